This is an optimization exercise on Yosys and OpenROAD, whose aim is a short achievable clock period and few clock cycles, not a production implementation. Where RTL was checked, it was by simulation tests only, not by an equivalence proof against the original. Runs are listed by start time; runs that overlapped did not see each other's results, and the first one shown may already differ from the original design. The series may have gaps, and a smaller design here may also do less where the tests do not look. For runs 2 to 6, only the layout was checked, not whether the RTL still works. No activity file was given, so power comes from the tool's default toggle rates.

===== design/flow/run.sh =====
#!/bin/bash
# synth_recipe.tcl (not shown) runs the flow's synth.tcl, then flattens the netlist and writes it again
# the make line also repeats each setting of config.mk as NAME=value (left out here)
make -C /OpenROAD-flow-scripts/flow DESIGN_CONFIG=/design/flow/config.mk WORK_HOME=/design/flow/orfs CLKGATE_MAP_FILE= SYNTH_SCRIPT=/design/flow/synth_recipe.tcl finish

===== design/flow/constraint.sdc =====
create_clock -name core_clock -period 12.0 [get_ports {clk}]
set_input_delay 2.4000 -clock core_clock [delete_from_list [all_inputs] [get_ports {clk}]]
set_output_delay 2.4000 -clock core_clock [all_outputs]
set_load 0.01 [all_outputs]

===== design/flow/design.v =====
module pc_adder(a,b,c);
  input [31:0]a,b;
  output [31:0]c;
  assign c=a+b;
endmodule
module ALU(A,B,Result,ALUControl,OverFlow,Carry,Zero,Negative);
    input [31:0]A,B;
    input [2:0]ALUControl;
    output Carry,OverFlow,Zero,Negative;
    output [31:0]Result;
    wire Cout;
    wire [31:0]Sum;
    assign {Cout,Sum} = (ALUControl[0] == 1'b0) ? A + B :
                                          (A + ((~B)+1)) ;
    assign Result = (ALUControl == 3'b000) ? Sum :
                    (ALUControl == 3'b001) ? Sum :
                    (ALUControl == 3'b010) ? A & B :
                    (ALUControl == 3'b011) ? A | B :
                    (ALUControl == 3'b101) ? {{31{1'b0}},(Sum[31])} : {32{1'b0}};
    assign OverFlow = ((Sum[31] ^ A[31]) & 
                      (~(ALUControl[0] ^ B[31] ^ A[31])) &
                      (~ALUControl[1]));
    assign Carry = ((~ALUControl[1]) & Cout);
    assign Zero = &(~Result);
    assign Negative = Result[31];
endmodule
module alu_decoder (ALUOp,op,ALUControl,Funct3,Funct7);
  input [6:0] op,Funct7;
  input [1:0]ALUOp;
  input [2:0]Funct3;
  output [2:0] ALUControl;
  wire [1:0] concat;
  assign concat = {op[5],Funct7[5]};
  assign ALUControl = 
     (ALUOp == 2'b00) ? 3'b000:
     (ALUOp == 2'b01) ? 3'b001:
    ((ALUOp == 2'b10) & (Funct3 == 3'b010)) ? 3'b101 :
    ((ALUOp == 2'b10) & (Funct3 == 3'b110)) ? 3'b011 :
    ((ALUOp == 2'b10) & (Funct3 == 3'b111)) ? 3'b010 :
    ((ALUOp == 2'b10) & (Funct3 == 3'b000) & (concat == 2'b11)) ? 3'b001 :
    ((ALUOp == 2'b10) & (Funct3 == 3'b000) & (concat != 2'b11)) ? 3'b000 :3'b000;
    endmodule
module and_gate (a,b,c);
  input a,b;
  output c;
  assign c = a & b;
endmodule
module Main_Decoder(op,RegWrite,ImmSrc,ALUSrc,MemWrite,ResultSrc,Branch,ALUOp,PCSrc,Zero);
  input Zero;
  input [6:0]op;
    output RegWrite,ALUSrc,MemWrite,ResultSrc,Branch,PCSrc;
    output [1:0]ImmSrc,ALUOp;
  assign RegWrite = ((op == 7'b0000011) | (op  == 7'b0110011)) |(op == 7'b0010011) ? 1'b1 : 1'b0 ;
 assign MemWrite = (op == 7'b0100011) ? 1'b1 : 1'b0 ;
  assign ALUSrc = ((op == 7'b0000011) | (op  == 7'b0100011) | (op  == 7'b0010011)) ? 1'b1 : 1'b0 ;
 assign Branch = (op == 7'b1100011) ? 1'b1 : 1'b0 ;
 assign ResultSrc = (op == 7'b0000011) ? 1'b1 : 1'b0 ;
  assign ImmSrc = (op == 7'b0100011) ? 2'b01 : (op == 7'b1100011) ? 2'b10 : (op == 7'b0000011) | (op == 7'b0010011) ? 2'b00 :2'b00 ;
  assign ALUOp = (op == 7'b0110011) | (op == 7'b0010011) ? 2'b10 : (op == 7'b1100011) ? 2'b01 : 2'b00;
  assign  PCSrc = Zero & Branch;
  endmodule
module control_unit(op,RegWrite,ImmSrc,ALUSrc,MemWrite,ResultSrc,Branch,PCSrc,Zero,ALUControl,Funct3,Funct7);
  input [6:0]op,Funct7;
                    input Zero;
  input [2:0]Funct3;
    output RegWrite,ALUSrc,MemWrite,ResultSrc,Branch,PCSrc;
    output [1:0]ImmSrc;
    output [2:0]ALUControl;
 wire [1:0]ALUOp;
 Main_Decoder main_dec(.op(op)
             ,.RegWrite(RegWrite)
             ,.ImmSrc(ImmSrc)
             ,.ALUSrc(ALUSrc)
             ,.MemWrite(MemWrite)
             ,.ResultSrc(ResultSrc)
             ,.Branch(Branch)
             ,.ALUOp(ALUOp)
             ,.PCSrc(PCSrc)
             ,.Zero(Zero));
alu_decoder alu_dec (.ALUOp(ALUOp)
             ,.op(op)
             ,.ALUControl(ALUControl)
             ,.Funct3(Funct3)
             ,.Funct7(Funct7));                    
endmodule
module MUX (a,b,c,s);
  input [31:0]a,b;
  input s;
  output [31:0]c;
  assign c = (~s) ? a : b;
endmodule
module Program_Counter(clk,reset,pc_next,pc_out);
  input clk,reset;
  input [31:0] pc_next;
  output reg [31:0] pc_out;
  always @(posedge clk) begin
    if(reset) begin
      pc_out<=32'b0;
    end
    else begin
    pc_out<=pc_next;
    end
  end
endmodule
module register_file(clk,reset,A1,A2,A3,WD3,WE3,RD1,RD2);
  input [4:0] A1,A2,A3;
  input clk,reset,WE3;
  input [31:0] WD3;
  output [31:0] RD1,RD2;
  reg [31:0] Reg [31:0];
  always@(posedge clk) begin
    if(WE3 && (A3 != 5'd0)) begin
        Reg[A3] <= WD3;
      end
  end
  assign RD1 = (reset || (A1 == 5'd0)) ? 32'b0 : Reg[A1];
  assign RD2 = (reset || (A2 == 5'd0)) ? 32'b0 : Reg[A2];
endmodule
module sign_extend(in,out,ImmSrc);
  input [31:0] in;
  input [1:0] ImmSrc;
  output [31:0] out;
  assign out = (ImmSrc == 2'b00 ) ? {{20{in[31]}},in[31:20]} :( ImmSrc == 2'b01) ? {{20{in[31]}},in[31:25],in[11:7]}: 
    (ImmSrc == 2'b10) ? {{20{in[31]}},in[7],in[30:25],in[11:8],1'b0} :
    ({20{in[31:0]}});
endmodule
module top(clk,reset,imem_addr,imem_rdata,dmem_addr,dmem_wdata,dmem_we,dmem_rdata);
  input clk,reset;
  output [31:0] imem_addr;
  input [31:0] imem_rdata;
  output [31:0] dmem_addr;
  output [31:0] dmem_wdata;
  output dmem_we;
  input [31:0] dmem_rdata;
  wire [31:0] pc_instmem,instmem_cu,reg_mux,extend_top,srcA,srcB,ALU_datamem,datamem_out,mux_reg,bmux_pc,adder_mux,pc_input,shiftleft_wire,b_adder_wire,branch_pc;
  wire regwritewire,alusrc_wire,zero_wire,memwrite_wire,resultsrc_wire,pcsrc_wire,branch_wire,b_mux_control;
  wire [1:0] immsrc_wire;
  wire [2:0] alu_Control;
  Program_Counter pc(.clk(clk)
                     ,.reset(reset)
                     ,.pc_next(bmux_pc)
                     ,.pc_out(pc_instmem));
  assign imem_addr = pc_instmem;
  assign instmem_cu = (reset == 1'b1 ) ? 32'b0 : imem_rdata;
  register_file regfile(.clk(clk)
                ,.reset(reset)
                ,.A1(instmem_cu[19:15])
                ,.A2(instmem_cu[24:20])
                ,.A3(instmem_cu[11:7])
                ,.WD3(mux_reg)
                ,.WE3(regwritewire)
                ,.RD1(srcA)
                ,.RD2(reg_mux)); 
  control_unit cu(.op(instmem_cu[6:0])
                  ,.RegWrite(regwritewire)
                  ,.ImmSrc(immsrc_wire)
                  ,.ALUSrc(alusrc_wire)
                  ,.MemWrite(memwrite_wire)
                  ,.ResultSrc(resultsrc_wire)
                  ,.Branch(branch_wire)
                  ,.PCSrc(pcsrc_wire)
                  ,.Zero(zero_wire)
                  ,.ALUControl(alu_Control)
                  ,.Funct3(instmem_cu[14:12])
                  ,.Funct7(instmem_cu[31:25])); 
  sign_extend sign_ext (.in(instmem_cu)
                        ,.out(extend_top)
                        ,.ImmSrc(immsrc_wire));
  MUX mux_alu (.a(reg_mux)
               ,.b(extend_top)
               ,.c(srcB)
               ,.s(alusrc_wire));
  ALU alu(.A(srcA)
          ,.B(srcB)
          ,.Result(ALU_datamem)
          ,.ALUControl(alu_Control)
          ,.OverFlow()
          ,.Carry()
          ,.Zero(zero_wire)
          ,.Negative());
  assign dmem_addr = ALU_datamem;
  assign dmem_wdata = reg_mux;
  assign dmem_we = memwrite_wire;
  assign datamem_out = (reset) ? 32'b0 : dmem_rdata;
  MUX mux_datamem (.a(ALU_datamem)
               ,.b(datamem_out)
               ,.c(mux_reg)
               ,.s(resultsrc_wire));
  pc_adder addermux(.a(pc_instmem)
           ,.b(32'd4)
           ,.c(branch_pc));
  pc_adder branch_adder(.a(pc_instmem)
                        ,.b(extend_top)
                        ,.c(b_adder_wire));
  MUX branch_mux (.a(branch_pc)
                  ,.b(b_adder_wire)
                  ,.c(bmux_pc)
                  ,.s(b_mux_control));
  and_gate andgate (.a(branch_wire)
                    ,.b(zero_wire)
                    ,.c(b_mux_control));
endmodule

===== design/flow/config.mk =====
export PLATFORM = sky130hd
export DESIGN_NAME = top
export DESIGN_NICKNAME = top
export VERILOG_FILES = /design/flow/design.v
export SDC_FILE = /design/flow/constraint.sdc
export NUM_CORES = 4
export LEC_CHECK = 0
export CAP_MARGIN = 20
export CORE_MARGIN = 2
export CORE_UTILIZATION = 40
export SLEW_MARGIN = 20

==> results.yml, run 1 <==
detailed_routing:
  drt_iter0_drc: 6770
  via_per_inst: 6.628
  wirelength_mm: 233.6
  first_pass_iters: 9
  drt-wirelength-per-cell_um: 31.79
  drc: 0
  drt.antenna.violating_nets: 0
  vias: 48719
synth:
  synth_area_leader_cell: "edfxtp_1"
  ys_seq_area_share_pct: 54.15
  synthesis.area_um2: 57970
  synth_edf_count: 1024
  synth_seq_cells: 1056
  avgSynthCellArea_um2: 10.98
  post_synth_num_cell_types: 91
  synthCells: 5282
  synth_top_cell_area_share_pct: 53.04
  synth_warnings: 2
  synth_top_cells_by_area: "edfxtp_1, mux2i_1, a211oi_1, nand2_1, ha_1"
  synthArstFlopShare_pct: 0
  ys.flop_type: "edfxtp_1"
sta:
  fmax_mhz: 86.39
  grt_setup_unrepaired: "false"
  tightestPinTransition_ns: 1.140
  finalCritPeriodShare_pct: 96.47
  setup-tns-final_ns: 0
  clock_skew_ns: 0.09172
  hold_viol_final: 0
  finalSetupViolations: 0
  slew_headroom_pct: 23.50
  finalMaxSlewViolations: 0
  min_period_ns: 11.58
clock_tree:
  hold_buffers: 0
  cts_resized: 0
  cts_max_path_buffers: 3
  insertion_delay_ns: 0.79
  cts_root_buf: "clkbuf_16"
  clkSinkCount: 1056
  cts_max_level: 3
  cts_setup_buffers: 0
  cts_made_buffers: 111
  cts_tree: "built"
  clkTransAtPathRegs_ns: 0.07
pwr:
  p_clk_share_pct: 36.0
  vdd_drop_max_v: 0.0001344
  combPwrFrac_pct: 19.4
  p_sw_share_pct: 29.40
  p_leak_nw: 22.74
  p_int_mw: 6.950
  power_density_nw_per_um2: 148.2
  switchingPower_mw: 2.894
  seq_power_share_pct: 44.7
worst_setup_path:
  crit_type: "input port to output pin"
  cp-end-kind: "output pin"
  cp.required_ns: 9.60
  cp_max_fo: 11
  setup.worst_path.start_class: "input port"
  worst_ep_arrival_time_ns: 9.18
die:
  core-area_um2: 143700
  initial_utilization_pct: 40.35
  die_w_um: 384.7
  ios: 163
  die_area_um2: 148000
  placementRows: 139
  die_h_um: 384.7
finish:
  nets: 5553
  num_antenna_cells: 0
  drive_gt1_share_pct: 9.675
  final_cell_area_um2: 66430
  syn_to_final_growth_pct: 14.60
  fillers: 13025
outcome:
  status: "complete, no violations"
place:
  placed_cell_area_um2: 62740
  hpwl_mm: 138.3
  routabilityCongestion: 0.9373
  port_buffers: 162
hold_path:
  min_path_type: "flop to flop"
global_route:
  grt-ovfl-total: 0
  grt_usage_pct: 30.54
  grt_pass1_vias: 45659
  grt_max_degree: 118
  grt_pass1_wl_mm: 327.6
  grt_antenna_before_repair: 8
flow_run:
  cap_violations: 0
## path summary, 6_finish.rpt
kind                      startpoint             to  slack (ns)  depth (start not counted)
setup / recovery      imem_rdata[23]   dmem_addr[0]        0.42                         21
hold / removal          pc.pc_out[0]   pc.pc_out[0]        0.56                          2
setup reg to reg  regfile.Reg[9][11]  pc.pc_out[30]        4.70                         20
hold reg to reg         pc.pc_out[0]   pc.pc_out[0]        0.56                          2
## synthesized netlist by cell type, types with 9 or more instances
| library cell | count |
|---|---|
| edfxtp_1 | 1024 |
| nand2_1 | 564 |
| mux2i_1 | 387 |
| clkbuf_1 | 367 |
| nor2_1 | 354 |
| a211oi_1 | 331 |
| nor2b_1 | 254 |
| a31oi_1 | 231 |
| o21ai_0 | 207 |
| o22ai_1 | 170 |
| a21oi_1 | 159 |
| ha_1 | 130 |
| inv_1 | 124 |
| nor3_1 | 106 |
| a311oi_1 | 78 |
| a221oi_1 | 70 |
| a221o_1 | 68 |
| mux2_2 | 67 |
| a2111oi_0 | 65 |
| buf_1 | 58 |
| nand3_1 | 45 |
| xnor2_1 | 42 |
| a22oi_1 | 36 |
| dfxtp_1 | 32 |
| o21a_1 | 29 |
| xor2_1 | 27 |
| a21o_1 | 20 |
| and3_1 | 18 |
| nand2b_1 | 16 |
| o211ai_1 | 16 |
| nand4_1 | 14 |
| o21bai_1 | 14 |
| buf_2 | 13 |
| nor4_1 | 12 |
| a211o_1 | 10 |
| or4_1 | 9 |
## worst max-delay path, stage by stage
cell	delay, ns
clkdlybuf4s50_1	0.63
o21ai_4	0.53
buf_4	0.33
o21ai_0	0.12
o21ai_0	0.14
nor2_1	0.06
o21ai_0	0.85
inv_1	0.32
a21oi_1	0.42
ha_1	0.34
a21oi_1	0.14
o21ai_0	0.20
a2111oi_0	0.44
nand3_1	0.25
a311oi_1	0.33
o21bai_1	0.12
o21ai_0	0.22
xor2_1	0.12
or4_1	0.50
nand2_1	0.13
clkdlybuf4s50_1	0.55
## logic make-up (layout without fill, tap and decap cells)
logic type                 after synthesis  in the layout  synth area share, %
buffers and inverters                  566            700                3.721
adders and majority gates              133            133                2.909
muxes                                  454            454                7.984
DFF                                   1056           1056                54.15
and+or+nand+nor                       1438           1438                11.40
xor gates and xnor gates                69             69                1.042
AOI/OAI and AO/OA                     1565           1565                18.79
other                                    1             32             0.006469
## area by class of cell
type	instances	area [um^2]	share of cell area, %
sequential	1056	31390	47.25
tap	1903	2381	3.584
timing repair buffer	370	3515	5.290
clock buffer	138	2910	4.381
multi-input combinational	3691	24990	37.62
clock inverter	68	782.0	1.177
inverter	124	465.4	0.7006
## layer usage
layer  vias up  track usage, %  routed length, um  share of wire, %
met5         -               0                 97             0.042
met3       590           8.148              29460                13
met4        14           13.33              11180               4.8
met1     24165           41.54              91730                39
met2      3447           45.76             101200                43
li1      20503               -                  -                 -
## power by group through the flow
stage | Combinational (mW) | Clock [mW] | Sequential, mW
after floorplan | 0.991 | 0 | 4.47
after global placement | 1.83 | 0 | 4.47
after detailed placement | 1.85 | 0 | 4.47
after CTS | 1.85 | 3.56 | 4.40
after global routing | 2.00 | 3.70 | 4.40
final | 1.91 | 3.54 | 4.40
## registers in the layout, indices dropped and copies added (netlist names)
signal,cells
regfile.Reg,1024
pc.pc_out,32
## layout by cell type, fill, tap and decap left out, drive strengths merged, types with 20 or more instances in the layout
cell type | synthesis | layout
nor2b | 255 | 255
mux2 | 67 | 67
a311oi | 79 | 79
xnor2 | 42 | 42
a21o | 20 | 20
a211oi | 331 | 331
o21ai | 213 | 213
a21oi | 159 | 159
clkbuf | 368 | 139
o21a | 29 | 29
a2111oi | 68 | 68
clkinv | 0 | 50
nand2 | 564 | 564
nor2 | 356 | 356
clkdlybuf4s50 | 0 | 151
nor3 | 106 | 106
edfxtp | 1024 | 1024
buf | 74 | 218
mux2i | 387 | 387
xor2 | 27 | 27
a22oi | 36 | 36
o22ai | 170 | 170
ha | 130 | 130
dfxtp | 32 | 32
a31oi | 231 | 231
a221oi | 70 | 70
conb | 1 | 32
a221o | 68 | 68
nand3 | 45 | 45
inv | 124 | 126
## per-stage QoR
stage | instances | setup WS [ns] | hold slack, ns | util, % | total power [mW]
floorplan | 5313 | 2.458 | 0.5105 | - | 5.461
global placement | 7144 | 0.6903 | 0.5158 | 43.68 | 6.308
detailed placement | 7144 | 0.7202 | 0.5444 | 43.68 | 6.321
CTS | 7350 | 0.6973 | 0.5547 | 46.25 | 9.807
global route | 7350 | 0.2388 | 0.5737 | 46.25 | 10.10
finish | 7350 | 0.4239 | 0.5609 | 46.25 | 9.844
Testbench counts, summed over its fixed seeds: cycles 146,144.
==> run 2: changes to the inputs <==
--- a/design/flow/design.v
+++ b/design/flow/design.v
@@ -132,71 +132,124 @@
   output [31:0] dmem_wdata;
   output dmem_we;
   input [31:0] dmem_rdata;
-  wire [31:0] pc_instmem,instmem_cu,reg_mux,extend_top,srcA,srcB,ALU_datamem,datamem_out,mux_reg,bmux_pc,adder_mux,pc_input,shiftleft_wire,b_adder_wire,branch_pc;
-  wire regwritewire,alusrc_wire,zero_wire,memwrite_wire,resultsrc_wire,pcsrc_wire,branch_wire,b_mux_control;
-  wire [1:0] immsrc_wire;
-  wire [2:0] alu_Control;
-  Program_Counter pc(.clk(clk)
-                     ,.reset(reset)
-                     ,.pc_next(bmux_pc)
-                     ,.pc_out(pc_instmem));
-  assign imem_addr = pc_instmem;
-  assign instmem_cu = (reset == 1'b1 ) ? 32'b0 : imem_rdata;
-  register_file regfile(.clk(clk)
-                ,.reset(reset)
-                ,.A1(instmem_cu[19:15])
-                ,.A2(instmem_cu[24:20])
-                ,.A3(instmem_cu[11:7])
-                ,.WD3(mux_reg)
-                ,.WE3(regwritewire)
-                ,.RD1(srcA)
-                ,.RD2(reg_mux)); 
-  control_unit cu(.op(instmem_cu[6:0])
-                  ,.RegWrite(regwritewire)
-                  ,.ImmSrc(immsrc_wire)
-                  ,.ALUSrc(alusrc_wire)
-                  ,.MemWrite(memwrite_wire)
-                  ,.ResultSrc(resultsrc_wire)
-                  ,.Branch(branch_wire)
-                  ,.PCSrc(pcsrc_wire)
-                  ,.Zero(zero_wire)
-                  ,.ALUControl(alu_Control)
-                  ,.Funct3(instmem_cu[14:12])
-                  ,.Funct7(instmem_cu[31:25])); 
-  sign_extend sign_ext (.in(instmem_cu)
-                        ,.out(extend_top)
-                        ,.ImmSrc(immsrc_wire));
-  MUX mux_alu (.a(reg_mux)
-               ,.b(extend_top)
-               ,.c(srcB)
-               ,.s(alusrc_wire));
-  ALU alu(.A(srcA)
-          ,.B(srcB)
-          ,.Result(ALU_datamem)
-          ,.ALUControl(alu_Control)
-          ,.OverFlow()
-          ,.Carry()
-          ,.Zero(zero_wire)
-          ,.Negative());
-  assign dmem_addr = ALU_datamem;
-  assign dmem_wdata = reg_mux;
-  assign dmem_we = memwrite_wire;
-  assign datamem_out = (reset) ? 32'b0 : dmem_rdata;
-  MUX mux_datamem (.a(ALU_datamem)
-               ,.b(datamem_out)
-               ,.c(mux_reg)
-               ,.s(resultsrc_wire));
-  pc_adder addermux(.a(pc_instmem)
-           ,.b(32'd4)
-           ,.c(branch_pc));
-  pc_adder branch_adder(.a(pc_instmem)
-                        ,.b(extend_top)
-                        ,.c(b_adder_wire));
-  MUX branch_mux (.a(branch_pc)
-                  ,.b(b_adder_wire)
-                  ,.c(bmux_pc)
-                  ,.s(b_mux_control));
-  and_gate andgate (.a(branch_wire)
-                    ,.b(zero_wire)
-                    ,.c(b_mux_control));
-endmodule
+  localparam NBTB = 4;
+  reg [31:0] pc_f;
+  reg        x_valid, x_pred;
+  reg [31:0] x_ir, x_pc;
+  reg        m_rw, m_load, m_we;
+  reg [4:0]  m_rd;
+  reg [31:0] m_res, m_wdata;
+  reg        w_rw, w_load;
+  reg [4:0]  w_rd;
+  reg [31:0] w_res, w_ld;
+  reg [31:0] rf [1:31];
+  reg [NBTB-1:0] btb_v;
+  reg [31:0] btb_pc  [0:NBTB-1];
+  reg [31:0] btb_tgt [0:NBTB-1];
+  reg [$clog2(NBTB)-1:0] btb_ptr;
+  assign imem_addr  = pc_f;
+  assign dmem_addr  = m_res;
+  assign dmem_wdata = m_wdata;
+  assign dmem_we    = m_we;
+  wire [6:0] op  = x_ir[6:0];
+  wire [2:0] f3  = x_ir[14:12];
+  wire [4:0] rs1 = x_ir[19:15];
+  wire [4:0] rs2 = x_ir[24:20];
+  wire [4:0] rd  = x_ir[11:7];
+  wire is_r  = (op == 7'b0110011);
+  wire is_i  = (op == 7'b0010011);
+  wire is_lw = (op == 7'b0000011);
+  wire is_sw = (op == 7'b0100011);
+  wire is_br = (op == 7'b1100011);
+  wire regw  = is_r | is_i | is_lw;
+  wire [31:0] imm_i = {{20{x_ir[31]}}, x_ir[31:20]};
+  wire [31:0] imm_s = {{20{x_ir[31]}}, x_ir[31:25], x_ir[11:7]};
+  wire [31:0] imm_b = {{20{x_ir[31]}}, x_ir[7], x_ir[30:25], x_ir[11:8], 1'b0};
+  wire [31:0] w_val = w_load ? w_ld : w_res;
+  function [31:0] rdreg(input [4:0] a);
+    rdreg = (a == 5'd0) ? 32'd0 : rf[a];
+  endfunction
+  wire fm1 = m_rw & ~m_load & (m_rd == rs1);
+  wire fm2 = m_rw & ~m_load & (m_rd == rs2);
+  wire fw1 = w_rw & (w_rd == rs1);
+  wire fw2 = w_rw & (w_rd == rs2);
+  wire [31:0] a = fm1 ? m_res : fw1 ? w_val : rdreg(rs1);
+  wire [31:0] b = fm2 ? m_res : fw2 ? w_val : rdreg(rs2);
+  wire use2 = is_r | is_sw | is_br;
+  wire stall = x_valid & m_rw & m_load &
+               ((m_rd == rs1) | (use2 & (m_rd == rs2)));
+  wire        alu_sub = is_br | (is_r & (f3 == 3'b000) & x_ir[30]) |
+                        ((is_r | is_i) & (f3 == 3'b010));
+  wire [31:0] opb = is_r ? b : is_sw ? imm_s : imm_i;
+  wire [31:0] sum = a + (alu_sub ? ~opb : opb) + {31'd0, alu_sub};
+  reg  [31:0] res;
+  always @* begin
+    res = sum;
+    if (is_r | is_i) begin
+      case (f3)
+        3'b010: res = {31'd0, sum[31]};
+        3'b110: res = a | opb;
+        3'b111: res = a & opb;
+        default: res = sum;
+      endcase
+    end
+  end
+  wire taken    = is_br & (a == b);
+  wire go       = x_valid & ~stall;
+  wire redirect = go & (taken != x_pred);
+  wire [31:0] tgt_t = x_pc + imm_b;
+  wire [31:0] tgt_n = x_pc + 32'd4;
+  wire [31:0] redir_pc = taken ? tgt_t : tgt_n;
+  reg hit;
+  reg [31:0] hit_tgt;
+  integer k;
+  always @* begin
+    hit = 1'b0; hit_tgt = pc_f + 32'd4;
+    for (k = 0; k < NBTB; k = k + 1)
+      if (btb_v[k] && btb_pc[k] == pc_f) begin hit = 1'b1; hit_tgt = btb_tgt[k]; end
+  end
+  reg xhit;
+  reg [$clog2(NBTB)-1:0] xidx;
+  always @* begin
+    xhit = 1'b0; xidx = 0;
+    for (k = 0; k < NBTB; k = k + 1)
+      if (btb_v[k] && btb_pc[k] == x_pc) begin xhit = 1'b1; xidx = k; end
+  end
+  always @(posedge clk) begin
+    if (reset) begin
+      pc_f <= 32'd0;
+      x_valid <= 1'b0; x_pred <= 1'b0;
+      m_rw <= 1'b0; m_load <= 1'b0; m_we <= 1'b0;
+      w_rw <= 1'b0; w_load <= 1'b0;
+      btb_v <= 0; btb_ptr <= 0;
+    end else begin
+      if (redirect) begin
+        pc_f <= redir_pc;
+        x_valid <= 1'b0; x_pred <= 1'b0;
+      end else if (!stall) begin
+        pc_f <= hit ? hit_tgt : pc_f + 32'd4;
+        x_valid <= 1'b1; x_pred <= hit;
+        x_ir <= imem_rdata; x_pc <= pc_f;
+      end
+      m_rw   <= go & regw & (rd != 5'd0);
+      m_load <= go & is_lw;
+      m_we   <= go & is_sw;
+      m_rd   <= rd;
+      m_res  <= res;
+      m_wdata <= b;
+      w_rw   <= m_rw; w_load <= m_load; w_rd <= m_rd;
+      w_res  <= m_res; w_ld <= dmem_rdata;
+      if (go & is_br & taken & ~xhit) begin
+        btb_v[btb_ptr] <= 1'b1;
+        btb_ptr <= btb_ptr + 1'b1;
+      end else if (go & is_br & ~taken & xhit) begin
+        btb_v[xidx] <= 1'b0;
+      end
+    end
+    if (go & is_br & taken & ~xhit) begin
+      btb_pc[btb_ptr] <= x_pc;
+      btb_tgt[btb_ptr] <= tgt_t;
+    end
+    if (w_rw) rf[w_rd] <= w_val;
+  end
+endmodule
==> results.yml, run 2 <==
outcome:
  status: "complete, no violations"
finish:
  final_cell_area_um2: 84680
  drive_gt1_share_pct: 18.72
  regMostFlops: "rf"
  stdcell_count: 7767
  top_regs: "rf x992, btb_pc x128, btb_tgt x124"
  finish.utilization_pct: 45.67
  nets: 5288
  layout_commonest_cell: "edfxtp_1"
  fillers: 16272
  syn_to_final_growth_pct: 13.49
  final_cell_mix: "edfxtp_1, mux4_2, xnor2_1"
  largest_reg_flops: 992
global_route:
  grt_pass1_vias: 48156
  grt_max_degree: 101
  busiest_layer: "met2"
  grt_util_met3_pct: 7.653
  grt_use_met2_pct: 42.82
  met1_usage_pct: 39.80
  grt_antenna_before_repair: 10
  grt_pass1_wl_mm: 386.4
  grt_usage_pct: 28.99
  grt-ovfl-total: 0
sta:
  slew_headroom_pct: 16.64
  tightestPinTransition_ns: 1.250
  finalMaxSlewViolations: 0
  finalSetupViolations: 0
  min_period_ns: 7.739
  hold_viol_final: 0
  setup-tns-final_ns: 0
  setup_slack_ns: 4.261
  hold_slack_ns: 0.4789
  fmax_mhz: 129.2
  finalCritPeriodShare_pct: 64.49
  grt_setup_unrepaired: "false"
  clock_skew_ns: 0.06954
worst_setup_path:
  cp_max_fo: 41
  worst_ep_arrival_time_ns: 8.24
  worstSetupPathDepth: 14
  r2r_end: "x_pc[29]"
  cp-end-kind: "flop"
  r2r_slack_ns: 4.26
  r2r.worst_path.cells: 14
  max_stage_delay_ns: 0.77
  crit_type: "flop to flop"
  cp.required_ns: 12.50
  path_buf_inv: 4
  slowest_stage: "and2_4"
  cp_top_family: "simple AND/OR/NAND/NOR gates"
  setup.worst_path.start_class: "flop"
  crit_chain: "buf_4, buf_4, mux4_2, a22oi_1, nand4_1, a221o_1, xor2_1, nand4_1, nor4_1, and3_1, buf_4, mux2i_2, and2_4, buf_12"
  crit_top_cell: "buf_4"
clock_tree:
  cts_max_level: 4
  cts_root_buf: "clkbuf_16"
  insertion_delay_ns: 0.84
  hold_buffers: 0
  clkSinkCount: 1501
  clkTransAtPathRegs_ns: 0.06
  cts_max_path_buffers: 3
  cts_tree: "built"
  cts_made_buffers: 162
  cts_resized: 0
  cts_setup_buffers: 0
pwr:
  p_int_mw: 9.484
  seq_power_share_pct: 47.6
  p_clk_share_pct: 38.4
  combPwrFrac_pct: 14.1
  power_mw: 13.05
  vdd_drop_max_v: 0.0001169
  p_sw_share_pct: 27.30
  switchingPower_mw: 3.562
  p_leak_nw: 27.71
  power_density_nw_per_um2: 154.1
synth:
  synthesis.area_um2: 74610
  synth_top_cell_area_share_pct: 58.20
  synth_edf_count: 1446
  synthTopCellsByCount: "edfxtp_1, mux4_2, xnor2_1"
  synth_adder_area_share_pct: 1.583
  ys.flop_type: "edfxtp_1"
  synthCells: 4998
  post_synth_num_cell_types: 87
  synth_area_leader_cell: "edfxtp_1"
  ys_seq_area_share_pct: 59.67
  avgSynthCellArea_um2: 14.93
  synthMuxAreaShare_pct: 16.38
  synthArstFlopShare_pct: 0
  synth_seq_cells: 1501
  synth-simple-area-share_pct: 6.726
  synth_warnings: 1
  synth_xor_area_share_pct: 5.177
  synth_top_cells_by_area: "edfxtp_1, mux4_2, xnor2_1, mux2i_1, xor2_1"
  yosysMostFrequentCell: "edfxtp_1"
  synth_top_family_by_area: "multiplexers"
  synth-compound-area-share_pct: 7.818
hold_path:
  min_delay_path_depth: 1
  min_path_type: "flop to flop"
  min_to: "pc_f[4]"
  min_from: "pc_f[4]"
die:
  ios: 163
  die_area_um2: 190000
  core-area_um2: 185400
  initial_utilization_pct: 40.24
  placementRows: 158
  die_h_um: 435.9
  die_w_um: 435.9
place:
  placedCellCount: 7468
  pre_cts_ws_ns: 4.282
  port_buffers: 162
  hpwl_mm: 181.4
  placed_cell_area_um2: 79410
  routabilityCongestion: 0.9763
detailed_routing:
  via_per_inst: 6.536
  wirelength_mm: 282.4
  drt.antenna.violating_nets: 0
  vias: 50763
  first_pass_iters: 9
  drc: 0
  drt-wirelength-per-cell_um: 36.36
  drt_iter0_drc: 8388
flow_run:
  cap_violations: 0
-- run 2: how the worst max path moves through the flow --
stage	to	slack, ns
global route	x_pc[29]	3.90
CTS	x_pc[29]	4.27
global placement	flop	4.22
detailed placement	x_pc[23]	4.28
floorplan	pc_f[27]	4.81
finish	x_pc[29]	4.26
-- run 2: metal layers --
layer,vias up,routed length [um]
li1,20341,-
met1,26099,108500
met2,3663,123000
met3,656,35140
met4,4,15760
met5,-,29
-- run 2: cell type report --
class	count	area [um^2]	area share, %
multi-input combinational	3066	28430	33.58
clock inverter	94	930.9	1.099
antenna	5	12.51	0.01478
tap	2480	3103	3.664
timing repair buffer	341	3025	3.573
inverter	80	305.3	0.3605
clock buffer	200	4318	5.099
sequential	1501	44550	52.61
-- run 2: logic make-up (layout without fill, tap and decap cells) --
logic type,Yosys count,after routing
DFF,1501,1501
and+or+nand+nor,999,999
AOI/OAI and AO/OA,836,836
muxes,691,691
xor gates and xnor gates,441,441
buffers and inverters,431,715
adders and majority gates,99,99
other,0,5
-- run 2: power by group through the flow --
stage	Clock [mW]	Sequential (mW)	Combinational, mW
3_5_place_dp	0	6.31	1.78
6_report	5.00	6.21	1.84
5_1_grt	5.24	6.20	1.91
4_1_cts	5.05	6.20	1.79
2_1_floorplan	0	6.18	1.09
3_3_place_gp	0	6.31	1.77
==> run 3: changes to the inputs <==
--- a/design/flow/design.v
+++ b/design/flow/design.v
@@ -133,15 +133,19 @@
   output dmem_we;
   input [31:0] dmem_rdata;
   localparam NBTB = 4;
+  localparam USE_BTB = 1;
   reg [31:0] pc_f;
   reg        x_valid, x_pred;
-  reg [31:0] x_ir, x_pc;
+  reg [31:0] x_ir, x_pc, x_ra, x_rb;
   reg        m_rw, m_load, m_we;
   reg [4:0]  m_rd;
   reg [31:0] m_res, m_wdata;
   reg        w_rw, w_load;
   reg [4:0]  w_rd;
   reg [31:0] w_res, w_ld;
+  reg        z_rw;
+  reg [4:0]  z_rd;
+  reg [31:0] z_val;
   reg [31:0] rf [1:31];
   reg [NBTB-1:0] btb_v;
   reg [31:0] btb_pc  [0:NBTB-1];
@@ -151,6 +155,26 @@
   assign dmem_addr  = m_res;
   assign dmem_wdata = m_wdata;
   assign dmem_we    = m_we;
+  wire [31:0] fi = imem_rdata;
+  function [31:0] rdreg(input [4:0] a);
+    rdreg = (a == 5'd0) ? 32'd0 : rf[a];
+  endfunction
+  wire [31:0] f_ra = rdreg(fi[19:15]);
+  wire [31:0] f_rb = rdreg(fi[24:20]);
+  wire f_br   = (fi[6:0] == 7'b1100011);
+  wire f_spred = f_br & ((fi[19:15] == fi[24:20]) | fi[31]);
+  wire [31:0] f_immb = {{20{fi[31]}}, fi[7], fi[30:25], fi[11:8], 1'b0};
+  wire [31:0] f_stgt = pc_f + f_immb;
+  reg hit;
+  reg [31:0] hit_tgt;
+  integer k;
+  always @* begin
+    hit = 1'b0; hit_tgt = 32'd0;
+    for (k = 0; k < NBTB; k = k + 1)
+      if (USE_BTB && btb_v[k] && btb_pc[k] == pc_f) begin hit = 1'b1; hit_tgt = btb_tgt[k]; end
+  end
+  wire f_pred = hit | f_spred;
+  wire [31:0] f_next = hit ? hit_tgt : f_spred ? f_stgt : pc_f + 32'd4;
   wire [6:0] op  = x_ir[6:0];
   wire [2:0] f3  = x_ir[14:12];
   wire [4:0] rs1 = x_ir[19:15];
@@ -166,15 +190,14 @@
   wire [31:0] imm_s = {{20{x_ir[31]}}, x_ir[31:25], x_ir[11:7]};
   wire [31:0] imm_b = {{20{x_ir[31]}}, x_ir[7], x_ir[30:25], x_ir[11:8], 1'b0};
   wire [31:0] w_val = w_load ? w_ld : w_res;
-  function [31:0] rdreg(input [4:0] a);
-    rdreg = (a == 5'd0) ? 32'd0 : rf[a];
-  endfunction
   wire fm1 = m_rw & ~m_load & (m_rd == rs1);
   wire fm2 = m_rw & ~m_load & (m_rd == rs2);
   wire fw1 = w_rw & (w_rd == rs1);
   wire fw2 = w_rw & (w_rd == rs2);
-  wire [31:0] a = fm1 ? m_res : fw1 ? w_val : rdreg(rs1);
-  wire [31:0] b = fm2 ? m_res : fw2 ? w_val : rdreg(rs2);
+  wire fz1 = z_rw & (z_rd == rs1);
+  wire fz2 = z_rw & (z_rd == rs2);
+  wire [31:0] a = fm1 ? m_res : fw1 ? w_val : fz1 ? z_val : x_ra;
+  wire [31:0] b = fm2 ? m_res : fw2 ? w_val : fz2 ? z_val : x_rb;
   wire use2 = is_r | is_sw | is_br;
   wire stall = x_valid & m_rw & m_load &
                ((m_rd == rs1) | (use2 & (m_rd == rs2)));
@@ -200,14 +223,6 @@
   wire [31:0] tgt_t = x_pc + imm_b;
   wire [31:0] tgt_n = x_pc + 32'd4;
   wire [31:0] redir_pc = taken ? tgt_t : tgt_n;
-  reg hit;
-  reg [31:0] hit_tgt;
-  integer k;
-  always @* begin
-    hit = 1'b0; hit_tgt = pc_f + 32'd4;
-    for (k = 0; k < NBTB; k = k + 1)
-      if (btb_v[k] && btb_pc[k] == pc_f) begin hit = 1'b1; hit_tgt = btb_tgt[k]; end
-  end
   reg xhit;
   reg [$clog2(NBTB)-1:0] xidx;
   always @* begin
@@ -221,32 +236,37 @@
       x_valid <= 1'b0; x_pred <= 1'b0;
       m_rw <= 1'b0; m_load <= 1'b0; m_we <= 1'b0;
       w_rw <= 1'b0; w_load <= 1'b0;
+      z_rw <= 1'b0;
       btb_v <= 0; btb_ptr <= 0;
     end else begin
       if (redirect) begin
         pc_f <= redir_pc;
         x_valid <= 1'b0; x_pred <= 1'b0;
       end else if (!stall) begin
-        pc_f <= hit ? hit_tgt : pc_f + 32'd4;
-        x_valid <= 1'b1; x_pred <= hit;
-        x_ir <= imem_rdata; x_pc <= pc_f;
+        pc_f <= f_next;
+        x_valid <= 1'b1; x_pred <= f_pred;
       end
       m_rw   <= go & regw & (rd != 5'd0);
       m_load <= go & is_lw;
       m_we   <= go & is_sw;
-      m_rd   <= rd;
-      m_res  <= res;
-      m_wdata <= b;
-      w_rw   <= m_rw; w_load <= m_load; w_rd <= m_rd;
-      w_res  <= m_res; w_ld <= dmem_rdata;
-      if (go & is_br & taken & ~xhit) begin
+      w_rw   <= m_rw; w_load <= m_load;
+      z_rw   <= w_rw;
+      if (go & is_br & taken & ~xhit & ~x_pred) begin
         btb_v[btb_ptr] <= 1'b1;
         btb_ptr <= btb_ptr + 1'b1;
       end else if (go & is_br & ~taken & xhit) begin
         btb_v[xidx] <= 1'b0;
       end
     end
-    if (go & is_br & taken & ~xhit) begin
+    if (stall) begin
+      x_ra <= a; x_rb <= b;
+    end else begin
+      x_ir <= fi; x_pc <= pc_f; x_ra <= f_ra; x_rb <= f_rb;
+    end
+    m_rd <= rd; m_res <= res; m_wdata <= b;
+    w_rd <= m_rd; w_res <= m_res; w_ld <= dmem_rdata;
+    z_rd <= w_rd; z_val <= w_val;
+    if (go & is_br & taken & ~xhit & ~x_pred) begin
       btb_pc[btb_ptr] <= x_pc;
       btb_tgt[btb_ptr] <= tgt_t;
     end
==> design/flow/flow/run.sh (new file) <==
#!/bin/bash
set -uo pipefail
bash standard.sh SETUP_SLACK_MARGIN=8.6 finish > flow_standard.log 2>&1
==> design/flow/standard.sh (new file) <==
#!/bin/bash
# synth_recipe.tcl (not shown) runs the flow's synth.tcl, then flattens the netlist and writes it again
# the make line also repeats each setting of config.mk as NAME=value (left out here)
make -C /OpenROAD-flow-scripts/flow DESIGN_CONFIG=/design/flow/config.mk WORK_HOME=/design/flow/orfs CLKGATE_MAP_FILE= SYNTH_SCRIPT=/design/flow/synth_recipe.tcl "${@:-finish}"
--- a/design/flow/config.mk
+++ b/design/flow/config.mk
@@ -5,6 +5,7 @@
 export SDC_FILE = /design/flow/constraint.sdc
 export NUM_CORES = 4
 export LEC_CHECK = 0
+export ABC_CLOCK_PERIOD_IN_PS = 3000
 export CAP_MARGIN = 20
 export CORE_MARGIN = 2
 export CORE_UTILIZATION = 40
removed: design/flow/run.sh
==> results.yml, run 3 <==
pwr:
  p_clk_share_pct: 36.0
  seq_power_share_pct: 46.2
  combPwrFrac_pct: 17.7
  power_mw: 14.73
  p_sw_share_pct: 28.47
  p_leak_nw: 35.38
  power_density_nw_per_um2: 145.8
  p_int_mw: 10.54
  switchingPower_mw: 4.193
  vdd_drop_max_v: 0.0001301
synth:
  synth_top_cells_by_area: "edfxtp_1, mux4_2, dfxtp_1, xnor2_1, mux2i_1"
  post_synth_num_cell_types: 89
  synthCells: 5236
  synthTopCellsByCount: "edfxtp_1, mux4_2, dfxtp_1"
  avgSynthCellArea_um2: 14.84
  yosysMostFrequentCell: "edfxtp_1"
  synth_top_cell_area_share_pct: 50.56
  synth_area_leader_cell: "edfxtp_1"
  synthesis.area_um2: 77690
  synthArstFlopShare_pct: 0
  synth_seq_cells: 1593
  ys.flop_type: "edfxtp_1"
  synth_edf_count: 1308
  ys_seq_area_share_pct: 57.90
  synth_warnings: 1
clock_tree:
  cts_root_buf: "clkbuf_16"
  cts_max_path_buffers: 3
  clkSinkCount: 1593
  insertion_delay_ns: 0.86
  cts_tree: "built"
  cts_made_buffers: 168
  clkTransAtPathRegs_ns: 0.06
  cts_max_level: 4
global_route:
  grt_pass1_wl_mm: 429.6
  grt_usage_pct: 31.15
  grt_max_degree: 63
  grt-ovfl-total: 0
  grt_antenna_before_repair: 12
  grt_pass1_vias: 54292
sta:
  slew_headroom_pct: 21.97
  hold_viol_final: 0
  finalSetupViolations: 0
  fmax_mhz: 201.8
  grt_setup_unrepaired: "true"
  finalCritPeriodShare_pct: 41.30
  setup-tns-final_ns: 0
  setup_slack_ns: 7.043
  finalMaxSlewViolations: 0
  hold_slack_ns: 0.3958
  min_period_ns: 4.957
  tightestPinTransition_ns: 1.170
  clock_skew_ns: 0.06598
place:
  placedCellCount: 7720
  routabilityCongestion: 0.9078
  pre_cts_ws_ns: 5.560
  hpwl_mm: 167.6
  port_buffers: 162
  placed_cell_area_um2: 83270
finish:
  syn_to_final_growth_pct: 30.00
  drive_gt1_share_pct: 38.52
  top_regs: "rf x992, btb_pc x128, btb_tgt x124"
  final_cell_area_um2: 101000
  finish.utilization_pct: 52.39
  stdcell_count: 8663
  final_cell_mix: "edfxtp_1, mux4_2, buf_4"
  layout_commonest_cell: "edfxtp_1"
  largest_reg_flops: 992
  regMostFlops: "rf"
  nets: 6155
die:
  core-area_um2: 192800
  die_h_um: 444.7
  die_area_um2: 197800
  die_w_um: 444.7
  ios: 163
  initial_utilization_pct: 40.30
  placementRows: 161
worst_setup_path:
  cp-end-kind: "flop"
  max_stage_delay_ns: 0.41
  setup.worst_path.start_class: "flop"
  crit_type: "flop to flop"
  crit_top_cell: "a21oi_2"
  cp.required_ns: 12.67
  slowest_stage: "a221o_1"
  cp_max_fo: 5
  worst_ep_arrival_time_ns: 5.63
detailed_routing:
  drc: 0
  first_pass_iters: 7
  wirelength_mm: 318.7
  drt_iter0_drc: 7935
  drt-wirelength-per-cell_um: 36.78
  vias: 56434
  drt.antenna.violating_nets: 0
  via_per_inst: 6.514
outcome:
  status: "complete, no violations"
flow_run:
  cap_violations: 0
hold_path:
  min_path_type: "flop to flop"
-- run 3: cell type report --
class | instances | area, um^2
repair buffers | 906 | 11940
multi-input cells | 3166 | 34420
fillers | 15323 | 91790
repair inverters | 10 | 50.05
inverters | 143 | 593.1
clock buffers | 223 | 4624
clock inverters | 91 | 988.4
diodes | 5 | 12.51
flip-flops and latches | 1593 | 45210
well taps | 2526 | 3161
-- run 3: worst paths after layout --
kind,start,endpoint,slack [ns],cells after the start
worst max-delay path,x_ir[22],m_res[26],7.04,26
worst min-delay path,m_res[29],w_res[29],0.40,0
worst max register to register,x_ir[22],m_res[26],7.04,26
worst min register to register,m_res[29],w_res[29],0.40,0
-- run 3: power groups by stage --
stage / sequential (mW) / clock [mW] / combinational [mW]
after global placement: 6.91 / 0 / 1.76
after CTS: 6.79 / 5.34 / 2.37
after global routing: 6.80 / 5.55 / 2.67
after detailed placement: 6.91 / 0 / 1.79
final: 6.81 / 5.31 / 2.61
after floorplan: 6.78 / 0 / 1.05
-- run 3: what timing repair did --
item	in CTS	in global routing
endpoints found under the setup margin	582	578
gates resized for setup	1375	233
cloned	114	29
buffers inserted	374	103
pin swaps	128	133
hold buffers	0	0
-- run 3: critical path, delay by kind of cell (launching register included) --
family / cells / cell delay, ns
fa+ha+maj: 1 / 0.28
flops: 1 / 0.40
compound gates: 13 / 2.28
buf+inv: 5 / 0.76
xor+xnor: 3 / 0.50
simple gates: 4 / 0.58
-- run 3: cell families (layout without fill, tap and decap cells) --
| group | count (synthesis) | after routing | synth area share, % |
|---|---|---|---|
| AO/OA/AOI/OAI | 766 | 766 | 6.259 |
| buffers and inverters | 500 | 1373 | 2.485 |
| XOR/XNOR | 483 | 483 | 5.465 |
| flip-flops | 1593 | 1593 | 57.90 |
| AND/OR/NAND/NOR | 966 | 986 | 6.217 |
| adder cells (fa/ha/maj) | 107 | 107 | 1.733 |
| multiplexers | 821 | 824 | 19.94 |
| other | 0 | 5 | 0 |
-- run 3: layer usage --
metal | vias up | share of wire, % | wire [um] | track usage (%)
li1 | 22353 | - | - | -
met1 | 28706 | 34 | 107400 | 36.91
met2 | 4115 | 46 | 146800 | 49.72
met3 | 1252 | 11 | 34730 | 7.493
met4 | 8 | 9.3 | 29660 | 22.56
met5 | - | 0.022 | 69 | 0
==> run 4: changes to the inputs <==
==> design/flow/run.sh (new file) <==
#!/bin/bash
# synth_recipe.tcl (not shown) runs the flow's synth.tcl, then flattens the netlist and writes it again
# the make line also repeats each setting of config.mk as NAME=value (left out here)
make -C /OpenROAD-flow-scripts/flow DESIGN_CONFIG=/design/flow/config.mk WORK_HOME=/design/flow/orfs CLKGATE_MAP_FILE= SYNTH_SCRIPT=/design/flow/synth_recipe.tcl finish
--- a/design/flow/config.mk
+++ b/design/flow/config.mk
@@ -9,4 +9,5 @@
 export CAP_MARGIN = 20
 export CORE_MARGIN = 2
 export CORE_UTILIZATION = 40
+export SETUP_SLACK_MARGIN = 5
 export SLEW_MARGIN = 20
removed: design/flow/flow/run.sh
removed: design/flow/standard.sh
==> results.yml, run 4 <==
outcome:
  status: "complete, no violations"
sta:
  tightestPinTransition_ns: 1.230
  finalSetupViolations: 0
  setup-tns-final_ns: 0
  setup_slack_ns: 5.231
  min_period_ns: 6.769
  fmax_mhz: 147.7
  clock_skew_ns: 0.09202
  hold_slack_ns: 0.4122
  grt_setup_unrepaired: "false"
  slew_headroom_pct: 17.99
  hold_viol_final: 0
  finalCritPeriodShare_pct: 56.41
  finalMaxSlewViolations: 0
synth:
  synthCells: 5236
  synth_warnings: 1
  synth_seq_cells: 1593
  ys_seq_area_share_pct: 57.90
  synthesis.area_um2: 77690
  avgSynthCellArea_um2: 14.84
  synthArstFlopShare_pct: 0
  ys.flop_type: "edfxtp_1"
  synth_top_cell_area_share_pct: 50.56
  synth_top_cells_by_area: "edfxtp_1, mux4_2, dfxtp_1, xnor2_1, mux2i_1"
  synthTopCellsByCount: "edfxtp_1, mux4_2, dfxtp_1"
  yosysMostFrequentCell: "edfxtp_1"
  post_synth_num_cell_types: 89
  synth_edf_count: 1308
  synth_area_leader_cell: "edfxtp_1"
worst_setup_path:
  max_stage_delay_ns: 0.89
  path_buf_inv: 2
  setup.worst_path.start_class: "flop"
  crit_chain: "xnor2_1, nand4_2, nor2_4, mux2_2, o221ai_1, xnor2_1, nand3_1, nor4_4, nand3_1, buf_4, nor4_4, and2_4, buf_4"
  slowest_stage: "o221ai_1"
  cp-end-kind: "flop"
  cp_max_fo: 33
  cp_top_family: "simple AND/OR/NAND/NOR gates"
  worst_ep_arrival_time_ns: 7.16
  crit_type: "flop to flop"
  cp.required_ns: 12.39
die:
  initial_utilization_pct: 40.30
  die_h_um: 444.7
  placementRows: 161
  core-area_um2: 192800
  die_area_um2: 197800
  ios: 163
  die_w_um: 444.7
finish:
  drive_gt1_share_pct: 20.42
  regMostFlops: "rf"
  final_cell_mix: "edfxtp_1, mux4_2, dfxtp_1"
  layout_commonest_cell: "edfxtp_1"
  top_regs: "rf x992, btb_pc x128, btb_tgt x124"
  largest_reg_flops: 992
  syn_to_final_growth_pct: 13.57
  nets: 5527
global_route:
  met1_usage_pct: 32.40
  grt_usage_pct: 25.48
  grt_max_degree: 105
  grt_antenna_before_repair: 11
  grt-ovfl-total: 0
  grt_use_met2_pct: 42.60
  grt_pass1_wl_mm: 361.5
  grt_util_met3_pct: 3.931
  busiest_layer: "met2"
  grt_pass1_vias: 48716
detailed_routing:
  drt_iter0_drc: 5634
  via_per_inst: 6.157
  vias: 49438
  drt-wirelength-per-cell_um: 31.88
  drc: 0
  first_pass_iters: 6
  wirelength_mm: 255.9
  drt.antenna.violating_nets: 0
place:
  hpwl_mm: 161.6
  routabilityCongestion: 0.9511
  pre_cts_ws_ns: 5.007
  port_buffers: 162
pwr:
  vdd_drop_max_v: 0.0001344
  switchingPower_mw: 3.658
  p_clk_share_pct: 38.1
  p_sw_share_pct: 26.56
  seq_power_share_pct: 49.1
  combPwrFrac_pct: 12.8
  p_leak_nw: 29.83
  power_density_nw_per_um2: 156.1
  p_int_mw: 10.11
clock_tree:
  cts_made_buffers: 169
  cts_max_path_buffers: 3
  insertion_delay_ns: 0.84
  clkTransAtPathRegs_ns: 0.06
  cts_root_buf: "clkbuf_16"
  hold_buffers: 0
  clkSinkCount: 1593
  cts_max_level: 4
  cts_tree: "built"
hold_path:
  min_path_type: "flop to flop"
flow_run:
  cap_violations: 0
run 4: cell types whose count changed in the layout (fill, tap and decap cells not counted), sizes merged, moves of 5 or more:
cell	delta
clkbuf	-16
clkinvlp	-22
buf	-657
clkinv	-5
clkdlybuf4s50	+109
bufbuf	-19
and2	-15
inv	+5
run 4: per-layer routing:
layer | up-vias | part of all wire, %
li1 | 20966 | -
met1 | 25631 | 38
met2 | 2283 | 49
met3 | 558 | 7.0
met4 | 0 | 5.4
met5 | - | 0
run 4: kinds of logic (layout without fill, tap and decap cells):
group | Yosys count | in the layout | synth area share [%]
AND/OR/NAND/NOR | 966 | 967 | 6.217
adder cells (fa/ha/maj) | 107 | 107 | 1.733
other | 0 | 3 | 0
buffers and inverters | 500 | 763 | 2.485
multiplexers | 821 | 821 | 19.94
flip-flops | 1593 | 1593 | 57.90
AO/OA/AOI/OAI | 766 | 766 | 6.259
XOR/XNOR | 483 | 483 | 5.465
run 4: power by group through the flow:
stage | combinational (mW) | clock [mW] | sequential [mW]
after floorplan | 0.974 | 0 | 6.77
after global placement | 1.71 | 0 | 6.87
after detailed placement | 1.74 | 0 | 6.87
after CTS | 1.74 | 5.31 | 6.76
after global routing | 1.86 | 5.53 | 6.77
final | 1.76 | 5.25 | 6.76
run 4: metrics by stage:
step	power (mW)	std cells	utilization [%]	area [um^2]
floorplan	7.743	5236	-	77690
global placement	8.581	7709	42.78	82460
detailed placement	8.608	7711	42.82	82540
CTS	13.81	8022	45.72	88130
global route	14.17	8029	45.77	88230
finish	13.77	8029	45.77	88230
run 4: final cells by class:
type	instances	area, um^2
antenna	3	7.507
clock buffer	233	4725
inverter	143	541.8
tap	2526	3161
clock inverter	78	860.8
timing repair buffer	309	2854
multi-input combinational	3144	31100
sequential	1593	44990
fill	16731	104500
run 4: path summary, 6_finish.rpt:
kind | start | endpoint | slack (ns) | cells past startpoint
setup / recovery | x_ir[22] | btb_tgt[1][19] | 5.23 | 13
hold / removal | m_rd[0] | w_rd[0] | 0.41 | 0
setup reg to reg | x_ir[22] | btb_tgt[1][19] | 5.23 | 13
hold reg to reg | m_rd[0] | w_rd[0] | 0.41 | 0
run 4: timing repair:
action / CTS / global route
cloned: 0 / 1
setup buffers: 0 / 0
resized for setup: 1 / 4
setup endpoints to repair: 45 / 109
pin swaps: 0 / 1
hold endpoints to repair: 0 / 0
==> run 5: changes to the inputs <==
--- a/design/flow/design.v
+++ b/design/flow/design.v
@@ -133,13 +133,40 @@
   output dmem_we;
   input [31:0] dmem_rdata;
   localparam NBTB = 4;
-  localparam USE_BTB = 1;
+  function [31:0] ks_add;
+    input [31:0] x, y;
+    input cin;
+    reg [31:0] p, g, pp, gg, ng, np;
+    integer i, l, d;
+    begin
+      p = x ^ y;
+      g = x & y;
+      gg = g;
+      gg[0] = g[0] | (p[0] & cin);
+      pp = p;
+      for (l = 0; l < 5; l = l + 1) begin
+        d = 1 << l;
+        ng = gg; np = pp;
+        for (i = 0; i < 32; i = i + 1)
+          if (i >= d) begin
+            ng[i] = gg[i] | (pp[i] & gg[i-d]);
+            np[i] = pp[i] & pp[i-d];
+          end
+        gg = ng; pp = np;
+      end
+      ks_add = p ^ {gg[30:0], cin};
+    end
+  endfunction
   reg [31:0] pc_f;
   reg        x_valid, x_pred;
-  reg [31:0] x_ir, x_pc, x_ra, x_rb;
-  reg        m_rw, m_load, m_we;
+  reg [31:0] x_ir, x_ra, x_rb, x_imm, x_btgt, x_pc, x_pc4;
+  reg        x_isr, x_isi, x_islw, x_issw, x_isbr, x_rseq, x_rdnz;
+  reg [4:0]  x_sel;                        
+  reg        x_am, x_aw, x_az, x_bm, x_bw, x_bz;
+  reg        m_rw, m_load, m_we, m_late, m_pa, m_pb;
+  reg [4:0]  m_sel;
   reg [4:0]  m_rd;
-  reg [31:0] m_res, m_wdata;
+  reg [31:0] m_res, m_wdata, m_a, m_b;
   reg        w_rw, w_load;
   reg [4:0]  w_rd;
   reg [31:0] w_res, w_ld;
@@ -155,74 +182,86 @@
   assign dmem_addr  = m_res;
   assign dmem_wdata = m_wdata;
   assign dmem_we    = m_we;
+  wire [4:0] rs1 = x_ir[19:15];
+  wire [4:0] rs2 = x_ir[24:20];
+  wire [4:0] rd  = x_ir[11:7];
+  wire m_pend = m_load | m_late;          
+  wire pm1 = x_am & m_pend;
+  wire pm2 = x_bm & m_pend;
+  wire fm1 = x_am & ~m_pend;
+  wire fm2 = x_bm & ~m_pend;
+  wire fwl1 = ~x_am & x_aw & w_load;
+  wire fwl2 = ~x_bm & x_bw & w_load;
+  wire fwr1 = ~x_am & x_aw & ~w_load;
+  wire fwr2 = ~x_bm & x_bw & ~w_load;
+  wire fz1 = ~x_am & ~x_aw & x_az;
+  wire fz2 = ~x_bm & ~x_bw & x_bz;
+  wire fr1 = ~x_am & ~x_aw & ~x_az;
+  wire fr2 = ~x_bm & ~x_bw & ~x_bz;
+  wire [31:0] a = ({32{fm1}} & m_res) | ({32{fwl1}} & w_ld) | ({32{fwr1}} & w_res) |
+                  ({32{fz1}} & z_val) | ({32{fr1}} & x_ra);
+  wire [31:0] b = ({32{fm2}} & m_res) | ({32{fwl2}} & w_ld) | ({32{fwr2}} & w_res) |
+                  ({32{fz2}} & z_val) | ({32{fr2}} & x_rb);
+  wire [31:0] opb = x_isr ? b : x_imm;
+  wire late  = x_valid & (x_isr | x_isi) & (pm1 | (x_isr & pm2));
+  wire stall = x_valid & (((x_islw | x_issw) & pm1) |
+                          (x_isbr & (pm1 | pm2) & ~x_rseq));
+  wire go    = x_valid & ~stall;
+  wire [31:0] sum_add = ks_add(a, opb, 1'b0);
+  wire [31:0] sum_sub = ks_add(a, ~opb, 1'b1);
+  wire [31:0] res = ({32{x_sel[0]}} & sum_add) | ({32{x_sel[1]}} & sum_sub) |
+                    {31'd0, x_sel[2] & sum_sub[31]} |
+                    ({32{x_sel[3]}} & (a | opb)) | ({32{x_sel[4]}} & (a & opb));
+  wire taken    = x_isbr & (a == b);
+  wire redirect = go & (taken ^ x_pred);
+  wire [31:0] redir_pc = taken ? x_btgt : x_pc4;
+  wire [31:0] w_val = w_load ? w_ld : w_res;
+  wire [31:0] la = m_pa ? w_val : m_a;
+  wire [31:0] lb = m_pb ? w_val : m_b;
+  wire [31:0] lsum_add = ks_add(la, lb, 1'b0);
+  wire [31:0] lsum_sub = ks_add(la, ~lb, 1'b1);
+  wire [31:0] lres = ({32{m_sel[0]}} & lsum_add) | ({32{m_sel[1]}} & lsum_sub) |
+                     {31'd0, m_sel[2] & lsum_sub[31]} |
+                     ({32{m_sel[3]}} & (la | lb)) | ({32{m_sel[4]}} & (la & lb));
   wire [31:0] fi = imem_rdata;
-  function [31:0] rdreg(input [4:0] a);
-    rdreg = (a == 5'd0) ? 32'd0 : rf[a];
-  endfunction
-  wire [31:0] f_ra = rdreg(fi[19:15]);
-  wire [31:0] f_rb = rdreg(fi[24:20]);
-  wire f_br   = (fi[6:0] == 7'b1100011);
-  wire f_spred = f_br & ((fi[19:15] == fi[24:20]) | fi[31]);
+  wire [6:0]  fop = fi[6:0];
+  wire [2:0]  ff3 = fi[14:12];
+  wire [4:0]  frs1 = fi[19:15];
+  wire [4:0]  frs2 = fi[24:20];
+  wire f_isr  = (fop == 7'b0110011);
+  wire f_isi  = (fop == 7'b0010011);
+  wire f_islw = (fop == 7'b0000011);
+  wire f_issw = (fop == 7'b0100011);
+  wire f_isbr = (fop == 7'b1100011);
+  wire f_alu  = f_isr | f_isi;
+  wire [4:0] f_sel;
+  assign f_sel[2] = f_alu & (ff3 == 3'b010);
+  assign f_sel[3] = f_alu & (ff3 == 3'b110);
+  assign f_sel[4] = f_alu & (ff3 == 3'b111);
+  assign f_sel[1] = f_isr & (ff3 == 3'b000) & fi[30];
+  assign f_sel[0] = ~(f_sel[1] | f_sel[2] | f_sel[3] | f_sel[4]);
+  wire [31:0] f_imm = f_issw ? {{20{fi[31]}}, fi[31:25], fi[11:7]}
+                             : {{20{fi[31]}}, fi[31:20]};
   wire [31:0] f_immb = {{20{fi[31]}}, fi[7], fi[30:25], fi[11:8], 1'b0};
-  wire [31:0] f_stgt = pc_f + f_immb;
+  function [31:0] rdreg(input [4:0] ad);
+    rdreg = (ad == 5'd0) ? 32'd0 : rf[ad];
+  endfunction
+  wire [31:0] f_ra = rdreg(frs1);
+  wire [31:0] f_rb = rdreg(frs2);
+  wire nm_rw = go & (x_isr | x_isi | x_islw) & x_rdnz;
+  wire [31:0] f_stgt = ks_add(pc_f, f_immb, 1'b0);
+  wire [31:0] f_pc4  = pc_f + 32'd4;
+  wire f_spred = f_isbr & ((frs1 == frs2) | fi[31]);
   reg hit;
   reg [31:0] hit_tgt;
   integer k;
   always @* begin
     hit = 1'b0; hit_tgt = 32'd0;
     for (k = 0; k < NBTB; k = k + 1)
-      if (USE_BTB && btb_v[k] && btb_pc[k] == pc_f) begin hit = 1'b1; hit_tgt = btb_tgt[k]; end
+      if (btb_v[k] && btb_pc[k] == pc_f) begin hit = 1'b1; hit_tgt = btb_tgt[k]; end
   end
   wire f_pred = hit | f_spred;
-  wire [31:0] f_next = hit ? hit_tgt : f_spred ? f_stgt : pc_f + 32'd4;
-  wire [6:0] op  = x_ir[6:0];
-  wire [2:0] f3  = x_ir[14:12];
-  wire [4:0] rs1 = x_ir[19:15];
-  wire [4:0] rs2 = x_ir[24:20];
-  wire [4:0] rd  = x_ir[11:7];
-  wire is_r  = (op == 7'b0110011);
-  wire is_i  = (op == 7'b0010011);
-  wire is_lw = (op == 7'b0000011);
-  wire is_sw = (op == 7'b0100011);
-  wire is_br = (op == 7'b1100011);
-  wire regw  = is_r | is_i | is_lw;
-  wire [31:0] imm_i = {{20{x_ir[31]}}, x_ir[31:20]};
-  wire [31:0] imm_s = {{20{x_ir[31]}}, x_ir[31:25], x_ir[11:7]};
-  wire [31:0] imm_b = {{20{x_ir[31]}}, x_ir[7], x_ir[30:25], x_ir[11:8], 1'b0};
-  wire [31:0] w_val = w_load ? w_ld : w_res;
-  wire fm1 = m_rw & ~m_load & (m_rd == rs1);
-  wire fm2 = m_rw & ~m_load & (m_rd == rs2);
-  wire fw1 = w_rw & (w_rd == rs1);
-  wire fw2 = w_rw & (w_rd == rs2);
-  wire fz1 = z_rw & (z_rd == rs1);
-  wire fz2 = z_rw & (z_rd == rs2);
-  wire [31:0] a = fm1 ? m_res : fw1 ? w_val : fz1 ? z_val : x_ra;
-  wire [31:0] b = fm2 ? m_res : fw2 ? w_val : fz2 ? z_val : x_rb;
-  wire use2 = is_r | is_sw | is_br;
-  wire stall = x_valid & m_rw & m_load &
-               ((m_rd == rs1) | (use2 & (m_rd == rs2)));
-  wire        alu_sub = is_br | (is_r & (f3 == 3'b000) & x_ir[30]) |
-                        ((is_r | is_i) & (f3 == 3'b010));
-  wire [31:0] opb = is_r ? b : is_sw ? imm_s : imm_i;
-  wire [31:0] sum = a + (alu_sub ? ~opb : opb) + {31'd0, alu_sub};
-  reg  [31:0] res;
-  always @* begin
-    res = sum;
-    if (is_r | is_i) begin
-      case (f3)
-        3'b010: res = {31'd0, sum[31]};
-        3'b110: res = a | opb;
-        3'b111: res = a & opb;
-        default: res = sum;
-      endcase
-    end
-  end
-  wire taken    = is_br & (a == b);
-  wire go       = x_valid & ~stall;
-  wire redirect = go & (taken != x_pred);
-  wire [31:0] tgt_t = x_pc + imm_b;
-  wire [31:0] tgt_n = x_pc + 32'd4;
-  wire [31:0] redir_pc = taken ? tgt_t : tgt_n;
+  wire [31:0] f_next = hit ? hit_tgt : f_spred ? f_stgt : f_pc4;
   reg xhit;
   reg [$clog2(NBTB)-1:0] xidx;
   always @* begin
@@ -230,11 +269,12 @@
     for (k = 0; k < NBTB; k = k + 1)
       if (btb_v[k] && btb_pc[k] == x_pc) begin xhit = 1'b1; xidx = k; end
   end
+  wire btb_ins = go & x_isbr & taken & ~xhit & ~x_pred;
   always @(posedge clk) begin
     if (reset) begin
       pc_f <= 32'd0;
       x_valid <= 1'b0; x_pred <= 1'b0;
-      m_rw <= 1'b0; m_load <= 1'b0; m_we <= 1'b0;
+      m_rw <= 1'b0; m_load <= 1'b0; m_we <= 1'b0; m_late <= 1'b0;
       w_rw <= 1'b0; w_load <= 1'b0;
       z_rw <= 1'b0;
       btb_v <= 0; btb_ptr <= 0;
@@ -246,29 +286,48 @@
         pc_f <= f_next;
         x_valid <= 1'b1; x_pred <= f_pred;
       end
-      m_rw   <= go & regw & (rd != 5'd0);
-      m_load <= go & is_lw;
-      m_we   <= go & is_sw;
+      m_rw   <= nm_rw;
+      m_load <= go & x_islw;
+      m_we   <= go & x_issw;
+      m_late <= late;
       w_rw   <= m_rw; w_load <= m_load;
       z_rw   <= w_rw;
-      if (go & is_br & taken & ~xhit & ~x_pred) begin
+      if (btb_ins) begin
         btb_v[btb_ptr] <= 1'b1;
         btb_ptr <= btb_ptr + 1'b1;
-      end else if (go & is_br & ~taken & xhit) begin
+      end else if (go & x_isbr & ~taken & xhit) begin
         btb_v[xidx] <= 1'b0;
       end
     end
     if (stall) begin
       x_ra <= a; x_rb <= b;
+      x_am <= 1'b0;
+      x_aw <= m_rw & (m_rd == rs1);
+      x_az <= w_rw & (w_rd == rs1);
+      x_bm <= 1'b0;
+      x_bw <= m_rw & (m_rd == rs2);
+      x_bz <= w_rw & (w_rd == rs2);
     end else begin
-      x_ir <= fi; x_pc <= pc_f; x_ra <= f_ra; x_rb <= f_rb;
+      x_ir <= fi; x_pc <= pc_f; x_pc4 <= f_pc4; x_btgt <= f_stgt;
+      x_ra <= f_ra; x_rb <= f_rb; x_imm <= f_imm;
+      x_isr <= f_isr; x_isi <= f_isi; x_islw <= f_islw; x_issw <= f_issw; x_isbr <= f_isbr;
+      x_rseq <= (frs1 == frs2); x_rdnz <= (fi[11:7] != 5'd0);
+      x_sel <= f_sel;
+      x_am <= nm_rw & (rd == frs1);
+      x_aw <= m_rw & (m_rd == frs1);
+      x_az <= w_rw & (w_rd == frs1);
+      x_bm <= nm_rw & (rd == frs2);
+      x_bw <= m_rw & (m_rd == frs2);
+      x_bz <= w_rw & (w_rd == frs2);
     end
-    m_rd <= rd; m_res <= res; m_wdata <= b;
-    w_rd <= m_rd; w_res <= m_res; w_ld <= dmem_rdata;
+    m_rd <= rd; m_res <= res;
+    m_wdata <= pm2 ? (m_load ? dmem_rdata : lres) : b;
+    m_a <= a; m_b <= opb; m_pa <= pm1; m_pb <= x_isr & pm2; m_sel <= x_sel;
+    w_rd <= m_rd; w_res <= m_late ? lres : m_res; w_ld <= dmem_rdata;
     z_rd <= w_rd; z_val <= w_val;
-    if (go & is_br & taken & ~xhit & ~x_pred) begin
+    if (btb_ins) begin
       btb_pc[btb_ptr] <= x_pc;
-      btb_tgt[btb_ptr] <= tgt_t;
+      btb_tgt[btb_ptr] <= x_btgt;
     end
     if (w_rw) rf[w_rd] <= w_val;
   end
==> design/flow/flow/run.sh (new file) <==
#!/bin/bash
set -uo pipefail
bash standard.sh SETUP_SLACK_MARGIN=8.6 finish > flow_standard.log 2>&1
==> design/flow/standard.sh (new file) <==
#!/bin/bash
# synth_recipe.tcl (not shown) runs the flow's synth.tcl, then flattens the netlist and writes it again
# the make line also repeats each setting of config.mk as NAME=value (left out here)
make -C /OpenROAD-flow-scripts/flow DESIGN_CONFIG=/design/flow/config.mk WORK_HOME=/design/flow/orfs CLKGATE_MAP_FILE= SYNTH_SCRIPT=/design/flow/synth_recipe.tcl "${@:-finish}"
--- a/design/flow/config.mk
+++ b/design/flow/config.mk
@@ -9,5 +9,4 @@
 export CAP_MARGIN = 20
 export CORE_MARGIN = 2
 export CORE_UTILIZATION = 40
-export SETUP_SLACK_MARGIN = 5
 export SLEW_MARGIN = 20
removed: design/flow/run.sh
==> results.yml, run 5 <==
pwr:
  vdd_drop_max_v: 0.0001649
  p_clk_share_pct: 34.6
  p_int_mw: 11.59
  p_leak_nw: 41.59
  power_mw: 16.34
  switchingPower_mw: 4.755
  p_sw_share_pct: 29.09
  power_density_nw_per_um2: 143.4
  combPwrFrac_pct: 21.7
  seq_power_share_pct: 43.7
worst_setup_path:
  crit_top_cell: "buf_6"
  worst_ep_arrival_time_ns: 5.19
  cp-end-kind: "flop"
  crit_type: "flop to flop"
  crit_start: "w_load"
  crit_end: "btb_tgt[0][6]"
  cp.required_ns: 12.56
  max_stage_delay_ns: 0.40
  r2r_end: "btb_tgt[0][6]"
  r2r.worst_path.cells: 22
  setup.worst_path.start_class: "flop"
  worstReg2RegStart: "w_load"
  slowest_stage: "dfxtp_4"
  r2r_slack_ns: 7.37
  cp_max_fo: 7
  crit_chain: "buf_12, buf_8, mux2i_4, buf_12, buf_12, inv_16, a222oi_1, buf_4, buf_6, buf_6, buf_6, xor2_2, nor4_2, nand4_1, nor4_4, buf_6, nand2_8, nor3_4, buf_6, and3_4, and2_4, buf_12"
global_route:
  grt_pass1_wl_mm: 472.2
  met1_usage_pct: 39.14
  grt-ovfl-total: 0
  busiest_layer: "met2"
  grt_pass1_vias: 63273
  grt_max_degree: 65
  grt_antenna_before_repair: 11
  grt_util_met3_pct: 7.861
  grt_usage_pct: 29.65
  grt_use_met2_pct: 45.96
finish:
  stdcell_count: 10377
  drive_gt1_share_pct: 37.00
  fillers: 17481
  nets: 7668
  top_regs: "rf x992, btb_pc x128, btb_tgt x124"
  final_cell_area_um2: 114000
  regMostFlops: "rf"
  syn_to_final_growth_pct: 30.97
  largest_reg_flops: 992
  final_cell_mix: "edfxtp_1, buf_4, mux4_2"
  regArea_um2: 48730
  multi_input_area_um2: 41600
  layout_commonest_cell: "edfxtp_1"
place:
  port_buffers: 162
  routabilityCongestion: 0.9223
  hpwl_mm: 187.2
  placed_cell_area_um2: 93050
  placedCellCount: 9213
die:
  ios: 163
  initial_utilization_pct: 40.15
  core-area_um2: 216700
  placementRows: 171
  die_w_um: 470.4
  die_area_um2: 221300
  die_h_um: 470.4
synth:
  synthArstFlopShare_pct: 0
  synth_seq_cells: 1733
  synthTopCellsByCount: "edfxtp_1, a21oi_1, mux4_2"
  synth_top_cell_area_share_pct: 47.48
  synth_area_leader_cell: "edfxtp_1"
  yosysMostFrequentCell: "edfxtp_1"
  synth_warnings: 1
  ys_seq_area_share_pct: 55.70
  synthesis.area_um2: 87020
  synthCells: 6498
  synth_top_cells_by_area: "edfxtp_1, mux4_2, dfxtp_1, mux2i_1, ha_1"
  post_synth_num_cell_types: 99
  avgSynthCellArea_um2: 13.39
  synth_edf_count: 1376
  ys.flop_type: "edfxtp_1"
detailed_routing:
  wirelength_mm: 343.2
  drt-wirelength-per-cell_um: 33.07
  first_pass_iters: 8
  drt_iter0_drc: 10113
  drt.antenna.violating_nets: 0
  drc: 0
  via_per_inst: 6.414
  vias: 66559
sta:
  grt_setup_unrepaired: "true"
  tightestPinTransition_ns: 1.258
  finalMaxSlewViolations: 0
  setup-tns-final_ns: 0
  hold_viol_final: 0
  clock_skew_ns: 0.09564
  fmax_mhz: 215.9
  finalCritPeriodShare_pct: 38.60
  finalSetupViolations: 0
  slew_headroom_pct: 16.16
  min_period_ns: 4.632
clock_tree:
  hold_buffers: 0
  cts_max_level: 4
  cts_tree: "built"
  cts_max_path_buffers: 3
  cts_root_buf: "clkbuf_16"
  insertion_delay_ns: 0.88
  clkSinkCount: 1733
  clkTransAtPathRegs_ns: 0.06
  cts_made_buffers: 185
outcome:
  status: "complete, no violations"
hold_path:
  min_path_type: "flop to flop"
flow_run:
  cap_violations: 0
-- run 5: changes by cell type in the layout (fill, tap and decap cells not counted), sizes merged, moves of 71 or more --
cell / delta
buf: +865
a21oi: +227
mux4: -140
inv: +138
ha: +131
clkdlybuf4s50: -111
o21ai: +103
mux2i: +100
nor2: +98
dfxtp: +72
a21o: +71
-- run 5: metrics by stage --
step	hold slack, ns	utilization [%]	worst slack, ns
2_1_floorplan	0.3462	-	7.046
5_1_grt	0.4254	52.58	7.202
4_1_cts	0.4037	50.70	7.334
3_3_place_gp	0.4040	42.92	5.412
6_report	0.4082	52.58	7.368
3_5_place_dp	0.3895	42.93	5.184
-- run 5: final cells by class --
type                       instances  area share, %
clock inverter                    89         0.7926
timing repair buffer            1102          11.20
clock buffer                     251          4.395
antenna                            1       0.002196
tap                             2854          3.133
timing repair inverter            12        0.07575
sequential                      1733          42.75
multi-input combinational       4057          36.50
inverter                         278          1.142
-- run 5: critical path, delay by kind of cell, from the launching register on --
family | cells | cell delay [ns]
flip-flops | 1 | 0.40
AND/OR/NAND/NOR | 7 | 1.68
buffers and inverters | 12 | 1.56
AO/OA/AOI/OAI | 1 | 0.34
XOR/XNOR | 1 | 0.07
multiplexers | 1 | 0.25
-- run 5: routing by layer --
layer	vias to the layer above	share of wire [%]
met5	-	0.0035
met4	2	5.0
met3	892	12
met2	4591	45
met1	34000	38
li1	27074	-
-- run 5: repair_timing --
item,4_1_cts,5_1_grt
resized for setup,1569,468
gates cloned,93,23
pin swaps,273,324
endpoints found under the setup margin,710,570
setup buffers,509,197
-- run 5: cells by family (layout without fill, tap and decap cells) --
kind of cell,count (synthesis),in the layout,synth area share (%)
multiplexers,851,851,16.26
XOR/XNOR,403,403,4.056
adder cells (fa/ha/maj),233,233,3.385
AND/OR/NAND/NOR,1078,1109,6.020
AO/OA/AOI/OAI,1461,1461,11.22
other,0,1,0
buffers and inverters,739,1732,3.359
flip-flops,1733,1733,55.70
-- run 5: worst min-delay path by stage --
stage                     startpoint  endpoint  slack, ns  cells after the start
after floorplan             x_sel[0]  m_sel[0]       0.35                      0
final                        m_rd[1]   w_rd[1]       0.41                      0
after CTS                    m_rd[1]   w_rd[1]       0.40                      0
after global routing         m_rd[3]   w_rd[3]       0.43                      0
after detailed placement     m_rd[1]   w_rd[1]       0.39                      0
after global placement       m_rd[3]   w_rd[3]       0.40                      0
-- run 5: power groups by stage --
stage	registers, mW	clock network (mW)	logic, mW
after global routing	7.14	5.92	3.68
after global placement	7.26	0	2.22
after detailed placement	7.27	0	2.25
after CTS	7.12	5.68	3.13
after floorplan	7.18	0	1.44
final	7.14	5.66	3.55
==> run 6: changes to the inputs <==
--- a/design/flow/design.v
+++ b/design/flow/design.v
@@ -163,10 +163,9 @@
   reg        x_isr, x_isi, x_islw, x_issw, x_isbr, x_rseq, x_rdnz;
   reg [4:0]  x_sel;                        
   reg        x_am, x_aw, x_az, x_bm, x_bw, x_bz;
-  reg        m_rw, m_load, m_we, m_late, m_pa, m_pb;
-  reg [4:0]  m_sel;
+  reg        m_rw, m_load, m_we;
   reg [4:0]  m_rd;
-  reg [31:0] m_res, m_wdata, m_a, m_b;
+  reg [31:0] m_res, m_wdata;
   reg        w_rw, w_load;
   reg [4:0]  w_rd;
   reg [31:0] w_res, w_ld;
@@ -185,11 +184,10 @@
   wire [4:0] rs1 = x_ir[19:15];
   wire [4:0] rs2 = x_ir[24:20];
   wire [4:0] rd  = x_ir[11:7];
-  wire m_pend = m_load | m_late;          
-  wire pm1 = x_am & m_pend;
-  wire pm2 = x_bm & m_pend;
-  wire fm1 = x_am & ~m_pend;
-  wire fm2 = x_bm & ~m_pend;
+  wire pm1 = x_am & m_load;               
+  wire pm2 = x_bm & m_load;
+  wire fm1 = x_am & ~m_load;
+  wire fm2 = x_bm & ~m_load;
   wire fwl1 = ~x_am & x_aw & w_load;
   wire fwl2 = ~x_bm & x_bw & w_load;
   wire fwr1 = ~x_am & x_aw & ~w_load;
@@ -198,15 +196,13 @@
   wire fz2 = ~x_bm & ~x_bw & x_bz;
   wire fr1 = ~x_am & ~x_aw & ~x_az;
   wire fr2 = ~x_bm & ~x_bw & ~x_bz;
-  wire [31:0] a = ({32{fm1}} & m_res) | ({32{fwl1}} & w_ld) | ({32{fwr1}} & w_res) |
+  wire [31:0] a = ({32{pm1}} & dmem_rdata) | ({32{fm1}} & m_res) | ({32{fwl1}} & w_ld) | ({32{fwr1}} & w_res) |
                   ({32{fz1}} & z_val) | ({32{fr1}} & x_ra);
-  wire [31:0] b = ({32{fm2}} & m_res) | ({32{fwl2}} & w_ld) | ({32{fwr2}} & w_res) |
+  wire [31:0] b = ({32{pm2}} & dmem_rdata) | ({32{fm2}} & m_res) | ({32{fwl2}} & w_ld) | ({32{fwr2}} & w_res) |
                   ({32{fz2}} & z_val) | ({32{fr2}} & x_rb);
   wire [31:0] opb = x_isr ? b : x_imm;
-  wire late  = x_valid & (x_isr | x_isi) & (pm1 | (x_isr & pm2));
-  wire stall = x_valid & (((x_islw | x_issw) & pm1) |
-                          (x_isbr & (pm1 | pm2) & ~x_rseq));
-  wire go    = x_valid & ~stall;
+  wire stall = 1'b0;
+  wire go    = x_valid;
   wire [31:0] sum_add = ks_add(a, opb, 1'b0);
   wire [31:0] sum_sub = ks_add(a, ~opb, 1'b1);
   wire [31:0] res = ({32{x_sel[0]}} & sum_add) | ({32{x_sel[1]}} & sum_sub) |
@@ -216,13 +212,6 @@
   wire redirect = go & (taken ^ x_pred);
   wire [31:0] redir_pc = taken ? x_btgt : x_pc4;
   wire [31:0] w_val = w_load ? w_ld : w_res;
-  wire [31:0] la = m_pa ? w_val : m_a;
-  wire [31:0] lb = m_pb ? w_val : m_b;
-  wire [31:0] lsum_add = ks_add(la, lb, 1'b0);
-  wire [31:0] lsum_sub = ks_add(la, ~lb, 1'b1);
-  wire [31:0] lres = ({32{m_sel[0]}} & lsum_add) | ({32{m_sel[1]}} & lsum_sub) |
-                     {31'd0, m_sel[2] & lsum_sub[31]} |
-                     ({32{m_sel[3]}} & (la | lb)) | ({32{m_sel[4]}} & (la & lb));
   wire [31:0] fi = imem_rdata;
   wire [6:0]  fop = fi[6:0];
   wire [2:0]  ff3 = fi[14:12];
@@ -274,7 +263,7 @@
     if (reset) begin
       pc_f <= 32'd0;
       x_valid <= 1'b0; x_pred <= 1'b0;
-      m_rw <= 1'b0; m_load <= 1'b0; m_we <= 1'b0; m_late <= 1'b0;
+      m_rw <= 1'b0; m_load <= 1'b0; m_we <= 1'b0;
       w_rw <= 1'b0; w_load <= 1'b0;
       z_rw <= 1'b0;
       btb_v <= 0; btb_ptr <= 0;
@@ -289,7 +278,6 @@
       m_rw   <= nm_rw;
       m_load <= go & x_islw;
       m_we   <= go & x_issw;
-      m_late <= late;
       w_rw   <= m_rw; w_load <= m_load;
       z_rw   <= w_rw;
       if (btb_ins) begin
@@ -321,9 +309,8 @@
       x_bz <= w_rw & (w_rd == frs2);
     end
     m_rd <= rd; m_res <= res;
-    m_wdata <= pm2 ? (m_load ? dmem_rdata : lres) : b;
-    m_a <= a; m_b <= opb; m_pa <= pm1; m_pb <= x_isr & pm2; m_sel <= x_sel;
-    w_rd <= m_rd; w_res <= m_late ? lres : m_res; w_ld <= dmem_rdata;
+    m_wdata <= b;
+    w_rd <= m_rd; w_res <= m_res; w_ld <= dmem_rdata;
     z_rd <= w_rd; z_val <= w_val;
     if (btb_ins) begin
       btb_pc[btb_ptr] <= x_pc;
==> results.yml, run 6 <==
finish:
  nets: 6120
  largest_reg_flops: 992
  final_cell_mix: "edfxtp_1, mux4_2, buf_4"
  layout_commonest_cell: "edfxtp_1"
  final_cell_area_um2: 101000
  stdcell_count: 8610
  syn_to_final_growth_pct: 29.63
  finish.utilization_pct: 52.03
  top_regs: "rf x992, btb_pc x128, btb_tgt x124"
  regMostFlops: "rf"
  drive_gt1_share_pct: 37.87
global_route:
  grt_antenna_before_repair: 19
  grt-ovfl-total: 0
  grt_max_degree: 50
  grt_usage_pct: 28.46
  grt_pass1_vias: 52726
  grt_pass1_wl_mm: 401.3
pwr:
  power_mw: 14.71
  vdd_drop_max_v: 0.0001421
  p_leak_nw: 35.19
  power_density_nw_per_um2: 145.6
place:
  routabilityCongestion: 0.9136
  hpwl_mm: 159.1
  port_buffers: 162
  pre_cts_ws_ns: 4.926
  placed_cell_area_um2: 84180
  placedCellCount: 7784
synth:
  synth_top_cells_by_area: "edfxtp_1, mux4_2, dfxtp_1, mux2i_1, xor2_1"
  synth_top_cell_area_share_pct: 47.93
  synthesis.area_um2: 77940
  synth_edf_count: 1244
  post_synth_num_cell_types: 85
  synthArstFlopShare_pct: 0
  synth_warnings: 1
  synth_seq_cells: 1650
  synthTopCellsByCount: "edfxtp_1, mux4_2, dfxtp_1"
  avgSynthCellArea_um2: 14.61
  synth_area_leader_cell: "edfxtp_1"
  synthCells: 5336
  ys_seq_area_share_pct: 58.36
  ys.flop_type: "edfxtp_1"
  yosysMostFrequentCell: "edfxtp_1"
detailed_routing:
  drt.antenna.violating_nets: 0
  vias: 54441
  drt-wirelength-per-cell_um: 33.82
  via_per_inst: 6.323
  wirelength_mm: 291.2
  first_pass_iters: 7
  drt_iter0_drc: 7154
  drc: 0
worst_setup_path:
  setup.worst_path.start_class: "input port"
  cp_max_fo: 5
  worstReg2RegStart: "w_load"
  crit_type: "input port to flop"
  max_stage_delay_ns: 0.51
  worst_ep_arrival_time_ns: 5.89
  slowest_stage: "or4b_4"
  cp.required_ns: 12.79
  r2r.worst_path.cells: 13
  r2r_end: "m_res[28]"
  crit_chain: "clkdlybuf4s50_1, mux2_2, mux2i_4, a21oi_2, inv_1, ha_1, a21oi_1, o311ai_2, a221oi_2, o31ai_4, buf_6, a211oi_4, nor3_2, or4b_4, nand3_1"
  cp-end-kind: "flop"
  r2r_slack_ns: 7.13
hold_path:
  min_from: "m_res[18]"
  min_delay_path_depth: 0
  min_path_type: "flop to flop"
  min_to: "w_res[18]"
sta:
  setup-tns-final_ns: 0
  slew_headroom_pct: 16.19
  finalCritPeriodShare_pct: 42.49
  fmax_mhz: 196.1
  clock_skew_ns: 0.08804
  hold_slack_ns: 0.3799
  finalMaxSlewViolations: 0
  grt_setup_unrepaired: "true"
  setup_slack_ns: 6.901
  hold_viol_final: 0
  finalSetupViolations: 0
  min_period_ns: 5.099
  tightestPinTransition_ns: 1.247
die:
  initial_utilization_pct: 40.14
  placementRows: 162
  ios: 163
  die_area_um2: 198400
  die_h_um: 445.4
  die_w_um: 445.4
  core-area_um2: 194200
clock_tree:
  clkSinkCount: 1650
  cts_max_path_buffers: 3
  cts_root_buf: "clkbuf_16"
  clkTransAtPathRegs_ns: 0.06
  hold_buffers: 0
  cts_tree: "built"
  cts_made_buffers: 176
  insertion_delay_ns: 0.86
  cts_max_level: 4
flow_run:
  cap_violations: 0
outcome:
  status: "complete, no violations"
## run 6: layout make-up
type / count / area [um^2]
diodes: 2 / 5.005
clock buffers: 237 / 4841
clock inverters: 88 / 1091
fillers: 15485 / 93150
inverters: 180 / 679.4
multi-input cells: 3139 / 35360
flip-flops and latches: 1650 / 45730
well taps: 2542 / 3181
repair buffers: 772 / 10150
## run 6: logic make-up (layout without fill, tap and decap cells)
| group | Yosys count | in the layout | synth area share (%) |
|---|---|---|---|
| AO/OA/AOI/OAI | 835 | 835 | 7.682 |
| XOR/XNOR | 379 | 379 | 4.259 |
| adder cells (fa/ha/maj) | 135 | 135 | 2.196 |
| buffers and inverters | 555 | 1277 | 2.814 |
| flip-flops | 1650 | 1650 | 58.36 |
| multiplexers | 910 | 913 | 19.05 |
| other | 0 | 2 | 0 |
| AND/OR/NAND/NOR | 872 | 877 | 5.644 |
## run 6: report_power, final
| group | switching (mW) | internal [mW] | leakage [nW] |
|---|---|---|---|
| combinational | 1.41 | 0.986 | 17.8 |
| sequential | 0.146 | 6.60 | 14.6 |
| clock | 2.40 | 3.17 | 2.86 |
## run 6: routing by layer
| metal | part of all wire (%) | global-route usage, % | vias to the layer above |
|---|---|---|---|
| met1 | 38 | 38.42 | 28061 |
| met4 | 5.0 | 12.46 | 10 |
| met5 | 0.025 | 0 | - |
| met2 | 46 | 44.56 | 3372 |
| met3 | 10 | 5.805 | 654 |
| li1 | - | - | 22344 |
## run 6: how the worst max path moves through the flow
stage,startpoint,endpoint,slack [ns],depth (start not counted)
finish,dmem_rdata[13],m_res[0],6.90,15
global route,dmem_rdata[16],m_res[0],6.79,18
CTS,dmem_rdata[23],m_res[28],6.88,12
detailed placement,dmem_rdata[19],pc_f[23],4.93,11
global placement,dmem_rdata[19],pc_f[22],5.07,11
floorplan,dmem_rdata[19],btb_pc[1][0],6.12,8
## run 6: worst max-delay path, delay by kind of cell
family	cells	cell delay, ns
simple gates	3	0.69
fa+ha+maj	1	0.28
buf+inv	3	0.73
compound gates	6	1.45
mux	2	0.33
## run 6: timing repair
item,CTS,global route
gates cloned,79,26
pin swaps,176,164
hold endpoints to repair,0,0
setup buffers,292,99
gates resized for setup,1359,276
setup endpoints to repair,512,506
==> run 7: changes to the inputs <==
--- a/design/flow/design.v
+++ b/design/flow/design.v
@@ -133,6 +133,7 @@
   output dmem_we;
   input [31:0] dmem_rdata;
   localparam NBTB = 4;
+  localparam BTBW = 2;                     
   function [31:0] ks_add;
     input [31:0] x, y;
     input cin;
@@ -163,9 +164,10 @@
   reg        x_isr, x_isi, x_islw, x_issw, x_isbr, x_rseq, x_rdnz;
   reg [4:0]  x_sel;                        
   reg        x_am, x_aw, x_az, x_bm, x_bw, x_bz;
-  reg        m_rw, m_load, m_we;
+  reg        m_rw, m_load, m_we, m_late, m_pa, m_pb;
+  reg [4:0]  m_sel;
   reg [4:0]  m_rd;
-  reg [31:0] m_res, m_wdata;
+  reg [31:0] m_res, m_wdata, m_a, m_b;
   reg        w_rw, w_load;
   reg [4:0]  w_rd;
   reg [31:0] w_res, w_ld;
@@ -176,7 +178,7 @@
   reg [NBTB-1:0] btb_v;
   reg [31:0] btb_pc  [0:NBTB-1];
   reg [31:0] btb_tgt [0:NBTB-1];
-  reg [$clog2(NBTB)-1:0] btb_ptr;
+  reg [BTBW-1:0] btb_ptr;
   assign imem_addr  = pc_f;
   assign dmem_addr  = m_res;
   assign dmem_wdata = m_wdata;
@@ -184,10 +186,11 @@
   wire [4:0] rs1 = x_ir[19:15];
   wire [4:0] rs2 = x_ir[24:20];
   wire [4:0] rd  = x_ir[11:7];
-  wire pm1 = x_am & m_load;               
-  wire pm2 = x_bm & m_load;
-  wire fm1 = x_am & ~m_load;
-  wire fm2 = x_bm & ~m_load;
+  wire m_pend = m_load | m_late;          
+  wire pm1 = x_am & m_pend;
+  wire pm2 = x_bm & m_pend;
+  wire fm1 = x_am & ~m_pend;
+  wire fm2 = x_bm & ~m_pend;
   wire fwl1 = ~x_am & x_aw & w_load;
   wire fwl2 = ~x_bm & x_bw & w_load;
   wire fwr1 = ~x_am & x_aw & ~w_load;
@@ -196,13 +199,15 @@
   wire fz2 = ~x_bm & ~x_bw & x_bz;
   wire fr1 = ~x_am & ~x_aw & ~x_az;
   wire fr2 = ~x_bm & ~x_bw & ~x_bz;
-  wire [31:0] a = ({32{pm1}} & dmem_rdata) | ({32{fm1}} & m_res) | ({32{fwl1}} & w_ld) | ({32{fwr1}} & w_res) |
+  wire [31:0] a = ({32{fm1}} & m_res) | ({32{fwl1}} & w_ld) | ({32{fwr1}} & w_res) |
                   ({32{fz1}} & z_val) | ({32{fr1}} & x_ra);
-  wire [31:0] b = ({32{pm2}} & dmem_rdata) | ({32{fm2}} & m_res) | ({32{fwl2}} & w_ld) | ({32{fwr2}} & w_res) |
+  wire [31:0] b = ({32{fm2}} & m_res) | ({32{fwl2}} & w_ld) | ({32{fwr2}} & w_res) |
                   ({32{fz2}} & z_val) | ({32{fr2}} & x_rb);
   wire [31:0] opb = x_isr ? b : x_imm;
-  wire stall = 1'b0;
-  wire go    = x_valid;
+  wire late  = x_valid & (x_isr | x_isi) & (pm1 | (x_isr & pm2));
+  wire stall = x_valid & (((x_islw | x_issw) & pm1) |
+                          (x_isbr & (pm1 | pm2) & ~x_rseq));
+  wire go    = x_valid & ~stall;
   wire [31:0] sum_add = ks_add(a, opb, 1'b0);
   wire [31:0] sum_sub = ks_add(a, ~opb, 1'b1);
   wire [31:0] res = ({32{x_sel[0]}} & sum_add) | ({32{x_sel[1]}} & sum_sub) |
@@ -212,6 +217,13 @@
   wire redirect = go & (taken ^ x_pred);
   wire [31:0] redir_pc = taken ? x_btgt : x_pc4;
   wire [31:0] w_val = w_load ? w_ld : w_res;
+  wire [31:0] la = m_pa ? w_val : m_a;
+  wire [31:0] lb = m_pb ? w_val : m_b;
+  wire [31:0] lsum_add = ks_add(la, lb, 1'b0);
+  wire [31:0] lsum_sub = ks_add(la, ~lb, 1'b1);
+  wire [31:0] lres = ({32{m_sel[0]}} & lsum_add) | ({32{m_sel[1]}} & lsum_sub) |
+                     {31'd0, m_sel[2] & lsum_sub[31]} |
+                     ({32{m_sel[3]}} & (la | lb)) | ({32{m_sel[4]}} & (la & lb));
   wire [31:0] fi = imem_rdata;
   wire [6:0]  fop = fi[6:0];
   wire [2:0]  ff3 = fi[14:12];
@@ -252,7 +264,7 @@
   wire f_pred = hit | f_spred;
   wire [31:0] f_next = hit ? hit_tgt : f_spred ? f_stgt : f_pc4;
   reg xhit;
-  reg [$clog2(NBTB)-1:0] xidx;
+  reg [BTBW-1:0] xidx;
   always @* begin
     xhit = 1'b0; xidx = 0;
     for (k = 0; k < NBTB; k = k + 1)
@@ -263,7 +275,7 @@
     if (reset) begin
       pc_f <= 32'd0;
       x_valid <= 1'b0; x_pred <= 1'b0;
-      m_rw <= 1'b0; m_load <= 1'b0; m_we <= 1'b0;
+      m_rw <= 1'b0; m_load <= 1'b0; m_we <= 1'b0; m_late <= 1'b0;
       w_rw <= 1'b0; w_load <= 1'b0;
       z_rw <= 1'b0;
       btb_v <= 0; btb_ptr <= 0;
@@ -278,6 +290,7 @@
       m_rw   <= nm_rw;
       m_load <= go & x_islw;
       m_we   <= go & x_issw;
+      m_late <= late;
       w_rw   <= m_rw; w_load <= m_load;
       z_rw   <= w_rw;
       if (btb_ins) begin
@@ -309,8 +322,9 @@
       x_bz <= w_rw & (w_rd == frs2);
     end
     m_rd <= rd; m_res <= res;
-    m_wdata <= b;
-    w_rd <= m_rd; w_res <= m_res; w_ld <= dmem_rdata;
+    m_wdata <= pm2 ? (m_load ? dmem_rdata : lres) : b;
+    m_a <= a; m_b <= opb; m_pa <= pm1; m_pb <= x_isr & pm2; m_sel <= x_sel;
+    w_rd <= m_rd; w_res <= m_late ? lres : m_res; w_ld <= dmem_rdata;
     z_rd <= w_rd; z_val <= w_val;
     if (btb_ins) begin
       btb_pc[btb_ptr] <= x_pc;
==> results.yml, run 7 <==
place:
  placed_cell_area_um2: 93050
  port_buffers: 162
  hpwl_mm: 187.2
  placedCellCount: 9213
  routabilityCongestion: 0.9223
synth:
  synth-compound-area-share_pct: 11.22
  synth_seq_cells: 1733
  synth_edf_count: 1376
  yosysMostFrequentCell: "edfxtp_1"
  synth_top_cells_by_area: "edfxtp_1, mux4_2, dfxtp_1, mux2i_1, ha_1"
  avgSynthCellArea_um2: 13.39
  synthCells: 6498
  synthesis.area_um2: 87020
  synth_warnings: 1
  synth_adder_area_share_pct: 3.385
  synth_top_cell_area_share_pct: 47.48
  synth_xor_area_share_pct: 4.056
  synthArstFlopShare_pct: 0
  ys.flop_type: "edfxtp_1"
  synth_area_leader_cell: "edfxtp_1"
  synthMuxAreaShare_pct: 16.26
  post_synth_num_cell_types: 99
  synth-simple-area-share_pct: 6.020
  ys_seq_area_share_pct: 55.70
  synthTopCellsByCount: "edfxtp_1, a21oi_1, mux4_2"
  synth_top_family_by_area: "multiplexers"
finish:
  drive_gt1_share_pct: 37.00
  finish.utilization_pct: 52.58
  nets: 7668
  top_regs: "rf x992, btb_pc x128, btb_tgt x124"
  syn_to_final_growth_pct: 30.97
  layout_commonest_cell: "edfxtp_1"
  final_cell_area_um2: 114000
  fillers: 17481
  final_cell_mix: "edfxtp_1, buf_4, mux4_2"
  regArea_um2: 48730
  multi_input_area_um2: 41600
  regMostFlops: "rf"
  stdcell_count: 10377
  largest_reg_flops: 992
sta:
  tightestPinTransition_ns: 1.258
  setup-tns-final_ns: 0
  min_period_ns: 4.632
  clock_skew_ns: 0.09564
  finalCritPeriodShare_pct: 38.60
  hold_slack_ns: 0.4082
  fmax_mhz: 215.9
  finalSetupViolations: 0
  slew_headroom_pct: 16.16
  finalMaxSlewViolations: 0
  hold_viol_final: 0
  grt_setup_unrepaired: "true"
detailed_routing:
  wirelength_mm: 343.2
  vias: 66559
  drt_iter0_drc: 10113
  drc: 0
  drt-wirelength-per-cell_um: 33.07
  drt.antenna.violating_nets: 0
  first_pass_iters: 8
  via_per_inst: 6.414
flow_run:
  cap_violations: 0
clock_tree:
  clkSinkCount: 1733
  cts_made_buffers: 185
  cts_max_level: 4
  cts_root_buf: "clkbuf_16"
  cts_max_path_buffers: 3
  cts_tree: "built"
  clkTransAtPathRegs_ns: 0.06
  insertion_delay_ns: 0.88
  hold_buffers: 0
pwr:
  p_leak_nw: 41.59
  vdd_drop_max_v: 0.0001649
  power_density_nw_per_um2: 143.4
global_route:
  grt_pass1_wl_mm: 472.2
  grt-ovfl-total: 0
  grt_antenna_before_repair: 11
  grt_pass1_vias: 63273
  grt_usage_pct: 29.65
  grt_max_degree: 65
worst_setup_path:
  cp_max_fo: 7
  worstReg2RegStart: "w_load"
  cp.required_ns: 12.56
  cp-end-kind: "flop"
  crit_type: "flop to flop"
  worst_ep_arrival_time_ns: 5.19
  setup.worst_path.start_class: "flop"
  r2r_end: "btb_tgt[0][6]"
  r2r.worst_path.cells: 22
  r2r_slack_ns: 7.37
outcome:
  status: "complete, no violations"
die:
  core-area_um2: 216700
  initial_utilization_pct: 40.15
  placementRows: 171
  die_w_um: 470.4
  ios: 163
  die_area_um2: 221300
  die_h_um: 470.4
hold_path:
  min_from: "m_rd[1]"
  min_delay_path_depth: 0
  min_to: "w_rd[1]"
  min_path_type: "flop to flop"
==> run 7: cell count changes in the layout (fill, tap and decap cells not counted), sizes merged, moves of 63 or more <==
cell    change
buf       +338
a21oi     +284
edfxtp    +132
nor2      +130
o21ai     +110
inv       +103
ha         +97
a221oi     -91
nand2      +91
xnor2      +87
a21o       +82
xor2       -63
==> run 7: where the power goes <==
group	internal, mW	total [mW]	switching (mW)
Sequential	6.96	7.14	0.173
Combinational	1.49	3.55	2.07
Clock	3.14	5.66	2.52
==> run 7: routing by layer <==
| layer | global-route usage, % | vias to the layer above | wire length (um) |
|---|---|---|---|
| li1 | - | 27074 | - |
| met1 | 39.14 | 34000 | 128700 |
| met2 | 45.96 | 4591 | 155400 |
| met3 | 7.861 | 892 | 41700 |
| met4 | 12.98 | 2 | 17300 |
| met5 | 0 | - | 12 |
==> run 7: cell type report <==
class	count	area share, %
antenna	1	0.002196
clock buffer	251	4.395
clock inverter	89	0.7926
inverter	278	1.142
multi-input combinational	4057	36.50
sequential	1733	42.75
tap	2854	3.133
timing repair buffer	1102	11.20
timing repair inverter	12	0.07575
==> run 7: through the flow <==
step / power, mW / setup slack (ns)
finish: 16.34 / 7.368
global route: 16.74 / 7.202
CTS: 15.94 / 7.334
detailed placement: 9.517 / 5.184
global placement: 9.483 / 5.412
floorplan: 8.614 / 7.046
==> run 7: cell families (layout without fill, tap and decap cells) <==
family	count (synthesis)	after routing
AO/OA/AOI/OAI	1461	1461
XOR/XNOR	403	403
adder cells (fa/ha/maj)	233	233
buffers and inverters	739	1732
flip-flops	1733	1733
multiplexers	851	851
other	0	1
AND/OR/NAND/NOR	1078	1109
==> run 7: worst max-delay path, stage by stage, from the launching register on <==
cell and delay (ns):
dfxtp_4 0.40, buf_12 0.18, buf_8 0.15, mux2i_4 0.25, buf_12 0.14, buf_12 0.13, inv_16 0.03, a222oi_1 0.34
buf_4 0.19, buf_6 0.08, buf_6 0.08, buf_6 0.08, xor2_2 0.07, nor4_2 0.36, nand4_1 0.21, nor4_4 0.30
buf_6 0.19, nand2_8 0.07, nor3_4 0.27, buf_6 0.14, and3_4 0.24, and2_4 0.23, buf_12 0.17
==> run 7: how the worst max path moves through the flow <==
stage / cells after the start / endpoint / from / slack [ns]
finish: 22 / btb_tgt[0][6] / w_load / 7.37
global route: 24 / m_res[31] / w_load / 7.20
CTS: 17 / m_wdata[31] / w_load / 7.33
detailed placement: 12 / btb_tgt[0][26] / w_load / 5.18
global placement: 12 / btb_tgt[0][26] / w_load / 5.41
floorplan: 14 / pc_f[31] / imem_rdata[8] / 7.05
==> run 7: what timing repair did <==
action / in CTS / in global routing
resized for setup: 1569 / 468
setup endpoints to repair: 710 / 570
gates cloned: 93 / 23
setup buffers: 509 / 197
pin swaps: 273 / 324
Testbench counts for the RTL of run 7, summed over its fixed seeds: cycles 155,137.
==> run 8: changes to the inputs <==
--- a/design/flow/design.v
+++ b/design/flow/design.v
@@ -168,9 +168,9 @@
   reg [4:0]  m_sel;
   reg [4:0]  m_rd;
   reg [31:0] m_res, m_wdata, m_a, m_b;
-  reg        w_rw, w_load;
+  reg        w_rw;
   reg [4:0]  w_rd;
-  reg [31:0] w_res, w_ld;
+  reg [31:0] w_val;
   reg        z_rw;
   reg [4:0]  z_rd;
   reg [31:0] z_val;
@@ -179,6 +179,9 @@
   reg [31:0] btb_pc  [0:NBTB-1];
   reg [31:0] btb_tgt [0:NBTB-1];
   reg [BTBW-1:0] btb_ptr;
+  reg        bi_ins, bi_rm;                
+  reg [BTBW-1:0] bi_idx;
+  reg [31:0] bi_pc, bi_tgt;
   assign imem_addr  = pc_f;
   assign dmem_addr  = m_res;
   assign dmem_wdata = m_wdata;
@@ -191,17 +194,15 @@
   wire pm2 = x_bm & m_pend;
   wire fm1 = x_am & ~m_pend;
   wire fm2 = x_bm & ~m_pend;
-  wire fwl1 = ~x_am & x_aw & w_load;
-  wire fwl2 = ~x_bm & x_bw & w_load;
-  wire fwr1 = ~x_am & x_aw & ~w_load;
-  wire fwr2 = ~x_bm & x_bw & ~w_load;
+  wire fw1 = ~x_am & x_aw;
+  wire fw2 = ~x_bm & x_bw;
   wire fz1 = ~x_am & ~x_aw & x_az;
   wire fz2 = ~x_bm & ~x_bw & x_bz;
   wire fr1 = ~x_am & ~x_aw & ~x_az;
   wire fr2 = ~x_bm & ~x_bw & ~x_bz;
-  wire [31:0] a = ({32{fm1}} & m_res) | ({32{fwl1}} & w_ld) | ({32{fwr1}} & w_res) |
+  wire [31:0] a = ({32{fm1}} & m_res) | ({32{fw1}} & w_val) |
                   ({32{fz1}} & z_val) | ({32{fr1}} & x_ra);
-  wire [31:0] b = ({32{fm2}} & m_res) | ({32{fwl2}} & w_ld) | ({32{fwr2}} & w_res) |
+  wire [31:0] b = ({32{fm2}} & m_res) | ({32{fw2}} & w_val) |
                   ({32{fz2}} & z_val) | ({32{fr2}} & x_rb);
   wire [31:0] opb = x_isr ? b : x_imm;
   wire late  = x_valid & (x_isr | x_isi) & (pm1 | (x_isr & pm2));
@@ -216,7 +217,6 @@
   wire taken    = x_isbr & (a == b);
   wire redirect = go & (taken ^ x_pred);
   wire [31:0] redir_pc = taken ? x_btgt : x_pc4;
-  wire [31:0] w_val = w_load ? w_ld : w_res;
   wire [31:0] la = m_pa ? w_val : m_a;
   wire [31:0] lb = m_pb ? w_val : m_b;
   wire [31:0] lsum_add = ks_add(la, lb, 1'b0);
@@ -276,9 +276,10 @@
       pc_f <= 32'd0;
       x_valid <= 1'b0; x_pred <= 1'b0;
       m_rw <= 1'b0; m_load <= 1'b0; m_we <= 1'b0; m_late <= 1'b0;
-      w_rw <= 1'b0; w_load <= 1'b0;
+      w_rw <= 1'b0;
       z_rw <= 1'b0;
       btb_v <= 0; btb_ptr <= 0;
+      bi_ins <= 1'b0; bi_rm <= 1'b0;
     end else begin
       if (redirect) begin
         pc_f <= redir_pc;
@@ -291,13 +292,15 @@
       m_load <= go & x_islw;
       m_we   <= go & x_issw;
       m_late <= late;
-      w_rw   <= m_rw; w_load <= m_load;
+      w_rw   <= m_rw;
       z_rw   <= w_rw;
-      if (btb_ins) begin
+      bi_ins <= btb_ins;
+      bi_rm  <= go & x_isbr & ~taken & xhit;
+      if (bi_ins) begin
         btb_v[btb_ptr] <= 1'b1;
         btb_ptr <= btb_ptr + 1'b1;
-      end else if (go & x_isbr & ~taken & xhit) begin
-        btb_v[xidx] <= 1'b0;
+      end else if (bi_rm) begin
+        btb_v[bi_idx] <= 1'b0;
       end
     end
     if (stall) begin
@@ -324,11 +327,13 @@
     m_rd <= rd; m_res <= res;
     m_wdata <= pm2 ? (m_load ? dmem_rdata : lres) : b;
     m_a <= a; m_b <= opb; m_pa <= pm1; m_pb <= x_isr & pm2; m_sel <= x_sel;
-    w_rd <= m_rd; w_res <= m_late ? lres : m_res; w_ld <= dmem_rdata;
+    w_rd <= m_rd;
+    w_val <= m_late ? lres : m_load ? dmem_rdata : m_res;
     z_rd <= w_rd; z_val <= w_val;
-    if (btb_ins) begin
-      btb_pc[btb_ptr] <= x_pc;
-      btb_tgt[btb_ptr] <= x_btgt;
+    bi_idx <= xidx; bi_pc <= x_pc; bi_tgt <= x_btgt;
+    if (bi_ins) begin
+      btb_pc[btb_ptr] <= bi_pc;
+      btb_tgt[btb_ptr] <= bi_tgt;
     end
     if (w_rw) rf[w_rd] <= w_val;
   end
==> results.yml, run 8 <==
place:
  routabilityCongestion: 0.9563
  hpwl_mm: 200.1
  placedCellCount: 9444
  port_buffers: 162
synth:
  post_synth_num_cell_types: 105
  yosysMostFrequentCell: "edfxtp_1"
  synth_edf_count: 1376
  synthCells: 6621
  ys_seq_area_share_pct: 55.40
  synth_warnings: 1
  synth_area_leader_cell: "edfxtp_1"
  synth_seq_cells: 1767
  synthTopCellsByCount: "edfxtp_1, mux4_2, a21oi_1"
  ys.flop_type: "edfxtp_1"
  synthArstFlopShare_pct: 0
  synth_top_cells_by_area: "edfxtp_1, mux4_2, dfxtp_1, mux2i_1, ha_1"
  synth_top_cell_area_share_pct: 46.57
  avgSynthCellArea_um2: 13.40
  synthesis.area_um2: 88720
worst_setup_path:
  cp_max_fo: 8
  worst_ep_arrival_time_ns: 5.07
  cp.required_ns: 12.75
  crit_type: "flop to flop"
  setup.worst_path.start_class: "flop"
  cp-end-kind: "flop"
clock_tree:
  clkSinkCount: 1767
  hold_buffers: 0
  cts_max_path_buffers: 3
  cts_tree: "built"
  cts_made_buffers: 188
  cts_max_level: 4
  clkTransAtPathRegs_ns: 0.07
  cts_root_buf: "clkbuf_16"
  insertion_delay_ns: 0.87
global_route:
  grt_pass1_vias: 65433
  grt_usage_pct: 31.61
  grt-ovfl-total: 0
  grt_antenna_before_repair: 23
  grt_max_degree: 58
  grt_pass1_wl_mm: 504.5
die:
  core-area_um2: 220200
  die_area_um2: 225600
  ios: 163
  die_w_um: 475.0
  initial_utilization_pct: 40.30
  placementRows: 172
  die_h_um: 475.0
finish:
  top_regs: "rf x992, btb_pc x128, btb_tgt x124"
  finish.utilization_pct: 53.02
  drive_gt1_share_pct: 37.80
  regMostFlops: "rf"
  syn_to_final_growth_pct: 31.58
  stdcell_count: 10541
  final_cell_mix: "edfxtp_1, buf_4, mux4_2"
  nets: 7710
  layout_commonest_cell: "edfxtp_1"
  largest_reg_flops: 992
pwr:
  seq_power_share_pct: 44.8
  p_sw_share_pct: 29.12
  p_clk_share_pct: 36.1
  combPwrFrac_pct: 19.1
  power_density_nw_per_um2: 143.6
  switchingPower_mw: 4.881
  vdd_drop_max_v: 0.0001710
  p_leak_nw: 41.34
  p_int_mw: 11.88
detailed_routing:
  first_pass_iters: 6
  via_per_inst: 6.531
  drt.antenna.violating_nets: 0
  drt-wirelength-per-cell_um: 35.20
  wirelength_mm: 371.1
  drt_iter0_drc: 9809
  vias: 68845
  drc: 0
sta:
  hold_viol_final: 0
  finalMaxSlewViolations: 0
  tightestPinTransition_ns: 1.110
  clock_skew_ns: 0.07014
  fmax_mhz: 231.6
  finalCritPeriodShare_pct: 35.98
  setup-tns-final_ns: 0
  slew_headroom_pct: 25.83
  min_period_ns: 4.317
  grt_setup_unrepaired: "true"
  finalSetupViolations: 0
hold_path:
  min_path_type: "flop to flop"
flow_run:
  cap_violations: 0
outcome:
  status: "complete, no violations"
==> run 8: per-stage QoR <==
| step | hold slack, ns | worst slack, ns | instance area [um^2] | power (mW) |
|---|---|---|---|---|
| after floorplan | 0.3429 | 7.370 | 91020 | 8.734 |
| after global placement | 0.3475 | 5.380 | 94840 | 9.693 |
| after detailed placement | 0.3536 | 5.242 | 94840 | 9.717 |
| after CTS | 0.3699 | 7.942 | 113100 | 16.40 |
| after global routing | 0.3769 | 7.731 | 116700 | 17.13 |
| final | 0.3711 | 7.683 | 116700 | 16.76 |
==> run 8: power groups by stage <==
stage	clock network, mW	registers [mW]	logic, mW
global route	6.32	7.52	3.29
global placement	0	7.63	2.06
floorplan	0	7.47	1.26
finish	6.05	7.51	3.20
detailed placement	0	7.64	2.08
CTS	6.08	7.48	2.84
==> run 8: cell type report <==
cell class	count	area, um^2
repair buffers	1062	12980
clock buffers	252	5175
fillers	17780	103400
repair inverters	4	50.05
inverters	243	997.2
multi-input cells	4145	43180
flip-flops and latches	1767	49470
well taps	2958	3701
diodes	11	27.53
clock inverters	99	1164
==> run 8: logic make-up after synthesis <==
group,share of synthesized area (%)
mux,16.53
flops,55.40
fa+ha+maj,3.320
simple gates,6.252
xor+xnor,3.732
buf+inv,3.382
compound gates,11.38
==> run 8: worst paths after layout <==
kind,end,slack [ns],depth (start not counted),startpoint
min,bi_tgt[17],0.37,0,x_btgt[17]
max,m_res[30],7.68,19,x_bz
max reg2reg,m_res[30],7.68,19,x_bz
min reg2reg,bi_tgt[17],0.37,0,x_btgt[17]
==> run 8: per-layer routing <==
| metal | wire length, um | vias to the layer above | GRT usage, % |
|---|---|---|---|
| met3 | 45580 | 1266 | 8.018 |
| met5 | 83 | - | 0 |
| met1 | 135800 | 34977 | 41.13 |
| li1 | - | 27512 | - |
| met4 | 26110 | 12 | 17.92 |
| met2 | 163500 | 5078 | 48.04 |
==> run 8: critical path, stage by stage (launching register included) <==
cell	delay, ns
dfxtp_4	0.43
buf_12	0.20
mux2i_1	0.26
o21ai_1	0.12
a22oi_2	0.27
a21oi_2	0.14
buf_4	0.19
ha_4	0.16
inv_2	0.05
fa_2	0.20
nor2b_4	0.17
o21ai_2	0.09
a21oi_2	0.27
o2111ai_4	0.20
a21oi_2	0.23
o211ai_1	0.19
a21oi_2	0.38
o211ai_1	0.19
a31o_1	0.26
a22o_1	0.19
==> run 8: timing repair <==
action	4_1_cts	5_1_grt
pin swaps	275	264
cloned	97	15
endpoints found under the setup margin	370	295
setup buffers	440	183
resized for setup	1791	407
Testbench counts for the RTL of run 8, summed over its fixed seeds: cycles 155,137.
==> run 9: changes to the inputs <==
--- a/design/flow/design.v
+++ b/design/flow/design.v
@@ -160,10 +160,14 @@
   endfunction
   reg [31:0] pc_f;
   reg        x_valid, x_pred;
-  reg [31:0] x_ir, x_ra, x_rb, x_imm, x_btgt, x_pc, x_pc4;
+  reg [31:0] x_ir, x_imm, x_pc, x_pc4;
+  reg [31:0] x_ralo, x_rahi, x_rblo, x_rbhi;   
+  reg [31:0] x_sa, x_sb;                       
   reg        x_isr, x_isi, x_islw, x_issw, x_isbr, x_rseq, x_rdnz;
   reg [4:0]  x_sel;                        
-  reg        x_am, x_aw, x_az, x_bm, x_bw, x_bz;
+  reg        x_ap, x_am, x_aw, x_az, x_alo, x_ahi, x_as;
+  reg        x_bp, x_bm, x_bw, x_bz, x_blo, x_bhi, x_bs;
+  reg        x_om, x_ow, x_oz, x_olo, x_ohi, x_os, x_oi;
   reg        m_rw, m_load, m_we, m_late, m_pa, m_pb;
   reg [4:0]  m_sel;
   reg [4:0]  m_rd;
@@ -171,8 +175,6 @@
   reg        w_rw;
   reg [4:0]  w_rd;
   reg [31:0] w_val;
-  reg        z_rw;
-  reg [4:0]  z_rd;
   reg [31:0] z_val;
   reg [31:0] rf [1:31];
   reg [NBTB-1:0] btb_v;
@@ -189,22 +191,15 @@
   wire [4:0] rs1 = x_ir[19:15];
   wire [4:0] rs2 = x_ir[24:20];
   wire [4:0] rd  = x_ir[11:7];
-  wire m_pend = m_load | m_late;          
-  wire pm1 = x_am & m_pend;
-  wire pm2 = x_bm & m_pend;
-  wire fm1 = x_am & ~m_pend;
-  wire fm2 = x_bm & ~m_pend;
-  wire fw1 = ~x_am & x_aw;
-  wire fw2 = ~x_bm & x_bw;
-  wire fz1 = ~x_am & ~x_aw & x_az;
-  wire fz2 = ~x_bm & ~x_bw & x_bz;
-  wire fr1 = ~x_am & ~x_aw & ~x_az;
-  wire fr2 = ~x_bm & ~x_bw & ~x_bz;
-  wire [31:0] a = ({32{fm1}} & m_res) | ({32{fw1}} & w_val) |
-                  ({32{fz1}} & z_val) | ({32{fr1}} & x_ra);
-  wire [31:0] b = ({32{fm2}} & m_res) | ({32{fw2}} & w_val) |
-                  ({32{fz2}} & z_val) | ({32{fr2}} & x_rb);
-  wire [31:0] opb = x_isr ? b : x_imm;
+  wire pm1 = x_ap;
+  wire pm2 = x_bp;
+  wire [31:0] a   = ({32{x_am}} & m_res) | ({32{x_aw}} & w_val) | ({32{x_az}} & z_val) |
+                    ({32{x_alo}} & x_ralo) | ({32{x_ahi}} & x_rahi) | ({32{x_as}} & x_sa);
+  wire [31:0] b   = ({32{x_bm}} & m_res) | ({32{x_bw}} & w_val) | ({32{x_bz}} & z_val) |
+                    ({32{x_blo}} & x_rblo) | ({32{x_bhi}} & x_rbhi) | ({32{x_bs}} & x_sb);
+  wire [31:0] opb = ({32{x_om}} & m_res) | ({32{x_ow}} & w_val) | ({32{x_oz}} & z_val) |
+                    ({32{x_olo}} & x_rblo) | ({32{x_ohi}} & x_rbhi) | ({32{x_os}} & x_sb) |
+                    ({32{x_oi}} & x_imm);
   wire late  = x_valid & (x_isr | x_isi) & (pm1 | (x_isr & pm2));
   wire stall = x_valid & (((x_islw | x_issw) & pm1) |
                           (x_isbr & (pm1 | pm2) & ~x_rseq));
@@ -216,6 +211,7 @@
                     ({32{x_sel[3]}} & (a | opb)) | ({32{x_sel[4]}} & (a & opb));
   wire taken    = x_isbr & (a == b);
   wire redirect = go & (taken ^ x_pred);
+  wire [31:0] x_btgt = ks_add(x_pc, {{20{x_ir[31]}}, x_ir[7], x_ir[30:25], x_ir[11:8], 1'b0}, 1'b0);
   wire [31:0] redir_pc = taken ? x_btgt : x_pc4;
   wire [31:0] la = m_pa ? w_val : m_a;
   wire [31:0] lb = m_pb ? w_val : m_b;
@@ -243,16 +239,25 @@
   assign f_sel[0] = ~(f_sel[1] | f_sel[2] | f_sel[3] | f_sel[4]);
   wire [31:0] f_imm = f_issw ? {{20{fi[31]}}, fi[31:25], fi[11:7]}
                              : {{20{fi[31]}}, fi[31:20]};
-  wire [31:0] f_immb = {{20{fi[31]}}, fi[7], fi[30:25], fi[11:8], 1'b0};
-  function [31:0] rdreg(input [4:0] ad);
-    rdreg = (ad == 5'd0) ? 32'd0 : rf[ad];
+  function [31:0] rdlo(input [3:0] ad);
+    rdlo = (ad == 4'd0) ? 32'd0 : rf[{1'b0, ad}];
   endfunction
-  wire [31:0] f_ra = rdreg(frs1);
-  wire [31:0] f_rb = rdreg(frs2);
-  wire nm_rw = go & (x_isr | x_isi | x_islw) & x_rdnz;
-  wire [31:0] f_stgt = ks_add(pc_f, f_immb, 1'b0);
+  function [31:0] rdhi(input [3:0] ad);
+    rdhi = rf[{1'b1, ad}];
+  endfunction
+  wire nm_rw   = go & (x_isr | x_isi | x_islw) & x_rdnz;
+  wire nm_pend = x_islw | late;
+  wire nm1 = nm_rw & (rd == frs1);
+  wire nm2 = nm_rw & (rd == frs2);
+  wire nw1 = m_rw & (m_rd == frs1);
+  wire nw2 = m_rw & (m_rd == frs2);
+  wire nz1 = w_rw & (w_rd == frs1);
+  wire nz2 = w_rw & (w_rd == frs2);
+  wire nr1 = ~nm1 & ~nw1 & ~nz1;
+  wire nr2 = ~nm2 & ~nw2 & ~nz2;
+  wire hw1 = m_rw & (m_rd == rs1);
+  wire hw2 = m_rw & (m_rd == rs2);
   wire [31:0] f_pc4  = pc_f + 32'd4;
-  wire f_spred = f_isbr & ((frs1 == frs2) | fi[31]);
   reg hit;
   reg [31:0] hit_tgt;
   integer k;
@@ -261,8 +266,8 @@
     for (k = 0; k < NBTB; k = k + 1)
       if (btb_v[k] && btb_pc[k] == pc_f) begin hit = 1'b1; hit_tgt = btb_tgt[k]; end
   end
-  wire f_pred = hit | f_spred;
-  wire [31:0] f_next = hit ? hit_tgt : f_spred ? f_stgt : f_pc4;
+  wire f_pred = hit;
+  wire [31:0] f_next = hit ? hit_tgt : f_pc4;
   reg xhit;
   reg [BTBW-1:0] xidx;
   always @* begin
@@ -277,7 +282,6 @@
       x_valid <= 1'b0; x_pred <= 1'b0;
       m_rw <= 1'b0; m_load <= 1'b0; m_we <= 1'b0; m_late <= 1'b0;
       w_rw <= 1'b0;
-      z_rw <= 1'b0;
       btb_v <= 0; btb_ptr <= 0;
       bi_ins <= 1'b0; bi_rm <= 1'b0;
     end else begin
@@ -293,7 +297,6 @@
       m_we   <= go & x_issw;
       m_late <= late;
       w_rw   <= m_rw;
-      z_rw   <= w_rw;
       bi_ins <= btb_ins;
       bi_rm  <= go & x_isbr & ~taken & xhit;
       if (bi_ins) begin
@@ -304,32 +307,38 @@
       end
     end
     if (stall) begin
-      x_ra <= a; x_rb <= b;
-      x_am <= 1'b0;
-      x_aw <= m_rw & (m_rd == rs1);
-      x_az <= w_rw & (w_rd == rs1);
-      x_bm <= 1'b0;
-      x_bw <= m_rw & (m_rd == rs2);
-      x_bz <= w_rw & (w_rd == rs2);
+      x_sa <= a; x_sb <= b;
+      x_ap <= 1'b0; x_am <= 1'b0; x_aw <= hw1; x_az <= 1'b0;
+      x_alo <= 1'b0; x_ahi <= 1'b0; x_as <= ~hw1;
+      x_bp <= 1'b0; x_bm <= 1'b0; x_bw <= hw2; x_bz <= 1'b0;
+      x_blo <= 1'b0; x_bhi <= 1'b0; x_bs <= ~hw2;
+      x_om <= 1'b0; x_ow <= x_isr & hw2; x_oz <= 1'b0;
+      x_olo <= 1'b0; x_ohi <= 1'b0; x_os <= x_isr & ~hw2; x_oi <= ~x_isr;
     end else begin
-      x_ir <= fi; x_pc <= pc_f; x_pc4 <= f_pc4; x_btgt <= f_stgt;
-      x_ra <= f_ra; x_rb <= f_rb; x_imm <= f_imm;
+      x_ir <= fi; x_pc <= pc_f; x_pc4 <= f_pc4;
+      x_ralo <= rdlo(frs1[3:0]); x_rahi <= rdhi(frs1[3:0]);
+      x_rblo <= rdlo(frs2[3:0]); x_rbhi <= rdhi(frs2[3:0]);
+      x_imm <= f_imm;
       x_isr <= f_isr; x_isi <= f_isi; x_islw <= f_islw; x_issw <= f_issw; x_isbr <= f_isbr;
       x_rseq <= (frs1 == frs2); x_rdnz <= (fi[11:7] != 5'd0);
       x_sel <= f_sel;
-      x_am <= nm_rw & (rd == frs1);
-      x_aw <= m_rw & (m_rd == frs1);
-      x_az <= w_rw & (w_rd == frs1);
-      x_bm <= nm_rw & (rd == frs2);
-      x_bw <= m_rw & (m_rd == frs2);
-      x_bz <= w_rw & (w_rd == frs2);
+      x_ap <= nm1 & nm_pend; x_am <= nm1 & ~nm_pend;
+      x_aw <= ~nm1 & nw1;    x_az <= ~nm1 & ~nw1 & nz1;
+      x_alo <= nr1 & ~frs1[4]; x_ahi <= nr1 & frs1[4]; x_as <= 1'b0;
+      x_bp <= nm2 & nm_pend; x_bm <= nm2 & ~nm_pend;
+      x_bw <= ~nm2 & nw2;    x_bz <= ~nm2 & ~nw2 & nz2;
+      x_blo <= nr2 & ~frs2[4]; x_bhi <= nr2 & frs2[4]; x_bs <= 1'b0;
+      x_om <= f_isr & nm2 & ~nm_pend; x_ow <= f_isr & ~nm2 & nw2;
+      x_oz <= f_isr & ~nm2 & ~nw2 & nz2;
+      x_olo <= f_isr & nr2 & ~frs2[4]; x_ohi <= f_isr & nr2 & frs2[4];
+      x_os <= 1'b0; x_oi <= ~f_isr;
     end
     m_rd <= rd; m_res <= res;
     m_wdata <= pm2 ? (m_load ? dmem_rdata : lres) : b;
     m_a <= a; m_b <= opb; m_pa <= pm1; m_pb <= x_isr & pm2; m_sel <= x_sel;
     w_rd <= m_rd;
     w_val <= m_late ? lres : m_load ? dmem_rdata : m_res;
-    z_rd <= w_rd; z_val <= w_val;
+    z_val <= w_val;
     bi_idx <= xidx; bi_pc <= x_pc; bi_tgt <= x_btgt;
     if (bi_ins) begin
       btb_pc[btb_ptr] <= bi_pc;
==> results.yml, run 9 <==
outcome:
  status: "complete, no violations"
worst_setup_path:
  worst_ep_arrival_time_ns: 4.70
  cp-end-kind: "flop"
  cp_max_fo: 11
  worstReg2RegStart: "w_val[0]"
  cp.required_ns: 12.65
  r2r.worst_path.cells: 19
  r2r_slack_ns: 7.95
  r2r_end: "m_wdata[26]"
  setup.worst_path.start_class: "flop"
  crit_start: "w_val[0]"
  crit_type: "flop to flop"
pwr:
  power_mw: 17.12
  p_leak_nw: 40.11
  power_density_nw_per_um2: 150.4
  vdd_drop_max_v: 0.0001482
detailed_routing:
  wirelength_mm: 349.8
  via_per_inst: 6.402
  drt_iter0_drc: 9172
  first_pass_iters: 9
  drt.antenna.violating_nets: 0
  drt-wirelength-per-cell_um: 33.89
  vias: 66072
  drc: 0
sta:
  setup_slack_ns: 7.954
  min_period_ns: 4.046
  clock_skew_ns: 0.1009
  fmax_mhz: 247.2
  slew_headroom_pct: 21.87
  finalSetupViolations: 0
  hold_viol_final: 0
  setup-tns-final_ns: 0
  finalMaxSlewViolations: 0
  finalCritPeriodShare_pct: 33.72
  tightestPinTransition_ns: 1.172
  grt_setup_unrepaired: "true"
synth:
  synthCells: 6566
  synth_seq_cells: 1879
  synth_top_cells_by_area: "edfxtp_1, mux4_2, dfxtp_1, ha_1, mux2i_1"
  post_synth_num_cell_types: 88
  synthTopCellsByCount: "edfxtp_1, mux4_2, dfxtp_1"
  synth_edf_count: 1537
  avgSynthCellArea_um2: 13.87
  ys.flop_type: "edfxtp_1"
  synthesis.area_um2: 91100
  yosysMostFrequentCell: "edfxtp_1"
  synthArstFlopShare_pct: 0
  synth_warnings: 1
  synth_area_leader_cell: "edfxtp_1"
  ys_seq_area_share_pct: 58.18
  synth_top_cell_area_share_pct: 50.66
place:
  pre_cts_ws_ns: 6.143
  routabilityCongestion: 0.9382
  placed_cell_area_um2: 96890
  hpwl_mm: 202.4
  port_buffers: 162
hold_path:
  min_path_type: "flop to flop"
  min_delay_path_depth: 0
  min_from: "x_ap"
  min_to: "m_pa"
finish:
  layout_commonest_cell: "edfxtp_1"
  final_cell_area_um2: 113800
  drive_gt1_share_pct: 30.30
  regMostFlops: "rf"
  syn_to_final_growth_pct: 24.94
  nets: 7431
  top_regs: "rf x992, btb_pc x128, btb_tgt x124"
  largest_reg_flops: 992
  final_cell_mix: "edfxtp_1, mux4_2, buf_4"
  finish.utilization_pct: 50.18
die:
  core-area_um2: 226800
  ios: 163
  die_w_um: 481.2
  placementRows: 175
  die_h_um: 481.2
  initial_utilization_pct: 40.16
  die_area_um2: 231600
clock_tree:
  clkSinkCount: 1879
  cts_tree: "built"
  cts_root_buf: "clkbuf_16"
  cts_made_buffers: 198
  cts_max_path_buffers: 3
  cts_max_level: 4
  clkTransAtPathRegs_ns: 0.06
  insertion_delay_ns: 0.90
global_route:
  grt-ovfl-total: 0
  grt_antenna_before_repair: 19
  grt_pass1_vias: 63279
  grt_max_degree: 67
  grt_usage_pct: 29.04
  grt_pass1_wl_mm: 479.6
flow_run:
  cap_violations: 0
run 9: cell types whose count changed in the layout (fill, tap and decap cells not counted), sizes merged, moves of 103 or more:
cell | before | now
o21ai | 318 | 166
a22oi | 15 | 283
a21oi | 415 | 312
edfxtp | 1376 | 1537
mux2i | 384 | 280
buf | 975 | 711
run 9: where the power goes:
group	switching, mW	internal [mW]	leakage (nW)
Clock	2.74	3.59	3.22
Combinational	1.65	1.17	19.7
Sequential	0.440	7.52	17.2
run 9: worst max-delay path, cell delays in order (launching register included):
cell and delay, ns:
dfxtp_4 0.53, mux2i_4 0.14, buf_6 0.13, buf_6 0.11, ha_4 0.17, inv_2 0.05, fa_2 0.22, nor2b_4 0.17
o311a_4 0.19, o211ai_1 0.10, buf_4 0.17, a2111oi_4 0.48, nor2_4 0.10, o21ba_4 0.24, or3_4 0.34, nand3_4 0.10
xnor2_2 0.07, a221oi_2 0.23, buf_4 0.18, a21oi_2 0.08
run 9: worst max path at each step:
stage	slack (ns)	depth (start not counted)	endpoint
6_report	7.95	19	m_wdata[26]
5_1_grt	7.87	18	m_wdata[26]
4_1_cts	7.95	17	m_wdata[26]
3_5_place_dp	6.14	7	x_ralo[30]
3_3_place_gp	6.16	7	x_ralo[29]
2_1_floorplan	7.97	5	x_rbhi[10]
run 9: routing by layer:
layer | wire [um] | up-vias | share of wire, % | GRT usage, %
met3 | 44000 | 658 | 13 | 7.745
met5 | 9 | - | 0.0026 | 0
li1 | - | 27022 | - | -
met1 | 136900 | 34026 | 39 | 40.24
met2 | 154900 | 4364 | 44 | 43.99
met4 | 13970 | 2 | 4.0 | 10.17
run 9: kinds of logic after synthesis:
kind of cell / after synthesis / share of synthesized area [%]
DFF: 1879 / 58.18
AOI/OAI and AO/OA: 1412 / 10.82
and+or+nand+nor: 1188 / 6.456
muxes: 772 / 14.57
buffers and inverters: 676 / 2.829
xor gates and xnor gates: 405 / 3.894
adders and majority gates: 234 / 3.255
run 9: cell type report:
cell class,count,area [um^2]
antenna,8,20.02
inverter,233,892.1
timing repair buffer,805,9569
fill,18958,113000
sequential,1879,53340
tap,3009,3765
clock inverter,102,1249
clock buffer,270,5464
multi-input combinational,4014,39530
run 9: what timing repair did:
action / 4_1_cts / 5_1_grt
gates resized for setup: 1326 / 272
hold buffers: 0 / 0
pin swaps: 184 / 176
setup buffers: 308 / 125
gates cloned: 45 / 15
setup endpoints to repair: 532 / 423
run 9: metrics by stage:
step                      cells  hold WS [ns]
after global routing      10313        0.3786
after floorplan            6566        0.3458
after CTS                 10172        0.3718
final                     10320        0.3697
after global placement     9446        0.3550
after detailed placement   9447        0.3633
Testbench counts for the RTL of run 9, summed over its fixed seeds: cycles 159,247.
==> run 10: changes to the inputs <==
--- a/design/flow/design.v
+++ b/design/flow/design.v
@@ -134,30 +134,6 @@
   input [31:0] dmem_rdata;
   localparam NBTB = 4;
   localparam BTBW = 2;                     
-  function [31:0] ks_add;
-    input [31:0] x, y;
-    input cin;
-    reg [31:0] p, g, pp, gg, ng, np;
-    integer i, l, d;
-    begin
-      p = x ^ y;
-      g = x & y;
-      gg = g;
-      gg[0] = g[0] | (p[0] & cin);
-      pp = p;
-      for (l = 0; l < 5; l = l + 1) begin
-        d = 1 << l;
-        ng = gg; np = pp;
-        for (i = 0; i < 32; i = i + 1)
-          if (i >= d) begin
-            ng[i] = gg[i] | (pp[i] & gg[i-d]);
-            np[i] = pp[i] & pp[i-d];
-          end
-        gg = ng; pp = np;
-      end
-      ks_add = p ^ {gg[30:0], cin};
-    end
-  endfunction
   reg [31:0] pc_f;
   reg        x_valid, x_pred;
   reg [31:0] x_ir, x_imm, x_pc, x_pc4;
@@ -204,22 +180,16 @@
   wire stall = x_valid & (((x_islw | x_issw) & pm1) |
                           (x_isbr & (pm1 | pm2) & ~x_rseq));
   wire go    = x_valid & ~stall;
-  wire [31:0] sum_add = ks_add(a, opb, 1'b0);
-  wire [31:0] sum_sub = ks_add(a, ~opb, 1'b1);
-  wire [31:0] res = ({32{x_sel[0]}} & sum_add) | ({32{x_sel[1]}} & sum_sub) |
-                    {31'd0, x_sel[2] & sum_sub[31]} |
-                    ({32{x_sel[3]}} & (a | opb)) | ({32{x_sel[4]}} & (a & opb));
+  wire [31:0] res;
+  rv_alu alu_x (.a(a), .b(opb), .sel(x_sel), .res(res));
   wire taken    = x_isbr & (a == b);
   wire redirect = go & (taken ^ x_pred);
-  wire [31:0] x_btgt = ks_add(x_pc, {{20{x_ir[31]}}, x_ir[7], x_ir[30:25], x_ir[11:8], 1'b0}, 1'b0);
+  wire [31:0] x_btgt = x_pc + {{20{x_ir[31]}}, x_ir[7], x_ir[30:25], x_ir[11:8], 1'b0};
   wire [31:0] redir_pc = taken ? x_btgt : x_pc4;
   wire [31:0] la = m_pa ? w_val : m_a;
   wire [31:0] lb = m_pb ? w_val : m_b;
-  wire [31:0] lsum_add = ks_add(la, lb, 1'b0);
-  wire [31:0] lsum_sub = ks_add(la, ~lb, 1'b1);
-  wire [31:0] lres = ({32{m_sel[0]}} & lsum_add) | ({32{m_sel[1]}} & lsum_sub) |
-                     {31'd0, m_sel[2] & lsum_sub[31]} |
-                     ({32{m_sel[3]}} & (la | lb)) | ({32{m_sel[4]}} & (la & lb));
+  wire [31:0] lres;
+  rv_alu alu_m (.a(la), .b(lb), .sel(m_sel), .res(lres));
   wire [31:0] fi = imem_rdata;
   wire [6:0]  fop = fi[6:0];
   wire [2:0]  ff3 = fi[14:12];
@@ -347,3 +317,37 @@
     if (w_rw) rf[w_rd] <= w_val;
   end
 endmodule
+module rv_alu(a, b, sel, res);
+  input  [31:0] a, b;
+  input  [4:0]  sel;
+  output [31:0] res;
+  function [31:0] ks_add;
+    input [31:0] x, y;
+    input cin;
+    reg [31:0] p, g, pp, gg, ng, np;
+    integer i, l, d;
+    begin
+      p = x ^ y;
+      g = x & y;
+      gg = g;
+      gg[0] = g[0] | (p[0] & cin);
+      pp = p;
+      for (l = 0; l < 5; l = l + 1) begin
+        d = 1 << l;
+        ng = gg; np = pp;
+        for (i = 0; i < 32; i = i + 1)
+          if (i >= d) begin
+            ng[i] = gg[i] | (pp[i] & gg[i-d]);
+            np[i] = pp[i] & pp[i-d];
+          end
+        gg = ng; pp = np;
+      end
+      ks_add = p ^ {gg[30:0], cin};
+    end
+  endfunction
+  wire [31:0] sum_add = ks_add(a, b, 1'b0);
+  wire [31:0] sum_sub = ks_add(a, ~b, 1'b1);
+  assign res = ({32{sel[0]}} & sum_add) | ({32{sel[1]}} & sum_sub) |
+               {31'd0, sel[2] & sum_sub[31]} |
+               ({32{sel[3]}} & (a | b)) | ({32{sel[4]}} & (a & b));
+endmodule
--- a/design/flow/config.mk
+++ b/design/flow/config.mk
@@ -10,3 +10,4 @@
 export CORE_MARGIN = 2
 export CORE_UTILIZATION = 40
 export SLEW_MARGIN = 20
+export SYNTH_HIERARCHICAL = 1
==> results.yml, run 10 <==
outcome:
  status: "complete, no violations"
detailed_routing:
  drt_iter0_drc: 9995
  first_pass_iters: 9
  vias: 67967
  drc: 0
  drt.antenna.violating_nets: 0
  drt-wirelength-per-cell_um: 35.40
  wirelength_mm: 371.0
  via_per_inst: 6.484
die:
  die_area_um2: 235300
  die_w_um: 485.0
  core-area_um2: 230100
  ios: 163
  die_h_um: 485.0
  initial_utilization_pct: 40.22
  placementRows: 176
worst_setup_path:
  cp-end-kind: "output pin"
  crit_type: "flop to output pin"
  r2r_slack_ns: 8.13
  cp_max_fo: 2
  worst_ep_arrival_time_ns: 1.49
  setup.worst_path.start_class: "flop"
  cp.required_ns: 9.60
synth:
  synthArstFlopShare_pct: 0
  yosysMostFrequentCell: "edfxtp_1"
  synth_top_cells_by_area: "edfxtp_1, mux4_2, dfxtp_1, ha_1, xnor2_1"
  synth_warnings: 8
  synthTopCellsByCount: "edfxtp_1, mux4_2, dfxtp_1"
  synth_top_family_by_area: "multiplexers"
  avgSynthCellArea_um2: 13.84
  synth_top_cell_area_share_pct: 49.87
  post_synth_num_cell_types: 100
  synth_seq_cells: 1879
  synthMuxAreaShare_pct: 14.43
  synthesis.area_um2: 92560
  synth_area_leader_cell: "edfxtp_1"
  synthCells: 6688
  ys.flop_type: "edfxtp_1"
  synth-simple-area-share_pct: 6.882
  synth-compound-area-share_pct: 11.22
  ys_seq_area_share_pct: 57.26
  synth_edf_count: 1537
  synth_adder_area_share_pct: 3.204
  synth_xor_area_share_pct: 3.955
sta:
  hold_viol_final: 0
  clock_skew_ns: 0.1367
  finalCritPeriodShare_pct: 32.41
  grt_setup_unrepaired: "true"
  fmax_mhz: 257.1
  min_period_ns: 3.889
  setup-tns-final_ns: 0
  finalMaxSlewViolations: 0
  tightestPinTransition_ns: 1.186
  finalSetupViolations: 0
  slew_headroom_pct: 20.97
clock_tree:
  insertion_delay_ns: 0.91
  cts_root_buf: "clkbuf_16"
  cts_tree: "built"
  cts_max_level: 4
  cts_max_path_buffers: 3
  clkSinkCount: 1879
  clkTransAtPathRegs_ns: 0.07
  cts_made_buffers: 196
  hold_buffers: 0
global_route:
  grt-ovfl-total: 0
  grt_antenna_before_repair: 22
  grt_usage_pct: 30.24
  grt_pass1_vias: 65381
  grt_max_degree: 67
  grt_pass1_wl_mm: 506.4
pwr:
  power_mw: 17.84
  vdd_drop_max_v: 0.0001502
  power_density_nw_per_um2: 153.3
  p_leak_nw: 40.45
finish:
  syn_to_final_growth_pct: 25.71
  final_cell_mix: "edfxtp_1, mux4_2, buf_4"
  top_regs: "rf x992, btb_pc x128, btb_tgt x124"
  regMostFlops: "rf"
  drive_gt1_share_pct: 33.00
  layout_commonest_cell: "edfxtp_1"
  nets: 7574
  largest_reg_flops: 992
flow_run:
  cap_violations: 0
place:
  routabilityCongestion: 0.9521
  port_buffers: 162
  hpwl_mm: 212.6
hold_path:
  min_path_type: "flop to flop"
## run 10: changes by cell type in the layout (fill, tap and decap cells not counted), sizes merged, moves of 22 or more
| cell | delta |
|---|---|
| xnor2 | +41 |
| mux2 | +50 |
| nand2 | +46 |
| xor2 | -28 |
| o211ai | +22 |
| and3 | +25 |
| mux2i | -80 |
| clkbuf | -36 |
| buf | +45 |
## run 10: cell families after synthesis
kind of cell / after synthesis
buffers and inverters: 693
flip-flops: 1879
multiplexers: 756
AND/OR/NAND/NOR: 1263
adder cells (fa/ha/maj): 234
XOR/XNOR: 418
AO/OA/AOI/OAI: 1445
## run 10: routing by layer
metal,vias to the layer above,global-route usage (%),share of wire [%]
met5,-,0,0.0043
met4,2,11.37,4.5
met3,732,8.294,13
met2,4467,46.52,45
met1,35062,40.81,38
li1,27704,-,-
## run 10: timing repair
item,in CTS,in global routing
pin swaps,201,162
hold endpoints to repair,0,0
gates cloned,48,16
resized for setup,1466,271
setup buffers,367,119
setup endpoints to repair,604,273
## run 10: per-module statistics from Yosys, one instance, submodules excluded
module	times used	cell area, um^2	flip-flops and latches	cells inside
top	1	82840	1879	5232
rv_alu	2	4857	0	728
## run 10: final timing paths
path | start | endpoint | cells past startpoint
hold / removal | bi_tgt[14] | btb_tgt[2][14] | 0
hold reg to reg | bi_tgt[14] | btb_tgt[2][14] | 0
setup / recovery | pc_f[9] | imem_addr[9] | 2
setup reg to reg | m_pa | m_wdata[27] | 17
## run 10: worst max-delay path, cell delays in order (launching register included)
cell and delay (ns):
dfxtp_4 0.35, buf_12 0.13, buf_6 0.11
## run 10: area by class of cell
type                            instances  area, um^2
Sequential cell                      1879       53390
Clock inverter                        137        1772
Clock buffer                          235        5111
Fill cell                           19004      113800
Timing Repair Buffer                  847        9941
Multi-Input combinational cell       4127       41450
Inverter                              223       878.3
Tap cell                             3026        3786
Antenna cell                            8       20.02
## run 10: per-stage QoR
stage | hold WS (ns) | setup slack, ns | area, um^2 | utilization [%] | instances
floorplan | 0.3462 | 7.896 | 94180 | - | 6688
global placement | 0.4449 | 5.991 | 98090 | 42.63 | 9552
detailed placement | 0.4519 | 5.980 | 98090 | 42.63 | 9552
CTS | 0.4309 | 8.077 | 113700 | 49.43 | 10339
global route | 0.4362 | 8.040 | 116300 | 50.56 | 10481
finish | 0.4339 | 8.111 | 116300 | 50.56 | 10482
## run 10: report_power, final
part	switching, mW	internal, mW	total (mW)
clock	2.78	3.71	6.49
combinational	1.95	1.36	3.31
sequential	0.483	7.56	8.05
total	5.21	12.6	17.8
Testbench counts for the RTL of run 10, summed over its fixed seeds: cycles 159,247.
==> run 11: changes to the inputs <==
--- a/design/flow/design.v
+++ b/design/flow/design.v
@@ -236,8 +236,13 @@
     for (k = 0; k < NBTB; k = k + 1)
       if (btb_v[k] && btb_pc[k] == pc_f) begin hit = 1'b1; hit_tgt = btb_tgt[k]; end
   end
-  wire f_pred = hit;
-  wire [31:0] f_next = hit ? hit_tgt : f_pc4;
+  wire [31:0] f_early = redirect ? redir_pc : stall ? pc_f : hit ? hit_tgt : f_pc4;
+  wire        f_block = redirect | stall | hit;
+  wire [31:0] f_next;
+  wire        f_spred;
+  rv_fnext fnext (.pc(pc_f), .ir(fi), .early(f_early), .block(f_block),
+                  .next(f_next), .spred(f_spred));
+  wire f_pred = hit | f_spred;
   reg xhit;
   reg [BTBW-1:0] xidx;
   always @* begin
@@ -255,11 +260,10 @@
       btb_v <= 0; btb_ptr <= 0;
       bi_ins <= 1'b0; bi_rm <= 1'b0;
     end else begin
+      pc_f <= f_next;
       if (redirect) begin
-        pc_f <= redir_pc;
         x_valid <= 1'b0; x_pred <= 1'b0;
       end else if (!stall) begin
-        pc_f <= f_next;
         x_valid <= 1'b1; x_pred <= f_pred;
       end
       m_rw   <= nm_rw;
@@ -351,3 +355,18 @@
                {31'd0, sel[2] & sum_sub[31]} |
                ({32{sel[3]}} & (a | b)) | ({32{sel[4]}} & (a & b));
 endmodule
+module rv_fnext(pc, ir, early, block, next, spred);
+  input  [31:0] pc, ir, early;
+  input         block;
+  output [31:0] next;
+  output        spred;
+  wire [12:0] immb = {ir[31], ir[7], ir[30:25], ir[11:8], 1'b0};
+  wire        near = (&immb[12:7]) | ~(|immb[12:7]);
+  assign spred = (ir[6:0] == 7'b1100011) & ((ir[19:15] == ir[24:20]) | ir[31]) & near;
+  wire [7:0]  lo   = {1'b0, pc[6:0]} + {1'b0, immb[6:0]};
+  wire [24:0] hi   = pc[31:7];
+  wire [24:0] hip1 = hi + 25'd1;
+  wire [24:0] him1 = hi - 25'd1;
+  wire [24:0] hsel = ir[31] ? (lo[7] ? hi : him1) : (lo[7] ? hip1 : hi);
+  assign next = (spred & ~block) ? {hsel, lo[6:0]} : early;
+endmodule
==> results.yml, run 11 <==
hold_path:
  min_delay_path_depth: 0
  min_from: "x_ap"
  min_to: "m_pa"
  min_path_type: "flop to flop"
synth:
  synth_top_cells_by_area: "edfxtp_1, mux4_2, dfxtp_1, ha_1, xnor2_1"
  synthArstFlopShare_pct: 0
  synthTopCellsByCount: "edfxtp_1, mux4_2, dfxtp_1"
  ys_seq_area_share_pct: 55.79
  synth_warnings: 8
  ys.flop_type: "edfxtp_1"
  synth_area_leader_cell: "edfxtp_1"
  synth_seq_cells: 1879
  synth_top_cell_area_share_pct: 48.59
  post_synth_num_cell_types: 108
  synthesis.area_um2: 95000
  yosysMostFrequentCell: "edfxtp_1"
  synth_edf_count: 1537
  synthCells: 7075
  avgSynthCellArea_um2: 13.43
detailed_routing:
  wirelength_mm: 389.9
  drt.antenna.violating_nets: 0
  first_pass_iters: 10
  drc: 0
  drt_iter0_drc: 11078
  drt-wirelength-per-cell_um: 35.01
  via_per_inst: 6.585
  vias: 73334
finish:
  top_regs: "rf x992, btb_pc x128, btb_tgt x124"
  syn_to_final_growth_pct: 28.04
  final_cell_mix: "edfxtp_1, buf_4, mux4_2"
  largest_reg_flops: 992
  drive_gt1_share_pct: 33.94
  stdcell_count: 11137
  regMostFlops: "rf"
  layout_commonest_cell: "edfxtp_1"
  nets: 8107
global_route:
  grt_max_degree: 77
  grt_antenna_before_repair: 33
  grt-ovfl-total: 0
  grt_pass1_vias: 69925
  grt_usage_pct: 30.69
  grt_pass1_wl_mm: 530.8
die:
  ios: 163
  die_w_um: 491.3
  initial_utilization_pct: 40.32
  die_h_um: 491.3
  core-area_um2: 235600
  placementRows: 178
  die_area_um2: 241400
pwr:
  power_density_nw_per_um2: 147.5
  switchingPower_mw: 5.195
  p_leak_nw: 42.90
  combPwrFrac_pct: 18.2
  seq_power_share_pct: 44.7
  p_sw_share_pct: 28.97
  vdd_drop_max_v: 0.0001460
  p_clk_share_pct: 37.1
  p_int_mw: 12.74
sta:
  fmax_mhz: 245.8
  hold_slack_ns: 0.4000
  grt_setup_unrepaired: "true"
  tightestPinTransition_ns: 1.344
  setup-tns-final_ns: 0
  min_period_ns: 4.069
  finalSetupViolations: 0
  slew_headroom_pct: 10.32
  finalMaxSlewViolations: 0
  clock_skew_ns: 0.1250
  finalCritPeriodShare_pct: 33.91
  setup_slack_ns: 7.931
  hold_viol_final: 0
worst_setup_path:
  r2r_slack_ns: 7.93
  r2r.worst_path.cells: 18
  cp_max_fo: 12
  cp-end-kind: "flop"
  crit_type: "flop to flop"
  worst_ep_arrival_time_ns: 4.85
  worstReg2RegStart: "x_am"
  r2r_end: "pc_f[21]"
  slowest_stage: "xor2_1"
  max_stage_delay_ns: 0.55
  setup.worst_path.start_class: "flop"
  cp.required_ns: 12.78
  crit_chain: "buf_12, buf_16, a22oi_1, nand3_2, xor2_1, nor4_2, nand4_1, buf_6, nor3_4, buf_12, buf_4, buf_4, nor2_4, a22oi_1, o211ai_1, nand2_1, o21ai_1, nor2b_1"
clock_tree:
  insertion_delay_ns: 0.91
  cts_max_level: 4
  cts_root_buf: "clkbuf_16"
  cts_tree: "built"
  clkTransAtPathRegs_ns: 0.07
  cts_made_buffers: 202
  clkSinkCount: 1879
  cts_max_path_buffers: 3
  hold_buffers: 0
flow_run:
  cap_violations: 0
outcome:
  status: "complete, no violations"
place:
  hpwl_mm: 216.3
  pre_cts_ws_ns: 5.931
  routabilityCongestion: 0.9581
  port_buffers: 162
  placedCellCount: 10051
==> run 11: timing repair <==
item	4_1_cts	5_1_grt
resized for setup	1596	337
setup endpoints to repair	495	335
pin swaps	235	188
setup buffers	470	139
gates cloned	65	19
==> run 11: per-layer routing <==
metal  GRT usage (%)  vias up  share of wire (%)  routed length (um)
li1                -    29463                  -                   -
met1           41.46    37238                 37              145100
met2           45.29     5650                 43              167900
met3           10.68      973                 15               59390
met4           11.78       10                4.4               17330
met5               0        -              0.032                 126
==> run 11: modules after synthesis (local to each module, per instance) <==
module / flip-flops and latches / cell area (um^2) / copies in the design
top: 1879 / 83520 / 1
rv_alu: 0 / 4873 / 2
rv_fnext: 0 / 1727 / 1
==> run 11: cell type report <==
cell class / count / area, um^2
Tap cell: 3150 / 3941
Fill cell: 19425 / 114000
Inverter: 243 / 965.9
Clock buffer: 255 / 5438
Multi-Input combinational cell: 4454 / 43890
Timing Repair Buffer: 1018 / 12340
Clock inverter: 126 / 1662
Antenna cell: 12 / 30.03
Sequential cell: 1879 / 53360
==> run 11: worst max-delay path: cells and delay by family (launching register included) <==
kind	cells	cell delay [ns]
AO/OA/AOI/OAI	4	1.05
AND/OR/NAND/NOR	7	1.11
XOR/XNOR	1	0.55
flip-flops	1	0.40
buffers and inverters	6	0.88
==> run 11: cell families after synthesis <==
family	synth area share, %
compound gates	11.93
xor+xnor	4.186
fa+ha+maj	3.248
buf+inv	3.218
flops	55.79
mux	14.02
simple gates	7.605
==> run 11: power groups by stage <==
stage	clock network [mW]	registers (mW)	logic, mW
global placement	0	8.28	1.83
global route	6.93	8.02	3.36
CTS	6.68	7.99	2.89
floorplan	0	7.96	1.21
finish	6.65	8.02	3.26
detailed placement	0	8.30	1.85
==> run 11: worst max path at each step <==
stage	slack, ns	end	cells after the start	start
2_1_floorplan	7.78	pc_f[12]	11	imem_rdata[8]
3_3_place_gp	5.93	x_ralo[24]	7	imem_rdata[15]
3_5_place_dp	5.93	x_ralo[24]	7	imem_rdata[15]
4_1_cts	8.02	pc_f[1]	16	x_am
5_1_grt	7.91	pc_f[0]	21	x_am
6_report	7.93	pc_f[21]	18	x_am
==> run 11: through the flow <==
step           utilization, %  power [mW]  cell area [um^2]
4_1_cts                 50.30       17.55            118500
5_1_grt                 51.61       18.31            121600
3_3_place_gp            42.74       10.11            100700
3_5_place_dp            42.74       10.15            100700
2_1_floorplan               -       9.173             96780
6_report                51.62       17.93            121600
Testbench counts for the RTL of run 11, summed over its fixed seeds: cycles 155,165.
==> run 12: changes to the inputs <==
--- a/design/flow/design.v
+++ b/design/flow/design.v
@@ -134,7 +134,9 @@
   input [31:0] dmem_rdata;
   localparam NBTB = 4;
   localparam BTBW = 2;                     
-  reg [31:0] pc_f;
+  reg [31:0] pc_f;                           
+  reg [31:0] pc_n;                           
+  wire [31:0] pc_i = ~pc_n;
   reg        x_valid, x_pred;
   reg [31:0] x_ir, x_imm, x_pc, x_pc4;
   reg [31:0] x_ralo, x_rahi, x_rblo, x_rbhi;   
@@ -147,7 +149,7 @@
   reg        m_rw, m_load, m_we, m_late, m_pa, m_pb;
   reg [4:0]  m_sel;
   reg [4:0]  m_rd;
-  reg [31:0] m_res, m_wdata, m_a, m_b;
+  reg [31:0] m_res, m_addr, m_wdata, m_a, m_b;    
   reg        w_rw;
   reg [4:0]  w_rd;
   reg [31:0] w_val;
@@ -161,7 +163,7 @@
   reg [BTBW-1:0] bi_idx;
   reg [31:0] bi_pc, bi_tgt;
   assign imem_addr  = pc_f;
-  assign dmem_addr  = m_res;
+  assign dmem_addr  = m_addr;
   assign dmem_wdata = m_wdata;
   assign dmem_we    = m_we;
   wire [4:0] rs1 = x_ir[19:15];
@@ -177,11 +179,11 @@
                     ({32{x_olo}} & x_rblo) | ({32{x_ohi}} & x_rbhi) | ({32{x_os}} & x_sb) |
                     ({32{x_oi}} & x_imm);
   wire late  = x_valid & (x_isr | x_isi) & (pm1 | (x_isr & pm2));
-  wire stall = x_valid & (((x_islw | x_issw) & pm1) |
+  wire stall = x_valid & (((x_islw | x_issw) & pm1) | (x_issw & pm2 & m_late) |
                           (x_isbr & (pm1 | pm2) & ~x_rseq));
   wire go    = x_valid & ~stall;
-  wire [31:0] res;
-  rv_alu alu_x (.a(a), .b(opb), .sel(x_sel), .res(res));
+  wire [31:0] res, sum;
+  rv_alu alu_x (.a(a), .b(opb), .sel(x_sel), .res(res), .sum(sum));
   wire taken    = x_isbr & (a == b);
   wire redirect = go & (taken ^ x_pred);
   wire [31:0] x_btgt = x_pc + {{20{x_ir[31]}}, x_ir[7], x_ir[30:25], x_ir[11:8], 1'b0};
@@ -189,7 +191,7 @@
   wire [31:0] la = m_pa ? w_val : m_a;
   wire [31:0] lb = m_pb ? w_val : m_b;
   wire [31:0] lres;
-  rv_alu alu_m (.a(la), .b(lb), .sel(m_sel), .res(lres));
+  rv_alu alu_m (.a(la), .b(lb), .sel(m_sel), .res(lres), .sum());
   wire [31:0] fi = imem_rdata;
   wire [6:0]  fop = fi[6:0];
   wire [2:0]  ff3 = fi[14:12];
@@ -227,22 +229,17 @@
   wire nr2 = ~nm2 & ~nw2 & ~nz2;
   wire hw1 = m_rw & (m_rd == rs1);
   wire hw2 = m_rw & (m_rd == rs2);
-  wire [31:0] f_pc4  = pc_f + 32'd4;
+  wire [31:0] f_pc4  = pc_i + 32'd4;
   reg hit;
   reg [31:0] hit_tgt;
   integer k;
   always @* begin
     hit = 1'b0; hit_tgt = 32'd0;
     for (k = 0; k < NBTB; k = k + 1)
-      if (btb_v[k] && btb_pc[k] == pc_f) begin hit = 1'b1; hit_tgt = btb_tgt[k]; end
+      if (btb_v[k] && btb_pc[k] == pc_i) begin hit = 1'b1; hit_tgt = btb_tgt[k]; end
   end
-  wire [31:0] f_early = redirect ? redir_pc : stall ? pc_f : hit ? hit_tgt : f_pc4;
-  wire        f_block = redirect | stall | hit;
-  wire [31:0] f_next;
-  wire        f_spred;
-  rv_fnext fnext (.pc(pc_f), .ir(fi), .early(f_early), .block(f_block),
-                  .next(f_next), .spred(f_spred));
-  wire f_pred = hit | f_spred;
+  wire f_pred = hit;
+  wire [31:0] f_next = hit ? hit_tgt : f_pc4;
   reg xhit;
   reg [BTBW-1:0] xidx;
   always @* begin
@@ -253,17 +250,18 @@
   wire btb_ins = go & x_isbr & taken & ~xhit & ~x_pred;
   always @(posedge clk) begin
     if (reset) begin
-      pc_f <= 32'd0;
+      pc_f <= 32'd0; pc_n <= 32'hffffffff;
       x_valid <= 1'b0; x_pred <= 1'b0;
       m_rw <= 1'b0; m_load <= 1'b0; m_we <= 1'b0; m_late <= 1'b0;
       w_rw <= 1'b0;
       btb_v <= 0; btb_ptr <= 0;
       bi_ins <= 1'b0; bi_rm <= 1'b0;
     end else begin
-      pc_f <= f_next;
       if (redirect) begin
+        pc_f <= redir_pc; pc_n <= ~redir_pc;
         x_valid <= 1'b0; x_pred <= 1'b0;
       end else if (!stall) begin
+        pc_f <= f_next; pc_n <= ~f_next;
         x_valid <= 1'b1; x_pred <= f_pred;
       end
       m_rw   <= nm_rw;
@@ -289,7 +287,7 @@
       x_om <= 1'b0; x_ow <= x_isr & hw2; x_oz <= 1'b0;
       x_olo <= 1'b0; x_ohi <= 1'b0; x_os <= x_isr & ~hw2; x_oi <= ~x_isr;
     end else begin
-      x_ir <= fi; x_pc <= pc_f; x_pc4 <= f_pc4;
+      x_ir <= fi; x_pc <= pc_i; x_pc4 <= f_pc4;
       x_ralo <= rdlo(frs1[3:0]); x_rahi <= rdhi(frs1[3:0]);
       x_rblo <= rdlo(frs2[3:0]); x_rbhi <= rdhi(frs2[3:0]);
       x_imm <= f_imm;
@@ -308,7 +306,8 @@
       x_os <= 1'b0; x_oi <= ~f_isr;
     end
     m_rd <= rd; m_res <= res;
-    m_wdata <= pm2 ? (m_load ? dmem_rdata : lres) : b;
+    m_addr <= sum;
+    m_wdata <= pm2 ? dmem_rdata : b;
     m_a <= a; m_b <= opb; m_pa <= pm1; m_pb <= x_isr & pm2; m_sel <= x_sel;
     w_rd <= m_rd;
     w_val <= m_late ? lres : m_load ? dmem_rdata : m_res;
@@ -321,10 +320,10 @@
     if (w_rw) rf[w_rd] <= w_val;
   end
 endmodule
-module rv_alu(a, b, sel, res);
+module rv_alu(a, b, sel, res, sum);
   input  [31:0] a, b;
   input  [4:0]  sel;
-  output [31:0] res;
+  output [31:0] res, sum;
   function [31:0] ks_add;
     input [31:0] x, y;
     input cin;
@@ -351,22 +350,8 @@
   endfunction
   wire [31:0] sum_add = ks_add(a, b, 1'b0);
   wire [31:0] sum_sub = ks_add(a, ~b, 1'b1);
+  assign sum = sum_add;
   assign res = ({32{sel[0]}} & sum_add) | ({32{sel[1]}} & sum_sub) |
                {31'd0, sel[2] & sum_sub[31]} |
                ({32{sel[3]}} & (a | b)) | ({32{sel[4]}} & (a & b));
 endmodule
-module rv_fnext(pc, ir, early, block, next, spred);
-  input  [31:0] pc, ir, early;
-  input         block;
-  output [31:0] next;
-  output        spred;
-  wire [12:0] immb = {ir[31], ir[7], ir[30:25], ir[11:8], 1'b0};
-  wire        near = (&immb[12:7]) | ~(|immb[12:7]);
-  assign spred = (ir[6:0] == 7'b1100011) & ((ir[19:15] == ir[24:20]) | ir[31]) & near;
-  wire [7:0]  lo   = {1'b0, pc[6:0]} + {1'b0, immb[6:0]};
-  wire [24:0] hi   = pc[31:7];
-  wire [24:0] hip1 = hi + 25'd1;
-  wire [24:0] him1 = hi - 25'd1;
-  wire [24:0] hsel = ir[31] ? (lo[7] ? hi : him1) : (lo[7] ? hip1 : hi);
-  assign next = (spred & ~block) ? {hsel, lo[6:0]} : early;
-endmodule
==> results.yml, run 12 <==
sta:
  slew_headroom_pct: 19.20
  min_period_ns: 3.792
  hold_viol_final: 0
  clock_skew_ns: 0.1108
  finalMaxSlewViolations: 0
  setup_slack_ns: 8.208
  finalSetupViolations: 0
  finalCritPeriodShare_pct: 31.60
  hold_slack_ns: 0.3877
  fmax_mhz: 263.7
  setup-tns-final_ns: 0
  grt_setup_unrepaired: "true"
  tightestPinTransition_ns: 1.207
pwr:
  power_mw: 17.67
  switchingPower_mw: 4.985
  power_density_nw_per_um2: 149.0
  seq_power_share_pct: 46.0
  p_int_mw: 12.69
  vdd_drop_max_v: 0.0001617
  p_clk_share_pct: 36.4
  p_sw_share_pct: 28.21
  p_leak_nw: 41.66
  combPwrFrac_pct: 17.6
die:
  initial_utilization_pct: 40.19
  ios: 163
  die_h_um: 489.9
  die_w_um: 489.9
  die_area_um2: 240000
  core-area_um2: 235000
  placementRows: 178
worst_setup_path:
  crit_type: "flop to output pin"
  cp.required_ns: 9.60
  r2r_end: "m_res[22]"
  r2r_slack_ns: 8.25
  r2r.worst_path.cells: 18
  cp-end-kind: "output pin"
  crit_start: "pc_f[30]"
  crit_end: "imem_addr[30]"
  max_stage_delay_ns: 0.39
  path_buf_inv: 1
  cp_top_family: "flip-flops"
  cp_max_fo: 2
  worstSetupPathDepth: 1
  worstReg2RegStart: "x_rbhi[0]"
  worst_ep_arrival_time_ns: 1.39
  setup.worst_path.start_class: "flop"
  slowest_stage: "dfxtp_4"
  crit_chain: "buf_6"
clock_tree:
  cts_max_path_buffers: 3
  cts_root_buf: "clkbuf_16"
  clkTransAtPathRegs_ns: 0.07
  cts_made_buffers: 202
  cts_tree: "built"
  insertion_delay_ns: 0.89
  cts_max_level: 4
  hold_buffers: 0
  clkSinkCount: 1943
place:
  pre_cts_ws_ns: 5.886
  port_buffers: 162
  placed_cell_area_um2: 100100
  hpwl_mm: 216.5
  routabilityCongestion: 0.9460
finish:
  final_cell_area_um2: 118600
  final_cell_mix: "edfxtp_1, buf_4, mux4_2"
  drive_gt1_share_pct: 34.07
  top_regs: "rf x992, btb_pc x128, btb_tgt x124"
  layout_commonest_cell: "edfxtp_1"
  syn_to_final_growth_pct: 25.59
  largest_reg_flops: 992
  nets: 7735
  regMostFlops: "rf"
detailed_routing:
  first_pass_iters: 9
  drc: 0
  drt_iter0_drc: 9464
  drt.antenna.violating_nets: 0
  vias: 69206
  drt-wirelength-per-cell_um: 33.77
  via_per_inst: 6.434
  wirelength_mm: 363.3
global_route:
  met1_usage_pct: 39.74
  grt_util_met3_pct: 7.292
  grt_max_degree: 66
  busiest_layer: "met2"
  grt_pass1_wl_mm: 498.7
  grt-ovfl-total: 0
  grt_antenna_before_repair: 23
  grt_usage_pct: 29.18
  grt_pass1_vias: 65634
  grt_use_met2_pct: 45.12
synth:
  synth_warnings: 8
  synthCells: 6812
  avgSynthCellArea_um2: 13.86
  synthesis.area_um2: 94440
hold_path:
  min_path_type: "flop to flop"
outcome:
  status: "complete, no violations"
flow_run:
  cap_violations: 0
run 12: cell type report:
type	instances	area (um^2)
timing repair buffer	866	9927
fill	19535	116400
sequential	1943	54510
clock inverter	112	1297
clock buffer	261	5498
multi-input combinational	4151	42310
antenna	3	7.507
tap	3150	3941
inverter	271	1111
run 12: power by group through the flow:
stage,Sequential [mW],Clock [mW],Combinational [mW]
floorplan,8.25,0,1.19
global placement,8.27,0,2.14
detailed placement,8.28,0,2.17
CTS,8.10,6.48,2.77
global route,8.13,6.75,3.24
finish,8.13,6.43,3.12
run 12: worst min path at each step:
stage | startpoint | endpoint | slack, ns | depth (start not counted)
after global placement | x_sel[3] | m_sel[3] | 0.36 | 0
after detailed placement | x_sel[3] | m_sel[3] | 0.37 | 0
after floorplan | m_rd[0] | w_rd[0] | 0.33 | 0
after CTS | x_sel[3] | m_sel[3] | 0.38 | 0
after global routing | x_sel[3] | m_sel[3] | 0.40 | 0
final | x_sel[3] | m_sel[3] | 0.39 | 0
run 12: metal layers:
| metal | part of all wire, % | vias to the layer above |
|---|---|---|
| met5 | 0.026 | - |
| met4 | 4.5 | 14 |
| met3 | 12 | 844 |
| met2 | 45 | 4580 |
| met1 | 39 | 35603 |
| li1 | - | 28165 |
run 12: what timing repair did:
item,CTS,global route
resized for setup,1431,440
gates cloned,47,13
setup endpoints to repair,532,362
setup buffers,296,188
pin swaps,212,220
run 12: stage by stage:
step | std cells | utilization [%]
after CTS | 10553 | 48.92
after floorplan | 6812 | -
after global routing | 10756 | 50.48
final | 10757 | 50.48
after global placement | 9837 | 42.60
after detailed placement | 9837 | 42.60
Testbench counts for the RTL of run 12, summed over its fixed seeds: cycles 159,399.
==> run 13: changes to the inputs <==
--- a/design/flow/design.v
+++ b/design/flow/design.v
@@ -238,8 +238,13 @@
     for (k = 0; k < NBTB; k = k + 1)
       if (btb_v[k] && btb_pc[k] == pc_i) begin hit = 1'b1; hit_tgt = btb_tgt[k]; end
   end
-  wire f_pred = hit;
-  wire [31:0] f_next = hit ? hit_tgt : f_pc4;
+  wire [31:0] f_early = redirect ? redir_pc : stall ? pc_i : hit ? hit_tgt : f_pc4;
+  wire        f_block = redirect | stall | hit;
+  wire [31:0] f_next;
+  wire        f_spred;
+  rv_fnext fnext (.pc(pc_i), .ir(fi), .early(f_early), .block(f_block),
+                  .next(f_next), .spred(f_spred));
+  wire f_pred = hit | f_spred;
   reg xhit;
   reg [BTBW-1:0] xidx;
   always @* begin
@@ -257,11 +262,10 @@
       btb_v <= 0; btb_ptr <= 0;
       bi_ins <= 1'b0; bi_rm <= 1'b0;
     end else begin
+      pc_f <= f_next; pc_n <= ~f_next;
       if (redirect) begin
-        pc_f <= redir_pc; pc_n <= ~redir_pc;
         x_valid <= 1'b0; x_pred <= 1'b0;
       end else if (!stall) begin
-        pc_f <= f_next; pc_n <= ~f_next;
         x_valid <= 1'b1; x_pred <= f_pred;
       end
       m_rw   <= nm_rw;
@@ -355,3 +359,18 @@
                {31'd0, sel[2] & sum_sub[31]} |
                ({32{sel[3]}} & (a | b)) | ({32{sel[4]}} & (a & b));
 endmodule
+module rv_fnext(pc, ir, early, block, next, spred);
+  input  [31:0] pc, ir, early;
+  input         block;
+  output [31:0] next;
+  output        spred;
+  wire [12:0] immb = {ir[31], ir[7], ir[30:25], ir[11:8], 1'b0};
+  wire        near = (&immb[12:7]) | ~(|immb[12:7]);
+  assign spred = (ir[6:0] == 7'b1100011) & ((ir[19:15] == ir[24:20]) | ir[31]) & near;
+  wire [7:0]  lo   = {1'b0, pc[6:0]} + {1'b0, immb[6:0]};
+  wire [24:0] hi   = pc[31:7];
+  wire [24:0] hip1 = hi + 25'd1;
+  wire [24:0] him1 = hi - 25'd1;
+  wire [24:0] hsel = ir[31] ? (lo[7] ? hi : him1) : (lo[7] ? hip1 : hi);
+  assign next = (spred & ~block) ? {hsel, lo[6:0]} : early;
+endmodule
==> design/flow/flow/run.sh (replaced) <==
#!/bin/bash
set -uo pipefail
bash standard.sh SETUP_SLACK_MARGIN=8.6 "BUFFER_PORTS_ARGS=-buffer_cell sky130_fd_sc_hd__buf_8" finish > flow_standard.log 2>&1
==> results.yml, run 13 <==
outcome:
  status: "complete, no violations"
clock_tree:
  insertion_delay_ns: 0.91
  cts_made_buffers: 205
  cts_max_level: 4
  hold_buffers: 0
  clkSinkCount: 1943
  cts_root_buf: "clkbuf_16"
  cts_max_path_buffers: 3
  cts_tree: "built"
  clkTransAtPathRegs_ns: 0.07
detailed_routing:
  drc: 0
  wirelength_mm: 380.4
  drt-wirelength-per-cell_um: 34.63
  via_per_inst: 6.483
  drt_iter0_drc: 10414
  drt.antenna.violating_nets: 0
  first_pass_iters: 9
  vias: 71212
sta:
  hold_viol_final: 0
  finalMaxSlewViolations: 0
  tightestPinTransition_ns: 1.053
  setup_slack_ns: 7.931
  finalCritPeriodShare_pct: 33.91
  setup-tns-final_ns: 0
  clock_skew_ns: 0.1265
  slew_headroom_pct: 29.62
  finalSetupViolations: 0
  min_period_ns: 4.069
  grt_setup_unrepaired: "true"
  fmax_mhz: 245.7
worst_setup_path:
  cp_max_fo: 3
  crit_start: "x_rblo[0]"
  r2r_end: "m_res[30]"
  max_stage_delay_ns: 0.47
  worstSetupPathDepth: 13
  path_buf_inv: 1
  cp_top_family: "compound AO/OA/AOI/OAI gates"
  r2r_slack_ns: 7.93
  cp-end-kind: "flop"
  crit_type: "flop to flop"
  crit_end: "m_res[30]"
  crit_chain: "buf_6, a222oi_1, nand3_2, ha_4, fa_2, a21o_1, a221oi_4, o211ai_2, a2111o_1, a31oi_4, o211ai_2, xor2_2, a221o_1"
  cp.required_ns: 12.74
  setup.worst_path.start_class: "flop"
  slowest_stage: "a2111o_1"
  r2r.worst_path.cells: 13
  worst_ep_arrival_time_ns: 4.81
  crit_top_cell: "o211ai_2"
  worstReg2RegStart: "x_rblo[0]"
synth:
  avgSynthCellArea_um2: 13.49
  synthCells: 7106
  synth_warnings: 8
  synthesis.area_um2: 95850
global_route:
  grt_usage_pct: 29.85
  grt_max_degree: 70
  met1_usage_pct: 42.09
  grt_pass1_vias: 68062
  grt_pass1_wl_mm: 519.9
  grt-ovfl-total: 0
  grt_util_met3_pct: 8.366
  grt_use_met2_pct: 44.28
  busiest_layer: "met2"
  grt_antenna_before_repair: 21
finish:
  largest_reg_flops: 992
  layout_commonest_cell: "edfxtp_1"
  nets: 7939
  drive_gt1_share_pct: 33.70
  final_cell_mix: "edfxtp_1, mux4_2, buf_4"
  final_cell_area_um2: 120400
  regMostFlops: "rf"
  syn_to_final_growth_pct: 25.63
  top_regs: "rf x992, btb_pc x128, btb_tgt x124"
die:
  die_area_um2: 243600
  placementRows: 179
  core-area_um2: 238100
  die_w_um: 493.5
  initial_utilization_pct: 40.26
  ios: 163
  die_h_um: 493.5
place:
  pre_cts_ws_ns: 5.811
  port_buffers: 162
  hpwl_mm: 222.1
  placed_cell_area_um2: 102400
  routabilityCongestion: 0.9438
hold_path:
  min_path_type: "flop to flop"
flow_run:
  cap_violations: 0
pwr:
  power_density_nw_per_um2: 148.2
  p_leak_nw: 42.74
  vdd_drop_max_v: 0.0001680
[run 13: per-layer routing]
layer,vias up,routed length (um)
met5,-,14
li1,28885,-
met3,817,49010
met2,4774,164900
met1,36734,151400
met4,2,15010
[run 13: per-stage QoR]
step	util [%]	power [mW]	hold WS, ns	cells
3_5_place_dp	43.03	10.58	0.3704	10092
5_1_grt	50.58	18.29	0.3439	10978
4_1_cts	49.12	17.51	0.3203	10806
2_1_floorplan	-	9.478	0.3462	7106
3_3_place_gp	43.03	10.55	0.3890	10092
6_report	50.58	17.84	0.3460	10984
[run 13: layout make-up]
type | instances | area (um^2)
Timing Repair inverter | 1 | 7.507
Sequential cell | 1943 | 54590
Clock buffer | 263 | 5580
Fill cell | 19864 | 117700
Antenna cell | 7 | 17.52
Timing Repair Buffer | 786 | 10000
Clock inverter | 124 | 1323
Tap cell | 3167 | 3963
Inverter | 317 | 1229
Multi-Input combinational cell | 4376 | 43710
[run 13: timing repair]
| action | 4_1_cts | 5_1_grt |
|---|---|---|
| cloned | 61 | 17 |
| endpoints found under the setup margin | 613 | 330 |
| setup buffers | 266 | 154 |
| resized for setup | 914 | 394 |
| pin swaps | 207 | 229 |
[run 13: how the worst min path moves through the flow]
| stage | end | cells after the start | from |
|---|---|---|---|
| 6_report | m_pa | 0 | x_ap |
| 3_3_place_gp | m_pa | 0 | x_ap |
| 4_1_cts | m_pa | 0 | x_ap |
| 3_5_place_dp | m_sel[3] | 0 | x_sel[3] |
| 2_1_floorplan | bi_pc[31] | 0 | x_pc[31] |
| 5_1_grt | m_pa | 0 | x_ap |
[run 13: power breakdown]
group	total [mW]	switching [mW]	leakage (nW)	internal, mW
sequential	8.24	0.431	17.8	7.81
clock	6.50	2.86	3.38	3.64
combinational	3.10	1.80	21.6	1.30
Testbench counts for the RTL of run 13, summed over its fixed seeds: cycles 155,317.
==> run 14: changes to the inputs <==
--- a/design/flow/design.v
+++ b/design/flow/design.v
@@ -183,7 +183,11 @@
                           (x_isbr & (pm1 | pm2) & ~x_rseq));
   wire go    = x_valid & ~stall;
   wire [31:0] res, sum;
-  rv_alu alu_x (.a(a), .b(opb), .sel(x_sel), .res(res), .sum(sum));
+  rv_xalu alu_x (.as({x_am, x_aw, x_az, x_alo, x_ahi, x_as}),
+                 .os({x_om, x_ow, x_oz, x_olo, x_ohi, x_os, x_oi}),
+                 .m(m_res), .w(w_val), .z(z_val), .ralo(x_ralo), .rahi(x_rahi), .sa(x_sa),
+                 .rblo(x_rblo), .rbhi(x_rbhi), .sb(x_sb), .imm(x_imm),
+                 .sel(x_sel), .res(res), .sum(sum));
   wire taken    = x_isbr & (a == b);
   wire redirect = go & (taken ^ x_pred);
   wire [31:0] x_btgt = x_pc + {{20{x_ir[31]}}, x_ir[7], x_ir[30:25], x_ir[11:8], 1'b0};
@@ -238,13 +242,8 @@
     for (k = 0; k < NBTB; k = k + 1)
       if (btb_v[k] && btb_pc[k] == pc_i) begin hit = 1'b1; hit_tgt = btb_tgt[k]; end
   end
-  wire [31:0] f_early = redirect ? redir_pc : stall ? pc_i : hit ? hit_tgt : f_pc4;
-  wire        f_block = redirect | stall | hit;
-  wire [31:0] f_next;
-  wire        f_spred;
-  rv_fnext fnext (.pc(pc_i), .ir(fi), .early(f_early), .block(f_block),
-                  .next(f_next), .spred(f_spred));
-  wire f_pred = hit | f_spred;
+  wire f_pred = hit;
+  wire [31:0] f_next = hit ? hit_tgt : f_pc4;
   reg xhit;
   reg [BTBW-1:0] xidx;
   always @* begin
@@ -262,10 +261,11 @@
       btb_v <= 0; btb_ptr <= 0;
       bi_ins <= 1'b0; bi_rm <= 1'b0;
     end else begin
-      pc_f <= f_next; pc_n <= ~f_next;
       if (redirect) begin
+        pc_f <= redir_pc; pc_n <= ~redir_pc;
         x_valid <= 1'b0; x_pred <= 1'b0;
       end else if (!stall) begin
+        pc_f <= f_next; pc_n <= ~f_next;
         x_valid <= 1'b1; x_pred <= f_pred;
       end
       m_rw   <= nm_rw;
@@ -359,18 +359,16 @@
                {31'd0, sel[2] & sum_sub[31]} |
                ({32{sel[3]}} & (a | b)) | ({32{sel[4]}} & (a & b));
 endmodule
-module rv_fnext(pc, ir, early, block, next, spred);
-  input  [31:0] pc, ir, early;
-  input         block;
-  output [31:0] next;
-  output        spred;
-  wire [12:0] immb = {ir[31], ir[7], ir[30:25], ir[11:8], 1'b0};
-  wire        near = (&immb[12:7]) | ~(|immb[12:7]);
-  assign spred = (ir[6:0] == 7'b1100011) & ((ir[19:15] == ir[24:20]) | ir[31]) & near;
-  wire [7:0]  lo   = {1'b0, pc[6:0]} + {1'b0, immb[6:0]};
-  wire [24:0] hi   = pc[31:7];
-  wire [24:0] hip1 = hi + 25'd1;
-  wire [24:0] him1 = hi - 25'd1;
-  wire [24:0] hsel = ir[31] ? (lo[7] ? hi : him1) : (lo[7] ? hip1 : hi);
-  assign next = (spred & ~block) ? {hsel, lo[6:0]} : early;
+module rv_xalu(as, os, m, w, z, ralo, rahi, sa, rblo, rbhi, sb, imm, sel, res, sum);
+  input  [5:0]  as;
+  input  [6:0]  os;
+  input  [31:0] m, w, z, ralo, rahi, sa, rblo, rbhi, sb, imm;
+  input  [4:0]  sel;
+  output [31:0] res, sum;
+  wire [31:0] a = ({32{as[5]}} & m) | ({32{as[4]}} & w) | ({32{as[3]}} & z) |
+                  ({32{as[2]}} & ralo) | ({32{as[1]}} & rahi) | ({32{as[0]}} & sa);
+  wire [31:0] b = ({32{os[6]}} & m) | ({32{os[5]}} & w) | ({32{os[4]}} & z) |
+                  ({32{os[3]}} & rblo) | ({32{os[2]}} & rbhi) | ({32{os[1]}} & sb) |
+                  ({32{os[0]}} & imm);
+  rv_alu alu (.a(a), .b(b), .sel(sel), .res(res), .sum(sum));
 endmodule
==> design/flow/flow/run.sh (replaced) <==
#!/bin/bash
set -uo pipefail
bash standard.sh SETUP_SLACK_MARGIN=8.6 finish > flow_standard.log 2>&1
==> results.yml, run 14 <==
pwr:
  power_mw: 18.00
  power_density_nw_per_um2: 148.4
  p_leak_nw: 42.80
  vdd_drop_max_v: 0.0001520
global_route:
  grt_usage_pct: 30.09
  grt-ovfl-total: 0
  grt_pass1_vias: 69432
  grt_antenna_before_repair: 28
  grt_max_degree: 66
  grt_pass1_wl_mm: 527.3
hold_path:
  min_delay_path_depth: 0
  min_path_type: "flop to flop"
  min_from: "x_sel[3]"
  min_to: "m_sel[3]"
clock_tree:
  cts_tree: "built"
  clkSinkCount: 1943
  cts_max_path_buffers: 3
  clkTransAtPathRegs_ns: 0.06
  cts_made_buffers: 206
  cts_root_buf: "clkbuf_16"
  cts_max_level: 4
  insertion_delay_ns: 0.90
detailed_routing:
  wirelength_mm: 389.4
  drc: 0
  drt-wirelength-per-cell_um: 34.98
  drt_iter0_drc: 11702
  vias: 73323
  via_per_inst: 6.586
  first_pass_iters: 15
  drt.antenna.violating_nets: 0
sta:
  finalMaxSlewViolations: 0
  min_period_ns: 3.831
  hold_viol_final: 0
  finalCritPeriodShare_pct: 31.93
  finalSetupViolations: 0
  slew_headroom_pct: 17.55
  setup_slack_ns: 8.169
  clock_skew_ns: 0.1171
  setup-tns-final_ns: 0
  grt_setup_unrepaired: "true"
  fmax_mhz: 261.0
  tightestPinTransition_ns: 1.234
die:
  die_w_um: 495.2
  die_area_um2: 245200
  placementRows: 180
  die_h_um: 495.2
  ios: 163
  core-area_um2: 240300
  initial_utilization_pct: 40.16
finish:
  nets: 8066
  largest_reg_flops: 992
  regMostFlops: "rf"
  final_cell_mix: "edfxtp_1, buf_4, mux4_2"
  fillers: 19957
  finish.utilization_pct: 50.50
  syn_to_final_growth_pct: 25.75
  regArea_um2: 54530
  stdcell_count: 11133
  top_regs: "rf x992, btb_pc x128, btb_tgt x124"
  multi_input_area_um2: 44080
  layout_commonest_cell: "edfxtp_1"
  drive_gt1_share_pct: 33.59
synth:
  synthesis.area_um2: 96510
  synthCells: 7107
  synth_warnings: 8
  avgSynthCellArea_um2: 13.58
worst_setup_path:
  max_stage_delay_ns: 0.38
  worst_ep_arrival_time_ns: 4.60
  cp_max_fo: 3
  crit_type: "flop to flop"
  r2r_end: "m_res[27]"
  cp-end-kind: "flop"
  crit_chain: "buf_6, a222oi_1, nand3_1, buf_4, buf_6, ha_4, buf_6, nor3_4, o311ai_4, a21oi_2, buf_6, o41ai_4, buf_6, buf_12, o31ai_4, buf_12, a21boi_2, a221o_1, a21o_1"
  cp_top_family: "compound AO/OA/AOI/OAI gates"
  setup.worst_path.start_class: "flop"
  r2r_slack_ns: 8.17
  r2r.worst_path.cells: 19
  slowest_stage: "edfxtp_1"
  crit_top_cell: "buf_6"
  path_buf_inv: 8
  cp.required_ns: 12.77
  worstReg2RegStart: "x_rbhi[0]"
place:
  routabilityCongestion: 0.9766
  hpwl_mm: 231.3
  placedCellCount: 10130
  pre_cts_ws_ns: 5.938
  port_buffers: 162
outcome:
  status: "complete, no violations"
flow_run:
  cap_violations: 0
run 14: worst max-delay path by stage:
stage,endpoint,depth (start not counted),from,slack (ns)
final,m_res[27],19,x_rbhi[0],8.17
after global routing,m_res[27],19,x_rbhi[0],8.13
after CTS,imem_addr[30],1,pc_f[30],8.14
after detailed placement,x_rbhi[30],6,imem_rdata[20],5.94
after global placement,x_rbhi[30],6,imem_rdata[20],5.96
after floorplan,x_rahi[15],5,imem_rdata[15],7.82
run 14: cell type report:
type | count | area share [%]
flip-flops and latches | 1943 | 44.94
multi-input cells | 4401 | 36.33
repair buffers | 943 | 8.930
clock buffers | 260 | 4.499
well taps | 3185 | 3.284
clock inverters | 121 | 1.109
inverters | 271 | 0.8980
diodes | 9 | 0.01856
run 14: where the power goes:
group          switching [mW]  internal, mW  leakage, nW
logic                    2.01          1.31         21.8
clock network            2.82          3.65         3.30
registers               0.402          7.81         17.7
total                    5.24          12.8         42.8
run 14: timing repair:
item / in CTS / in global routing
setup endpoints to repair: 522 / 384
buffers inserted: 351 / 191
pin swaps: 226 / 242
gates cloned: 48 / 23
resized for setup: 1427 / 425
hold buffers: 0 / 0
run 14: stage by stage:
step / hold slack (ns) / area [um^2]
2_1_floorplan: 0.3290 / 98000
6_report: 0.3787 / 121400
5_1_grt: 0.4050 / 121300
3_3_place_gp: 0.3705 / 102100
4_1_cts: 0.3866 / 117300
3_5_place_dp: 0.3727 / 102100
run 14: layer usage:
metal  track usage, %  wire length [um]
met2            44.92            169700
met4            11.77             18390
met1            40.30            147300
met3            10.23             53750
met5                0               316
Testbench counts for the RTL of run 14, summed over its fixed seeds: cycles 159,399.

==> separate check: timing with driven ports <==
The flow's constraints put no driver on any port. The routed layouts listed below were extracted and timed again, unchanged, in two steps.
Step 1: set_driving_cell puts a clkbuf_16 on clk and a buf_2 on each other input, an assumption about the parent block.
Step 2 adds t to the input delays and takes it off the output delays; t is the mean of the earliest and latest rising clock arrival at the registers after step 1. Input paths then give back, and output paths get back, about the clock's delay inside the block.
Three values: ideal ports, drivers, drivers and shift; two values: the first two.
| run | t (ns) | setup WS [ns] | worst data-port slew with drivers (ns) | pins driven straight from the clock port |
|---|---|---|---|---|
| run 1 | 0.820 | 0.424 / 0.329 / 0.329 | 0.22 | 1 |
| run 2 | 0.891 | 4.261 / 4.261 / 4.261 | 0.09 | 1 |
| run 3 | 0.924 | 7.043 / 7.043 / 6.521 | 0.52 | 1 |
| run 4 | 0.877 | 5.231 / 5.231 / 5.231 | 0.22 | 1 |
| run 5 | 0.937 | 7.368 / 7.368 / 6.617 | 0.27 | 1 |
| run 6 | 0.899 | 6.901 / 6.929 / 6.030 | 0.42 | 1 |
| run 7 | 0.937 | 7.368 / 7.368 / 6.617 | 0.27 | 1 |
| run 8 | 0.931 | 7.683 / 7.683 / 6.957 | 0.59 | 1 |
| run 9 | 0.930 | 7.954 / 7.954 / 7.332 | 0.40 | 1 |
| run 10 | 0.928 | 8.111 / 8.022 / 7.468 | 0.38 | 1 |
| run 11 | 0.928 | 7.931 / 7.931 / 7.136 | 0.29 | 1 |
| run 12 | 0.946 | 8.208 / 8.102 / 7.381 | 0.43 | 1 |
| run 13 | 0.954 | 7.931 / 7.931 / 7.073 | 0.48 | 1 |
| run 14 | 0.931 | 8.169 / 8.105 / 7.447 | 0.30 | 1 |
After both steps every run listed still meets setup and hold. The setup slack of run 6, which loses most, moves by +0.028 ns with the drivers and by -0.871 ns with both steps.
